What follows belongs to an exercise in optimizing a design on an open flow for small area; a production flow would make more cautious choices. At most, simulation tests tie the RTL to the original design; equivalence was not proved. Runs are listed by start time; runs that overlapped did not see each other's results, and the first one shown may already differ from the original design. The series may have gaps, and a smaller design here may also do less where the tests do not look. No functional check of the RTL was part of runs 1 and 3.

==> design.v <==
module fp32_addsub (
    input  logic        sub,
    input  logic [31:0] a,
    input  logic [31:0] b,
    output logic        overflow,
    output logic [31:0] y
);
    logic        sign_a, sign_b;
    logic [ 7:0] exp_a_raw , exp_b_raw;
    logic [ 7:0] exp_a_eff , exp_b_eff;
    logic [22:0] frac_a_raw, frac_b_raw;
    logic        a_is_zero, b_is_zero;
    logic        a_is_denorm, b_is_denorm;
    logic [ 7:0] exp_a , exp_b;
    logic [31:0] mant_a, mant_b;
    logic [ 7:0] exp_diff, exp_res;
    logic [31:0] mant_a_align, mant_b_align;
    logic [31:0] alu_mant_res, mant_sub, mant_add;
    logic        alu_sign_res;
    logic        exact_zero_add;
    logic [ 4:0] leading_zeros;
    logic [31:0] alu_mant_norm;
    logic [ 8:0] alu_exp_norm;
    logic        alu_sign_out;
    logic [22:0] alu_mant_out;
    logic [ 8:0] alu_exp_out;
    always_comb begin
        sign_a      = a[31];
        sign_b      = sub ? ~b[31] : b[31];
        exp_a_raw   = a[30:23];
        exp_b_raw   = b[30:23];
        frac_a_raw  = a[22:0];
        frac_b_raw  = b[22:0];
        a_is_zero   = (exp_a_raw == 8'd0) && (frac_a_raw == 23'd0);
        b_is_zero   = (exp_b_raw == 8'd0) && (frac_b_raw == 23'd0);
        a_is_denorm = (exp_a_raw == 8'd0) && (frac_a_raw != 23'd0);
        b_is_denorm = (exp_b_raw == 8'd0) && (frac_b_raw != 23'd0);
        exp_a_eff   = (exp_a_raw == 8'd0) ? 8'd1 : exp_a_raw;
        exp_b_eff   = (exp_b_raw == 8'd0) ? 8'd1 : exp_b_raw;
        exp_a       = exp_a_eff;
        exp_b       = exp_b_eff;
        mant_a      = (exp_a_raw == 8'd0)
                        ? {2'b00, frac_a_raw, 7'd0}
                        : {2'b01, frac_a_raw, 7'd0};
        mant_b      = (exp_b_raw == 8'd0)
                        ? {2'b00, frac_b_raw, 7'd0}
                        : {2'b01, frac_b_raw, 7'd0};
    end
    always_comb begin
        if (exp_a > exp_b) begin
            exp_res      = exp_a;
            exp_diff     = exp_a - exp_b;
            mant_a_align = mant_a;
            mant_b_align = mant_b >> exp_diff;
        end else begin
            exp_res      = exp_b;
            exp_diff     = exp_b - exp_a;
            mant_a_align = mant_a >> exp_diff;
            mant_b_align = mant_b;
        end
    end
    always_comb begin
        mant_add = mant_a_align + mant_b_align;
        mant_sub = mant_a_align - mant_b_align;
        if (sign_a == sign_b) begin
            alu_sign_res = sign_a;
            alu_mant_res = mant_add;
        end else begin
            alu_sign_res = mant_sub[31] ? sign_b : sign_a;
            alu_mant_res = mant_sub[31] ? -mant_sub : mant_sub;
        end
        exact_zero_add = (alu_mant_res == 32'd0);
    end
    always_comb begin
        if (alu_mant_res == 32'd0) begin
            leading_zeros = 5'd31;
            alu_mant_norm = 32'd0;
            alu_exp_norm  = 9'd0;
        end else begin
            priority case (1'b1)
                alu_mant_res[30]: leading_zeros = 5'd0;
                alu_mant_res[29]: leading_zeros = 5'd1;
                alu_mant_res[28]: leading_zeros = 5'd2;
                alu_mant_res[27]: leading_zeros = 5'd3;
                alu_mant_res[26]: leading_zeros = 5'd4;
                alu_mant_res[25]: leading_zeros = 5'd5;
                alu_mant_res[24]: leading_zeros = 5'd6;
                alu_mant_res[23]: leading_zeros = 5'd7;
                alu_mant_res[22]: leading_zeros = 5'd8;
                alu_mant_res[21]: leading_zeros = 5'd9;
                alu_mant_res[20]: leading_zeros = 5'd10;
                alu_mant_res[19]: leading_zeros = 5'd11;
                alu_mant_res[18]: leading_zeros = 5'd12;
                alu_mant_res[17]: leading_zeros = 5'd13;
                alu_mant_res[16]: leading_zeros = 5'd14;
                alu_mant_res[15]: leading_zeros = 5'd15;
                alu_mant_res[14]: leading_zeros = 5'd16;
                alu_mant_res[13]: leading_zeros = 5'd17;
                alu_mant_res[12]: leading_zeros = 5'd18;
                alu_mant_res[11]: leading_zeros = 5'd19;
                alu_mant_res[10]: leading_zeros = 5'd20;
                alu_mant_res[9] : leading_zeros = 5'd21;
                alu_mant_res[8] : leading_zeros = 5'd22;
                alu_mant_res[7] : leading_zeros = 5'd23;
                alu_mant_res[6] : leading_zeros = 5'd24;
                alu_mant_res[5] : leading_zeros = 5'd25;
                alu_mant_res[4] : leading_zeros = 5'd26;
                alu_mant_res[3] : leading_zeros = 5'd27;
                alu_mant_res[2] : leading_zeros = 5'd28;
                alu_mant_res[1] : leading_zeros = 5'd29;
                alu_mant_res[0] : leading_zeros = 5'd30;
                default         : leading_zeros = 5'd31;
            endcase
            if (alu_mant_res[31]) begin
                alu_mant_norm = {1'd0, alu_mant_res[31:1]};
                alu_exp_norm  = {1'b0, exp_res} + 9'd1;
            end else begin
                alu_mant_norm = alu_mant_res << leading_zeros;
                alu_exp_norm  = {1'b0, exp_res} - {4'b0, leading_zeros};
            end
        end
    end
    always_comb begin
        alu_mant_out = alu_mant_norm[29:7];
        alu_exp_out  = alu_exp_norm;
        alu_sign_out = exact_zero_add ? 1'b0 : alu_sign_res;
        y = {alu_sign_out, alu_exp_out[7:0], alu_mant_out};
        overflow = alu_exp_norm[8] | alu_exp_out[8];
    end
endmodule
module fp32_mul (
    input  logic [31:0] a,
    input  logic [31:0] b,
    output logic        overflow,
    output logic [31:0] y
);
    logic        sign_1, sign_2;
    logic [ 7:0] exp1_raw, exp2_raw;
    logic [22:0] frac1_raw, frac2_raw;
    logic        is_zero_1, is_zero_2;
    logic        is_denorm_1, is_denorm_2;
    logic [ 8:0] exp_1 , exp_2;
    logic [23:0] mant_1, mant_2;
    logic        mul_sign_res;
    logic [ 8:0] mul_exp_res;
    logic [47:0] mul_mant_res;
    logic [ 8:0] mul_exp_norm;
    logic [31:0] mul_mant_norm;
    logic        mul_any_zero;
    logic        mul_sign_out;
    logic [ 8:0] mul_exp_out;
    logic [22:0] mul_mant_out;
    always_comb begin
        sign_1    = a[31];
        sign_2    = b[31];
        exp1_raw  = a[30:23];
        exp2_raw  = b[30:23];
        frac1_raw = a[22:0];
        frac2_raw = b[22:0];
        is_zero_1   = (exp1_raw == 8'd0) && (frac1_raw == 23'd0);
        is_zero_2   = (exp2_raw == 8'd0) && (frac2_raw == 23'd0);
        is_denorm_1 = (exp1_raw == 8'd0) && (frac1_raw != 23'd0);
        is_denorm_2 = (exp2_raw == 8'd0) && (frac2_raw != 23'd0);
        exp_1 = {1'b0, (exp1_raw == 8'd0) ? 8'd1 : exp1_raw};
        exp_2 = {1'b0, (exp2_raw == 8'd0) ? 8'd1 : exp2_raw};
        mant_1 = (exp1_raw == 8'd0) ? {1'b0, frac1_raw} : {1'b1, frac1_raw};
        mant_2 = (exp2_raw == 8'd0) ? {1'b0, frac2_raw} : {1'b1, frac2_raw};
        mul_any_zero = is_zero_1 || is_zero_2;
    end
    always_comb begin
        mul_sign_res = sign_1 ^ sign_2;
        mul_exp_res  = exp_1 + exp_2 - 9'd127;
        mul_mant_res = mant_1 * mant_2;
    end
    always_comb begin
        if (mul_mant_res == 48'd0 || mul_any_zero) begin
            mul_mant_norm = 32'd0;
            mul_exp_norm  = 9'd0;
        end else if (mul_mant_res[47]) begin
            mul_mant_norm = {1'd0, mul_mant_res[47:17]};
            mul_exp_norm  = mul_exp_res + 9'd1;
        end else begin
            mul_mant_norm = {1'd0, mul_mant_res[46:16]};
            mul_exp_norm  = mul_exp_res;
        end
    end
    always_comb begin
        mul_mant_out = mul_mant_norm[29:7];
        mul_exp_out  = mul_exp_norm;
        mul_sign_out = mul_sign_res;
        y = {mul_sign_out, mul_exp_out[7:0], mul_mant_out};
        overflow = mul_exp_res[8] | mul_exp_norm[8] | mul_exp_out[8];
    end
endmodule
module mv_mul_4x4_fp32 (
    input  logic        clk,
    input  logic        rst,
    input  logic        m_valid,
    input  logic [31:0] m00_i, m01_i, m02_i, m03_i,
    input  logic [31:0] m10_i, m11_i, m12_i, m13_i,
    input  logic [31:0] m20_i, m21_i, m22_i, m23_i,
    input  logic [31:0] m30_i, m31_i, m32_i, m33_i,
    input  logic        in_valid,
    input  logic [31:0] vx, vy, vz, vw,
    output logic        out_valid,
    output logic [31:0] ox, oy, oz, ow
);
    logic [127:0] m0_reg, m1_reg, m2_reg, m3_reg;
    always_ff @(posedge clk) begin
        if (rst) begin
            m0_reg <= '0;
            m1_reg <= '0;
            m2_reg <= '0;
            m3_reg <= '0;
        end else if (m_valid) begin
            m0_reg <= {m00_i, m01_i, m02_i, m03_i};
            m1_reg <= {m10_i, m11_i, m12_i, m13_i};
            m2_reg <= {m20_i, m21_i, m22_i, m23_i};
            m3_reg <= {m30_i, m31_i, m32_i, m33_i};
        end
    end
    logic [31:0] m00, m01, m02, m03;
    logic [31:0] m10, m11, m12, m13;
    logic [31:0] m20, m21, m22, m23;
    logic [31:0] m30, m31, m32, m33;
    always_comb begin
        if (m_valid) begin
            {m00, m01, m02, m03} = {m00_i, m01_i, m02_i, m03_i};
            {m10, m11, m12, m13} = {m10_i, m11_i, m12_i, m13_i};
            {m20, m21, m22, m23} = {m20_i, m21_i, m22_i, m23_i};
            {m30, m31, m32, m33} = {m30_i, m31_i, m32_i, m33_i};
        end else begin
            {m00, m01, m02, m03} = m0_reg;
            {m10, m11, m12, m13} = m1_reg;
            {m20, m21, m22, m23} = m2_reg;
            {m30, m31, m32, m33} = m3_reg;
        end
    end
    logic [31:0] p00,p01,p02,p03;
    logic [31:0] p10,p11,p12,p13;
    logic [31:0] p20,p21,p22,p23;
    logic [31:0] p30,p31,p32,p33;
    fp32_mul u_mul00 (.a(m00), .b(vx), .overflow(), .y(p00));
    fp32_mul u_mul01 (.a(m01), .b(vy), .overflow(), .y(p01));
    fp32_mul u_mul02 (.a(m02), .b(vz), .overflow(), .y(p02));
    fp32_mul u_mul03 (.a(m03), .b(vw), .overflow(), .y(p03));
    fp32_mul u_mul10 (.a(m10), .b(vx), .overflow(), .y(p10));
    fp32_mul u_mul11 (.a(m11), .b(vy), .overflow(), .y(p11));
    fp32_mul u_mul12 (.a(m12), .b(vz), .overflow(), .y(p12));
    fp32_mul u_mul13 (.a(m13), .b(vw), .overflow(), .y(p13));
    fp32_mul u_mul20 (.a(m20), .b(vx), .overflow(), .y(p20));
    fp32_mul u_mul21 (.a(m21), .b(vy), .overflow(), .y(p21));
    fp32_mul u_mul22 (.a(m22), .b(vz), .overflow(), .y(p22));
    fp32_mul u_mul23 (.a(m23), .b(vw), .overflow(), .y(p23));
    fp32_mul u_mul30 (.a(m30), .b(vx), .overflow(), .y(p30));
    fp32_mul u_mul31 (.a(m31), .b(vy), .overflow(), .y(p31));
    fp32_mul u_mul32 (.a(m32), .b(vz), .overflow(), .y(p32));
    fp32_mul u_mul33 (.a(m33), .b(vw), .overflow(), .y(p33));
    logic s1_valid;
    logic [31:0] s1_p00,s1_p01,s1_p02,s1_p03;
    logic [31:0] s1_p10,s1_p11,s1_p12,s1_p13;
    logic [31:0] s1_p20,s1_p21,s1_p22,s1_p23;
    logic [31:0] s1_p30,s1_p31,s1_p32,s1_p33;
    always_ff @(posedge clk) begin
        if (rst) begin
            s1_valid <= 1'b0;
        end else begin
            s1_valid <= in_valid;
            s1_p00 <= p00; s1_p01 <= p01; s1_p02 <= p02; s1_p03 <= p03;
            s1_p10 <= p10; s1_p11 <= p11; s1_p12 <= p12; s1_p13 <= p13;
            s1_p20 <= p20; s1_p21 <= p21; s1_p22 <= p22; s1_p23 <= p23;
            s1_p30 <= p30; s1_p31 <= p31; s1_p32 <= p32; s1_p33 <= p33;
        end
    end
    logic [31:0] a00,a01,a10,a11,a20,a21,a30,a31;
    fp32_addsub u_add00 (.sub(1'b0), .a(s1_p00), .b(s1_p01), .overflow(), .y(a00));
    fp32_addsub u_add01 (.sub(1'b0), .a(s1_p02), .b(s1_p03), .overflow(), .y(a01));
    fp32_addsub u_add10 (.sub(1'b0), .a(s1_p10), .b(s1_p11), .overflow(), .y(a10));
    fp32_addsub u_add11 (.sub(1'b0), .a(s1_p12), .b(s1_p13), .overflow(), .y(a11));
    fp32_addsub u_add20 (.sub(1'b0), .a(s1_p20), .b(s1_p21), .overflow(), .y(a20));
    fp32_addsub u_add21 (.sub(1'b0), .a(s1_p22), .b(s1_p23), .overflow(), .y(a21));
    fp32_addsub u_add30 (.sub(1'b0), .a(s1_p30), .b(s1_p31), .overflow(), .y(a30));
    fp32_addsub u_add31 (.sub(1'b0), .a(s1_p32), .b(s1_p33), .overflow(), .y(a31));
    logic [31:0] s2_a00, s2_a01, s2_a10, s2_a11;
    logic [31:0] s2_a20, s2_a21, s2_a30, s2_a31;
    logic         s2_valid;
    always_ff @(posedge clk) begin
        if (rst) begin
            out_valid <= 1'b0;
            s2_a00 <= '0; s2_a01 <= '0;
            s2_a10 <= '0; s2_a11 <= '0;
            s2_a20 <= '0; s2_a21 <= '0;
            s2_a30 <= '0; s2_a31 <= '0;
        end else begin
            out_valid <= s1_valid;
            s2_a00 <= a00; s2_a01 <= a01;
            s2_a10 <= a10; s2_a11 <= a11;
            s2_a20 <= a20; s2_a21 <= a21;
            s2_a30 <= a30; s2_a31 <= a31;
        end
    end
    fp32_addsub u_addf0 (.sub(1'b0), .a(s2_a00), .b(s2_a01), .overflow(), .y(ox));
    fp32_addsub u_addf1 (.sub(1'b0), .a(s2_a10), .b(s2_a11), .overflow(), .y(oy));
    fp32_addsub u_addf2 (.sub(1'b0), .a(s2_a20), .b(s2_a21), .overflow(), .y(oz));
    fp32_addsub u_addf3 (.sub(1'b0), .a(s2_a30), .b(s2_a31), .overflow(), .y(ow));
endmodule
==> run.sh <==
#!/bin/bash
# synth_recipe.tcl (not shown) runs the flow's synth.tcl, then flattens the netlist and writes it again
# the make line also repeats each setting of config.mk as NAME=value (left out here)
make -C /OpenROAD-flow-scripts/flow DESIGN_CONFIG=/design/flow/config.mk WORK_HOME=/design/flow/orfs CLKGATE_MAP_FILE= SYNTH_SCRIPT=/design/flow/synth_recipe.tcl finish
==> config.mk <==
export PLATFORM = sky130hd
export DESIGN_NAME = mv_mul_4x4_fp32
export DESIGN_NICKNAME = mv_mul_4x4_fp32
export VERILOG_FILES = /design/flow/design.v
export SDC_FILE = /design/flow/constraint.sdc
export NUM_CORES = 8
export LEC_CHECK = 0
export CAP_MARGIN = 20
export CORE_MARGIN = 2
export CORE_UTILIZATION = 35
export PLACE_DENSITY = 0.42
export SLEW_MARGIN = 20
==> constraint.sdc <==
create_clock -name core_clock -period 16.0 [get_ports {clk}]
set_input_delay 3.2000 -clock core_clock [delete_from_list [all_inputs] [get_ports {clk}]]
set_output_delay 3.2000 -clock core_clock [all_outputs]
set_load 0.01 [all_outputs]
==> parameters.txt, run 1 <==
Parameter                              Value

Synth
  Number of distinct library cells after synthesis ... 149
  Commonest cells post-synth ... sky130_fd_sc_hd__inv_1, sky130_fd_sc_hd__nand2_1, sky130_fd_sc_hd__fa_1
  Library cell with the largest summed area after synthesis ... sky130_fd_sc_hd__fa_1
  Most frequently used cell type in the post-synthesis netlist ... sky130_fd_sc_hd__inv_1
  Post-synthesis sequential element count ... 1282
  Number of enable flip-flop cells after synthesis ... 512
  Sequential area share after synthesis ... 6.32%
  Synthesized area per cell ... 8.22 µm²
  Most area-consuming cells after synthesis ... sky130_fd_sc_hd__fa_1, sky130_fd_sc_hd__ha_1, sky130_fd_sc_hd__inv_1, sky130_fd_sc_hd__nand2_1, sky130_fd_sc_hd__and2_1
  Proportion of synthesized flip-flops having asynchronous set or reset ... 0%
  Cell Area, Synth ... 487000 µm²
  Cell count after synthesis ... 59200
  Top FF cell, synth ... sky130_fd_sc_hd__dfxtp_1
  Share of Yosys cell area claimed by the top area cell type ... 31.9%
  Warning count from the yosys run ... 3

Worst setup path
  Critical path's largest stage delay ... 1140 ps
  Number of buffer and inverter stages on the critical path ... 2
  Depth of the critical timing path with buffers and inverters included ... 44
  R2r endpoint ... s2_a20[30]$_SDFF_PP0_
  Startpoint of the most critical register-to-register path ... s1_p21[25]$_SDFFCE_PP0N_
  Critical path start-end classification ... reg2reg
  CP endpoint kind ... flip-flop
  Data required, critical path ... 16870 ps
  Register-to-register setup slack ... 510 ps
  Critical-path cell with the highest stage delay ... sky130_fd_sc_hd__edfxtp_1
  Critical Path Source Type ... flip-flop
  Arrival time worst endpoint ... 16370 ps
  Family with the most delay on the worst path ... compound AO/OA/AOI/OAI gates
  Biggest fanout along the worst timing path ... 23
  Count of cells along the worst register-to-register path ... 44
  Crit-path most repeated cell ... sky130_fd_sc_hd__nor2_1

Global routing
  First-pass GRT wire length ... 3090000 µm
  Vias in the first global route ... 446000
  Total congestion overflow ... 0
  Number of antenna violations at the first check in global routing ... 245
  Maximum number of pins on one net before global-route repair ... 93
  Total global routing track utilization ... 29.4%

Clocking
  Buffer depth of the longest clock path ... 5
  # H-tree levels ... 4
  Root buf cell ... sky130_fd_sc_hd__clkbuf_16
  CTS Buf Count ... 210
  Hold_buf cts ... 0
  Clock Sink Count ... 1282
  Clk pin slew, worst setup/hold paths ... 70 ps
  TritonCTS clock tree ... done
  Clock latency on the worst-skew pair ... 1200 ps

Timing
  RSZ-0062 raised after global routing ... true
  Slew at the pin closest to its max-slew limit ... 1320 ps
  # setup viols final ... 0
  Share of the clock period used by the worst path after layout ... 96.8%
  Final worst clock skew ... 197 ps
  Final-report hold violation count ... 0
  Count of pins over their slew limit ... 0
  Min cycle time layout ... 15490 ps
  Final Hold Slack ... 463 ps
  Upper clock frequency limit ... 0.0645 GHz
  Max-slew headroom ... 11.1%

Die
  Height of the chip ... 1180 µm
  Core region area ... 1390000 µm²
  Ports ... 773
  Core Rows ... 433
  Chip Width ... 1180 µm
  Total Die Area ... 1400000 µm²
  Effective utilization at floorplan ... 35.1%

Cells and area
  Area growth from synthesis to layout ... 8.50%
  Fillers ... 144000
  Area taken by multi-input logic gates ... 410000 µm²
  Layout cells sized above 1 ... 7.26%
  Finished Cell Area ... 528000 µm²
  Register Area ... 30800 µm²
  Final net count ... 70800

Drt
  Via/cell ratio ... 5.54
  Remaining design rule violation count ... 0
  Post-DRT Antenna Nets ... 0
  Post-detailed-route wirelength per cell ... 27.2 µm
  Number of vias after detailed routing ... 427000
  Number of design-rule violations left by the first detailed-router iteration ... 34500
  Number of detailed-routing iterations run before antenna repair ... 8
  Overall routed net length ... 2100000 µm

Placement
  Global placement routability congestion ... 0.954
  # port buffers ... 772
  DP Area ... 519000 µm²
  HPWL Detailed ... 1690000 µm

Status
  Outcome ... complete, no violations

Hold path
  Hold Path Origin ... s1_valid$_SDFF_PP0_
  Worst Hold End ... out_valid$_SDFF_PP0_
  Tightest Hold Check Type ... reg2reg
  Hold depth ... 1

Flow run
  Maximum capacitance violations ... 0
[worst max-delay path by stage]
stage | from | endpoint | slack (ps)
detailed placement | s2_a10[26]$_SDFF_PP0_ | oy[30] | 210
finish | s1_p21[25]$_SDFFCE_PP0N_ | s2_a20[30]$_SDFF_PP0_ | 510
global route | s2_a11[24]$_SDFF_PP0_ | oy[30] | -90
floorplan | m_valid | s1_p10[0]$_SDFFCE_PP0N_ | 790
CTS | s2_a20[27]$_SDFF_PP0_ | oz[30] | 20
global placement | s2_a11[24]$_SDFF_PP0_ | oy[30] | 260
[cells by family (layout without fill, tap and decap cells)]
logic type | count (synthesis) | count (layout) | synth area share [%]
other cells | 0 | 87 | 0
fa+ha+maj | 11800 | 11800 | 42.2
compound gates | 8623 | 8623 | 11.9
simple gates | 20100 | 20100 | 19.4
mux | 2803 | 2803 | 6.87
buf+inv | 12800 | 12200 | 10.0
flops | 1282 | 1282 | 6.32
xor+xnor | 1822 | 1822 | 3.31
[per-stage QoR]
step	setup slack, ps	util, %	TNS, ps	std cells
6_report	508	38.0	0	77200
3_3_place_gp	261	37.3	0	76600
5_1_grt	-88.9	38.0	-146	77100
2_1_floorplan	790	-	0	59200
4_1_cts	15.5	37.9	0	77000
3_5_place_dp	213	37.4	0	76600
[cell type report]
type | instances | share of cell area (%)
multi-input cells | 45100 | 77.7
inverters | 9256 | 6.58
flip-flops and latches | 1282 | 5.83
well taps | 18500 | 4.38
repair buffers | 2555 | 4.11
clock buffers | 254 | 1.09
clock inverters | 123 | 0.278
diodes | 87 | 0.0412
[placed cells by master (no fill, tap or decap), types with 170 or more instances in the layout]
master                            netlist  layout
sky130_fd_sc_hd__inv_1               9207    9205
sky130_fd_sc_hd__nand2_1             8659    8649
sky130_fd_sc_hd__fa_1                7762    7757
sky130_fd_sc_hd__ha_1                4012    3989
sky130_fd_sc_hd__and2_1              3698    3697
sky130_fd_sc_hd__nor2_1              3465    3435
sky130_fd_sc_hd__a21oi_1             2209    2176
sky130_fd_sc_hd__buf_4                 42    1797
sky130_fd_sc_hd__mux2i_1             1667    1643
sky130_fd_sc_hd__o21ai_0             1488    1427
sky130_fd_sc_hd__xnor2_1             1302    1217
sky130_fd_sc_hd__nor3_1               979     959
sky130_fd_sc_hd__mux2_2               771     771
sky130_fd_sc_hd__dfxtp_1              770     770
sky130_fd_sc_hd__nand3_1              700     695
sky130_fd_sc_hd__clkdlybuf4s50_1        0     675
sky130_fd_sc_hd__a21o_1               541     541
sky130_fd_sc_hd__edfxtp_1             512     512
sky130_fd_sc_hd__xor2_1               500     469
sky130_fd_sc_hd__a211oi_1             483     467
sky130_fd_sc_hd__a31oi_1              417     410
sky130_fd_sc_hd__nand2b_1             399     399
sky130_fd_sc_hd__nor4_1               384     358
sky130_fd_sc_hd__mux4_2               352     352
sky130_fd_sc_hd__o211ai_1             303     303
sky130_fd_sc_hd__o21bai_1             298     292
sky130_fd_sc_hd__nor2b_1              291     289
sky130_fd_sc_hd__or3_1                288     287
sky130_fd_sc_hd__and3_1               279     278
sky130_fd_sc_hd__a22o_1               272     270
sky130_fd_sc_hd__o31ai_1              248     236
sky130_fd_sc_hd__o21a_1               222     222
sky130_fd_sc_hd__clkbuf_16              0     220
sky130_fd_sc_hd__nand4_1              211     211
sky130_fd_sc_hd__o22ai_1              208     200
sky130_fd_sc_hd__or2_2                171     170
[per-layer routing]
layer  vias up  global-route usage [%]  routed length [µm]
li1     190000                       -                   -
met1    221000                    41.3              953000
met2     13700                    47.4              950000
met3      2264                    3.78              124000
met4       108                    8.63               71800
met5         -                       0                 763
[timing repair]
action,CTS,global route
pin swaps,8,39
setup endpoints to repair,108,108
setup buffers,18,50
cloned,0,1
gates resized for setup,77,232
Power of run 1 is left out: the tool's default activity adds up to more than one toggle a clock period on the data nets, which glitch-free logic cannot reach.
==> run 2: too many edits to list; what changed since run 1 <==
design.v: 306 -> 1906 lines; modules unchanged: 0
  fp32_add: new, 62 lines
  gt31: new, 100 lines
  sub8: new, 48 lines
  add26: new, 145 lines
  lzc26: new, 126 lines
  booth_enc: new, 13 lines
  fp32_mul: edited, 64 -> 24 lines
  mul24_booth: new, 1333 lines, shown in part
  mv_mul_4x4_fp32: edited, 112 -> 55 lines
  removed: fp32_addsub
==> module fp32_add as of run 2 <==
module fp32_add #(
    parameter bit FAST_NORM = 1'b1    
) (
    input  logic [31:0] a,
    input  logic [31:0] b,
    output logic [31:0] y
);
    logic        a_gt, sub, sgn, hb, hs;
    logic [30:0] big, sml;
    logic [7:0]  ea, eb2, eb, da, db, d, e;
    logic        ha, hb2, da_pos;
    logic [30:0] x0, x1, x2, x3, x4, x5;      
    logic [24:0] xs;
    logic        sticky;
    logic [25:0] r, n1, n2, n3, n4, n5;
    logic [4:0]  lz;
    gt31 u_gt (.a(a[30:0]), .b(b[30:0]), .gt(a_gt));
    assign big = a_gt ? a[30:0] : b[30:0];
    assign sml = a_gt ? b[30:0] : a[30:0];
    assign sgn = a_gt ? a[31] : b[31];
    assign sub = a[31] ^ b[31];
    assign hb  = big[30:23] != 8'd0;
    assign hs  = sml[30:23] != 8'd0;
    assign eb  = {big[30:24], big[23] | ~hb};
    assign ha  = a[30:23] != 8'd0;
    assign hb2 = b[30:23] != 8'd0;
    assign ea  = {a[30:24], a[23] | ~ha};
    assign eb2 = {b[30:24], b[23] | ~hb2};
    sub8 u_da (.a(ea), .b(~eb2), .cin(1'b1), .s(da), .cout(da_pos));
    sub8 u_db (.a(eb2), .b(~ea), .cin(1'b1), .s(db), .cout());
    assign d = da_pos ? da : db;
    assign x0 = {hs, sml[22:0], 7'd0};
    assign x1 = d[0] ? {1'b0, x0[30:1]}   : x0;
    assign x2 = d[1] ? {2'b0, x1[30:2]}   : x1;
    assign x3 = d[2] ? {4'b0, x2[30:4]}   : x2;
    assign x4 = d[3] ? {8'b0, x3[30:8]}   : x3;
    assign x5 = d[4] ? {16'b0, x4[30:16]} : x4;
    assign xs     = (d[7:5] != 3'd0) ? 25'd0 : x5[30:6];
    assign sticky = (d[7:5] == 3'd0) & (x5[5:0] != 6'd0);
    add26 u_add (.a({1'b0, hb, big[22:0], 1'b0}), .b({sub, xs ^ {25{sub}}}), .cin(sub & ~sticky), .s(r));
    if (FAST_NORM) begin : g_fast
        lzc26 u_lz (.x(r), .z(lz));
        assign n1 = lz[4] ? {r[9:0], 16'd0} : r;
        assign n2 = lz[3] ? {n1[17:0], 8'd0} : n1;
        assign n3 = lz[2] ? {n2[21:0], 4'd0} : n2;
        assign n4 = lz[1] ? {n3[23:0], 2'd0} : n3;
        assign n5 = lz[0] ? {n4[24:0], 1'd0} : n4;
    end else begin : g_serial
        assign lz[4] = r[25:10] == 16'd0;
        assign n1    = lz[4] ? {r[9:0], 16'd0} : r;
        assign lz[3] = n1[25:18] == 8'd0;
        assign n2    = lz[3] ? {n1[17:0], 8'd0} : n1;
        assign lz[2] = n2[25:22] == 4'd0;
        assign n3    = lz[2] ? {n2[21:0], 4'd0} : n2;
        assign lz[1] = n3[25:24] == 2'd0;
        assign n4    = lz[1] ? {n3[23:0], 2'd0} : n3;
        assign lz[0] = ~n4[25];
        assign n5    = lz[0] ? {n4[24:0], 1'd0} : n4;
    end
    assign e = eb + 8'd1 - {3'd0, lz};
    assign y = n5[25] ? {sgn, e, n5[24:2]} : 32'd0;
endmodule
==> module gt31 as of run 2 <==
module gt31 (
    input  logic [30:0] a,
    input  logic [30:0] b,
    output logic gt
);
    logic [30:0] g, q;
    assign g = a & ~b;    
    assign q = a | ~b;    
    logic G1, Q1;
    assign G1 = g[30] | (q[30] & g[29]);
    assign Q1 = g[30] | (q[30] & q[29]);
    logic G2, Q2;
    assign G2 = g[28] | (q[28] & g[27]);
    assign Q2 = g[28] | (q[28] & q[27]);
    logic G3, Q3;
    assign G3 = G1 | (Q1 & G2);
    assign Q3 = G1 | (Q1 & Q2);
    logic G4, Q4;
    assign G4 = g[26] | (q[26] & g[25]);
    assign Q4 = g[26] | (q[26] & q[25]);
    logic G5, Q5;
    assign G5 = g[24] | (q[24] & g[23]);
    assign Q5 = g[24] | (q[24] & q[23]);
    logic G6, Q6;
    assign G6 = G4 | (Q4 & G5);
    assign Q6 = G4 | (Q4 & Q5);
    logic G7, Q7;
    assign G7 = G3 | (Q3 & G6);
    assign Q7 = G3 | (Q3 & Q6);
    logic G8, Q8;
    assign G8 = g[22] | (q[22] & g[21]);
    assign Q8 = g[22] | (q[22] & q[21]);
    logic G9, Q9;
    assign G9 = g[20] | (q[20] & g[19]);
    assign Q9 = g[20] | (q[20] & q[19]);
    logic G10, Q10;
    assign G10 = G8 | (Q8 & G9);
    assign Q10 = G8 | (Q8 & Q9);
    logic G11, Q11;
    assign G11 = g[18] | (q[18] & g[17]);
    assign Q11 = g[18] | (q[18] & q[17]);
    logic G12, Q12;
    assign G12 = g[16] | (q[16] & g[15]);
    assign Q12 = g[16] | (q[16] & q[15]);
    logic G13, Q13;
    assign G13 = G11 | (Q11 & G12);
    assign Q13 = G11 | (Q11 & Q12);
    logic G14, Q14;
    assign G14 = G10 | (Q10 & G13);
    assign Q14 = G10 | (Q10 & Q13);
    logic G15, Q15;
    assign G15 = G7 | (Q7 & G14);
    assign Q15 = G7 | (Q7 & Q14);
    logic G16, Q16;
    assign G16 = g[14] | (q[14] & g[13]);
    assign Q16 = g[14] | (q[14] & q[13]);
    logic G17, Q17;
    assign G17 = g[12] | (q[12] & g[11]);
    assign Q17 = g[12] | (q[12] & q[11]);
    logic G18, Q18;
    assign G18 = G16 | (Q16 & G17);
    assign Q18 = G16 | (Q16 & Q17);
    logic G19, Q19;
    assign G19 = g[10] | (q[10] & g[9]);
    assign Q19 = g[10] | (q[10] & q[9]);
    logic G20, Q20;
    assign G20 = g[8] | (q[8] & g[7]);
    assign Q20 = g[8] | (q[8] & q[7]);
    logic G21, Q21;
    assign G21 = G19 | (Q19 & G20);
    assign Q21 = G19 | (Q19 & Q20);
    logic G22, Q22;
    assign G22 = G18 | (Q18 & G21);
    assign Q22 = G18 | (Q18 & Q21);
    logic G23, Q23;
    assign G23 = g[6] | (q[6] & g[5]);
    assign Q23 = g[6] | (q[6] & q[5]);
    logic G24, Q24;
    assign G24 = g[4] | (q[4] & g[3]);
    assign Q24 = g[4] | (q[4] & q[3]);
    logic G25, Q25;
    assign G25 = G23 | (Q23 & G24);
    assign Q25 = G23 | (Q23 & Q24);
    logic G26, Q26;
    assign G26 = g[2] | (q[2] & g[1]);
    assign Q26 = g[2] | (q[2] & q[1]);
    logic G27, Q27;
    assign G27 = G26 | (Q26 & g[0]);
    assign Q27 = G26 | (Q26 & q[0]);
    logic G28, Q28;
    assign G28 = G25 | (Q25 & G27);
    assign Q28 = G25 | (Q25 & Q27);
    logic G29, Q29;
    assign G29 = G22 | (Q22 & G28);
    assign Q29 = G22 | (Q22 & Q28);
    logic G30, Q30;
    assign G30 = G15 | (Q15 & G29);
    assign Q30 = G15 | (Q15 & Q29);
    assign gt = G30;
endmodule
==> module sub8 as of run 2 <==
module sub8 (
    input  logic [7:0] a,
    input  logic [7:0] b,
    input  logic cin,
    output logic [7:0] s,
    output logic cout
);
    logic [7:0] g, p;
    assign g = a & b;
    assign p = a ^ b;
    logic G1, P1;
    assign G1 = g[0] | (p[0] & cin);
    logic G2, P2;
    assign G2 = g[2] | (p[2] & g[1]);
    assign P2 = p[2] & p[1];
    logic G3, P3;
    assign G3 = g[4] | (p[4] & g[3]);
    assign P3 = p[4] & p[3];
    logic G4, P4;
    assign G4 = g[6] | (p[6] & g[5]);
    assign P4 = p[6] & p[5];
    logic G5, P5;
    assign G5 = G2 | (P2 & G1);
    logic G6, P6;
    assign G6 = G4 | (P4 & G3);
    assign P6 = P4 & P3;
    logic G7, P7;
    assign G7 = G6 | (P6 & G5);
    logic G8, P8;
    assign G8 = G3 | (P3 & G5);
    logic G9, P9;
    assign G9 = g[1] | (p[1] & G1);
    logic G10, P10;
    assign G10 = g[3] | (p[3] & G5);
    logic G11, P11;
    assign G11 = g[5] | (p[5] & G8);
    logic G12, P12;
    assign G12 = g[7] | (p[7] & G7);
    assign s[0] = p[0] ^ cin;
    assign s[1] = p[1] ^ G1;
    assign s[2] = p[2] ^ G9;
    assign s[3] = p[3] ^ G5;
    assign s[4] = p[4] ^ G10;
    assign s[5] = p[5] ^ G8;
    assign s[6] = p[6] ^ G11;
    assign s[7] = p[7] ^ G7;
    assign cout = G12;
endmodule
==> module add26 as of run 2 <==
module add26 (
    input  logic [25:0] a,
    input  logic [25:0] b,
    input  logic cin,
    output logic [25:0] s
);
    logic [25:0] g, p;
    assign g = a & b;
    assign p = a ^ b;
    logic G1, P1;
    assign G1 = g[0] | (p[0] & cin);
    logic G2, P2;
    assign G2 = g[2] | (p[2] & g[1]);
    assign P2 = p[2] & p[1];
    logic G3, P3;
    assign G3 = g[4] | (p[4] & g[3]);
    assign P3 = p[4] & p[3];
    logic G4, P4;
    assign G4 = g[6] | (p[6] & g[5]);
    assign P4 = p[6] & p[5];
    logic G5, P5;
    assign G5 = g[8] | (p[8] & g[7]);
    assign P5 = p[8] & p[7];
    logic G6, P6;
    assign G6 = g[10] | (p[10] & g[9]);
    assign P6 = p[10] & p[9];
    logic G7, P7;
    assign G7 = g[12] | (p[12] & g[11]);
    assign P7 = p[12] & p[11];
    logic G8, P8;
    assign G8 = g[14] | (p[14] & g[13]);
    assign P8 = p[14] & p[13];
    logic G9, P9;
    assign G9 = g[16] | (p[16] & g[15]);
    assign P9 = p[16] & p[15];
    logic G10, P10;
    assign G10 = g[18] | (p[18] & g[17]);
    assign P10 = p[18] & p[17];
    logic G11, P11;
    assign G11 = g[20] | (p[20] & g[19]);
    assign P11 = p[20] & p[19];
    logic G12, P12;
    assign G12 = g[22] | (p[22] & g[21]);
    assign P12 = p[22] & p[21];
    logic G13, P13;
    assign G13 = g[24] | (p[24] & g[23]);
    assign P13 = p[24] & p[23];
    logic G14, P14;
    assign G14 = G2 | (P2 & G1);
    logic G15, P15;
    assign G15 = G4 | (P4 & G3);
    assign P15 = P4 & P3;
    logic G16, P16;
    assign G16 = G6 | (P6 & G5);
    assign P16 = P6 & P5;
    logic G17, P17;
    assign G17 = G8 | (P8 & G7);
    assign P17 = P8 & P7;
    logic G18, P18;
    assign G18 = G10 | (P10 & G9);
    assign P18 = P10 & P9;
    logic G19, P19;
    assign G19 = G12 | (P12 & G11);
    assign P19 = P12 & P11;
    logic G20, P20;
    assign G20 = G15 | (P15 & G14);
    logic G21, P21;
    assign G21 = G17 | (P17 & G16);
    assign P21 = P17 & P16;
    logic G22, P22;
    assign G22 = G19 | (P19 & G18);
    assign P22 = P19 & P18;
    logic G23, P23;
    assign G23 = G21 | (P21 & G20);
    logic G24, P24;
    assign G24 = G22 | (P22 & G23);
    logic G25, P25;
    assign G25 = G16 | (P16 & G20);
    logic G26, P26;
    assign G26 = G18 | (P18 & G23);
    logic G27, P27;
    assign G27 = G3 | (P3 & G14);
    logic G28, P28;
    assign G28 = G5 | (P5 & G20);
    logic G29, P29;
    assign G29 = G7 | (P7 & G25);
    logic G30, P30;
    assign G30 = G9 | (P9 & G23);
    logic G31, P31;
    assign G31 = G11 | (P11 & G26);
    logic G32, P32;
    assign G32 = G13 | (P13 & G24);
    logic G33, P33;
    assign G33 = g[1] | (p[1] & G1);
    logic G34, P34;
    assign G34 = g[3] | (p[3] & G14);
    logic G35, P35;
    assign G35 = g[5] | (p[5] & G27);
    logic G36, P36;
    assign G36 = g[7] | (p[7] & G20);
    logic G37, P37;
    assign G37 = g[9] | (p[9] & G28);
    logic G38, P38;
    assign G38 = g[11] | (p[11] & G25);
    logic G39, P39;
    assign G39 = g[13] | (p[13] & G29);
    logic G40, P40;
    assign G40 = g[15] | (p[15] & G23);
    logic G41, P41;
    assign G41 = g[17] | (p[17] & G30);
    logic G42, P42;
    assign G42 = g[19] | (p[19] & G26);
    logic G43, P43;
    assign G43 = g[21] | (p[21] & G31);
    logic G44, P44;
    assign G44 = g[23] | (p[23] & G24);
    logic G45, P45;
    assign G45 = g[25] | (p[25] & G32);
    assign s[0] = p[0] ^ cin;
    assign s[1] = p[1] ^ G1;
    assign s[2] = p[2] ^ G33;
    assign s[3] = p[3] ^ G14;
    assign s[4] = p[4] ^ G34;
    assign s[5] = p[5] ^ G27;
    assign s[6] = p[6] ^ G35;
    assign s[7] = p[7] ^ G20;
    assign s[8] = p[8] ^ G36;
    assign s[9] = p[9] ^ G28;
    assign s[10] = p[10] ^ G37;
    assign s[11] = p[11] ^ G25;
    assign s[12] = p[12] ^ G38;
    assign s[13] = p[13] ^ G29;
    assign s[14] = p[14] ^ G39;
    assign s[15] = p[15] ^ G23;
    assign s[16] = p[16] ^ G40;
    assign s[17] = p[17] ^ G30;
    assign s[18] = p[18] ^ G41;
    assign s[19] = p[19] ^ G26;
    assign s[20] = p[20] ^ G42;
    assign s[21] = p[21] ^ G31;
    assign s[22] = p[22] ^ G43;
    assign s[23] = p[23] ^ G24;
    assign s[24] = p[24] ^ G44;
    assign s[25] = p[25] ^ G32;
endmodule
==> module lzc26 as of run 2 <==
module lzc26 (
    input  logic [25:0] x,
    output logic [4:0] z
);
    logic [31:0] w;
    assign w = {x, 6'b111111};
    logic v1;
    assign v1 = w[31] | w[30];
    logic v2;
    assign v2 = w[29] | w[28];
    logic v3;
    assign v3 = v1 | v2;
    logic c3_0;
    assign c3_0 = v1 ? ~w[31] : ~w[29];
    logic v4;
    assign v4 = w[27] | w[26];
    logic v5;
    assign v5 = w[25] | w[24];
    logic v6;
    assign v6 = v4 | v5;
    logic c6_0;
    assign c6_0 = v4 ? ~w[27] : ~w[25];
    logic v7;
    assign v7 = v3 | v6;
    logic c7_0;
    assign c7_0 = v3 ? ~v1 : ~v4;
    logic c7_1;
    assign c7_1 = v3 ? c3_0 : c6_0;
    logic v8;
    assign v8 = w[23] | w[22];
    logic v9;
    assign v9 = w[21] | w[20];
    logic v10;
    assign v10 = v8 | v9;
    logic c10_0;
    assign c10_0 = v8 ? ~w[23] : ~w[21];
    logic v11;
    assign v11 = w[19] | w[18];
    logic v12;
    assign v12 = w[17] | w[16];
    logic v13;
    assign v13 = v11 | v12;
    logic c13_0;
    assign c13_0 = v11 ? ~w[19] : ~w[17];
    logic v14;
    assign v14 = v10 | v13;
    logic c14_0;
    assign c14_0 = v10 ? ~v8 : ~v11;
    logic c14_1;
    assign c14_1 = v10 ? c10_0 : c13_0;
    logic v15;
    assign v15 = v7 | v14;
    logic c15_0;
    assign c15_0 = v7 ? ~v3 : ~v10;
    logic c15_1;
    assign c15_1 = v7 ? c7_0 : c14_0;
    logic c15_2;
    assign c15_2 = v7 ? c7_1 : c14_1;
    logic v16;
    assign v16 = w[15] | w[14];
    logic v17;
    assign v17 = w[13] | w[12];
    logic v18;
    assign v18 = v16 | v17;
    logic c18_0;
    assign c18_0 = v16 ? ~w[15] : ~w[13];
    logic v19;
    assign v19 = w[11] | w[10];
    logic v20;
    assign v20 = w[9] | w[8];
    logic v21;
    assign v21 = v19 | v20;
    logic c21_0;
    assign c21_0 = v19 ? ~w[11] : ~w[9];
    logic v22;
    assign v22 = v18 | v21;
    logic c22_0;
    assign c22_0 = v18 ? ~v16 : ~v19;
    logic c22_1;
    assign c22_1 = v18 ? c18_0 : c21_0;
    logic v23;
    assign v23 = w[7] | w[6];
    logic v24;
    assign v24 = w[5] | w[4];
    logic v25;
    assign v25 = v23 | v24;
    logic c25_0;
    assign c25_0 = v23 ? ~w[7] : ~w[5];
    logic v26;
    assign v26 = w[3] | w[2];
    logic v27;
    assign v27 = w[1] | w[0];
    logic v28;
    assign v28 = v26 | v27;
    logic c28_0;
    assign c28_0 = v26 ? ~w[3] : ~w[1];
    logic v29;
    assign v29 = v25 | v28;
    logic c29_0;
    assign c29_0 = v25 ? ~v23 : ~v26;
    logic c29_1;
    assign c29_1 = v25 ? c25_0 : c28_0;
    logic v30;
    assign v30 = v22 | v29;
    logic c30_0;
    assign c30_0 = v22 ? ~v18 : ~v25;
    logic c30_1;
    assign c30_1 = v22 ? c22_0 : c29_0;
    logic c30_2;
    assign c30_2 = v22 ? c22_1 : c29_1;
    logic v31;
    assign v31 = v15 | v30;
    logic c31_0;
    assign c31_0 = v15 ? ~v7 : ~v22;
    logic c31_1;
    assign c31_1 = v15 ? c15_0 : c30_0;
    logic c31_2;
    assign c31_2 = v15 ? c15_1 : c30_1;
    logic c31_3;
    assign c31_3 = v15 ? c15_2 : c30_2;
    assign z[4] = ~v15;
    assign z[3] = c31_0;
    assign z[2] = c31_1;
    assign z[1] = c31_2;
    assign z[0] = c31_3;
endmodule
==> module booth_enc as of run 2 <==
module booth_enc (
    input  logic [23:0] b,
    output logic [11:0] one, two, neg
);
    for (genvar i = 0; i < 12; i++) begin : g_dig
        wire bm = (i == 0) ? 1'b0 : b[(i == 0) ? 0 : 2*i-1];
        wire b0 = b[2*i];
        wire b1 = b[2*i+1];
        assign one[i] = b0 ^ bm;
        assign two[i] = (b1 & ~b0 & ~bm) | (~b1 & b0 & bm);
        assign neg[i] = b1 & ~(b0 & bm);
    end
endmodule
==> module fp32_mul as of run 2 <==
module fp32_mul (
    input  logic [31:0] a,
    input  logic [31:0] b,
    input  logic [11:0] b_one, b_two, b_neg,
    input  logic        zm,
    output logic [31:0] y
);
    logic [23:0] ma;
    logic [47:0] sx, sy, p;
    logic        zero;
    logic [7:0]  ea, eb, e0, e1, e;
    assign ma = {|a[30:23], a[22:0]};
    mul24_booth u_m (.a(ma), .one(b_one), .two(b_two), .neg(b_neg), .b23(|b[30:23]), .sx(sx), .sy(sy));
    assign p = sx + sy;
    assign zero = zm | (a[30:0] == 31'd0) | (b[30:0] == 31'd0);
    assign ea = {a[30:24], a[23] | (a[30:23] == 8'd0)};
    assign eb = {b[30:24], b[23] | (b[30:23] == 8'd0)};
    assign e0 = ea + eb + 8'd129;
    assign e1 = ea + eb + 8'd130;
    assign e  = p[47] ? e1 : e0;
    assign y[31]    = (a[31] & ~zm) ^ b[31];
    assign y[30:23] = zero ? 8'd0 : e;
    assign y[22:0]  = zero ? 23'd0 : (p[47] ? p[46:24] : p[45:23]);
endmodule
==> module mul24_booth as of run 2, first 26 of 1333 lines <==
module mul24_booth (
    input  logic [23:0] a,
    input  logic [11:0] one, two, neg,    
    input  logic        b23,
    output logic [47:0] sx, sy           
);
    logic pp_0_0; assign pp_0_0 = ((one[0] & a[0])) ^ neg[0];
    logic pp_0_1; assign pp_0_1 = ((one[0] & a[1]) | (two[0] & a[0])) ^ neg[0];
    logic pp_0_2; assign pp_0_2 = ((one[0] & a[2]) | (two[0] & a[1])) ^ neg[0];
    logic pp_0_3; assign pp_0_3 = ((one[0] & a[3]) | (two[0] & a[2])) ^ neg[0];
    logic pp_0_4; assign pp_0_4 = ((one[0] & a[4]) | (two[0] & a[3])) ^ neg[0];
    logic pp_0_5; assign pp_0_5 = ((one[0] & a[5]) | (two[0] & a[4])) ^ neg[0];
    logic pp_0_6; assign pp_0_6 = ((one[0] & a[6]) | (two[0] & a[5])) ^ neg[0];
    logic pp_0_7; assign pp_0_7 = ((one[0] & a[7]) | (two[0] & a[6])) ^ neg[0];
    logic pp_0_8; assign pp_0_8 = ((one[0] & a[8]) | (two[0] & a[7])) ^ neg[0];
    logic pp_0_9; assign pp_0_9 = ((one[0] & a[9]) | (two[0] & a[8])) ^ neg[0];
    logic pp_0_10; assign pp_0_10 = ((one[0] & a[10]) | (two[0] & a[9])) ^ neg[0];
    logic pp_0_11; assign pp_0_11 = ((one[0] & a[11]) | (two[0] & a[10])) ^ neg[0];
    logic pp_0_12; assign pp_0_12 = ((one[0] & a[12]) | (two[0] & a[11])) ^ neg[0];
    logic pp_0_13; assign pp_0_13 = ((one[0] & a[13]) | (two[0] & a[12])) ^ neg[0];
    logic pp_0_14; assign pp_0_14 = ((one[0] & a[14]) | (two[0] & a[13])) ^ neg[0];
    logic pp_0_15; assign pp_0_15 = ((one[0] & a[15]) | (two[0] & a[14])) ^ neg[0];
    logic pp_0_16; assign pp_0_16 = ((one[0] & a[16]) | (two[0] & a[15])) ^ neg[0];
    logic pp_0_17; assign pp_0_17 = ((one[0] & a[17]) | (two[0] & a[16])) ^ neg[0];
    logic pp_0_18; assign pp_0_18 = ((one[0] & a[18]) | (two[0] & a[17])) ^ neg[0];
    logic pp_0_19; assign pp_0_19 = ((one[0] & a[19]) | (two[0] & a[18])) ^ neg[0];
==> module mv_mul_4x4_fp32 as of run 2 <==
module mv_mul_4x4_fp32 (
    input  logic        clk,
    input  logic        rst,
    input  logic        m_valid,
    input  logic [31:0] m00_i, m01_i, m02_i, m03_i,
    input  logic [31:0] m10_i, m11_i, m12_i, m13_i,
    input  logic [31:0] m20_i, m21_i, m22_i, m23_i,
    input  logic [31:0] m30_i, m31_i, m32_i, m33_i,
    input  logic        in_valid,
    input  logic [31:0] vx, vy, vz, vw,
    output logic        out_valid,
    output logic [31:0] ox, oy, oz, ow
);
    logic [511:0] m_reg, m_in, m_sel;
    logic         m_zero;
    assign m_in = {m33_i, m32_i, m31_i, m30_i, m23_i, m22_i, m21_i, m20_i,
                   m13_i, m12_i, m11_i, m10_i, m03_i, m02_i, m01_i, m00_i};
    assign m_sel = ({512{m_valid}} & m_in) | ({512{~m_valid}} & m_reg);
    always_ff @(posedge clk) begin
        m_reg <= m_sel;
        if (rst)          m_zero <= 1'b1;
        else if (m_valid) m_zero <= 1'b0;
    end
    wire zm = m_zero & ~m_valid;
    wire [127:0] v = {vw, vz, vy, vx};
    logic [511:0] p;
    for (genvar c = 0; c < 4; c++) begin : g_col
        wire [31:0] vc = v[32*c +: 32];
        wire [11:0] one, two, neg;
        booth_enc u_enc (.b({|vc[30:23], vc[22:0]}), .one(one), .two(two), .neg(neg));
        for (genvar r = 0; r < 4; r++) begin : g_row
            fp32_mul u_mul (.a(m_sel[32*(4*r+c) +: 32]), .b(vc), .b_one(one), .b_two(two),
                            .b_neg(neg), .zm(zm), .y(p[32*(4*r+c) +: 32]));
        end
    end
    logic         s1_valid;
    logic [511:0] s1_p;
    always_ff @(posedge clk) begin
        s1_valid <= in_valid & ~rst;
        s1_p     <= p;
    end
    logic [255:0] a;
    for (genvar i = 0; i < 8; i++) begin : g_add1
        fp32_add #(.FAST_NORM(1'b0)) u_add (.a(s1_p[64*i +: 32]), .b(s1_p[64*i+32 +: 32]), .y(a[32*i +: 32]));
    end
    logic [255:0] s2_a;
    always_ff @(posedge clk) begin
        out_valid <= s1_valid & ~rst;
        s2_a      <= a;
    end
    fp32_add u_addf0 (.a(s2_a[ 31:  0]), .b(s2_a[ 63: 32]), .y(ox));
    fp32_add u_addf1 (.a(s2_a[ 95: 64]), .b(s2_a[127: 96]), .y(oy));
    fp32_add u_addf2 (.a(s2_a[159:128]), .b(s2_a[191:160]), .y(oz));
    fp32_add u_addf3 (.a(s2_a[223:192]), .b(s2_a[255:224]), .y(ow));
endmodule
==> run 2 against run 1 <==
Against the previous run:
- register-to-register slack improved by 750 ps
- highest routed layer unchanged
- non-clock buffer count decreased by 616
- flip-flop and latch count rose by 1
- worst hold slack worse by 14 ps
- critical path depth grew 13
- critical path type is now reg2out
- first-iteration DRC count decreased by 14%
==> parameters.txt, run 2 <==
Parameter                              Value

Status
  Outcome ... complete, no violations

Synth
  Warning count from the yosys run ... 1 (-2)
  Number of enable flip-flop cells after synthesis ... 0 (-100%)
  Sequential area share after synthesis ... 7.48% (+1.2 points)
  Proportion of synthesized flip-flops having asynchronous set or reset ... 0% (unchanged)
  Synthesized area per cell ... 8.59 µm² (+4.5%)
  Top FF cell, synth ... sky130_fd_sc_hd__dfxtp_1
  Number of distinct library cells after synthesis ... 128 (-14%)
  Cell count after synthesis ... 40000 (-33%)
  Post-synthesis sequential element count ... 1283 (+0.078%)
  Most area-consuming cells after synthesis ... sky130_fd_sc_hd__fa_1, sky130_fd_sc_hd__xnor2_1, sky130_fd_sc_hd__a22oi_1, sky130_fd_sc_hd__ha_1, sky130_fd_sc_hd__dfxtp_1
  Most frequently used cell type in the post-synthesis netlist ... sky130_fd_sc_hd__inv_1
  Share of Yosys cell area claimed by the top area cell type ... 25.3% (-6.6 points)
  Library cell with the largest summed area after synthesis ... sky130_fd_sc_hd__fa_1
  Commonest cells post-synth ... sky130_fd_sc_hd__inv_1, sky130_fd_sc_hd__fa_1, sky130_fd_sc_hd__a22oi_1
  Cell Area, Synth ... 343000 µm² (-30%)

Global routing
  Number of antenna violations at the first check in global routing ... 180 (-27%)
  First-pass GRT wire length ... 2380000 µm (-23%)
  Total global routing track utilization ... 32.5% (+3.1 points)
  Maximum number of pins on one net before global-route repair ... 105 (+13%)
  Vias in the first global route ... 314000 (-30%)
  Total congestion overflow ... 0 (unchanged)

Cells and area
  Layout cells sized above 1 ... 7.79% (+0.54 points)
  Fillers ... 99800 (-31%)
  Final net count ... 46000 (-35%)
  Utilization of the core after routing ... 38.3% (+0.29 points)
  Finished Cell Area ... 375000 µm² (-29%)
  Commonest non-fill, non-tap cell in the layout ... sky130_fd_sc_hd__inv_1
  Area growth from synthesis to layout ... 9.17%
  Commonest cells after routing, fill and taps aside ... sky130_fd_sc_hd__inv_1, sky130_fd_sc_hd__fa_1, sky130_fd_sc_hd__a22oi_1, sky130_fd_sc_hd__xnor2_1, sky130_fd_sc_hd__nand2_1

Clocking
  # H-tree levels ... 4 (unchanged)
  Clk pin slew, worst setup/hold paths ... 60 ps (about the same)
  Buffer depth of the longest clock path ... 4 (-1)
  Clock latency on the worst-skew pair ... 1000 ps (-200 ps)
  Root buf cell ... sky130_fd_sc_hd__clkbuf_16
  TritonCTS clock tree ... done
  CTS Buf Count ... 187 (-11%)
  Clock Sink Count ... 1283 (+0.078%)

Die
  Height of the chip ... 994 µm (-16%)
  Ports ... 773 (unchanged)
  Total Die Area ... 989000 µm² (-29%)
  Core Rows ... 363 (-16%)
  Chip Width ... 994 µm (-16%)
  Core region area ... 977000 µm² (-30%)
  Effective utilization at floorplan ... 35.1% (+0.047 points)

Drt
  Post-detailed-route wirelength per cell ... 31.9 µm (+17%)
  Remaining design rule violation count ... 0 (unchanged)
  Via/cell ratio ... 5.89 (+6.4%)
  Post-DRT Antenna Nets ... 0 (unchanged)
  Number of detailed-routing iterations run before antenna repair ... 7 (-1)
  Number of vias after detailed routing ... 308000 (-28%)
  Overall routed net length ... 1670000 µm (-21%)
  Number of design-rule violations left by the first detailed-router iteration ... 29600 (-14%)

Placement
  HPWL Detailed ... 1240000 µm (-26%)
  # port buffers ... 772 (unchanged)
  Global placement routability congestion ... 0.987 (+3.4%)
  DP Area ... 367000 µm² (-29%)
  Setup Slack @ Placement ... 895 ps (+682 ps)

Hold path
  Tightest Hold Check Type ... reg2reg
  Worst Hold End ... out_valid$_DFF_P_
  Hold Path Origin ... s1_valid$_DFF_P_
  Hold depth ... 1 (unchanged)

Timing
  Min cycle time layout ... 15170 ps (-326 ps)
  Share of the clock period used by the worst path after layout ... 94.8% (-2.0 points)
  Final Hold Slack ... 449 ps (-14.2 ps)
  Max-slew headroom ... 9.39% (-1.7 points)
  Count of pins over their slew limit ... 0 (unchanged)
  Final-report hold violation count ... 0 (unchanged)
  RSZ-0062 raised after global routing ... false
  Upper clock frequency limit ... 0.0659 GHz (+2.1%)
  # setup viols final ... 0 (unchanged)
  Crit path setup slack, layout ... 834 ps (+326 ps)
  Final worst clock skew ... 96.2 ps (-101 ps)
  Slew at the pin closest to its max-slew limit ... 1350 ps (+25.4 ps)

Worst setup path
  Arrival time worst endpoint ... 11970 ps (-4400 ps)
  Start point of the critical path ... s2_a[57]$_SDFF_PN0_
  R2r endpoint ... s2_a[126]$_SDFF_PN0_
  Critical Path Source Type ... flip-flop
  Critical path's largest stage delay ... 550 ps (-590 ps)
  CP endpoint kind ... primary output
  Count of cells along the worst register-to-register path ... 52 (+18%)
  Biggest fanout along the worst timing path ... 7 (-70%)
  Critical path start-end classification ... reg2out
  Data required, critical path ... 12800 ps (-4070 ps)
  Critical-path cell with the highest stage delay ... sky130_fd_sc_hd__clkdlybuf4s50_1
  Startpoint of the most critical register-to-register path ... s1_p[254]$_SDFF_PP0_
  Register-to-register setup slack ... 1260 ps (+750 ps)

Flow run
  Maximum capacitance violations ... 0 (unchanged)
-- run 2: changes by cell type in the layout (fill, tap and decap cells not counted), sizes merged, moves of 513 or more --
cell / delta
nand2: -6368
inv: -4199
a22oi: +4112
fa: -3426
and2: -3299
xnor2: +2724
ha: -1927
nor2: -1795
xor2: +1022
a21oi: -767
buf: -702
o21ai: -663
nor3: -573
dfxtp: +513
-- run 2: stage by stage --
stage | setup TNS [ps] | instances
2_1_floorplan | 0 | 40000
3_3_place_gp | -7570 | 51700
3_5_place_dp | 0 | 51700
4_1_cts | 0 | 52000
5_1_grt | 0 | 52100
6_report | 0 | 52200
-- run 2: worst max-delay path by stage --
stage                           end  cells after the start  slack, ps
2_1_floorplan                oy[30]                     57       2330
3_3_place_gp   s1_p[124]$_SDFF_PP0_                     26       -590
3_5_place_dp                 oy[30]                     53        890
4_1_cts                      oz[30]                     50          4
5_1_grt                      oz[30]                     51         10
6_report                     ox[30]                     57        830
-- run 2: cell type report --
cell class / instances / area, µm² / share of cell area (%)
multi-input combinational: 30500 / 289000 / 77.2
sequential: 1283 / 25700 / 6.86
inverter: 5040 / 19000 / 5.06
timing repair buffer: 1939 / 17600 / 4.69
tap: 13000 / 16200 / 4.33
clock buffer: 224 / 5080 / 1.36
clock inverter: 122 / 1590 / 0.425
antenna: 172 / 430 / 0.115
-- run 2: repair_timing --
action / in CTS / in global routing
hold buffers: 0 / 0
pin swaps: 0 / 4
endpoints found under the setup margin: 3 / 65
cloned: 0 / 1
setup buffers: 0 / 19
resized for setup: 4 / 72
-- run 2: kinds of logic after synthesis --
family                     count (synthesis)  share of synthesized area, %
AOI/OAI and AO/OA                       9511                          19.5
buffers and inverters                   8186                          9.09
and+or+nand+nor                         6631                          9.06
adders and majority gates               6565                          33.3
xor gates and xnor gates                5568                          14.2
muxes                                   2207                          7.37
DFF                                     1283                          7.48
-- run 2: critical path: cells and delay by family, from the launching register on --
family	cells	cell delay [ps]
buffers and inverters	7	1150
adder cells (fa/ha/maj)	7	1890
AND/OR/NAND/NOR	18	2450
multiplexers	1	380
AO/OA/AOI/OAI	21	4160
XOR/XNOR	3	640
flip-flops	1	370
-- run 2: layer usage --
metal  global-route usage, %  part of all wire, %  up-vias
li1                        -                    -   134000
met1                    46.0                   45   158000
met2                    49.9                   43    13300
met3                    6.14                  7.8     2221
met4                    10.6                  3.7       72
met5                       0                0.032        -
Power of run 2 is left out for the same reason.
==> inputs of run 3 (changes only) <==
--- a/design.v
+++ b/design.v
@@ -506,5 +506,8 @@
     assign ma = {|a[30:23], a[22:0]};
     mul24_booth u_m (.a(ma), .one(b_one), .two(b_two), .neg(b_neg), .b23(|b[30:23]), .sx(sx), .sy(sy));
-    assign p = sx + sy;
+    logic c23;
+    carry23 u_c (.a(sx[22:0]), .b(sy[22:0]), .cout(c23));
+    add25 u_cpa (.a(sx[47:23]), .b(sy[47:23]), .cin(c23), .s(p[47:23]));
+    assign p[22:0] = 23'd0;
     assign zero = zm | (a[30:0] == 31'd0) | (b[30:0] == 31'd0);
     assign ea = {a[30:24], a[23] | (a[30:23] == 8'd0)};
@@ -1850,4 +1853,222 @@
     assign sy[47] = s595;
 endmodule
+module carry23 (
+    input  logic [22:0] a,
+    input  logic [22:0] b,
+    output logic cout
+);
+    logic [22:0] g, p;
+    assign g = a & b;
+    assign p = a | b;
+    logic G1, P1;
+    assign G1 = g[22] | (p[22] & g[21]);
+    assign P1 = p[22] & p[21];
+    logic G2, P2;
+    assign G2 = G1 | (P1 & g[20]);
+    assign P2 = P1 & p[20];
+    logic G3, P3;
+    assign G3 = g[19] | (p[19] & g[18]);
+    assign P3 = p[19] & p[18];
+    logic G4, P4;
+    assign G4 = G3 | (P3 & g[17]);
+    assign P4 = P3 & p[17];
+    logic G5, P5;
+    assign G5 = G2 | (P2 & G4);
+    assign P5 = P2 & P4;
+    logic G6, P6;
+    assign G6 = g[16] | (p[16] & g[15]);
+    assign P6 = p[16] & p[15];
+    logic G7, P7;
+    assign G7 = G6 | (P6 & g[14]);
+    assign P7 = P6 & p[14];
+    logic G8, P8;
+    assign G8 = g[13] | (p[13] & g[12]);
+    assign P8 = p[13] & p[12];
+    logic G9, P9;
+    assign G9 = G8 | (P8 & g[11]);
+    assign P9 = P8 & p[11];
+    logic G10, P10;
+    assign G10 = G7 | (P7 & G9);
+    assign P10 = P7 & P9;
+    logic G11, P11;
+    assign G11 = G5 | (P5 & G10);
+    assign P11 = P5 & P10;
+    logic G12, P12;
+    assign G12 = g[10] | (p[10] & g[9]);
+    assign P12 = p[10] & p[9];
+    logic G13, P13;
+    assign G13 = G12 | (P12 & g[8]);
+    assign P13 = P12 & p[8];
+    logic G14, P14;
+    assign G14 = g[7] | (p[7] & g[6]);
+    assign P14 = p[7] & p[6];
+    logic G15, P15;
+    assign G15 = G14 | (P14 & g[5]);
+    assign P15 = P14 & p[5];
+    logic G16, P16;
+    assign G16 = G13 | (P13 & G15);
+    assign P16 = P13 & P15;
+    logic G17, P17;
+    assign G17 = g[4] | (p[4] & g[3]);
+    assign P17 = p[4] & p[3];
+    logic G18, P18;
+    assign G18 = G17 | (P17 & g[2]);
+    assign P18 = P17 & p[2];
+    logic G19, P19;
+    assign G19 = g[1] | (p[1] & g[0]);
+    assign P19 = p[1] & p[0];
+    logic G20, P20;
+    assign G20 = G18 | (P18 & G19);
+    assign P20 = P18 & P19;
+    logic G21, P21;
+    assign G21 = G16 | (P16 & G20);
+    assign P21 = P16 & P20;
+    logic G22, P22;
+    assign G22 = G11 | (P11 & G21);
+    assign P22 = P11 & P21;
+    assign cout = G22;
+endmodule
+module add25 (
+    input  logic [24:0] a,
+    input  logic [24:0] b,
+    input  logic cin,
+    output logic [24:0] s
+);
+    logic [24:0] g, p;
+    assign g = a & b;
+    assign p = a ^ b;
+    logic G1, P1;
+    assign G1 = g[0] | (p[0] & cin);
+    logic G2, P2;
+    assign G2 = g[2] | (p[2] & g[1]);
+    assign P2 = p[2] & p[1];
+    logic G3, P3;
+    assign G3 = g[4] | (p[4] & g[3]);
+    assign P3 = p[4] & p[3];
+    logic G4, P4;
+    assign G4 = g[6] | (p[6] & g[5]);
+    assign P4 = p[6] & p[5];
+    logic G5, P5;
+    assign G5 = g[8] | (p[8] & g[7]);
+    assign P5 = p[8] & p[7];
+    logic G6, P6;
+    assign G6 = g[10] | (p[10] & g[9]);
+    assign P6 = p[10] & p[9];
+    logic G7, P7;
+    assign G7 = g[12] | (p[12] & g[11]);
+    assign P7 = p[12] & p[11];
+    logic G8, P8;
+    assign G8 = g[14] | (p[14] & g[13]);
+    assign P8 = p[14] & p[13];
+    logic G9, P9;
+    assign G9 = g[16] | (p[16] & g[15]);
+    assign P9 = p[16] & p[15];
+    logic G10, P10;
+    assign G10 = g[18] | (p[18] & g[17]);
+    assign P10 = p[18] & p[17];
+    logic G11, P11;
+    assign G11 = g[20] | (p[20] & g[19]);
+    assign P11 = p[20] & p[19];
+    logic G12, P12;
+    assign G12 = g[22] | (p[22] & g[21]);
+    assign P12 = p[22] & p[21];
+    logic G13, P13;
+    assign G13 = g[24] | (p[24] & g[23]);
+    assign P13 = p[24] & p[23];
+    logic G14, P14;
+    assign G14 = G2 | (P2 & G1);
+    logic G15, P15;
+    assign G15 = G4 | (P4 & G3);
+    assign P15 = P4 & P3;
+    logic G16, P16;
+    assign G16 = G6 | (P6 & G5);
+    assign P16 = P6 & P5;
+    logic G17, P17;
+    assign G17 = G8 | (P8 & G7);
+    assign P17 = P8 & P7;
+    logic G18, P18;
+    assign G18 = G10 | (P10 & G9);
+    assign P18 = P10 & P9;
+    logic G19, P19;
+    assign G19 = G12 | (P12 & G11);
+    assign P19 = P12 & P11;
+    logic G20, P20;
+    assign G20 = G15 | (P15 & G14);
+    logic G21, P21;
+    assign G21 = G17 | (P17 & G16);
+    assign P21 = P17 & P16;
+    logic G22, P22;
+    assign G22 = G19 | (P19 & G18);
+    assign P22 = P19 & P18;
+    logic G23, P23;
+    assign G23 = G21 | (P21 & G20);
+    logic G24, P24;
+    assign G24 = G22 | (P22 & G23);
+    logic G25, P25;
+    assign G25 = G16 | (P16 & G20);
+    logic G26, P26;
+    assign G26 = G18 | (P18 & G23);
+    logic G27, P27;
+    assign G27 = G3 | (P3 & G14);
+    logic G28, P28;
+    assign G28 = G5 | (P5 & G20);
+    logic G29, P29;
+    assign G29 = G7 | (P7 & G25);
+    logic G30, P30;
+    assign G30 = G9 | (P9 & G23);
+    logic G31, P31;
+    assign G31 = G11 | (P11 & G26);
+    logic G32, P32;
+    assign G32 = G13 | (P13 & G24);
+    logic G33, P33;
+    assign G33 = g[1] | (p[1] & G1);
+    logic G34, P34;
+    assign G34 = g[3] | (p[3] & G14);
+    logic G35, P35;
+    assign G35 = g[5] | (p[5] & G27);
+    logic G36, P36;
+    assign G36 = g[7] | (p[7] & G20);
+    logic G37, P37;
+    assign G37 = g[9] | (p[9] & G28);
+    logic G38, P38;
+    assign G38 = g[11] | (p[11] & G25);
+    logic G39, P39;
+    assign G39 = g[13] | (p[13] & G29);
+    logic G40, P40;
+    assign G40 = g[15] | (p[15] & G23);
+    logic G41, P41;
+    assign G41 = g[17] | (p[17] & G30);
+    logic G42, P42;
+    assign G42 = g[19] | (p[19] & G26);
+    logic G43, P43;
+    assign G43 = g[21] | (p[21] & G31);
+    logic G44, P44;
+    assign G44 = g[23] | (p[23] & G24);
+    assign s[0] = p[0] ^ cin;
+    assign s[1] = p[1] ^ G1;
+    assign s[2] = p[2] ^ G33;
+    assign s[3] = p[3] ^ G14;
+    assign s[4] = p[4] ^ G34;
+    assign s[5] = p[5] ^ G27;
+    assign s[6] = p[6] ^ G35;
+    assign s[7] = p[7] ^ G20;
+    assign s[8] = p[8] ^ G36;
+    assign s[9] = p[9] ^ G28;
+    assign s[10] = p[10] ^ G37;
+    assign s[11] = p[11] ^ G25;
+    assign s[12] = p[12] ^ G38;
+    assign s[13] = p[13] ^ G29;
+    assign s[14] = p[14] ^ G39;
+    assign s[15] = p[15] ^ G23;
+    assign s[16] = p[16] ^ G40;
+    assign s[17] = p[17] ^ G30;
+    assign s[18] = p[18] ^ G41;
+    assign s[19] = p[19] ^ G26;
+    assign s[20] = p[20] ^ G42;
+    assign s[21] = p[21] ^ G31;
+    assign s[22] = p[22] ^ G43;
+    assign s[23] = p[23] ^ G24;
+    assign s[24] = p[24] ^ G44;
+endmodule
 module mv_mul_4x4_fp32 (
     input  logic        clk,
--- a/config.mk
+++ b/config.mk
@@ -8,5 +8,5 @@
 export CAP_MARGIN = 20
 export CORE_MARGIN = 2
-export CORE_UTILIZATION = 35
-export PLACE_DENSITY = 0.42
+export CORE_UTILIZATION = 55
+export PLACE_DENSITY = 0.65
 export SLEW_MARGIN = 20
==> run 3 against run 2 <==
Against the previous run:
- routed wire length fell by 19%
- synthesized cell count fell by 3.5%
- highest routed layer unchanged
- largest cell class unchanged
- final cell count fell by 12%
- non-clock buffer count rose by 79
- critical path type unchanged
- synthesized area fell by 2.5%
- flip-flop and latch count did not move
- setup slack got worse by 130 ps
- clock-buffer cell count fell by 10
- via count fell by 1.9%
==> parameters.txt, run 3 <==
Parameter                              Value

Status
  Outcome ... complete, no violations

Cells and area
  Finished Cell Area ... 359000 µm² (-4.1%)
  Commonest non-fill, non-tap cell in the layout ... sky130_fd_sc_hd__inv_1
  Final net count ... 44600 (-3.1%)
  Register Area ... 25700 µm² (about the same)
  Fillers ... 54300 (-46%)
  Area taken by multi-input logic gates ... 281000 µm² (-2.9%)
  Layout cells sized above 1 ... 7.65% (-0.14 points)
  Commonest cells after routing, fill and taps aside ... sky130_fd_sc_hd__inv_1, sky130_fd_sc_hd__fa_1, sky130_fd_sc_hd__a22oi_1, sky130_fd_sc_hd__xnor2_1, sky130_fd_sc_hd__nand2_1
  Area growth from synthesis to layout ... 7.41%

Synth
  Complex-gate fraction of the synthesized area ... 19.1% (-0.33 points)
  Number of distinct library cells after synthesis ... 110 (-14%)
  Library cell with the largest summed area after synthesis ... sky130_fd_sc_hd__fa_1
  Most frequently used cell type in the post-synthesis netlist ... sky130_fd_sc_hd__inv_1
  Post-synthesis sequential element count ... 1283 (unchanged)
  Cell Area, Synth ... 335000 µm² (-2.5%)
  Synthesized area per cell ... 8.68 µm² (+1.0%)
  Cell count after synthesis ... 38500 (-3.5%)
  Share of Yosys cell area claimed by the top area cell type ... 27.2% (+1.9 points)
  Top FF cell, synth ... sky130_fd_sc_hd__dfxtp_1
  Sequential area share after synthesis ... 7.68% (+0.19 points)
  Fraction of synthesized area in multiplexers ... 6.96% (-0.40 points)
  Most area-consuming cells after synthesis ... sky130_fd_sc_hd__fa_1, sky130_fd_sc_hd__xnor2_1, sky130_fd_sc_hd__a22oi_1, sky130_fd_sc_hd__dfxtp_1, sky130_fd_sc_hd__ha_1
  Adder-cell share of the synthesized area ... 34.4% (+1.1 points)
  Combinational family with the most area after synthesis ... adder cells
  Warning count from the yosys run ... 1 (unchanged)
  Commonest cells post-synth ... sky130_fd_sc_hd__inv_1, sky130_fd_sc_hd__fa_1, sky130_fd_sc_hd__a22oi_1
  Synth Area in XOR/XNOR ... 14.5% (+0.26 points)
  Proportion of synthesized flip-flops having asynchronous set or reset ... 0% (unchanged)
  Number of enable flip-flop cells after synthesis ... 0 (unchanged)
  Area fraction in and, or, nand and nor cells after synthesis ... 8.15% (-0.91 points)

Die
  Effective utilization at floorplan ... 55.2% (+20 points)
  Total Die Area ... 615000 µm² (-38%)
  Chip Width ... 784 µm (-21%)
  Ports ... 773 (unchanged)
  Core Rows ... 286 (-21%)
  Height of the chip ... 784 µm (-21%)
  Core region area ... 606000 µm² (-38%)

Drt
  Overall routed net length ... 1350000 µm (-19%)
  Via/cell ratio ... 6.58 (+12%)
  Number of design-rule violations left by the first detailed-router iteration ... 38000 (+28%)
  Post-DRT Antenna Nets ... 0 (unchanged)
  Number of vias after detailed routing ... 302000 (-1.9%)
  Number of detailed-routing iterations run before antenna repair ... 9 (+2)
  Remaining design rule violation count ... 0 (unchanged)
  Post-detailed-route wirelength per cell ... 29.3 µm (-8.1%)

Clocking
  Clock Sink Count ... 1283 (unchanged)
  Clk pin slew, worst setup/hold paths ... 60 ps (about the same)
  Buffer depth of the longest clock path ... 4 (unchanged)
  Clock latency on the worst-skew pair ... 990 ps (about the same)
  # H-tree levels ... 4 (unchanged)
  TritonCTS clock tree ... done
  CTS Buf Count ... 168 (-10%)
  Root buf cell ... sky130_fd_sc_hd__clkbuf_16

Worst setup path
  Critical path's largest stage delay ... 650 ps (+100 ps)
  CP endpoint kind ... primary output
  Data required, critical path ... 12800 ps (about the same)
  Biggest fanout along the worst timing path ... 28 (+21)
  Arrival time worst endpoint ... 12090 ps (+120 ps)
  Crit-path most repeated cell ... sky130_fd_sc_hd__a21o_1
  Critical path start-end classification ... reg2out
  Critical Path Source Type ... flip-flop
  Critical-path cell with the highest stage delay ... sky130_fd_sc_hd__fa_1

Placement
  Global placement routability congestion ... 1.03 (+4.1%)
  HPWL Detailed ... 1020000 µm (-18%)
  DP Area ... 353000 µm² (-3.9%)
  # port buffers ... 772 (unchanged)

Timing
  Slew at the pin closest to its max-slew limit ... 1310 ps (-40.0 ps)
  Share of the clock period used by the worst path after layout ... 95.6% (+0.78 points)
  Upper clock frequency limit ... 0.0654 GHz (-0.82%)
  Min cycle time layout ... 15290 ps (+126 ps)
  Final Hold Slack ... 446 ps (-2.71 ps)
  Final-report hold violation count ... 0 (unchanged)
  Max-slew headroom ... 12.5% (+3.1 points)
  Count of pins over their slew limit ... 0 (unchanged)
  Final worst clock skew ... 84.0 ps (-12.2 ps)
  # setup viols final ... 0 (unchanged)

Global routing
  First-pass GRT wire length ... 1990000 µm (-16%)
  Total global routing track utilization ... 42.6% (+10 points)
  Number of antenna violations at the first check in global routing ... 89 (-51%)
  Maximum number of pins on one net before global-route repair ... 99 (-5.7%)
  Total congestion overflow ... 0 (unchanged)
  Vias in the first global route ... 304000 (-3.1%)

Hold path
  Tightest Hold Check Type ... reg2reg

Flow run
  Maximum capacitance violations ... 0 (unchanged)
-- run 3: changes by cell type after synthesis, sizes merged, moves of 117 or more --
cell    before   now
a21oi     1448  1112
buf       1146  1029
fa        4336  4544
nand2     2294  1873
a211oi     226   502
ha        2085  1717
-- run 3: per-layer routing --
| metal | track usage, % | up-vias | wire length, µm |
|---|---|---|---|
| li1 | - | 128000 | - |
| met1 | 56.2 | 149000 | 520000 |
| met2 | 62.8 | 19800 | 565000 |
| met3 | 11.8 | 4170 | 166000 |
| met4 | 24.9 | 67 | 95400 |
| met5 | 0 | - | 494 |
-- run 3: cells by family (layout without fill, tap and decap cells) --
| kind of cell | Yosys count | after routing |
|---|---|---|
| DFF | 1283 | 1283 |
| other | 0 | 46 |
| AOI/OAI and AO/OA | 9083 | 9086 |
| muxes | 2053 | 2055 |
| buffers and inverters | 8180 | 7409 |
| xor gates and xnor gates | 5532 | 5532 |
| and+or+nand+nor | 5901 | 5901 |
| adders and majority gates | 6515 | 6515 |
-- run 3: path summary, 6_finish.rpt --
kind                   startpoint                   end  slack, ps  cells past startpoint
max          s2_a[248]$_SDFF_PN0_                ow[30]        710                     51
min              s1_valid$_DFF_P_     out_valid$_DFF_P_        450                      1
max reg2reg  s1_p[344]$_SDFF_PP0_  s2_a[190]$_SDFF_PN0_       1240                     53
min reg2reg      s1_valid$_DFF_P_     out_valid$_DFF_P_        450                      1
-- run 3: timing repair --
item,CTS,global route
pin swaps,0,7
buffers inserted,0,37
endpoints found under the setup margin,7,85
hold buffers,0,0
resized for setup,10,81
cloned,0,6
-- run 3: worst max-delay path: cells and delay by family (launching register included) --
kind            cells  cell delay (ps)
compound gates     18             3160
xor+xnor            2              280
fa+ha+maj           7             2340
buf+inv             7             1320
flops               1              380
mux                 1              370
simple gates       16             3280
-- run 3: area by class of cell --
type / instances / area share, %
multi-input combinational: 29100 / 78.1
sequential: 1283 / 7.15
inverter: 5090 / 5.32
timing repair buffer: 2018 / 4.97
tap: 8064 / 2.81
clock buffer: 214 / 1.28
clock inverter: 87 / 0.300
antenna: 46 / 0.0320
-- run 3: per-stage QoR --
step / util [%] / TNS (ps) / setup WS [ps] / cells
floorplan: - / 0 / 181 / 38500
global placement: 58.2 / 0 / 605 / 45500
detailed placement: 58.2 / 0 / 483 / 45500
CTS: 59.1 / 0 / 9.66 / 45800
global route: 59.3 / -41.6 / -25.9 / 45900
finish: 59.3 / 0 / 708 / 45900
Power of run 3 is left out for the same reason.
==> inputs of run 4 (changes only) <==
==> design.v: back to that of run 2 <==
--- a/config.mk
+++ b/config.mk
@@ -6,7 +6,7 @@
 export NUM_CORES = 8
 export LEC_CHECK = 0
-export CAP_MARGIN = 20
+export CAP_MARGIN = 0
 export CORE_MARGIN = 2
 export CORE_UTILIZATION = 55
 export PLACE_DENSITY = 0.65
-export SLEW_MARGIN = 20
+export SLEW_MARGIN = 0
==> run 4 against run 3 <==
Against the previous run:
- sequential share of layout area decreased by 0.13 points
- the layout now fails its checks (capacitance limit, slew limit)
- core utilization decreased by 0.50 points
- critical endpoint unchanged
- synthesized cell count is 3.6% higher
- global-route usage rose by 2.2 points
- highest routed layer unchanged
- via count rose by 5.5%
==> parameters.txt, run 4 <==
Parameter                              Value

Status
  Outcome ... complete, but fails checks
  Failing Checks ... capacitance limit, slew limit

Placement
  HPWL Detailed ... 1060000 µm (+3.7%)
  DP Area ... 359000 µm² (+1.7%)
  # port buffers ... 772 (unchanged)
  Global placement routability congestion ... 1.05 (+2.6%)

Worst setup path
  Crit-path most repeated cell ... sky130_fd_sc_hd__a21o_1
  Depth of the critical timing path with buffers and inverters included ... 53 (+3.9%)
  Critical-path cell with the highest stage delay ... sky130_fd_sc_hd__clkdlybuf4s50_1
  Register-to-register setup slack ... 1470 ps (+230 ps)
  Number of buffer and inverter stages on the critical path ... 6 (-1)
  R2r endpoint ... s2_a[158]$_SDFF_PN0_
  CP endpoint kind ... primary output
  Critical Path Source Type ... flip-flop
  Count of cells along the worst register-to-register path ... 55 (+3.8%)
  Biggest fanout along the worst timing path ... 8 (-71%)
  Data required, critical path ... 12800 ps (about the same)
  Critical path's largest stage delay ... 550 ps (-100 ps)
  Family with the most delay on the worst path ... compound AO/OA/AOI/OAI gates
  Startpoint of the most critical register-to-register path ... s1_p[312]$_SDFF_PP0_
  Arrival time worst endpoint ... 12000 ps (-90 ps)
  Critical path start-end classification ... reg2out
  Start point of the critical path ... s2_a[250]$_SDFF_PN0_

Timing
  Count of pins over their slew limit ... 3 (+3)
  Final-report hold violation count ... 0 (unchanged)
  Final worst clock skew ... 125 ps (+41.1 ps)
  # setup viols final ... 0 (unchanged)
  Max-slew headroom ... -5.57% (-18 points)
  Upper clock frequency limit ... 0.0658 GHz (+0.60%)
  Share of the clock period used by the worst path after layout ... 95.0% (-0.57 points)
  Slew at the pin closest to its max-slew limit ... 1580 ps (+270 ps)
  Min cycle time layout ... 15200 ps (-91.4 ps)

Clocking
  Clk pin slew, worst setup/hold paths ... 60 ps (about the same)
  # H-tree levels ... 4 (unchanged)
  Buffer depth of the longest clock path ... 4 (unchanged)
  CTS Buf Count ... 181 (+7.7%)
  Hold_buf cts ... 0 (unchanged)
  Clock Sink Count ... 1283 (unchanged)
  Clock latency on the worst-skew pair ... 1070 ps (+80 ps)
  TritonCTS clock tree ... done
  Root buf cell ... sky130_fd_sc_hd__clkbuf_16

Synth
  Warning count from the yosys run ... 1 (unchanged)
  Number of distinct library cells after synthesis ... 128 (+16%)
  Cell Area, Synth ... 343000 µm² (+2.6%)
  Proportion of synthesized flip-flops having asynchronous set or reset ... 0% (unchanged)
  Share of Yosys cell area claimed by the top area cell type ... 25.3% (-1.9 points)
  Number of enable flip-flop cells after synthesis ... 0 (unchanged)
  Commonest cells post-synth ... sky130_fd_sc_hd__inv_1, sky130_fd_sc_hd__fa_1, sky130_fd_sc_hd__a22oi_1
  Cell count after synthesis ... 40000 (+3.6%)
  Sequential area share after synthesis ... 7.48% (-0.19 points)
  Top FF cell, synth ... sky130_fd_sc_hd__dfxtp_1
  Most frequently used cell type in the post-synthesis netlist ... sky130_fd_sc_hd__inv_1
  Library cell with the largest summed area after synthesis ... sky130_fd_sc_hd__fa_1
  Synthesized area per cell ... 8.59 µm² (-1.0%)
  Post-synthesis sequential element count ... 1283 (unchanged)
  Most area-consuming cells after synthesis ... sky130_fd_sc_hd__fa_1, sky130_fd_sc_hd__xnor2_1, sky130_fd_sc_hd__a22oi_1, sky130_fd_sc_hd__ha_1, sky130_fd_sc_hd__dfxtp_1

Die
  Core Rows ... 290 (+1.4%)
  Ports ... 773 (unchanged)
  Height of the chip ... 794 µm (+1.3%)
  Total Die Area ... 630000 µm² (+2.6%)
  Chip Width ... 794 µm (+1.3%)
  Effective utilization at floorplan ... 55.1% (-0.079 points)
  Core region area ... 623000 µm² (+2.7%)

Drt
  Overall routed net length ... 1460000 µm (+8.5%)
  Post-detailed-route wirelength per cell ... 30.9 µm (+5.4%)
  Remaining design rule violation count ... 0 (unchanged)
  Post-DRT Antenna Nets ... 0 (unchanged)
  Via/cell ratio ... 6.74 (+2.5%)
  Number of vias after detailed routing ... 318000 (+5.5%)
  Number of design-rule violations left by the first detailed-router iteration ... 42500 (+12%)
  Number of detailed-routing iterations run before antenna repair ... 12 (+3)

Hold path
  Tightest Hold Check Type ... reg2reg
  Hold Path Origin ... s1_valid$_DFF_P_
  Hold depth ... 1 (unchanged)
  Worst Hold End ... out_valid$_DFF_P_

Cells and area
  Commonest non-fill, non-tap cell in the layout ... sky130_fd_sc_hd__inv_1
  Area growth from synthesis to layout ... 6.66%
  Layout cells sized above 1 ... 7.06% (-0.59 points)
  Final net count ... 45700 (+2.6%)
  Finished Cell Area ... 366000 µm² (+1.9%)
  Utilization of the core after routing ... 58.8% (-0.50 points)
  Commonest cells after routing, fill and taps aside ... sky130_fd_sc_hd__inv_1, sky130_fd_sc_hd__fa_1, sky130_fd_sc_hd__a22oi_1, sky130_fd_sc_hd__xnor2_1, sky130_fd_sc_hd__nand2_1

Global routing
  Total global routing track utilization ... 44.8% (+2.2 points)
  First-pass GRT wire length ... 2140000 µm (+7.3%)
  Number of antenna violations at the first check in global routing ... 179 (+100%)
  Maximum number of pins on one net before global-route repair ... 97 (-2.0%)
  Vias in the first global route ... 321000 (+5.5%)
  Total congestion overflow ... 0 (unchanged)

Flow run
  Maximum capacitance violations ... 1 (+1)
-- run 4: cell types whose count changed in the layout (fill, tap and decap cells not counted), sizes merged, moves of 82 or more --
cell	delta
nand2	+421
a21o	+96
o21a	+103
a211oi	-276
buf	-354
a21oi	+335
fa	-208
maj3	-110
nand4	+82
ha	+368
-- run 4: cell families after synthesis --
logic type                 share of synthesized area, %
and+or+nand+nor                                    9.06
DFF                                                7.48
xor gates and xnor gates                           14.2
buffers and inverters                              9.09
muxes                                              7.37
AOI/OAI and AO/OA                                  19.5
adders and majority gates                          33.3
-- run 4: how the worst max path moves through the flow --
stage / slack, ps / end
after global placement: 900 / ow[30]
final: 800 / ow[30]
after floorplan: 2330 / oy[30]
after CTS: 7 / oz[30]
after detailed placement: 940 / ow[30]
after global routing: -70 / oy[30]
-- run 4: final cells by class --
| type | instances | area, µm² |
|---|---|---|
| Multi-Input combinational cell | 30500 | 289000 |
| Clock buffer | 215 | 4850 |
| Clock inverter | 115 | 1380 |
| Inverter | 5040 | 18900 |
| Timing Repair Buffer | 1662 | 15400 |
| Tap cell | 8322 | 10400 |
| Fill cell | 55800 | 257000 |
| Sequential cell | 1283 | 25700 |
| Antenna cell | 125 | 313 |
-- run 4: what timing repair did --
item                                    CTS  global route
pin swaps                                 0             8
gates resized for setup                   4            81
endpoints found under the setup margin    4            91
gates cloned                              0             3
setup buffers                             0            33
-- run 4: metrics by stage --
step	hold WS [ps]	cells	setup TNS (ps)	setup slack, ps
after global routing	467	47200	-130	-71.2
after global placement	423	46800	0	898
final	441	47200	0	800
after CTS	446	47100	0	6.73
after detailed placement	430	46800	0	939
after floorplan	414	40000	0	2330
-- run 4: per-layer routing --
metal	vias to the layer above	wire, µm	GRT usage [%]
li1	133000	-	-
met2	23000	601000	64.7
met5	-	1310	0.355
met1	157000	552000	57.8
met4	144	104000	26.3
met3	5669	202000	15.7
Power of run 4 is left out for the same reason.
## Run 5: large edit since run 4, in outline
design.v: 1906 -> 2391 lines; modules unchanged: 1
  ha: new, 7 lines
  gt31: edited, 100 -> 99 lines
  sub8: edited, 48 -> 58 lines
  add26: edited, 145 -> 187 lines
  fa: new, 7 lines
  aoi222: new, 6 lines
  cpa48: new, 256 lines
  mv_mul_4x4_fp32: edited, 55 -> 1645 lines, shown in part
  removed: fp32_add, booth_enc, fp32_mul, mul24_booth
==> module ha as of run 5 <==
module ha (
    input  logic a, b,
    output logic s, co
);
    assign s  = a ^ b;
    assign co = a & b;
endmodule
==> module gt31, changes in run 5 <==
@@ -1,10 +1,9 @@
 module gt31 (
-    input  logic [30:0] a,
-    input  logic [30:0] b,
+    input  logic [30:0] a, b,
     output logic gt
 );
     logic [30:0] g, q;
-    assign g = a & ~b;    
-    assign q = a | ~b;    
+    assign g = a & ~b;
+    assign q = a | ~b;
     logic G1, Q1;
     assign G1 = g[30] | (q[30] & g[29]);
==> module sub8 as of run 5 <==
module sub8 (
    input  logic [7:0] a, b,
    output logic [7:0] d,
    output logic pos
);
    logic [7:0] nb;
    assign nb = ~b;
    logic [7:0] g, p;
    ha h0 (.a(a[0]), .b(nb[0]), .s(p[0]), .co(g[0]));
    ha h1 (.a(a[1]), .b(nb[1]), .s(p[1]), .co(g[1]));
    ha h2 (.a(a[2]), .b(nb[2]), .s(p[2]), .co(g[2]));
    ha h3 (.a(a[3]), .b(nb[3]), .s(p[3]), .co(g[3]));
    ha h4 (.a(a[4]), .b(nb[4]), .s(p[4]), .co(g[4]));
    ha h5 (.a(a[5]), .b(nb[5]), .s(p[5]), .co(g[5]));
    ha h6 (.a(a[6]), .b(nb[6]), .s(p[6]), .co(g[6]));
    ha h7 (.a(a[7]), .b(nb[7]), .s(p[7]), .co(g[7]));
    logic G1;
    assign G1 = g[0] | (p[0] & 1'b1);
    logic G2;
    assign G2 = g[2] | (p[2] & g[1]);
    logic P2;
    assign P2 = p[2] & p[1];
    logic G3;
    assign G3 = g[4] | (p[4] & g[3]);
    logic P3;
    assign P3 = p[4] & p[3];
    logic G4;
    assign G4 = g[6] | (p[6] & g[5]);
    logic P4;
    assign P4 = p[6] & p[5];
    logic G5;
    assign G5 = G2 | (P2 & G1);
    logic G6;
    assign G6 = G4 | (P4 & G3);
    logic P6;
    assign P6 = P4 & P3;
    logic G7;
    assign G7 = G6 | (P6 & G5);
    logic G8;
    assign G8 = G3 | (P3 & G5);
    logic G9;
    assign G9 = g[1] | (p[1] & G1);
    logic G10;
    assign G10 = g[3] | (p[3] & G5);
    logic G11;
    assign G11 = g[5] | (p[5] & G8);
    logic G12;
    assign G12 = g[7] | (p[7] & G7);
    assign d[0] = p[0] ^ 1'b1;
    assign d[1] = p[1] ^ G1;
    assign d[2] = p[2] ^ G9;
    assign d[3] = p[3] ^ G5;
    assign d[4] = p[4] ^ G10;
    assign d[5] = p[5] ^ G8;
    assign d[6] = p[6] ^ G11;
    assign d[7] = p[7] ^ G7;
    assign pos = G12;
endmodule
==> module add26 as of run 5 <==
module add26 (
    input  logic [25:0] a, b,
    input  logic cin,
    output logic [25:0] s
);
    logic [25:0] g, p;
    ha h0 (.a(a[0]), .b(b[0]), .s(p[0]), .co(g[0]));
    ha h1 (.a(a[1]), .b(b[1]), .s(p[1]), .co(g[1]));
    ha h2 (.a(a[2]), .b(b[2]), .s(p[2]), .co(g[2]));
    ha h3 (.a(a[3]), .b(b[3]), .s(p[3]), .co(g[3]));
    ha h4 (.a(a[4]), .b(b[4]), .s(p[4]), .co(g[4]));
    ha h5 (.a(a[5]), .b(b[5]), .s(p[5]), .co(g[5]));
    ha h6 (.a(a[6]), .b(b[6]), .s(p[6]), .co(g[6]));
    ha h7 (.a(a[7]), .b(b[7]), .s(p[7]), .co(g[7]));
    ha h8 (.a(a[8]), .b(b[8]), .s(p[8]), .co(g[8]));
    ha h9 (.a(a[9]), .b(b[9]), .s(p[9]), .co(g[9]));
    ha h10 (.a(a[10]), .b(b[10]), .s(p[10]), .co(g[10]));
    ha h11 (.a(a[11]), .b(b[11]), .s(p[11]), .co(g[11]));
    ha h12 (.a(a[12]), .b(b[12]), .s(p[12]), .co(g[12]));
    ha h13 (.a(a[13]), .b(b[13]), .s(p[13]), .co(g[13]));
    ha h14 (.a(a[14]), .b(b[14]), .s(p[14]), .co(g[14]));
    ha h15 (.a(a[15]), .b(b[15]), .s(p[15]), .co(g[15]));
    ha h16 (.a(a[16]), .b(b[16]), .s(p[16]), .co(g[16]));
    ha h17 (.a(a[17]), .b(b[17]), .s(p[17]), .co(g[17]));
    ha h18 (.a(a[18]), .b(b[18]), .s(p[18]), .co(g[18]));
    ha h19 (.a(a[19]), .b(b[19]), .s(p[19]), .co(g[19]));
    ha h20 (.a(a[20]), .b(b[20]), .s(p[20]), .co(g[20]));
    ha h21 (.a(a[21]), .b(b[21]), .s(p[21]), .co(g[21]));
    ha h22 (.a(a[22]), .b(b[22]), .s(p[22]), .co(g[22]));
    ha h23 (.a(a[23]), .b(b[23]), .s(p[23]), .co(g[23]));
    ha h24 (.a(a[24]), .b(b[24]), .s(p[24]), .co(g[24]));
    ha h25 (.a(a[25]), .b(b[25]), .s(p[25]), .co(g[25]));
    logic G1;
    assign G1 = g[0] | (p[0] & cin);
    logic G2;
    assign G2 = g[2] | (p[2] & g[1]);
    logic P2;
    assign P2 = p[2] & p[1];
    logic G3;
    assign G3 = g[4] | (p[4] & g[3]);
    logic P3;
    assign P3 = p[4] & p[3];
    logic G4;
    assign G4 = g[6] | (p[6] & g[5]);
    logic P4;
    assign P4 = p[6] & p[5];
    logic G5;
    assign G5 = g[8] | (p[8] & g[7]);
    logic P5;
    assign P5 = p[8] & p[7];
    logic G6;
    assign G6 = g[10] | (p[10] & g[9]);
    logic P6;
    assign P6 = p[10] & p[9];
    logic G7;
    assign G7 = g[12] | (p[12] & g[11]);
    logic P7;
    assign P7 = p[12] & p[11];
    logic G8;
    assign G8 = g[14] | (p[14] & g[13]);
    logic P8;
    assign P8 = p[14] & p[13];
    logic G9;
    assign G9 = g[16] | (p[16] & g[15]);
    logic P9;
    assign P9 = p[16] & p[15];
    logic G10;
    assign G10 = g[18] | (p[18] & g[17]);
    logic P10;
    assign P10 = p[18] & p[17];
    logic G11;
    assign G11 = g[20] | (p[20] & g[19]);
    logic P11;
    assign P11 = p[20] & p[19];
    logic G12;
    assign G12 = g[22] | (p[22] & g[21]);
    logic P12;
    assign P12 = p[22] & p[21];
    logic G13;
    assign G13 = g[24] | (p[24] & g[23]);
    logic P13;
    assign P13 = p[24] & p[23];
    logic G14;
    assign G14 = G2 | (P2 & G1);
    logic G15;
    assign G15 = G4 | (P4 & G3);
    logic P15;
    assign P15 = P4 & P3;
    logic G16;
    assign G16 = G6 | (P6 & G5);
    logic P16;
    assign P16 = P6 & P5;
    logic G17;
    assign G17 = G8 | (P8 & G7);
    logic P17;
    assign P17 = P8 & P7;
    logic G18;
    assign G18 = G10 | (P10 & G9);
    logic P18;
    assign P18 = P10 & P9;
    logic G19;
    assign G19 = G12 | (P12 & G11);
    logic P19;
    assign P19 = P12 & P11;
    logic G20;
    assign G20 = G15 | (P15 & G14);
    logic G21;
    assign G21 = G17 | (P17 & G16);
    logic P21;
    assign P21 = P17 & P16;
    logic G22;
    assign G22 = G19 | (P19 & G18);
    logic P22;
    assign P22 = P19 & P18;
    logic G23;
    assign G23 = G21 | (P21 & G20);
    logic G24;
    assign G24 = G22 | (P22 & G23);
    logic G25;
    assign G25 = G16 | (P16 & G20);
    logic G26;
    assign G26 = G18 | (P18 & G23);
    logic G27;
    assign G27 = G3 | (P3 & G14);
    logic G28;
    assign G28 = G5 | (P5 & G20);
    logic G29;
    assign G29 = G7 | (P7 & G25);
    logic G30;
    assign G30 = G9 | (P9 & G23);
    logic G31;
    assign G31 = G11 | (P11 & G26);
    logic G32;
    assign G32 = G13 | (P13 & G24);
    logic G33;
    assign G33 = g[1] | (p[1] & G1);
    logic G34;
    assign G34 = g[3] | (p[3] & G14);
    logic G35;
    assign G35 = g[5] | (p[5] & G27);
    logic G36;
    assign G36 = g[7] | (p[7] & G20);
    logic G37;
    assign G37 = g[9] | (p[9] & G28);
    logic G38;
    assign G38 = g[11] | (p[11] & G25);
    logic G39;
    assign G39 = g[13] | (p[13] & G29);
    logic G40;
    assign G40 = g[15] | (p[15] & G23);
    logic G41;
    assign G41 = g[17] | (p[17] & G30);
    logic G42;
    assign G42 = g[19] | (p[19] & G26);
    logic G43;
    assign G43 = g[21] | (p[21] & G31);
    logic G44;
    assign G44 = g[23] | (p[23] & G24);
    logic G45;
    assign G45 = g[25] | (p[25] & G32);
    assign s[0] = p[0] ^ cin;
    assign s[1] = p[1] ^ G1;
    assign s[2] = p[2] ^ G33;
    assign s[3] = p[3] ^ G14;
    assign s[4] = p[4] ^ G34;
    assign s[5] = p[5] ^ G27;
    assign s[6] = p[6] ^ G35;
    assign s[7] = p[7] ^ G20;
    assign s[8] = p[8] ^ G36;
    assign s[9] = p[9] ^ G28;
    assign s[10] = p[10] ^ G37;
    assign s[11] = p[11] ^ G25;
    assign s[12] = p[12] ^ G38;
    assign s[13] = p[13] ^ G29;
    assign s[14] = p[14] ^ G39;
    assign s[15] = p[15] ^ G23;
    assign s[16] = p[16] ^ G40;
    assign s[17] = p[17] ^ G30;
    assign s[18] = p[18] ^ G41;
    assign s[19] = p[19] ^ G26;
    assign s[20] = p[20] ^ G42;
    assign s[21] = p[21] ^ G31;
    assign s[22] = p[22] ^ G43;
    assign s[23] = p[23] ^ G24;
    assign s[24] = p[24] ^ G44;
    assign s[25] = p[25] ^ G32;
endmodule
==> module fa as of run 5 <==
module fa (
    input  logic a, b, c,
    output logic s, co
);
    assign s  = a ^ b ^ c;
    assign co = (a & b) | (a & c) | (b & c);
endmodule
==> module aoi222 as of run 5 <==
module aoi222 (
    input  logic a1, a2, b1, b2, c1, c2,
    output logic y
);
    assign y = ~((a1 & a2) | (b1 & b2) | (c1 & c2));
endmodule
==> module cpa48 as of run 5 <==
module cpa48 (
    input  logic [47:0] xn, yn,
    output logic [24:0] phn
);
    logic c23;
    logic [22:0] k_g, k_p;
    assign k_g = xn[22:0] & yn[22:0];
    assign k_p = xn[22:0] | yn[22:0];
    logic k_G1, k_P1;
    assign k_G1 = k_g[22] | (k_p[22] & k_g[21]);
    assign k_P1 = k_p[22] & k_p[21];
    logic k_G2, k_P2;
    assign k_G2 = k_G1 | (k_P1 & k_g[20]);
    assign k_P2 = k_P1 & k_p[20];
    logic k_G3, k_P3;
    assign k_G3 = k_g[19] | (k_p[19] & k_g[18]);
    assign k_P3 = k_p[19] & k_p[18];
    logic k_G4, k_P4;
    assign k_G4 = k_G3 | (k_P3 & k_g[17]);
    assign k_P4 = k_P3 & k_p[17];
    logic k_G5, k_P5;
    assign k_G5 = k_G2 | (k_P2 & k_G4);
    assign k_P5 = k_P2 & k_P4;
    logic k_G6, k_P6;
    assign k_G6 = k_g[16] | (k_p[16] & k_g[15]);
    assign k_P6 = k_p[16] & k_p[15];
    logic k_G7, k_P7;
    assign k_G7 = k_G6 | (k_P6 & k_g[14]);
    assign k_P7 = k_P6 & k_p[14];
    logic k_G8, k_P8;
    assign k_G8 = k_g[13] | (k_p[13] & k_g[12]);
    assign k_P8 = k_p[13] & k_p[12];
    logic k_G9, k_P9;
    assign k_G9 = k_G8 | (k_P8 & k_g[11]);
    assign k_P9 = k_P8 & k_p[11];
    logic k_G10, k_P10;
    assign k_G10 = k_G7 | (k_P7 & k_G9);
    assign k_P10 = k_P7 & k_P9;
    logic k_G11, k_P11;
    assign k_G11 = k_G5 | (k_P5 & k_G10);
    assign k_P11 = k_P5 & k_P10;
    logic k_G12, k_P12;
    assign k_G12 = k_g[10] | (k_p[10] & k_g[9]);
    assign k_P12 = k_p[10] & k_p[9];
    logic k_G13, k_P13;
    assign k_G13 = k_G12 | (k_P12 & k_g[8]);
    assign k_P13 = k_P12 & k_p[8];
    logic k_G14, k_P14;
    assign k_G14 = k_g[7] | (k_p[7] & k_g[6]);
    assign k_P14 = k_p[7] & k_p[6];
    logic k_G15, k_P15;
    assign k_G15 = k_G14 | (k_P14 & k_g[5]);
    assign k_P15 = k_P14 & k_p[5];
    logic k_G16, k_P16;
    assign k_G16 = k_G13 | (k_P13 & k_G15);
    assign k_P16 = k_P13 & k_P15;
    logic k_G17, k_P17;
    assign k_G17 = k_g[4] | (k_p[4] & k_g[3]);
    assign k_P17 = k_p[4] & k_p[3];
    logic k_G18, k_P18;
    assign k_G18 = k_G17 | (k_P17 & k_g[2]);
    assign k_P18 = k_P17 & k_p[2];
    logic k_G19, k_P19;
    assign k_G19 = k_g[1] | (k_p[1] & k_g[0]);
    assign k_P19 = k_p[1] & k_p[0];
    logic k_G20, k_P20;
    assign k_G20 = k_G18 | (k_P18 & k_G19);
    assign k_P20 = k_P18 & k_P19;
    logic k_G21, k_P21;
    assign k_G21 = k_G16 | (k_P16 & k_G20);
    assign k_P21 = k_P16 & k_P20;
    logic k_G22, k_P22;
    assign k_G22 = k_G11 | (k_P11 & k_G21);
    assign k_P22 = k_P11 & k_P21;
    assign c23 = k_G22 | (k_P22 & 1'b1);
    logic [24:0] q_a, q_b;
    assign q_a = xn[47:23];
    assign q_b = yn[47:23];
    logic [24:0] q_g, q_p;
    ha q_h0 (.a(q_a[0]), .b(q_b[0]), .s(q_p[0]), .co(q_g[0]));
    ha q_h1 (.a(q_a[1]), .b(q_b[1]), .s(q_p[1]), .co(q_g[1]));
    ha q_h2 (.a(q_a[2]), .b(q_b[2]), .s(q_p[2]), .co(q_g[2]));
    ha q_h3 (.a(q_a[3]), .b(q_b[3]), .s(q_p[3]), .co(q_g[3]));
    ha q_h4 (.a(q_a[4]), .b(q_b[4]), .s(q_p[4]), .co(q_g[4]));
    ha q_h5 (.a(q_a[5]), .b(q_b[5]), .s(q_p[5]), .co(q_g[5]));
    ha q_h6 (.a(q_a[6]), .b(q_b[6]), .s(q_p[6]), .co(q_g[6]));
    ha q_h7 (.a(q_a[7]), .b(q_b[7]), .s(q_p[7]), .co(q_g[7]));
    ha q_h8 (.a(q_a[8]), .b(q_b[8]), .s(q_p[8]), .co(q_g[8]));
    ha q_h9 (.a(q_a[9]), .b(q_b[9]), .s(q_p[9]), .co(q_g[9]));
    ha q_h10 (.a(q_a[10]), .b(q_b[10]), .s(q_p[10]), .co(q_g[10]));
    ha q_h11 (.a(q_a[11]), .b(q_b[11]), .s(q_p[11]), .co(q_g[11]));
    ha q_h12 (.a(q_a[12]), .b(q_b[12]), .s(q_p[12]), .co(q_g[12]));
    ha q_h13 (.a(q_a[13]), .b(q_b[13]), .s(q_p[13]), .co(q_g[13]));
    ha q_h14 (.a(q_a[14]), .b(q_b[14]), .s(q_p[14]), .co(q_g[14]));
    ha q_h15 (.a(q_a[15]), .b(q_b[15]), .s(q_p[15]), .co(q_g[15]));
    ha q_h16 (.a(q_a[16]), .b(q_b[16]), .s(q_p[16]), .co(q_g[16]));
    ha q_h17 (.a(q_a[17]), .b(q_b[17]), .s(q_p[17]), .co(q_g[17]));
    ha q_h18 (.a(q_a[18]), .b(q_b[18]), .s(q_p[18]), .co(q_g[18]));
    ha q_h19 (.a(q_a[19]), .b(q_b[19]), .s(q_p[19]), .co(q_g[19]));
    ha q_h20 (.a(q_a[20]), .b(q_b[20]), .s(q_p[20]), .co(q_g[20]));
    ha q_h21 (.a(q_a[21]), .b(q_b[21]), .s(q_p[21]), .co(q_g[21]));
    ha q_h22 (.a(q_a[22]), .b(q_b[22]), .s(q_p[22]), .co(q_g[22]));
    ha q_h23 (.a(q_a[23]), .b(q_b[23]), .s(q_p[23]), .co(q_g[23]));
    ha q_h24 (.a(q_a[24]), .b(q_b[24]), .s(q_p[24]), .co(q_g[24]));
    logic q_G1;
    assign q_G1 = q_g[0] | (q_p[0] & c23);
    logic q_G2;
    assign q_G2 = q_g[2] | (q_p[2] & q_g[1]);
    logic q_P2;
    assign q_P2 = q_p[2] & q_p[1];
    logic q_G3;
    assign q_G3 = q_g[4] | (q_p[4] & q_g[3]);
    logic q_P3;
    assign q_P3 = q_p[4] & q_p[3];
    logic q_G4;
    assign q_G4 = q_g[6] | (q_p[6] & q_g[5]);
    logic q_P4;
    assign q_P4 = q_p[6] & q_p[5];
    logic q_G5;
    assign q_G5 = q_g[8] | (q_p[8] & q_g[7]);
    logic q_P5;
    assign q_P5 = q_p[8] & q_p[7];
    logic q_G6;
    assign q_G6 = q_g[10] | (q_p[10] & q_g[9]);
    logic q_P6;
    assign q_P6 = q_p[10] & q_p[9];
    logic q_G7;
    assign q_G7 = q_g[12] | (q_p[12] & q_g[11]);
    logic q_P7;
    assign q_P7 = q_p[12] & q_p[11];
    logic q_G8;
    assign q_G8 = q_g[14] | (q_p[14] & q_g[13]);
    logic q_P8;
    assign q_P8 = q_p[14] & q_p[13];
    logic q_G9;
    assign q_G9 = q_g[16] | (q_p[16] & q_g[15]);
    logic q_P9;
    assign q_P9 = q_p[16] & q_p[15];
    logic q_G10;
    assign q_G10 = q_g[18] | (q_p[18] & q_g[17]);
    logic q_P10;
    assign q_P10 = q_p[18] & q_p[17];
    logic q_G11;
    assign q_G11 = q_g[20] | (q_p[20] & q_g[19]);
    logic q_P11;
    assign q_P11 = q_p[20] & q_p[19];
    logic q_G12;
    assign q_G12 = q_g[22] | (q_p[22] & q_g[21]);
    logic q_P12;
    assign q_P12 = q_p[22] & q_p[21];
    logic q_G13;
    assign q_G13 = q_g[24] | (q_p[24] & q_g[23]);
    logic q_P13;
    assign q_P13 = q_p[24] & q_p[23];
    logic q_G14;
    assign q_G14 = q_G2 | (q_P2 & q_G1);
    logic q_G15;
    assign q_G15 = q_G4 | (q_P4 & q_G3);
    logic q_P15;
    assign q_P15 = q_P4 & q_P3;
    logic q_G16;
    assign q_G16 = q_G6 | (q_P6 & q_G5);
    logic q_P16;
    assign q_P16 = q_P6 & q_P5;
    logic q_G17;
    assign q_G17 = q_G8 | (q_P8 & q_G7);
    logic q_P17;
    assign q_P17 = q_P8 & q_P7;
    logic q_G18;
    assign q_G18 = q_G10 | (q_P10 & q_G9);
    logic q_P18;
    assign q_P18 = q_P10 & q_P9;
    logic q_G19;
    assign q_G19 = q_G12 | (q_P12 & q_G11);
    logic q_P19;
    assign q_P19 = q_P12 & q_P11;
    logic q_G20;
    assign q_G20 = q_G15 | (q_P15 & q_G14);
    logic q_G21;
    assign q_G21 = q_G17 | (q_P17 & q_G16);
    logic q_P21;
    assign q_P21 = q_P17 & q_P16;
    logic q_G22;
    assign q_G22 = q_G19 | (q_P19 & q_G18);
    logic q_P22;
    assign q_P22 = q_P19 & q_P18;
    logic q_G23;
    assign q_G23 = q_G21 | (q_P21 & q_G20);
    logic q_G24;
    assign q_G24 = q_G22 | (q_P22 & q_G23);
    logic q_G25;
    assign q_G25 = q_G16 | (q_P16 & q_G20);
    logic q_G26;
    assign q_G26 = q_G18 | (q_P18 & q_G23);
    logic q_G27;
    assign q_G27 = q_G3 | (q_P3 & q_G14);
    logic q_G28;
    assign q_G28 = q_G5 | (q_P5 & q_G20);
    logic q_G29;
    assign q_G29 = q_G7 | (q_P7 & q_G25);
    logic q_G30;
    assign q_G30 = q_G9 | (q_P9 & q_G23);
    logic q_G31;
    assign q_G31 = q_G11 | (q_P11 & q_G26);
    logic q_G32;
    assign q_G32 = q_G13 | (q_P13 & q_G24);
    logic q_G33;
    assign q_G33 = q_g[1] | (q_p[1] & q_G1);
    logic q_G34;
    assign q_G34 = q_g[3] | (q_p[3] & q_G14);
    logic q_G35;
    assign q_G35 = q_g[5] | (q_p[5] & q_G27);
    logic q_G36;
    assign q_G36 = q_g[7] | (q_p[7] & q_G20);
    logic q_G37;
    assign q_G37 = q_g[9] | (q_p[9] & q_G28);
    logic q_G38;
    assign q_G38 = q_g[11] | (q_p[11] & q_G25);
    logic q_G39;
    assign q_G39 = q_g[13] | (q_p[13] & q_G29);
    logic q_G40;
    assign q_G40 = q_g[15] | (q_p[15] & q_G23);
    logic q_G41;
    assign q_G41 = q_g[17] | (q_p[17] & q_G30);
    logic q_G42;
    assign q_G42 = q_g[19] | (q_p[19] & q_G26);
    logic q_G43;
    assign q_G43 = q_g[21] | (q_p[21] & q_G31);
    logic q_G44;
    assign q_G44 = q_g[23] | (q_p[23] & q_G24);
    assign phn[0] = q_p[0] ^ c23;
    assign phn[1] = q_p[1] ^ q_G1;
    assign phn[2] = q_p[2] ^ q_G33;
    assign phn[3] = q_p[3] ^ q_G14;
    assign phn[4] = q_p[4] ^ q_G34;
    assign phn[5] = q_p[5] ^ q_G27;
    assign phn[6] = q_p[6] ^ q_G35;
    assign phn[7] = q_p[7] ^ q_G20;
    assign phn[8] = q_p[8] ^ q_G36;
    assign phn[9] = q_p[9] ^ q_G28;
    assign phn[10] = q_p[10] ^ q_G37;
    assign phn[11] = q_p[11] ^ q_G25;
    assign phn[12] = q_p[12] ^ q_G38;
    assign phn[13] = q_p[13] ^ q_G29;
    assign phn[14] = q_p[14] ^ q_G39;
    assign phn[15] = q_p[15] ^ q_G23;
    assign phn[16] = q_p[16] ^ q_G40;
    assign phn[17] = q_p[17] ^ q_G30;
    assign phn[18] = q_p[18] ^ q_G41;
    assign phn[19] = q_p[19] ^ q_G26;
    assign phn[20] = q_p[20] ^ q_G42;
    assign phn[21] = q_p[21] ^ q_G31;
    assign phn[22] = q_p[22] ^ q_G43;
    assign phn[23] = q_p[23] ^ q_G24;
    assign phn[24] = q_p[24] ^ q_G44;
endmodule
==> module mv_mul_4x4_fp32, changes in run 5, first 30 of 1630 lines <==
@@ -26,10 +26,1505 @@
     logic [511:0] p;
     for (genvar c = 0; c < 4; c++) begin : g_col
-        wire [31:0] vc = v[32*c +: 32];
-        wire [11:0] one, two, neg;
-        booth_enc u_enc (.b({|vc[30:23], vc[22:0]}), .one(one), .two(two), .neg(neg));
+        wire [31:0] b = v[32*c +: 32];
+        wire        bh = |b[30:23];
+        wire [23:0] bm = {bh, b[22:0]};
+        wire [7:0]  ebp = {b[30:24], b[23] | ~bh} + 8'd129;
+        wire        bz  = b[30:0] == 31'd0;
+        logic [25:0] tb;
+        wire  [24:0] tb_a = {1'b0, bm};
+        wire  [24:0] tb_b = {bm, 1'b0};
+        logic [24:0] tb_g, tb_p;
+        ha tb_h0 (.a(tb_a[0]), .b(tb_b[0]), .s(tb_p[0]), .co(tb_g[0]));
+        ha tb_h1 (.a(tb_a[1]), .b(tb_b[1]), .s(tb_p[1]), .co(tb_g[1]));
+        ha tb_h2 (.a(tb_a[2]), .b(tb_b[2]), .s(tb_p[2]), .co(tb_g[2]));
+        ha tb_h3 (.a(tb_a[3]), .b(tb_b[3]), .s(tb_p[3]), .co(tb_g[3]));
+        ha tb_h4 (.a(tb_a[4]), .b(tb_b[4]), .s(tb_p[4]), .co(tb_g[4]));
+        ha tb_h5 (.a(tb_a[5]), .b(tb_b[5]), .s(tb_p[5]), .co(tb_g[5]));
+        ha tb_h6 (.a(tb_a[6]), .b(tb_b[6]), .s(tb_p[6]), .co(tb_g[6]));
+        ha tb_h7 (.a(tb_a[7]), .b(tb_b[7]), .s(tb_p[7]), .co(tb_g[7]));
+        ha tb_h8 (.a(tb_a[8]), .b(tb_b[8]), .s(tb_p[8]), .co(tb_g[8]));
+        ha tb_h9 (.a(tb_a[9]), .b(tb_b[9]), .s(tb_p[9]), .co(tb_g[9]));
+        ha tb_h10 (.a(tb_a[10]), .b(tb_b[10]), .s(tb_p[10]), .co(tb_g[10]));
+        ha tb_h11 (.a(tb_a[11]), .b(tb_b[11]), .s(tb_p[11]), .co(tb_g[11]));
+        ha tb_h12 (.a(tb_a[12]), .b(tb_b[12]), .s(tb_p[12]), .co(tb_g[12]));
+        ha tb_h13 (.a(tb_a[13]), .b(tb_b[13]), .s(tb_p[13]), .co(tb_g[13]));
+        ha tb_h14 (.a(tb_a[14]), .b(tb_b[14]), .s(tb_p[14]), .co(tb_g[14]));
--- a/config.mk
+++ b/config.mk
@@ -6,7 +6,8 @@
 export NUM_CORES = 8
 export LEC_CHECK = 0
-export CAP_MARGIN = 0
+export CAP_MARGIN = 20
 export CORE_MARGIN = 2
-export CORE_UTILIZATION = 55
-export PLACE_DENSITY = 0.65
-export SLEW_MARGIN = 0
+export CORE_UTILIZATION = 33
+export PLACE_DENSITY = 0.4
+export SLEW_MARGIN = 20
+export SYNTH_HIERARCHICAL = 1
==> run 5 against run 4 <==
Against the previous run:
- critical path type unchanged
- fmax down 1.3%
- routed wire length up 4.7%
- clock-buffer cell count up 14
- critical endpoint is now ox[30]
- the run now finishes clean
- global-route usage down 9.4 points
==> parameters.txt, run 5 <==
Parameter                              Value

Worst setup path
  Critical path start-end classification ... reg2out
  CP endpoint kind ... primary output
  Critical path's largest stage delay ... 560 ps (about the same)
  Critical Path Source Type ... flip-flop
  Data required, critical path ... 12800 ps (about the same)
  Family with the most delay on the worst path ... compound AO/OA/AOI/OAI gates
  Biggest fanout along the worst timing path ... 29 (+21)
  Arrival time worst endpoint ... 12200 ps (+200 ps)
  Critical-path cell with the highest stage delay ... sky130_fd_sc_hd__clkdlybuf4s50_1
  Number of buffer and inverter stages on the critical path ... 6 (unchanged)

Placement
  # port buffers ... 772 (unchanged)
  HPWL Detailed ... 1120000 µm (+6.2%)
  Setup Slack @ Placement ... 883 ps (-56.5 ps)
  Global placement routability congestion ... 0.981 (-6.9%)
  DP Area ... 303000 µm² (-15%)

Global routing
  Global Route met1 Usage ... 47.4% (-10 points)
  Total congestion overflow ... 0 (unchanged)
  Maximum number of pins on one net before global-route repair ... 98 (+1.0%)
  Most used routing layer ... met2
  GR Layer Usage met2 ... 53.8% (-11 points)
  Vias in the first global route ... 277000 (-14%)
  First-pass GRT wire length ... 2160000 µm (+0.87%)
  GRT met3 Usage ... 8.84% (-6.9 points)
  Total global routing track utilization ... 35.4% (-9.4 points)
  Number of antenna violations at the first check in global routing ... 157 (-12%)

Drt
  Via/cell ratio ... 6.87 (+2.0%)
  Overall routed net length ... 1530000 µm (+4.7%)
  Number of design-rule violations left by the first detailed-router iteration ... 58500 (+38%)
  Post-DRT Antenna Nets ... 0 (unchanged)
  Number of detailed-routing iterations run before antenna repair ... 15 (+3)
  Number of vias after detailed routing ... 277000 (-13%)
  Remaining design rule violation count ... 0 (unchanged)
  Post-detailed-route wirelength per cell ... 37.9 µm (+23%)

Cells and area
  Final net count ... 35300 (-23%)
  Finished Cell Area ... 311000 µm² (-15%)
  Area growth from synthesis to layout ... 14.9%
  Register Area ... 25700 µm² (unchanged)
  Commonest cells after routing, fill and taps aside ... sky130_fd_sc_hd__a222oi_1, sky130_fd_sc_hd__fa_1, sky130_fd_sc_hd__nand2_1, sky130_fd_sc_hd__nor2_1, sky130_fd_sc_hd__ha_1
  Commonest non-fill, non-tap cell in the layout ... sky130_fd_sc_hd__a222oi_1
  Fillers ... 82000 (+47%)
  Layout cells sized above 1 ... 13.0% (+5.9 points)
  Area taken by multi-input logic gates ... 241000 µm² (-16%)

Timing
  Count of pins over their slew limit ... 0 (-3)
  Slew at the pin closest to its max-slew limit ... 1370 ps (-206 ps)
  Upper clock frequency limit ... 0.0650 GHz (-1.3%)
  # setup viols final ... 0 (unchanged)
  Final total negative setup slack ... 0 ps (unchanged)
  Min cycle time layout ... 15400 ps (+195 ps)
  Crit path setup slack, layout ... 604 ps (-195 ps)
  Final worst clock skew ... 151 ps (+25.5 ps)
  RSZ-0062 raised after global routing ... false
  Share of the clock period used by the worst path after layout ... 96.2% (+1.2 points)
  Final-report hold violation count ... 0 (unchanged)
  Max-slew headroom ... 8.26% (+14 points)

Die
  Core Rows ... 332 (+14%)
  Total Die Area ... 827000 µm² (+31%)
  Effective utilization at floorplan ... 33.1% (-22 points)
  Ports ... 773 (unchanged)
  Height of the chip ... 909 µm (+15%)
  Core region area ... 817000 µm² (+31%)
  Chip Width ... 909 µm (+15%)

Clocking
  Clock Sink Count ... 1283 (unchanged)
  Buffer depth of the longest clock path ... 4 (unchanged)
  Hold_buf cts ... 0 (unchanged)
  Quantity of gates resized following cts ... 0 (-4)
  TritonCTS clock tree ... done
  Clk pin slew, worst setup/hold paths ... 60 ps (about the same)
  Root buf cell ... sky130_fd_sc_hd__clkbuf_16
  Clock latency on the worst-skew pair ... 1090 ps (+20 ps)
  Number of post-CTS setup repair buffers ... 0 (unchanged)
  # H-tree levels ... 4 (unchanged)
  CTS Buf Count ... 184 (+1.7%)

Synth
  Synthesized area per cell ... 9.96 µm² (+16%)
  Cell count after synthesis ... 27100 (-32%)
  Cell Area, Synth ... 270000 µm² (-21%)
  Warning count from the yosys run ... 7 (+6)

Status
  Outcome ... complete, no violations

Flow run
  Maximum capacitance violations ... 0 (-1)

Hold path
  Tightest Hold Check Type ... reg2reg
## run 5: layout make-up
cell class                      count  area share (%)
Multi-Input combinational cell  24300            77.7
Sequential cell                  1283            8.27
Timing Repair Buffer             2129            5.92
Tap cell                        10900            4.37
Clock buffer                      229            1.63
Inverter                         1202            1.46
Clock inverter                    102           0.466
Antenna cell                      221           0.178
## run 5: path summary, 6_finish.rpt
check                       startpoint              endpoint  slack [ps]  cells past startpoint
setup reg to reg  s1_p[459]$_SDFF_PP0_  s2_a[254]$_SDFF_PN0_         810                     52
hold reg to reg       s1_valid$_DFF_P_     out_valid$_DFF_P_         450                      1
setup / recovery   s2_a[58]$_SDFF_PN0_                ox[30]         600                     45
hold / removal        s1_valid$_DFF_P_     out_valid$_DFF_P_         450                      1
## run 5: per-layer routing
layer  vias to the layer above  part of all wire, %
li1                     114000                    -
met2                     19300                   43
met5                         -                0.027
met1                    140000                   40
met4                        62                  5.3
met3                      2899                   11
## run 5: through the flow
stage                     util (%)  hold slack [ps]  instances
after floorplan                  -              414      27600
after global placement        37.1              423      39700
after detailed placement      37.1              422      39800
after CTS                     37.9              449      40100
after global routing          38.0              482      40200
final                         38.0              448      40300
Power of run 5 is left out for the same reason.
==> inputs of run 6 (changes only) <==
--- a/design.v
+++ b/design.v
@@ -780,4 +780,5 @@
         wire  [24:0] tb_a = {1'b0, bm};
         wire  [24:0] tb_b = {bm, 1'b0};
+        logic [24:0] tb_s;
         logic [24:0] tb_g, tb_p;
         ha tb_h0 (.a(tb_a[0]), .b(tb_b[0]), .s(tb_p[0]), .co(tb_g[0]));
@@ -974,30 +975,31 @@
         logic tb_P42;
         assign tb_P42 = tb_p[24] & tb_P23;
-        assign tb[24:0][0] = tb_p[0];
-        assign tb[24:0][1] = tb_p[1] ^ tb_g[0];
-        assign tb[24:0][2] = tb_p[2] ^ tb_G1;
-        assign tb[24:0][3] = tb_p[3] ^ tb_G31;
-        assign tb[24:0][4] = tb_p[4] ^ tb_G13;
-        assign tb[24:0][5] = tb_p[5] ^ tb_G32;
-        assign tb[24:0][6] = tb_p[6] ^ tb_G26;
-        assign tb[24:0][7] = tb_p[7] ^ tb_G33;
-        assign tb[24:0][8] = tb_p[8] ^ tb_G19;
-        assign tb[24:0][9] = tb_p[9] ^ tb_G34;
-        assign tb[24:0][10] = tb_p[10] ^ tb_G27;
-        assign tb[24:0][11] = tb_p[11] ^ tb_G35;
-        assign tb[24:0][12] = tb_p[12] ^ tb_G24;
-        assign tb[24:0][13] = tb_p[13] ^ tb_G36;
-        assign tb[24:0][14] = tb_p[14] ^ tb_G28;
-        assign tb[24:0][15] = tb_p[15] ^ tb_G37;
-        assign tb[24:0][16] = tb_p[16] ^ tb_G22;
-        assign tb[24:0][17] = tb_p[17] ^ tb_G38;
-        assign tb[24:0][18] = tb_p[18] ^ tb_G29;
-        assign tb[24:0][19] = tb_p[19] ^ tb_G39;
-        assign tb[24:0][20] = tb_p[20] ^ tb_G25;
-        assign tb[24:0][21] = tb_p[21] ^ tb_G40;
-        assign tb[24:0][22] = tb_p[22] ^ tb_G30;
-        assign tb[24:0][23] = tb_p[23] ^ tb_G41;
-        assign tb[24:0][24] = tb_p[24] ^ tb_G23;
+        assign tb_s[0] = tb_p[0];
+        assign tb_s[1] = tb_p[1] ^ tb_g[0];
+        assign tb_s[2] = tb_p[2] ^ tb_G1;
+        assign tb_s[3] = tb_p[3] ^ tb_G31;
+        assign tb_s[4] = tb_p[4] ^ tb_G13;
+        assign tb_s[5] = tb_p[5] ^ tb_G32;
+        assign tb_s[6] = tb_p[6] ^ tb_G26;
+        assign tb_s[7] = tb_p[7] ^ tb_G33;
+        assign tb_s[8] = tb_p[8] ^ tb_G19;
+        assign tb_s[9] = tb_p[9] ^ tb_G34;
+        assign tb_s[10] = tb_p[10] ^ tb_G27;
+        assign tb_s[11] = tb_p[11] ^ tb_G35;
+        assign tb_s[12] = tb_p[12] ^ tb_G24;
+        assign tb_s[13] = tb_p[13] ^ tb_G36;
+        assign tb_s[14] = tb_p[14] ^ tb_G28;
+        assign tb_s[15] = tb_p[15] ^ tb_G37;
+        assign tb_s[16] = tb_p[16] ^ tb_G22;
+        assign tb_s[17] = tb_p[17] ^ tb_G38;
+        assign tb_s[18] = tb_p[18] ^ tb_G29;
+        assign tb_s[19] = tb_p[19] ^ tb_G39;
+        assign tb_s[20] = tb_p[20] ^ tb_G25;
+        assign tb_s[21] = tb_p[21] ^ tb_G40;
+        assign tb_s[22] = tb_p[22] ^ tb_G30;
+        assign tb_s[23] = tb_p[23] ^ tb_G41;
+        assign tb_s[24] = tb_p[24] ^ tb_G23;
         assign tb[25] = tb_G42;
+        assign tb[24:0] = tb_s;
         for (genvar r = 0; r < 4; r++) begin : g_row
             wire  [31:0] a = m_sel[32*(4*r+c) +: 32];
==> flow/run.sh (new file) <==
#!/bin/bash
# The standard layout (standard.sh: ORFS from synthesis to the routed layout, with the
# standard synthesis), with one change: the buffer that global placement puts on every input
# and output port is the smallest buffer cell, sky130_fd_sc_hd__buf_1, instead of the delay
# buffer the flow picks by default. Later repair steps may still resize these buffers.
# ORFS writes each step's full log under orfs/logs/; make's own output goes to make.log.
set -euo pipefail
export BUFFER_PORTS_ARGS="-buffer_cell sky130_fd_sc_hd__buf_1"
bash standard.sh finish > make.log 2>&1
==> standard.sh (new file) <==
#!/bin/bash
# synth_recipe.tcl (not shown) runs the flow's synth.tcl, then flattens the netlist and writes it again
# the make line also repeats each setting of config.mk as NAME=value (left out here)
make -C /OpenROAD-flow-scripts/flow DESIGN_CONFIG=/design/flow/config.mk WORK_HOME=/design/flow/orfs CLKGATE_MAP_FILE= SYNTH_SCRIPT=/design/flow/synth_recipe.tcl "${@:-finish}"
--- a/config.mk
+++ b/config.mk
@@ -7,4 +7,6 @@
 export LEC_CHECK = 0
 export CAP_MARGIN = 20
+export CELL_PAD_IN_SITES_DETAIL_PLACEMENT = 2
+export CELL_PAD_IN_SITES_GLOBAL_PLACEMENT = 2
 export CORE_MARGIN = 2
 export CORE_UTILIZATION = 33
removed: run.sh
==> run 6 against run 5 <==
Against the previous run:
- still clean on timing, DRC and antenna
- flip-flop and latch count unchanged
- fmax up 0.45%
- worst hold slack worse by 4.8 ps
- first-iteration DRC count down 5.2%
- synthesized cell count unchanged
- setup slack better by 69 ps
- critical endpoint is now ow[8]
- highest routed layer unchanged
==> parameters.txt, run 6 <==
Parameter                              Value

Status
  Outcome ... complete, no violations

Cells and area
  Commonest cells after routing, fill and taps aside ... sky130_fd_sc_hd__a222oi_1, sky130_fd_sc_hd__fa_1, sky130_fd_sc_hd__nand2_1, sky130_fd_sc_hd__nor2_1, sky130_fd_sc_hd__ha_1
  Final net count ... 35400 (+0.18%)
  Area growth from synthesis to layout ... 13.7%
  Register Area ... 25700 µm² (about the same)
  Finished Cell Area ... 307000 µm² (-1.0%)
  Layout cells sized above 1 ... 13.4% (+0.38 points)
  Fillers ... 88500 (+7.9%)
  Commonest non-fill, non-tap cell in the layout ... sky130_fd_sc_hd__a222oi_1
  Area taken by multi-input logic gates ... 242000 µm² (about the same)

Timing
  Max-slew headroom ... 9.50% (+1.2 points)
  Min cycle time layout ... 15330 ps (-69.1 ps)
  Final-report hold violation count ... 0 (unchanged)
  Count of pins over their slew limit ... 0 (unchanged)
  Final total negative setup slack ... 0 ps (unchanged)
  Final worst clock skew ... 115 ps (-35.3 ps)
  RSZ-0062 raised after global routing ... false
  # setup viols final ... 0 (unchanged)
  Slew at the pin closest to its max-slew limit ... 1350 ps (-24.2 ps)
  Share of the clock period used by the worst path after layout ... 95.8% (-0.43 points)
  Upper clock frequency limit ... 0.0652 GHz (+0.45%)

Synth
  Cell count after synthesis ... 27100 (unchanged)
  Warning count from the yosys run ... 7 (unchanged)
  Cell Area, Synth ... 270000 µm² (about the same)
  Synthesized area per cell ... 9.96 µm² (about the same)

Clocking
  Clk pin slew, worst setup/hold paths ... 60 ps (about the same)
  Clock Sink Count ... 1283 (unchanged)
  CTS Buf Count ... 189 (+2.7%)
  TritonCTS clock tree ... done
  # H-tree levels ... 4 (unchanged)
  Clock latency on the worst-skew pair ... 1090 ps (about the same)
  Hold_buf cts ... 0 (unchanged)
  Root buf cell ... sky130_fd_sc_hd__clkbuf_16
  Buffer depth of the longest clock path ... 4 (unchanged)

Worst setup path
  Critical Path Source Type ... flip-flop
  CP endpoint kind ... primary output
  Critical path's largest stage delay ... 550 ps (about the same)
  Data required, critical path ... 12800 ps (about the same)
  Crit-path most repeated cell ... sky130_fd_sc_hd__ha_1
  Arrival time worst endpoint ... 12130 ps (-70 ps)
  Critical-path cell with the highest stage delay ... sky130_fd_sc_hd__mux4_2
  Biggest fanout along the worst timing path ... 24 (-17%)
  Critical path start-end classification ... reg2out

Drt
  Via/cell ratio ... 7.04 (+2.4%)
  Number of detailed-routing iterations run before antenna repair ... 17 (+2)
  Remaining design rule violation count ... 0 (unchanged)
  Post-DRT Antenna Nets ... 0 (unchanged)
  Number of vias after detailed routing ... 285000 (+2.8%)
  Post-detailed-route wirelength per cell ... 40.5 µm (+6.7%)
  Number of design-rule violations left by the first detailed-router iteration ... 55400 (-5.2%)
  Overall routed net length ... 1640000 µm (+7.0%)

Placement
  HPWL Detailed ... 1220000 µm (+8.5%)
  # port buffers ... 772 (unchanged)
  Global placement routability congestion ... 1.03 (+4.7%)
  DP Area ... 300000 µm² (-1.1%)

Die
  Ports ... 773 (unchanged)
  Core region area ... 817000 µm² (unchanged)
  Chip Width ... 909 µm (about the same)
  Effective utilization at floorplan ... 33.1% (about the same)
  Height of the chip ... 909 µm (about the same)
  Total Die Area ... 827000 µm² (about the same)
  Core Rows ... 332 (unchanged)

Global routing
  Maximum number of pins on one net before global-route repair ... 99 (+1.0%)
  Total global routing track utilization ... 37.9% (+2.5 points)
  First-pass GRT wire length ... 2320000 µm (+7.3%)
  Vias in the first global route ... 301000 (+8.8%)
  Total congestion overflow ... 0 (unchanged)
  Number of antenna violations at the first check in global routing ... 191 (+22%)

Hold path
  Tightest Hold Check Type ... reg2reg

Flow run
  Maximum capacitance violations ... 0 (unchanged)
## run 6: cell type report
type	count	area share, %
Multi-Input combinational cell	24300	78.6
Sequential cell	1283	8.35
Timing Repair Buffer	2186	4.79
Tap cell	10900	4.42
Clock buffer	245	1.72
Inverter	1202	1.47
Clock inverter	103	0.430
Antenna cell	275	0.224
Timing Repair inverter	1	0.00163
## run 6: metrics by stage
| stage | hold slack (ps) | std cells | worst slack (ps) | util (%) |
|---|---|---|---|---|
| after global placement | 415 | 39800 | 805 | 36.7 |
| after global routing | 458 | 40400 | 4.14 | 37.6 |
| final | 444 | 40400 | 674 | 37.6 |
| after detailed placement | 433 | 39800 | 656 | 36.7 |
| after floorplan | 414 | 27600 | 1920 | - |
| after CTS | 448 | 40200 | 534 | 37.5 |
## run 6: worst max-delay path: cells and delay by family (launching register included)
kind | cells | cell delay (ps)
mux | 4 | 1250
buf+inv | 6 | 1390
compound gates | 13 | 2880
fa+ha+maj | 5 | 1420
flops | 1 | 430
xor+xnor | 1 | 130
simple gates | 13 | 3580
## run 6: final timing paths
kind,from,endpoint,slack (ps),cells past startpoint
worst max-delay path,s2_a[251]$_SDFF_PN0_,ow[8],670,42
worst min-delay path,s1_valid$_DFF_P_,out_valid$_DFF_P_,440,1
worst max register to register,s1_p[491]$_SDFF_PP0_,s2_a[254]$_SDFF_PN0_,930,53
worst min register to register,s1_valid$_DFF_P_,out_valid$_DFF_P_,440,1
## run 6: timing repair
item | in CTS | in global routing
buffers inserted | 0 | 0
hold endpoints to repair | 0 | 0
resized for setup | 0 | 9
endpoints found under the setup margin | 0 | 29
## run 6: per-layer routing
layer,up-vias,track usage [%],wire length [µm]
met3,3333,9.43,176000
met4,94,18.8,94200
met2,18200,57.6,705000
met5,-,0.0347,695
li1,114000,-,-
met1,149000,50.3,661000
Power of run 6 is left out for the same reason.
==> inputs of run 7 (changes only) <==
--- a/design.v
+++ b/design.v
@@ -164,8 +164,11 @@
 endmodule
 module add26 (
-    input  logic [25:0] a, b,
+    input  logic [24:1] ah,
+    input  logic [25:0] b,
     input  logic cin,
     output logic [25:0] s
 );
+    logic [25:0] a;
+    assign a = {1'b0, ah, 1'b0};
     logic [25:0] g, p;
     ha h0 (.a(a[0]), .b(b[0]), .s(p[0]), .co(g[0]));
@@ -483,4 +486,16 @@
     assign co = (a & b) | (a & c) | (b & c);
 endmodule
+module xnr (
+    input  logic a, b,
+    output logic y
+);
+    assign y = ~(a ^ b);
+endmodule
+module orr (
+    input  logic a, b,
+    output logic y
+);
+    assign y = a | b;
+endmodule
 module aoi222 (
     input  logic a1, a2, b1, b2, c1, c2,
@@ -490,8 +505,106 @@
 endmodule
 module cpa48 (
-    input  logic [47:0] xn, yn,
+    input  logic [47:0] xv,
+    input  logic [44:0] yv,
     output logic [24:0] phn
 );
+    logic [47:0] xn, yn;
     logic c23;
+    assign xn[0] = xv[0];
+    assign yn[0] = 1'b1;
+    assign xn[1] = xv[1];
+    assign yn[1] = 1'b1;
+    assign xn[2] = xv[2];
+    assign yn[2] = yv[0];
+    assign xn[3] = xv[3];
+    assign yn[3] = yv[1];
+    assign xn[4] = xv[4];
+    assign yn[4] = yv[2];
+    assign xn[5] = xv[5];
+    assign yn[5] = yv[3];
+    assign xn[6] = xv[6];
+    assign yn[6] = yv[4];
+    assign xn[7] = xv[7];
+    assign yn[7] = yv[5];
+    assign xn[8] = xv[8];
+    assign yn[8] = yv[6];
+    assign xn[9] = xv[9];
+    assign yn[9] = yv[7];
+    assign xn[10] = xv[10];
+    assign yn[10] = yv[8];
+    assign xn[11] = xv[11];
+    assign yn[11] = yv[9];
+    assign xn[12] = xv[12];
+    assign yn[12] = yv[10];
+    assign xn[13] = xv[13];
+    assign yn[13] = yv[11];
+    assign xn[14] = xv[14];
+    assign yn[14] = yv[12];
+    assign xn[15] = xv[15];
+    assign yn[15] = yv[13];
+    assign xn[16] = xv[16];
+    assign yn[16] = yv[14];
+    assign xn[17] = xv[17];
+    assign yn[17] = yv[15];
+    assign xn[18] = xv[18];
+    assign yn[18] = yv[16];
+    assign xn[19] = xv[19];
+    assign yn[19] = yv[17];
+    assign xn[20] = xv[20];
+    assign yn[20] = yv[18];
+    assign xn[21] = xv[21];
+    assign yn[21] = yv[19];
+    assign xn[22] = xv[22];
+    assign yn[22] = yv[20];
+    assign xn[23] = xv[23];
+    assign yn[23] = yv[21];
+    assign xn[24] = xv[24];
+    assign yn[24] = yv[22];
+    assign xn[25] = xv[25];
+    assign yn[25] = yv[23];
+    assign xn[26] = xv[26];
+    assign yn[26] = yv[24];
+    assign xn[27] = xv[27];
+    assign yn[27] = yv[25];
+    assign xn[28] = xv[28];
+    assign yn[28] = yv[26];
+    assign xn[29] = xv[29];
+    assign yn[29] = yv[27];
+    assign xn[30] = xv[30];
+    assign yn[30] = yv[28];
+    assign xn[31] = xv[31];
+    assign yn[31] = yv[29];
+    assign xn[32] = xv[32];
+    assign yn[32] = yv[30];
+    assign xn[33] = xv[33];
+    assign yn[33] = yv[31];
+    assign xn[34] = xv[34];
+    assign yn[34] = yv[32];
+    assign xn[35] = xv[35];
+    assign yn[35] = yv[33];
+    assign xn[36] = xv[36];
+    assign yn[36] = yv[34];
+    assign xn[37] = xv[37];
+    assign yn[37] = yv[35];
+    assign xn[38] = xv[38];
+    assign yn[38] = yv[36];
+    assign xn[39] = xv[39];
+    assign yn[39] = yv[37];
+    assign xn[40] = xv[40];
+    assign yn[40] = yv[38];
+    assign xn[41] = xv[41];
+    assign yn[41] = yv[39];
+    assign xn[42] = xv[42];
+    assign yn[42] = yv[40];
+    assign xn[43] = xv[43];
+    assign yn[43] = yv[41];
+    assign xn[44] = xv[44];
+    assign yn[44] = yv[42];
+    assign xn[45] = xv[45];
+    assign yn[45] = yv[43];
+    assign xn[46] = xv[46];
+    assign yn[46] = yv[44];
+    assign xn[47] = xv[47];
+    assign yn[47] = 1'b1;
     logic [22:0] k_g, k_p;
     assign k_g = xn[22:0] & yn[22:0];
@@ -1643,5 +1756,6 @@
             assign t_pn11_25 = ~((s3[11] & tb[25]));
             logic t_s1, t_c2;
-            fa t_s1_u (.a(t_pn0_18), .b(t_pn1_16), .c(1'b1), .s(t_s1), .co(t_c2));
+            xnr t_s1_u (.a(t_pn0_18), .b(t_pn1_16), .y(t_s1));
+            orr t_c2_u (.a(t_pn0_18), .b(t_pn1_16), .y(t_c2));
             logic t_s3, t_c4;
             fa t_s3_u (.a(t_pn0_19), .b(t_pn1_17), .c(t_pn2_15), .s(t_s3), .co(t_c4));
@@ -1649,5 +1763,6 @@
             fa t_s5_u (.a(t_pn0_20), .b(t_pn10_0), .c(t_pn1_18), .s(t_s5), .co(t_c6));
             logic t_s7, t_c8;
-            fa t_s7_u (.a(t_pn2_16), .b(t_pn3_14), .c(1'b1), .s(t_s7), .co(t_c8));
+            xnr t_s7_u (.a(t_pn2_16), .b(t_pn3_14), .y(t_s7));
+            orr t_c8_u (.a(t_pn2_16), .b(t_pn3_14), .y(t_c8));
             logic t_s9, t_c10;
             fa t_s9_u (.a(t_pn0_21), .b(t_pn10_1), .c(t_pn1_19), .s(t_s9), .co(t_c10));
@@ -1659,5 +1774,6 @@
             fa t_s15_u (.a(t_pn1_20), .b(t_pn2_18), .c(t_pn3_16), .s(t_s15), .co(t_c16));
             logic t_s17, t_c18;
-            fa t_s17_u (.a(t_pn4_14), .b(t_pn5_12), .c(1'b1), .s(t_s17), .co(t_c18));
+            xnr t_s17_u (.a(t_pn4_14), .b(t_pn5_12), .y(t_s17));
+            orr t_c18_u (.a(t_pn4_14), .b(t_pn5_12), .y(t_c18));
             logic t_s19, t_c20;
             fa t_s19_u (.a(t_pn0_23), .b(t_pn10_3), .c(t_pn11_1), .s(t_s19), .co(t_c20));
@@ -1683,5 +1799,6 @@
             fa t_s39_u (.a(t_pn2_22), .b(t_pn3_20), .c(t_pn4_18), .s(t_s39), .co(t_c40));
             logic t_s41, t_c42;
-            fa t_s41_u (.a(t_pn5_16), .b(t_pn6_14), .c(1'b1), .s(t_s41), .co(t_c42));
+            xnr t_s41_u (.a(t_pn5_16), .b(t_pn6_14), .y(t_s41));
+            orr t_c42_u (.a(t_pn5_16), .b(t_pn6_14), .y(t_c42));
             logic t_s43, t_c44;
             fa t_s43_u (.a(t_pn10_7), .b(t_pn11_5), .c(t_pn1_25), .s(t_s43), .co(t_c44));
@@ -1689,5 +1806,6 @@
             fa t_s45_u (.a(t_pn2_23), .b(t_pn3_21), .c(t_pn4_19), .s(t_s45), .co(t_c46));
             logic t_s47, t_c48;
-            fa t_s47_u (.a(t_pn5_17), .b(t_pn6_15), .c(1'b1), .s(t_s47), .co(t_c48));
+            xnr t_s47_u (.a(t_pn5_17), .b(t_pn6_15), .y(t_s47));
+            orr t_c48_u (.a(t_pn5_17), .b(t_pn6_15), .y(t_c48));
             logic t_s49, t_c50;
             fa t_s49_u (.a(t_pn10_8), .b(t_pn11_6), .c(t_pn2_24), .s(t_s49), .co(t_c50));
@@ -1697,11 +1815,14 @@
             fa t_s53_u (.a(t_pn10_9), .b(t_pn11_7), .c(t_pn2_25), .s(t_s53), .co(t_c54));
             logic t_s55, t_c56;
-            fa t_s55_u (.a(t_pn3_23), .b(t_pn4_21), .c(1'b1), .s(t_s55), .co(t_c56));
+            xnr t_s55_u (.a(t_pn3_23), .b(t_pn4_21), .y(t_s55));
+            orr t_c56_u (.a(t_pn3_23), .b(t_pn4_21), .y(t_c56));
             logic t_s57, t_c58;
             fa t_s57_u (.a(t_pn10_10), .b(t_pn11_8), .c(t_pn3_24), .s(t_s57), .co(t_c58));
             logic t_s59, t_c60;
-            fa t_s59_u (.a(t_pn10_11), .b(t_pn11_9), .c(1'b1), .s(t_s59), .co(t_c60));
+            xnr t_s59_u (.a(t_pn10_11), .b(t_pn11_9), .y(t_s59));
+            orr t_c60_u (.a(t_pn10_11), .b(t_pn11_9), .y(t_c60));
             logic t_s61, t_c62;
-            fa t_s61_u (.a(t_pn0_12), .b(t_pn1_10), .c(1'b1), .s(t_s61), .co(t_c62));
+            xnr t_s61_u (.a(t_pn0_12), .b(t_pn1_10), .y(t_s61));
+            orr t_c62_u (.a(t_pn0_12), .b(t_pn1_10), .y(t_c62));
             logic t_s63, t_c64;
             fa t_s63_u (.a(t_pn0_13), .b(t_pn1_11), .c(t_pn2_9), .s(t_s63), .co(t_c64));
@@ -1709,5 +1830,6 @@
             fa t_s65_u (.a(t_pn0_14), .b(t_pn1_12), .c(t_pn2_10), .s(t_s65), .co(t_c66));
             logic t_s67, t_c68;
-            fa t_s67_u (.a(t_pn3_8), .b(t_pn4_6), .c(1'b1), .s(t_s67), .co(t_c68));
+            xnr t_s67_u (.a(t_pn3_8), .b(t_pn4_6), .y(t_s67));
+            orr t_c68_u (.a(t_pn3_8), .b(t_pn4_6), .y(t_c68));
             logic t_s69, t_c70;
             fa t_s69_u (.a(t_pn0_15), .b(t_pn1_13), .c(t_pn2_11), .s(t_s69), .co(t_c70));
@@ -1719,5 +1841,6 @@
             fa t_s75_u (.a(t_pn3_10), .b(t_pn4_8), .c(t_pn5_6), .s(t_s75), .co(t_c76));
             logic t_s77, t_c78;
-            fa t_s77_u (.a(t_pn6_4), .b(t_pn7_2), .c(1'b1), .s(t_s77), .co(t_c78));
+            xnr t_s77_u (.a(t_pn6_4), .b(t_pn7_2), .y(t_s77));
+            orr t_c78_u (.a(t_pn6_4), .b(t_pn7_2), .y(t_c78));
             logic t_s79, t_c80;
             fa t_s79_u (.a(t_pn0_17), .b(t_pn1_15), .c(t_pn2_13), .s(t_s79), .co(t_c80));
@@ -1821,5 +1944,6 @@
             fa t_s177_u (.a(t_pn5_23), .b(t_pn6_21), .c(t_pn7_19), .s(t_s177), .co(t_c178));
             logic t_s179, t_c180;
-            fa t_s179_u (.a(t_pn8_17), .b(t_pn9_15), .c(1'b1), .s(t_s179), .co(t_c180));
+            xnr t_s179_u (.a(t_pn8_17), .b(t_pn9_15), .y(t_s179));
+            orr t_c180_u (.a(t_pn8_17), .b(t_pn9_15), .y(t_c180));
             logic t_s181, t_c182;
             fa t_s181_u (.a(t_pn10_14), .b(t_pn11_12), .c(t_pn5_24), .s(t_s181), .co(t_c182));
@@ -1829,11 +1953,14 @@
             fa t_s185_u (.a(t_pn10_15), .b(t_pn11_13), .c(t_pn5_25), .s(t_s185), .co(t_c186));
             logic t_s187, t_c188;
-            fa t_s187_u (.a(t_pn6_23), .b(t_pn7_21), .c(1'b1), .s(t_s187), .co(t_c188));
+            xnr t_s187_u (.a(t_pn6_23), .b(t_pn7_21), .y(t_s187));
+            orr t_c188_u (.a(t_pn6_23), .b(t_pn7_21), .y(t_c188));
             logic t_s189, t_c190;
             fa t_s189_u (.a(t_pn10_16), .b(t_pn11_14), .c(t_pn6_24), .s(t_s189), .co(t_c190));
             logic t_s191, t_c192;
-            fa t_s191_u (.a(t_pn10_17), .b(t_pn11_15), .c(1'b1), .s(t_s191), .co(t_c192));
+            xnr t_s191_u (.a(t_pn10_17), .b(t_pn11_15), .y(t_s191));
+            orr t_c192_u (.a(t_pn10_17), .b(t_pn11_15), .y(t_c192));
             logic t_s193, t_c194;
-            fa t_s193_u (.a(t_pn0_8), .b(t_pn1_6), .c(1'b1), .s(t_s193), .co(t_c194));
+            xnr t_s193_u (.a(t_pn0_8), .b(t_pn1_6), .y(t_s193));
+            orr t_c194_u (.a(t_pn0_8), .b(t_pn1_6), .y(t_c194));
             logic t_s195, t_c196;
             fa t_s195_u (.a(t_pn0_9), .b(t_pn1_7), .c(t_pn2_5), .s(t_s195), .co(t_c196));
@@ -1841,5 +1968,6 @@
             fa t_s197_u (.a(t_pn0_10), .b(t_pn1_8), .c(t_pn2_6), .s(t_s197), .co(t_c198));
             logic t_s199, t_c200;
-            fa t_s199_u (.a(t_pn3_4), .b(t_pn4_2), .c(1'b1), .s(t_s199), .co(t_c200));
+            xnr t_s199_u (.a(t_pn3_4), .b(t_pn4_2), .y(t_s199));
+            orr t_c200_u (.a(t_pn3_4), .b(t_pn4_2), .y(t_c200));
             logic t_s201, t_c202;
             fa t_s201_u (.a(t_pn0_11), .b(t_pn1_9), .c(t_pn2_7), .s(t_s201), .co(t_c202));
@@ -1957,11 +2085,14 @@
             fa t_s313_u (.a(t_pn10_19), .b(t_pn11_17), .c(t_pn7_25), .s(t_s313), .co(t_c314));
             logic t_s315, t_c316;
-            fa t_s315_u (.a(t_pn8_23), .b(t_pn9_21), .c(1'b1), .s(t_s315), .co(t_c316));
+            xnr t_s315_u (.a(t_pn8_23), .b(t_pn9_21), .y(t_s315));
+            orr t_c316_u (.a(t_pn8_23), .b(t_pn9_21), .y(t_c316));
             logic t_s317, t_c318;
             fa t_s317_u (.a(t_pn10_20), .b(t_pn11_18), .c(t_pn8_24), .s(t_s317), .co(t_c318));
             logic t_s319, t_c320;
-            fa t_s319_u (.a(t_pn10_21), .b(t_pn11_19), .c(1'b1), .s(t_s319), .co(t_c320));
+            xnr t_s319_u (.a(t_pn10_21), .b(t_pn11_19), .y(t_s319));
+            orr t_c320_u (.a(t_pn10_21), .b(t_pn11_19), .y(t_c320));
             logic t_s321, t_c322;
-            fa t_s321_u (.a(t_pn0_6), .b(t_pn1_4), .c(1'b1), .s(t_s321), .co(t_c322));
+            xnr t_s321_u (.a(t_pn0_6), .b(t_pn1_4), .y(t_s321));
+            orr t_c322_u (.a(t_pn0_6), .b(t_pn1_4), .y(t_c322));
             logic t_s323, t_c324;
             fa t_s323_u (.a(t_pn0_7), .b(t_pn1_5), .c(t_pn2_3), .s(t_s323), .co(t_c324));
@@ -2037,7 +2168,9 @@
             fa t_s393_u (.a(t_pn10_22), .b(t_pn11_20), .c(t_pn9_24), .s(t_s393), .co(t_c394));
             logic t_s395, t_c396;
-            fa t_s395_u (.a(t_pn10_23), .b(t_pn11_21), .c(1'b1), .s(t_s395), .co(t_c396));
+            xnr t_s395_u (.a(t_pn10_23), .b(t_pn11_21), .y(t_s395));
+            orr t_c396_u (.a(t_pn10_23), .b(t_pn11_21), .y(t_c396));
             logic t_s397, t_c398;
-            fa t_s397_u (.a(t_pn0_4), .b(t_pn1_2), .c(1'b1), .s(t_s397), .co(t_c398));
+            xnr t_s397_u (.a(t_pn0_4), .b(t_pn1_2), .y(t_s397));
+            orr t_c398_u (.a(t_pn0_4), .b(t_pn1_2), .y(t_c398));
             logic t_s399, t_c400;
             fa t_s399_u (.a(t_pn0_5), .b(t_pn1_3), .c(t_pn2_1), .s(t_s399), .co(t_c400));
@@ -2121,5 +2254,6 @@
             fa t_s477_u (.a(t_pn10_24), .b(t_pn11_22), .c(t_c396), .s(t_s477), .co(t_c478));
             logic t_s479, t_c480;
-            fa t_s479_u (.a(t_pn10_25), .b(t_pn11_23), .c(1'b1), .s(t_s479), .co(t_c480));
+            xnr t_s479_u (.a(t_pn10_25), .b(t_pn11_23), .y(t_s479));
+            orr t_c480_u (.a(t_pn10_25), .b(t_pn11_23), .y(t_c480));
             assign xn[0] = t_pn0_0;
             assign yn[0] = 1'b1;
@@ -2218,5 +2352,6 @@
             assign xn[47] = t_pn11_25;
             assign yn[47] = 1'b1;
-            cpa48 k_u (.xn(xn), .yn(yn), .phn(phn));
+            cpa48 k_u (.xv({xn[47], xn[46], xn[45], xn[44], xn[43], xn[42], xn[41], xn[40], xn[39], xn[38], xn[37], xn[36], xn[35], xn[34], xn[33], xn[32], xn[31], xn[30], xn[29], xn[28], xn[27], xn[26], xn[25], xn[24], xn[23], xn[22], xn[21], xn[20], xn[19], xn[18], xn[17], xn[16], xn[15], xn[14], xn[13], xn[12], xn[11], xn[10], xn[9], xn[8], xn[7], xn[6], xn[5], xn[4], xn[3], xn[2], xn[1], xn[0]}),
+                       .yv({yn[46], yn[45], yn[44], yn[43], yn[42], yn[41], yn[40], yn[39], yn[38], yn[37], yn[36], yn[35], yn[34], yn[33], yn[32], yn[31], yn[30], yn[29], yn[28], yn[27], yn[26], yn[25], yn[24], yn[23], yn[22], yn[21], yn[20], yn[19], yn[18], yn[17], yn[16], yn[15], yn[14], yn[13], yn[12], yn[11], yn[10], yn[9], yn[8], yn[7], yn[6], yn[5], yn[4], yn[3], yn[2]}), .phn(phn));
             assign ph   = ~phn;
             assign zero = zm | (a[30:0] == 31'd0) | bz;
@@ -2318,5 +2453,5 @@
         logic ad_ci;
         assign ad_ci = sub & ~sticky;
-        add26 ad_u (.a(ad_a), .b(ad_b), .cin(ad_ci), .s(r));
+        add26 ad_u (.ah(ad_a[24:1]), .b(ad_b), .cin(ad_ci), .s(r));
         assign lz[4] = r[25:10] == 16'd0;
         assign n1    = lz[4] ? {r[9:0], 16'd0} : r;
@@ -2379,5 +2514,5 @@
         logic ad_ci;
         assign ad_ci = sub & ~sticky;
-        add26 ad_u (.a(ad_a), .b(ad_b), .cin(ad_ci), .s(r));
+        add26 ad_u (.ah(ad_a[24:1]), .b(ad_b), .cin(ad_ci), .s(r));
         lzc26 lz_u (.x(r), .z(lz));
         assign n1 = lz[4] ? {r[9:0], 16'd0} : r;
==> run.sh (new file) <==
#!/bin/bash
# synth_recipe.tcl (not shown) runs the flow's synth.tcl, then flattens the netlist and writes it again
# the make line also repeats each setting of config.mk as NAME=value (left out here)
make -C /OpenROAD-flow-scripts/flow DESIGN_CONFIG=/design/flow/config.mk WORK_HOME=/design/flow/orfs CLKGATE_MAP_FILE= SYNTH_SCRIPT=/design/flow/synth_recipe.tcl finish
removed: flow/run.sh
removed: standard.sh
==> run 7 against run 6 <==
Against the previous run:
- now fails the layout checks on capacitance limit
- non-clock buffer count decreased by 115
- first-iteration DRC count increased by 0.73%
- flip-flop and latch count unchanged
- register-to-register slack improved by 200 ps
- setup slack improved by 190 ps
- global-route usage decreased by 1.0 points
- routed wire length decreased by 2.3%
- critical path type unchanged
- largest cell class unchanged
==> parameters.txt, run 7 <==
Parameter                              Value

Worst setup path
  Critical-path cell with the highest stage delay ... sky130_fd_sc_hd__clkdlybuf4s50_1
  Startpoint of the most critical register-to-register path ... s1_p[363]$_SDFF_PP0_
  Register-to-register setup slack ... 1130 ps (+200 ps)
  CP endpoint kind ... primary output
  Crit-path most repeated cell ... sky130_fd_sc_hd__ha_1
  Critical path start-end classification ... reg2out
  Arrival time worst endpoint ... 11940 ps (-190 ps)
  Data required, critical path ... 12800 ps (about the same)
  Count of cells along the worst register-to-register path ... 48 (-9.4%)
  R2r endpoint ... s2_a[186]$_SDFF_PN0_
  Critical path's largest stage delay ... 580 ps (+30 ps)
  Critical Path Source Type ... flip-flop
  Biggest fanout along the worst timing path ... 25 (+4.2%)

Drt
  Post-detailed-route wirelength per cell ... 39.5 µm (-2.5%)
  Remaining design rule violation count ... 0 (unchanged)
  Overall routed net length ... 1600000 µm (-2.3%)
  Number of design-rule violations left by the first detailed-router iteration ... 55800 (+0.73%)
  Number of detailed-routing iterations run before antenna repair ... 17 (unchanged)
  Post-DRT Antenna Nets ... 0 (unchanged)
  Via/cell ratio ... 7.01 (-0.46%)
  Number of vias after detailed routing ... 284000 (-0.32%)

Timing
  RSZ-0062 raised after global routing ... false
  Min cycle time layout ... 15140 ps (-187 ps)
  # setup viols final ... 0 (unchanged)
  Max-slew headroom ... -4.97% (-14 points)
  Final-report hold violation count ... 0 (unchanged)
  Slew at the pin closest to its max-slew limit ... 1570 ps (+222 ps)
  Count of pins over their slew limit ... 11 (+11)
  Final Hold Slack ... 454 ps (+10.9 ps)
  Upper clock frequency limit ... 0.0661 GHz (+1.2%)
  Final worst clock skew ... 139 ps (+23.5 ps)
  Share of the clock period used by the worst path after layout ... 94.6% (-1.2 points)
  Final total negative setup slack ... 0 ps (unchanged)

Clocking
  # H-tree levels ... 4 (unchanged)
  TritonCTS clock tree ... done
  Clock Sink Count ... 1283 (unchanged)
  Clock latency on the worst-skew pair ... 1060 ps (-30 ps)
  Clk pin slew, worst setup/hold paths ... 60 ps (about the same)
  Root buf cell ... sky130_fd_sc_hd__clkbuf_16
  CTS Buf Count ... 188 (-0.53%)
  Buffer depth of the longest clock path ... 4 (unchanged)

Die
  Core Rows ... 331 (-0.30%)
  Ports ... 773 (unchanged)
  Chip Width ... 907 µm (-0.26%)
  Core region area ... 813000 µm² (-0.55%)
  Total Die Area ... 822000 µm² (-0.52%)
  Height of the chip ... 907 µm (-0.26%)
  Effective utilization at floorplan ... 33.1% (about the same)

Cells and area
  Area growth from synthesis to layout ... 14.5%
  Layout cells sized above 1 ... 13.2% (-0.18 points)
  Finished Cell Area ... 308000 µm² (+0.19%)
  Final net count ... 34800 (-1.7%)
  Commonest cells after routing, fill and taps aside ... sky130_fd_sc_hd__a222oi_1, sky130_fd_sc_hd__fa_1, sky130_fd_sc_hd__nand2_1, sky130_fd_sc_hd__nor2_1, sky130_fd_sc_hd__ha_1
  Commonest non-fill, non-tap cell in the layout ... sky130_fd_sc_hd__a222oi_1

Global routing
  Total congestion overflow ... 0 (unchanged)
  Vias in the first global route ... 302000 (+0.14%)
  Total global routing track utilization ... 36.9% (-1.0 points)
  First-pass GRT wire length ... 2270000 µm (-2.2%)
  Number of antenna violations at the first check in global routing ... 190 (-0.52%)
  Maximum number of pins on one net before global-route repair ... 91 (-8.1%)

Placement
  HPWL Detailed ... 1160000 µm (-5.0%)
  DP Area ... 300000 µm² (about the same)
  Global placement routability congestion ... 0.932 (-9.2%)
  # port buffers ... 772 (unchanged)

Synth
  Cell Area, Synth ... 269000 µm² (-0.52%)
  Synthesized area per cell ... 9.81 µm² (-1.5%)
  Cell count after synthesis ... 27400 (+1.0%)
  Warning count from the yosys run ... 7 (unchanged)

Flow run
  Maximum capacitance violations ... 2 (+2)

Hold path
  Tightest Hold Check Type ... reg2reg
  Hold Path Origin ... s1_valid$_DFF_P_
  Worst Hold End ... out_valid$_DFF_P_
  Hold depth ... 1 (unchanged)

Status
  Outcome ... complete, but fails checks
  Failing Checks ... capacitance limit
-- run 7: layout make-up --
type / count / area [µm²]
clock inverters: 108 / 1340
fillers: 88200 / 505000
diodes: 641 / 1600
multi-input cells: 24200 / 239000
well taps: 10800 / 13500
flip-flops and latches: 1283 / 25700
clock buffers: 236 / 5120
repair buffers: 2071 / 17700
inverters: 1165 / 4370
-- run 7: timing repair --
action                                  CTS  global route
hold buffers                              0             0
endpoints found under the setup margin    0            34
gates resized for setup                   0             6
setup buffers                             0             3
-- run 7: worst max-delay path: cells and delay by family, from the launching register on --
| family | cells | cell delay [ps] |
|---|---|---|
| flops | 1 | 400 |
| simple gates | 11 | 2350 |
| compound gates | 15 | 3000 |
| mux | 4 | 1030 |
| fa+ha+maj | 8 | 2270 |
| buf+inv | 4 | 1430 |
| xor+xnor | 3 | 460 |
-- run 7: worst max path at each step --
stage / end / slack [ps] / startpoint / depth (start not counted)
floorplan: s1_p[413]$_SDFF_PP0_ / 2150 / vx[28] / 33
global placement: s2_a[62]$_SDFF_PN0_ / 1450 / s1_p[107]$_SDFF_PP0_ / 52
detailed placement: s2_a[62]$_SDFF_PN0_ / 1200 / s1_p[107]$_SDFF_PP0_ / 52
CTS: ow[30] / 320 / s2_a[251]$_SDFF_PN0_ / 43
global route: oz[30] / 40 / s2_a[190]$_SDFF_PN0_ / 46
finish: oy[30] / 860 / s2_a[122]$_SDFF_PN0_ / 45
-- run 7: per-stage QoR --
stage / setup WS [ps] / std cells / utilization [%]
2_1_floorplan: 2150 / 27400 / -
3_5_place_dp: 1200 / 39500 / 36.9
4_1_cts: 323 / 39900 / 37.7
6_report: 861 / 40500 / 37.9
3_3_place_gp: 1450 / 39500 / 36.9
5_1_grt: 40.5 / 40400 / 37.9
-- run 7: metal layers --
metal	GRT usage (%)	up-vias	wire [µm]
li1	-	115000	-
met1	47.9	147000	632000
met2	56.7	18200	701000
met3	8.85	3430	167000
met4	20.2	82	97700
met5	0	-	802
Power of run 7 is left out for the same reason.
==> inputs of run 8 (changes only) <==
==> flow/run.sh (new file) <==
#!/bin/bash
# The standard layout (standard.sh: ORFS from synthesis to the routed layout, with the
# standard synthesis), with one change: the buffer that global placement puts on every input
# and output port is the smallest buffer cell, sky130_fd_sc_hd__buf_1, instead of the delay
# buffer the flow picks by default. Later repair steps may still resize these buffers.
# ORFS writes each step's full log under orfs/logs/; make's own output goes to make.log.
set -euo pipefail
export BUFFER_PORTS_ARGS="-buffer_cell sky130_fd_sc_hd__buf_1"
bash standard.sh finish > make.log 2>&1
==> standard.sh (new file) <==
#!/bin/bash
# synth_recipe.tcl (not shown) runs the flow's synth.tcl, then flattens the netlist and writes it again
# the make line also repeats each setting of config.mk as NAME=value (left out here)
make -C /OpenROAD-flow-scripts/flow DESIGN_CONFIG=/design/flow/config.mk WORK_HOME=/design/flow/orfs CLKGATE_MAP_FILE= SYNTH_SCRIPT=/design/flow/synth_recipe.tcl "${@:-finish}"
removed: run.sh
==> run 8 against run 7 <==
Against the previous run:
- fails the layout checks on capacitance limit, slew limit
- setup slack worse by 56 ps
- global-route usage is 0.26 points higher
- synthesized cell count stayed put
- critical path type unchanged
==> parameters.txt, run 8 <==
Parameter                              Value

Clocking
  TritonCTS clock tree ... done
  CTS Buf Count ... 190 (+1.1%)
  Clock latency on the worst-skew pair ... 1090 ps (+30 ps)
  # H-tree levels ... 4 (unchanged)
  Quantity of gates resized following cts ... 0 (unchanged)
  Root buf cell ... sky130_fd_sc_hd__clkbuf_16
  Hold_buf cts ... 0 (unchanged)
  Number of post-CTS setup repair buffers ... 0 (unchanged)
  Clk pin slew, worst setup/hold paths ... 60 ps (about the same)
  Clock Sink Count ... 1283 (unchanged)
  Buffer depth of the longest clock path ... 4 (unchanged)

Drt
  Post-DRT Antenna Nets ... 0 (unchanged)
  Via/cell ratio ... 7.01 (about the same)
  Number of detailed-routing iterations run before antenna repair ... 15 (-2)
  Number of design-rule violations left by the first detailed-router iteration ... 52900 (-5.1%)
  Remaining design rule violation count ... 0 (unchanged)
  Number of vias after detailed routing ... 283000 (-0.28%)
  Overall routed net length ... 1600000 µm (+0.36%)
  Post-detailed-route wirelength per cell ... 39.7 µm (+0.59%)

Global routing
  Total congestion overflow ... 0 (unchanged)
  GR Layer Usage met2 ... 57.0% (+0.33 points)
  First-pass GRT wire length ... 2280000 µm (+0.55%)
  Vias in the first global route ... 302000 (+0.050%)
  Total global routing track utilization ... 37.2% (+0.26 points)
  Global Route met1 Usage ... 47.6% (-0.35 points)
  Number of antenna violations at the first check in global routing ... 227 (+19%)
  Most used routing layer ... met2
  GRT met3 Usage ... 10.0% (+1.2 points)
  Maximum number of pins on one net before global-route repair ... 94 (+3.3%)

Cells and area
  Layout cells sized above 1 ... 13.4% (+0.20 points)
  Commonest non-fill, non-tap cell in the layout ... sky130_fd_sc_hd__a222oi_1
  Fillers ... 88200 (+0.059%)
  Area growth from synthesis to layout ... 13.0%
  Final net count ... 34800 (-0.043%)
  Commonest cells after routing, fill and taps aside ... sky130_fd_sc_hd__a222oi_1, sky130_fd_sc_hd__fa_1, sky130_fd_sc_hd__nand2_1, sky130_fd_sc_hd__nor2_1, sky130_fd_sc_hd__ha_1

Die
  Effective utilization at floorplan ... 33.1% (unchanged)
  Core Rows ... 331 (unchanged)
  Ports ... 773 (unchanged)
  Total Die Area ... 822000 µm² (unchanged)
  Core region area ... 813000 µm² (unchanged)
  Height of the chip ... 907 µm (unchanged)
  Chip Width ... 907 µm (unchanged)

Worst setup path
  Biggest fanout along the worst timing path ... 29 (+16%)
  Start point of the critical path ... s2_a[251]$_SDFF_PN0_
  Startpoint of the most critical register-to-register path ... s1_p[331]$_SDFF_PP0_
  Critical Path Source Type ... flip-flop
  Data required, critical path ... 12800 ps (about the same)
  CP endpoint kind ... primary output
  Arrival time worst endpoint ... 12000 ps (+60 ps)
  Critical-path cell with the highest stage delay ... sky130_fd_sc_hd__mux2i_2
  Critical path's largest stage delay ... 900 ps (+320 ps)
  Critical path start-end classification ... reg2out

Timing
  Count of pins over their slew limit ... 28 (+17)
  Max-slew headroom ... -12.6% (-7.6 points)
  Final worst clock skew ... 140 ps (+1.73 ps)
  Final-report hold violation count ... 0 (unchanged)
  Upper clock frequency limit ... 0.0658 GHz (-0.37%)
  # setup viols final ... 0 (unchanged)
  Slew at the pin closest to its max-slew limit ... 1690 ps (+114 ps)
  Min cycle time layout ... 15200 ps (+56.1 ps)
  Share of the clock period used by the worst path after layout ... 95.0% (+0.35 points)
  Final total negative setup slack ... 0 ps (unchanged)

Synth
  Synthesized area per cell ... 9.81 µm² (unchanged)
  Warning count from the yosys run ... 7 (unchanged)
  Cell Area, Synth ... 269000 µm² (unchanged)
  Cell count after synthesis ... 27400 (unchanged)

Hold path
  Hold Path Origin ... s1_valid$_DFF_P_
  Tightest Hold Check Type ... reg2reg

Placement
  Global placement routability congestion ... 0.964 (+3.5%)
  HPWL Detailed ... 1160000 µm (+0.54%)
  # port buffers ... 772 (unchanged)

Flow run
  Maximum capacitance violations ... 5 (+3)

Status
  Outcome ... complete, but fails checks
  Failing Checks ... capacitance limit, slew limit
[run 8: changes by cell type in the layout (fill, tap and decap cells not counted), moves of 14 or more]
cell                              before   now
sky130_fd_sc_hd__a211oi_1            416   394
sky130_fd_sc_hd__a211oi_2             96   124
sky130_fd_sc_hd__buf_1                 0   678
sky130_fd_sc_hd__buf_12               31    45
sky130_fd_sc_hd__buf_4              1352  1234
sky130_fd_sc_hd__clkbuf_4              0    93
sky130_fd_sc_hd__clkdlybuf4s50_1     679     0
sky130_fd_sc_hd__diode_2             641   560
sky130_fd_sc_hd__nor2_1             1719  1704
sky130_fd_sc_hd__nor2_4               45    61
[run 8: critical path, delay by kind of cell (launching register included)]
| kind | cells | cell delay, ps |
|---|---|---|
| buffers and inverters | 5 | 1250 |
| adder cells (fa/ha/maj) | 7 | 2000 |
| AND/OR/NAND/NOR | 12 | 2850 |
| AO/OA/AOI/OAI | 14 | 2480 |
| multiplexers | 3 | 1540 |
| XOR/XNOR | 3 | 480 |
| flip-flops | 1 | 400 |
[run 8: path summary, 6_finish.rpt]
check,slack [ps],end,cells past startpoint
worst max register to register,940,s2_a[190]$_SDFF_PN0_,51
worst min register to register,450,out_valid$_DFF_P_,1
worst max-delay path,800,ow[30],44
worst min-delay path,450,out_valid$_DFF_P_,1
[run 8: through the flow]
step | utilization [%] | area, µm² | setup slack (ps) | hold WS, ps | instances
after global routing | 37.4 | 304000 | -120 | 468 | 40400
after global placement | 36.4 | 296000 | 1270 | 433 | 39500
after CTS | 37.2 | 302000 | 427 | 458 | 39800
final | 37.4 | 304000 | 805 | 452 | 40400
after floorplan | - | 269000 | 2150 | 414 | 27400
after detailed placement | 36.4 | 296000 | 982 | 444 | 39500
[run 8: layout make-up]
cell class                 instances  area, µm²  share of cell area [%]
tap                            10800      13500                    4.45
clock inverter                   128       1570                   0.517
inverter                        1165       4380                    1.44
multi-input combinational      24200     239000                    78.6
antenna                          560       1400                   0.461
timing repair buffer            2054      13500                    4.42
sequential                      1283      25700                    8.45
clock buffer                     223       5080                    1.67
[run 8: routing by layer]
layer	up-vias	part of all wire, %
li1	115000	-
met1	147000	39
met2	17900	44
met3	3459	11
met4	120	6.2
met5	-	0.050
Power of run 8 is left out for the same reason.
==> inputs of run 9 (changes only) <==
--- a/config.mk
+++ b/config.mk
@@ -6,5 +6,5 @@
 export NUM_CORES = 8
 export LEC_CHECK = 0
-export CAP_MARGIN = 20
+export CAP_MARGIN = 30
 export CELL_PAD_IN_SITES_DETAIL_PLACEMENT = 2
 export CELL_PAD_IN_SITES_GLOBAL_PLACEMENT = 2
@@ -12,4 +12,4 @@
 export CORE_UTILIZATION = 33
 export PLACE_DENSITY = 0.4
-export SLEW_MARGIN = 20
+export SLEW_MARGIN = 30
 export SYNTH_HIERARCHICAL = 1
==> run 9 against run 8 <==
Against the previous run:
- now clean on timing, DRC and antenna
- clock skew is essentially flat
- register-to-register slack worse by 120 ps
- critical path depth rose by 7
- die area unchanged
- non-clock buffer count is 5 higher
- worst hold slack better by 4.5 ps
- setup slack better by 15 ps
- synthesized cell count unchanged
- final cell count barely moved
- flip-flop and latch count is the same
- sequential share of layout area hardly changed
- routed wire length about the same
- critical path type is now reg2reg
- highest routed layer unchanged
==> parameters.txt, run 9 <==
Parameter                              Value

Die
  Total Die Area ... 822000 µm² (unchanged)
  Ports ... 773 (unchanged)
  Effective utilization at floorplan ... 33.1% (unchanged)
  Core region area ... 813000 µm² (unchanged)
  Core Rows ... 331 (unchanged)
  Height of the chip ... 907 µm (unchanged)
  Chip Width ... 907 µm (unchanged)

Timing
  Final-report hold violation count ... 0 (unchanged)
  Share of the clock period used by the worst path after layout ... 94.9% (-0.096 points)
  Count of pins over their slew limit ... 0 (-100%)
  Min cycle time layout ... 15180 ps (-15.4 ps)
  # setup viols final ... 0 (unchanged)
  Upper clock frequency limit ... 0.0659 GHz (+0.10%)
  Final total negative setup slack ... 0 ps (unchanged)
  Final worst clock skew ... 140 ps (-0.269 ps)
  RSZ-0062 raised after global routing ... false
  Slew at the pin closest to its max-slew limit ... 1380 ps (-301 ps)
  Max-slew headroom ... 7.56% (+20 points)

Drt
  Via/cell ratio ... 7.03 (+0.31%)
  Number of vias after detailed routing ... 284000 (+0.24%)
  Post-detailed-route wirelength per cell ... 39.7 µm (about the same)
  Post-DRT Antenna Nets ... 0 (unchanged)
  Overall routed net length ... 1600000 µm (about the same)
  Number of detailed-routing iterations run before antenna repair ... 15 (unchanged)
  Remaining design rule violation count ... 0 (unchanged)
  Number of design-rule violations left by the first detailed-router iteration ... 54400 (+2.8%)

Clocking
  Buffer depth of the longest clock path ... 4 (unchanged)
  CTS Buf Count ... 189 (-0.53%)
  Clock latency on the worst-skew pair ... 1090 ps (about the same)
  Hold_buf cts ... 0 (unchanged)
  Clock Sink Count ... 1283 (unchanged)
  Clk pin slew, worst setup/hold paths ... 60 ps (about the same)
  # H-tree levels ... 4 (unchanged)
  Number of post-CTS setup repair buffers ... 0 (unchanged)
  Quantity of gates resized following cts ... 0 (unchanged)
  TritonCTS clock tree ... done
  Root buf cell ... sky130_fd_sc_hd__clkbuf_16

Cells and area
  Area taken by multi-input logic gates ... 239000 µm² (+0.24%)
  Commonest non-fill, non-tap cell in the layout ... sky130_fd_sc_hd__a222oi_1
  Final net count ... 34800 (+0.011%)
  Fillers ... 88400 (+0.17%)
  Layout cells sized above 1 ... 13.6% (+0.16 points)
  Register Area ... 25700 µm² (unchanged)
  Area growth from synthesis to layout ... 13.2%
  Commonest cells after routing, fill and taps aside ... sky130_fd_sc_hd__a222oi_1, sky130_fd_sc_hd__fa_1, sky130_fd_sc_hd__nand2_1, sky130_fd_sc_hd__ha_1, sky130_fd_sc_hd__nor2_1

Global routing
  Total congestion overflow ... 0 (unchanged)
  Maximum number of pins on one net before global-route repair ... 94 (unchanged)
  First-pass GRT wire length ... 2280000 µm (about the same)
  Vias in the first global route ... 302000 (+0.095%)
  Total global routing track utilization ... 37.2% (about the same)
  Number of antenna violations at the first check in global routing ... 214 (-5.7%)

Worst setup path
  Critical path's largest stage delay ... 810 ps (-90 ps)
  Crit-path most repeated cell ... sky130_fd_sc_hd__ha_1
  Critical path start-end classification ... reg2reg
  Data required, critical path ... 16860 ps (+4060 ps)
  Number of buffer and inverter stages on the critical path ... 2 (-3)
  Register-to-register setup slack ... 820 ps (-120 ps)
  CP endpoint kind ... flip-flop
  Critical-path cell with the highest stage delay ... sky130_fd_sc_hd__nor2_1
  Critical Path Source Type ... flip-flop
  Biggest fanout along the worst timing path ... 23 (-21%)
  Arrival time worst endpoint ... 16040 ps (+4040 ps)
  Family with the most delay on the worst path ... simple AND/OR/NAND/NOR gates

Synth
  Warning count from the yosys run ... 7 (unchanged)
  Synthesized area per cell ... 9.81 µm² (unchanged)
  Cell count after synthesis ... 27400 (unchanged)
  Cell Area, Synth ... 269000 µm² (unchanged)

Flow run
  Maximum capacitance violations ... 0 (-5)

Placement
  HPWL Detailed ... 1160000 µm (about the same)
  # port buffers ... 772 (unchanged)
  Global placement routability congestion ... 0.964 (unchanged)

Status
  Outcome ... complete, no violations

Hold path
  Tightest Hold Check Type ... reg2reg
==> run 9: final timing paths <==
path / startpoint / end / depth (start not counted)
worst min register to register: s1_valid$_DFF_P_ / out_valid$_DFF_P_ / 1
worst min-delay path: s1_valid$_DFF_P_ / out_valid$_DFF_P_ / 1
worst max register to register: s1_p[107]$_SDFF_PP0_ / s2_a[62]$_SDFF_PN0_ / 51
worst max-delay path: s1_p[107]$_SDFF_PP0_ / s2_a[62]$_SDFF_PN0_ / 51
==> run 9: area by class of cell <==
class	count	share of cell area, %
clock buffer	224	1.67
clock inverter	125	0.534
inverter	1165	1.44
timing repair buffer	2059	4.43
antenna	529	0.435
sequential	1283	8.43
tap	10800	4.45
multi-input combinational	24200	78.6
==> run 9: stage by stage <==
stage               instances  area, µm²  setup slack [ps]  util, %  hold WS, ps
floorplan               27400     269000              2150        -          414
global placement        39500     296000              1270     36.4          433
detailed placement      39500     296000               925     36.5          437
CTS                     39800     303000               721     37.3          463
global route            40300     304000              55.9     37.5          479
finish                  40400     305000               820     37.5          456
==> run 9: per-layer routing <==
metal	track usage, %	part of all wire [%]	up-vias
met5	0	0.040	-
met3	9.43	11	3585
li1	-	-	115000
met1	47.9	39	147000
met4	20.4	6.2	90
met2	57.1	44	18500
Power of run 9 is left out for the same reason.
==> inputs of run 10 (changes only) <==
==> run.sh (new file) <==
#!/bin/bash
# synth_recipe.tcl (not shown) runs the flow's synth.tcl, then flattens the netlist and writes it again
# the make line also repeats each setting of config.mk as NAME=value (left out here)
make -C /OpenROAD-flow-scripts/flow DESIGN_CONFIG=/design/flow/config.mk WORK_HOME=/design/flow/orfs CLKGATE_MAP_FILE= SYNTH_SCRIPT=/design/flow/synth_recipe.tcl finish
removed: flow/run.sh
removed: standard.sh
==> run 10 against run 9 <==
Against the previous run:
- die area stayed put
- register-to-register slack better by 490 ps
- via count is 0.15% lower
- critical path type is now reg2out
- highest routed layer unchanged
==> parameters.txt, run 10 <==
Parameter                              Value

Worst setup path
  CP endpoint kind ... primary output
  Critical path's largest stage delay ... 610 ps (-200 ps)
  Critical-path cell with the highest stage delay ... sky130_fd_sc_hd__mux2i_4
  Register-to-register setup slack ... 1310 ps (+490 ps)
  Data required, critical path ... 12800 ps (-4060 ps)
  Biggest fanout along the worst timing path ... 29 (+26%)
  Arrival time worst endpoint ... 12030 ps (-4010 ps)
  Critical path start-end classification ... reg2out
  Critical Path Source Type ... flip-flop

Clocking
  Clock latency on the worst-skew pair ... 1080 ps (about the same)
  # H-tree levels ... 4 (unchanged)
  CTS Buf Count ... 186 (-1.6%)
  TritonCTS clock tree ... done
  Root buf cell ... sky130_fd_sc_hd__clkbuf_16
  Number of post-CTS setup repair buffers ... 0 (unchanged)
  Hold_buf cts ... 0 (unchanged)
  Clock Sink Count ... 1283 (unchanged)
  Buffer depth of the longest clock path ... 4 (unchanged)
  Clk pin slew, worst setup/hold paths ... 60 ps (about the same)

Drt
  Met3 WL post-DR ... 171000 µm (-1.8%)
  Via/cell ratio ... 7.00 (-0.35%)
  Number of vias after detailed routing ... 283000 (-0.15%)
  Met2 wire length ... 698000 µm (-0.67%)
  Number of detailed-routing iterations run before antenna repair ... 15 (unchanged)
  Remaining design rule violation count ... 0 (unchanged)
  Number of design-rule violations left by the first detailed-router iteration ... 54800 (+0.68%)
  Post-DRT Antenna Nets ... 0 (unchanged)
  Routed length on met1 ... 628000 µm (about the same)
  Highest routed layer ... met5
  Post-detailed-route wirelength per cell ... 39.4 µm (-0.74%)
  Overall routed net length ... 1600000 µm (-0.54%)

Placement
  # port buffers ... 772 (unchanged)
  Global placement routability congestion ... 0.932 (-3.4%)
  HPWL Detailed ... 1160000 µm (-0.54%)

Die
  Chip Width ... 907 µm (unchanged)
  Effective utilization at floorplan ... 33.1% (unchanged)
  Core region area ... 813000 µm² (unchanged)
  Total Die Area ... 822000 µm² (unchanged)
  Core Rows ... 331 (unchanged)
  Height of the chip ... 907 µm (unchanged)
  Ports ... 773 (unchanged)

Synth
  Warning count from the yosys run ... 7 (unchanged)
  Cell Area, Synth ... 269000 µm² (unchanged)
  Cell count after synthesis ... 27400 (unchanged)
  Synthesized area per cell ... 9.81 µm² (unchanged)

Global routing
  Total congestion overflow ... 0 (unchanged)
  Maximum number of pins on one net before global-route repair ... 91 (-3.2%)
  Vias in the first global route ... 302000 (-0.17%)
  Number of antenna violations at the first check in global routing ... 190 (-11%)
  First-pass GRT wire length ... 2270000 µm (-0.57%)
  Total global routing track utilization ... 36.9% (-0.26 points)

Timing
  Count of pins over their slew limit ... 0 (unchanged)
  RSZ-0062 raised after global routing ... false
  Max-slew headroom ... 6.99% (-0.57 points)
  # setup viols final ... 0 (unchanged)
  Final total negative setup slack ... 0 ps (unchanged)
  Upper clock frequency limit ... 0.0657 GHz (-0.31%)
  Min cycle time layout ... 15230 ps (+46.8 ps)
  Slew at the pin closest to its max-slew limit ... 1400 ps (+11.1 ps)
  Final-report hold violation count ... 0 (unchanged)
  Final worst clock skew ... 141 ps (+0.438 ps)
  Share of the clock period used by the worst path after layout ... 95.2% (+0.29 points)

Cells and area
  Commonest non-fill, non-tap cell in the layout ... sky130_fd_sc_hd__a222oi_1
  Layout cells sized above 1 ... 13.4% (-0.20 points)
  Final net count ... 34800 (+0.023%)
  Area taken by multi-input logic gates ... 239000 µm² (about the same)
  Utilization of the core after routing ... 38.0% (+0.50 points)
  Area growth from synthesis to layout ... 14.7%
  Fillers ... 87900 (-0.49%)
  Register Area ... 25700 µm² (about the same)
  Commonest cells after routing, fill and taps aside ... sky130_fd_sc_hd__a222oi_1, sky130_fd_sc_hd__fa_1, sky130_fd_sc_hd__nand2_1, sky130_fd_sc_hd__nor2_1, sky130_fd_sc_hd__ha_1

Status
  Outcome ... complete, no violations

Flow run
  Maximum capacitance violations ... 0 (unchanged)

Hold path
  Tightest Hold Check Type ... reg2reg
[run 10: changes by cell type in the layout (fill, tap and decap cells not counted), moves of 6 or more]
cell                              delta
sky130_fd_sc_hd__nor2_1             +23
sky130_fd_sc_hd__a211oi_4           +21
sky130_fd_sc_hd__nor2_4             -21
sky130_fd_sc_hd__a211oi_1           +24
sky130_fd_sc_hd__clkdlybuf4s50_1   +674
sky130_fd_sc_hd__buf_4             +112
sky130_fd_sc_hd__buf_1             -676
sky130_fd_sc_hd__diode_2            +75
sky130_fd_sc_hd__buf_12             -15
sky130_fd_sc_hd__inv_8               -7
sky130_fd_sc_hd__buf_16              +6
sky130_fd_sc_hd__clkbuf_4           -93
sky130_fd_sc_hd__a21oi_2             +6
sky130_fd_sc_hd__a211oi_2           -45
[run 10: stage by stage]
stage	hold slack (ps)	std cells	setup slack, ps	area (µm²)
floorplan	414	27400	2150	269000
global route	469	40400	59.8	308000
detailed placement	441	39500	1170	300000
CTS	459	39800	446	307000
finish	456	40500	773	309000
global placement	422	39500	1450	300000
[run 10: area by class of cell]
| cell class | instances | area share (%) |
|---|---|---|
| multi-input combinational | 24200 | 77.5 |
| inverter | 1165 | 1.42 |
| antenna | 604 | 0.490 |
| clock buffer | 224 | 1.63 |
| timing repair buffer | 2070 | 5.74 |
| tap | 10800 | 4.39 |
| sequential | 1283 | 8.32 |
| clock inverter | 119 | 0.502 |
[run 10: worst max-delay path, delay by kind of cell, from the launching register on]
family	cells	cell delay (ps)
adders and majority gates	7	1990
DFF	1	390
AOI/OAI and AO/OA	16	2840
muxes	2	980
buffers and inverters	5	1620
xor gates and xnor gates	3	490
and+or+nand+nor	10	2740
[run 10: what timing repair did]
item / CTS / global route
setup endpoints to repair: 0 / 11
endpoints found under the hold margin: 0 / 0
resized for setup: 0 / 5
[run 10: final timing paths]
kind / startpoint / end / depth (start not counted)
setup / recovery: s2_a[250]$_SDFF_PN0_ / ow[30] / 43
hold reg to reg: s1_valid$_DFF_P_ / out_valid$_DFF_P_ / 1
setup reg to reg: s1_p[331]$_SDFF_PP0_ / s2_a[186]$_SDFF_PN0_ / 48
hold / removal: s1_valid$_DFF_P_ / out_valid$_DFF_P_ / 1
[run 10: layer usage]
metal | vias up | GRT usage [%]
met3 | 3494 | 9.23
met5 | - | 0.0347
met1 | 147000 | 47.8
met4 | 96 | 20.0
met2 | 18300 | 56.7
li1 | 115000 | -
Power of run 10 is left out for the same reason.
==> inputs of run 11 (changes only) <==
==> flow/run.sh (new file) <==
#!/bin/bash
# The standard layout (standard.sh: ORFS from synthesis to the routed layout, with the
# standard synthesis), with two changes:
# - the buffer that global placement puts on every input and output port is the smallest
#   buffer cell, sky130_fd_sc_hd__buf_1, instead of the delay buffer the flow picks by default
#   (later repair steps may still resize these buffers);
# - the floorplan step removes the buffers synthesis inserted (REMOVE_ABC_BUFFERS) instead of
#   resizing gates against the placement-free timing estimate; timing is repaired after
#   placement, after clock tree synthesis and after global routing as usual.
# ORFS writes each step's full log under orfs/logs/; make's own output goes to make.log.
set -euo pipefail
export BUFFER_PORTS_ARGS="-buffer_cell sky130_fd_sc_hd__buf_1"
export REMOVE_ABC_BUFFERS=1
bash standard.sh finish > make.log 2>&1
==> standard.sh (new file) <==
#!/bin/bash
# synth_recipe.tcl (not shown) runs the flow's synth.tcl, then flattens the netlist and writes it again
# the make line also repeats each setting of config.mk as NAME=value (left out here)
make -C /OpenROAD-flow-scripts/flow DESIGN_CONFIG=/design/flow/config.mk WORK_HOME=/design/flow/orfs CLKGATE_MAP_FILE= SYNTH_SCRIPT=/design/flow/synth_recipe.tcl "${@:-finish}"
removed: run.sh
==> run 11 against run 10 <==
Against the previous run:
- clock-buffer cell count grew 9
- synthesized area unchanged
- synthesized cell count unchanged
- sequential share of layout area increased by 0.15 points
- setup slack better by 140 ps
- first-iteration DRC count shrank 4.8%
- die area did not move
- design area down 1.7%
- global-route usage is essentially flat
- critical endpoint is now ox[21]
==> parameters.txt, run 11 <==
Parameter                              Value

Drt
  Post-DRT Antenna Nets ... 0 (unchanged)
  Via/cell ratio ... 7.04 (+0.47%)
  Number of vias after detailed routing ... 283000 (-0.23%)
  Number of detailed-routing iterations run before antenna repair ... 14 (-1)
  Overall routed net length ... 1590000 µm (-0.39%)
  Number of design-rule violations left by the first detailed-router iteration ... 52200 (-4.8%)
  Post-detailed-route wirelength per cell ... 39.6 µm (+0.31%)
  Remaining design rule violation count ... 0 (unchanged)

Die
  Total Die Area ... 822000 µm² (unchanged)
  Ports ... 773 (unchanged)
  Height of the chip ... 907 µm (unchanged)
  Effective utilization at floorplan ... 33.1% (unchanged)
  Core Rows ... 331 (unchanged)
  Chip Width ... 907 µm (unchanged)
  Core region area ... 813000 µm² (unchanged)

Cells and area
  Commonest cells after routing, fill and taps aside ... sky130_fd_sc_hd__a222oi_1, sky130_fd_sc_hd__fa_1, sky130_fd_sc_hd__nand2_1, sky130_fd_sc_hd__nor2_1, sky130_fd_sc_hd__ha_1
  Final net count ... 34800 (-0.040%)
  Layout cells sized above 1 ... 13.1% (-0.27 points)
  Commonest non-fill, non-tap cell in the layout ... sky130_fd_sc_hd__a222oi_1
  Register Area ... 25700 µm² (about the same)
  Fillers ... 88300 (+0.40%)
  Area taken by multi-input logic gates ... 239000 µm² (-0.21%)
  Area growth from synthesis to layout ... 12.8%

Worst setup path
  Critical path's largest stage delay ... 600 ps (about the same)
  Critical-path cell with the highest stage delay ... sky130_fd_sc_hd__xnor2_1
  Data required, critical path ... 12800 ps (about the same)
  Arrival time worst endpoint ... 11890 ps (-140 ps)
  CP endpoint kind ... primary output
  Critical Path Source Type ... flip-flop
  Critical path start-end classification ... reg2out
  Biggest fanout along the worst timing path ... 35 (+21%)

Synth
  Cell count after synthesis ... 27400 (unchanged)
  Warning count from the yosys run ... 7 (unchanged)
  Synthesized area per cell ... 9.81 µm² (unchanged)
  Cell Area, Synth ... 269000 µm² (unchanged)

Timing
  Final-report hold violation count ... 0 (unchanged)
  Final worst clock skew ... 67.1 ps (-73.5 ps)
  # setup viols final ... 0 (unchanged)
  Upper clock frequency limit ... 0.0663 GHz (+0.94%)
  RSZ-0062 raised after global routing ... false
  Share of the clock period used by the worst path after layout ... 94.3% (-0.89 points)
  Final total negative setup slack ... 0 ps (unchanged)
  Count of pins over their slew limit ... 0 (unchanged)
  Max-slew headroom ... 25.4% (+18 points)
  Slew at the pin closest to its max-slew limit ... 1110 ps (-283 ps)
  Min cycle time layout ... 15090 ps (-142 ps)

Global routing
  Number of antenna violations at the first check in global routing ... 156 (-18%)
  First-pass GRT wire length ... 2270000 µm (about the same)
  Total global routing track utilization ... 36.9% (about the same)
  Maximum number of pins on one net before global-route repair ... 98 (+7.7%)
  Total congestion overflow ... 0 (unchanged)
  Vias in the first global route ... 304000 (+0.90%)

Clocking
  Clock Sink Count ... 1283 (unchanged)
  CTS Buf Count ... 193 (+3.8%)
  # H-tree levels ... 4 (unchanged)
  TritonCTS clock tree ... done
  Clk pin slew, worst setup/hold paths ... 60 ps (about the same)
  Root buf cell ... sky130_fd_sc_hd__clkbuf_16
  Buffer depth of the longest clock path ... 4 (unchanged)
  Number of post-CTS setup repair buffers ... 0 (unchanged)
  Clock latency on the worst-skew pair ... 1040 ps (-40 ps)

Placement
  HPWL Detailed ... 1150000 µm (-0.87%)
  # port buffers ... 772 (unchanged)
  Global placement routability congestion ... 0.921 (-1.2%)

Status
  Outcome ... complete, no violations

Hold path
  Tightest Hold Check Type ... reg2reg

Flow run
  Maximum capacitance violations ... 0 (unchanged)
## run 11: stage by stage
stage	hold WS (ps)	setup WS [ps]	instance area [µm²]	util, %	instances
6_report	440	915	303000	37.3	40200
4_1_cts	445	647	302000	37.2	39800
3_3_place_gp	420	1080	295000	36.3	39500
3_5_place_dp	428	1330	296000	36.4	39500
2_1_floorplan	414	42.1	266000	-	26600
5_1_grt	462	36.0	303000	37.3	40100
## run 11: path summary, 6_finish.rpt
path	start	to	slack (ps)	cells after the start
worst min-delay path	s1_valid$_DFF_P_	out_valid$_DFF_P_	440	1
worst min register to register	s1_valid$_DFF_P_	out_valid$_DFF_P_	440	1
worst max-delay path	s2_a[59]$_SDFF_PN0_	ox[21]	910	43
worst max register to register	s1_p[275]$_SDFF_PP0_	s2_a[158]$_SDFF_PN0_	1210	55
## run 11: layout make-up
cell class              count  share of cell area (%)
clock inverters           118                   0.512
flip-flops and latches   1283                    8.47
clock buffers             233                    1.71
diodes                    334                   0.276
well taps               10800                    4.46
multi-input cells       24200                    78.7
inverters                1165                    1.44
repair buffers           2049                    4.42
## run 11: metal layers
layer | GRT usage [%] | vias to the layer above | part of all wire, %
met4 | 20.0 | 80 | 6.2
met3 | 8.77 | 3785 | 10
met5 | 0.0463 | - | 0.033
li1 | - | 115000 | -
met2 | 58.7 | 17600 | 45
met1 | 46.3 | 147000 | 39
## run 11: timing repair
item,in CTS,in global routing
hold buffers,0,0
gates resized for setup,0,1
endpoints found under the setup margin,0,1
## run 11: worst max-delay path: cells and delay by family, from the launching register on
kind	cells	cell delay, ps
mux	4	1250
fa+ha+maj	4	820
xor+xnor	1	600
buf+inv	7	1760
simple gates	13	3400
flops	1	390
compound gates	14	2610
Power of run 11 is left out for the same reason.
==> inputs of run 12 (changes only) <==
--- a/design.v
+++ b/design.v
@@ -498,4 +498,12 @@
     assign y = a | b;
 endmodule
+module dig4 (
+    input  logic h, l,
+    output logic s1, s2, s3
+);
+    assign s1 = ~h &  l;
+    assign s2 =  h & ~l;
+    assign s3 =  h &  l;
+endmodule
 module aoi222 (
     input  logic a1, a2, b1, b2, c1, c2,
@@ -1126,8 +1134,8 @@
             logic [7:0]  ea, e;
             assign ma = {|a[30:23], a[22:0]};
+            logic [11:0] s1b, s2b, s3b;
             for (genvar i = 0; i < 12; i++) begin : g_dig
-                assign s1[i] = ~ma[2*i+1] &  ma[2*i];
-                assign s2[i] =  ma[2*i+1] & ~ma[2*i];
-                assign s3[i] =  ma[2*i+1] &  ma[2*i];
+                dig4 u_lo (.h(ma[2*i+1]), .l(ma[2*i]), .s1(s1[i]),  .s2(s2[i]),  .s3(s3[i]));
+                dig4 u_hi (.h(ma[2*i+1]), .l(ma[2*i]), .s1(s1b[i]), .s2(s2b[i]), .s3(s3b[i]));
             end
             logic t_pn0_0;
@@ -1158,29 +1166,29 @@
             aoi222 t_pn0_12_u (.a1(s1[0]), .a2(bm[12]), .b1(s2[0]), .b2(bm[11]), .c1(s3[0]), .c2(tb[12]), .y(t_pn0_12));
             logic t_pn0_13;
-            aoi222 t_pn0_13_u (.a1(s1[0]), .a2(bm[13]), .b1(s2[0]), .b2(bm[12]), .c1(s3[0]), .c2(tb[13]), .y(t_pn0_13));
+            aoi222 t_pn0_13_u (.a1(s1b[0]), .a2(bm[13]), .b1(s2b[0]), .b2(bm[12]), .c1(s3b[0]), .c2(tb[13]), .y(t_pn0_13));
             logic t_pn0_14;
-            aoi222 t_pn0_14_u (.a1(s1[0]), .a2(bm[14]), .b1(s2[0]), .b2(bm[13]), .c1(s3[0]), .c2(tb[14]), .y(t_pn0_14));
+            aoi222 t_pn0_14_u (.a1(s1b[0]), .a2(bm[14]), .b1(s2b[0]), .b2(bm[13]), .c1(s3b[0]), .c2(tb[14]), .y(t_pn0_14));
             logic t_pn0_15;
-            aoi222 t_pn0_15_u (.a1(s1[0]), .a2(bm[15]), .b1(s2[0]), .b2(bm[14]), .c1(s3[0]), .c2(tb[15]), .y(t_pn0_15));
+            aoi222 t_pn0_15_u (.a1(s1b[0]), .a2(bm[15]), .b1(s2b[0]), .b2(bm[14]), .c1(s3b[0]), .c2(tb[15]), .y(t_pn0_15));
             logic t_pn0_16;
-            aoi222 t_pn0_16_u (.a1(s1[0]), .a2(bm[16]), .b1(s2[0]), .b2(bm[15]), .c1(s3[0]), .c2(tb[16]), .y(t_pn0_16));
+            aoi222 t_pn0_16_u (.a1(s1b[0]), .a2(bm[16]), .b1(s2b[0]), .b2(bm[15]), .c1(s3b[0]), .c2(tb[16]), .y(t_pn0_16));
             logic t_pn0_17;
-            aoi222 t_pn0_17_u (.a1(s1[0]), .a2(bm[17]), .b1(s2[0]), .b2(bm[16]), .c1(s3[0]), .c2(tb[17]), .y(t_pn0_17));
+            aoi222 t_pn0_17_u (.a1(s1b[0]), .a2(bm[17]), .b1(s2b[0]), .b2(bm[16]), .c1(s3b[0]), .c2(tb[17]), .y(t_pn0_17));
             logic t_pn0_18;
-            aoi222 t_pn0_18_u (.a1(s1[0]), .a2(bm[18]), .b1(s2[0]), .b2(bm[17]), .c1(s3[0]), .c2(tb[18]), .y(t_pn0_18));
+            aoi222 t_pn0_18_u (.a1(s1b[0]), .a2(bm[18]), .b1(s2b[0]), .b2(bm[17]), .c1(s3b[0]), .c2(tb[18]), .y(t_pn0_18));
             logic t_pn0_19;
-            aoi222 t_pn0_19_u (.a1(s1[0]), .a2(bm[19]), .b1(s2[0]), .b2(bm[18]), .c1(s3[0]), .c2(tb[19]), .y(t_pn0_19));
+            aoi222 t_pn0_19_u (.a1(s1b[0]), .a2(bm[19]), .b1(s2b[0]), .b2(bm[18]), .c1(s3b[0]), .c2(tb[19]), .y(t_pn0_19));
             logic t_pn0_20;
-            aoi222 t_pn0_20_u (.a1(s1[0]), .a2(bm[20]), .b1(s2[0]), .b2(bm[19]), .c1(s3[0]), .c2(tb[20]), .y(t_pn0_20));
+            aoi222 t_pn0_20_u (.a1(s1b[0]), .a2(bm[20]), .b1(s2b[0]), .b2(bm[19]), .c1(s3b[0]), .c2(tb[20]), .y(t_pn0_20));
             logic t_pn0_21;
-            aoi222 t_pn0_21_u (.a1(s1[0]), .a2(bm[21]), .b1(s2[0]), .b2(bm[20]), .c1(s3[0]), .c2(tb[21]), .y(t_pn0_21));
+            aoi222 t_pn0_21_u (.a1(s1b[0]), .a2(bm[21]), .b1(s2b[0]), .b2(bm[20]), .c1(s3b[0]), .c2(tb[21]), .y(t_pn0_21));
             logic t_pn0_22;
-            aoi222 t_pn0_22_u (.a1(s1[0]), .a2(bm[22]), .b1(s2[0]), .b2(bm[21]), .c1(s3[0]), .c2(tb[22]), .y(t_pn0_22));
+            aoi222 t_pn0_22_u (.a1(s1b[0]), .a2(bm[22]), .b1(s2b[0]), .b2(bm[21]), .c1(s3b[0]), .c2(tb[22]), .y(t_pn0_22));
             logic t_pn0_23;
-            aoi222 t_pn0_23_u (.a1(s1[0]), .a2(bm[23]), .b1(s2[0]), .b2(bm[22]), .c1(s3[0]), .c2(tb[23]), .y(t_pn0_23));
+            aoi222 t_pn0_23_u (.a1(s1b[0]), .a2(bm[23]), .b1(s2b[0]), .b2(bm[22]), .c1(s3b[0]), .c2(tb[23]), .y(t_pn0_23));
             logic t_pn0_24;
-            assign t_pn0_24 = ~((s2[0] & bm[23]) | (s3[0] & tb[24]));
+            assign t_pn0_24 = ~((s2b[0] & bm[23]) | (s3b[0] & tb[24]));
             logic t_pn0_25;
-            assign t_pn0_25 = ~((s3[0] & tb[25]));
+            assign t_pn0_25 = ~((s3b[0] & tb[25]));
             logic t_pn1_0;
             assign t_pn1_0 = ~((s1[1] & bm[0]) | (s3[1] & tb[0]));
@@ -1210,29 +1218,29 @@
             aoi222 t_pn1_12_u (.a1(s1[1]), .a2(bm[12]), .b1(s2[1]), .b2(bm[11]), .c1(s3[1]), .c2(tb[12]), .y(t_pn1_12));
             logic t_pn1_13;
-            aoi222 t_pn1_13_u (.a1(s1[1]), .a2(bm[13]), .b1(s2[1]), .b2(bm[12]), .c1(s3[1]), .c2(tb[13]), .y(t_pn1_13));
+            aoi222 t_pn1_13_u (.a1(s1b[1]), .a2(bm[13]), .b1(s2b[1]), .b2(bm[12]), .c1(s3b[1]), .c2(tb[13]), .y(t_pn1_13));
             logic t_pn1_14;
-            aoi222 t_pn1_14_u (.a1(s1[1]), .a2(bm[14]), .b1(s2[1]), .b2(bm[13]), .c1(s3[1]), .c2(tb[14]), .y(t_pn1_14));
+            aoi222 t_pn1_14_u (.a1(s1b[1]), .a2(bm[14]), .b1(s2b[1]), .b2(bm[13]), .c1(s3b[1]), .c2(tb[14]), .y(t_pn1_14));
             logic t_pn1_15;
-            aoi222 t_pn1_15_u (.a1(s1[1]), .a2(bm[15]), .b1(s2[1]), .b2(bm[14]), .c1(s3[1]), .c2(tb[15]), .y(t_pn1_15));
+            aoi222 t_pn1_15_u (.a1(s1b[1]), .a2(bm[15]), .b1(s2b[1]), .b2(bm[14]), .c1(s3b[1]), .c2(tb[15]), .y(t_pn1_15));
             logic t_pn1_16;
-            aoi222 t_pn1_16_u (.a1(s1[1]), .a2(bm[16]), .b1(s2[1]), .b2(bm[15]), .c1(s3[1]), .c2(tb[16]), .y(t_pn1_16));
+            aoi222 t_pn1_16_u (.a1(s1b[1]), .a2(bm[16]), .b1(s2b[1]), .b2(bm[15]), .c1(s3b[1]), .c2(tb[16]), .y(t_pn1_16));
             logic t_pn1_17;
-            aoi222 t_pn1_17_u (.a1(s1[1]), .a2(bm[17]), .b1(s2[1]), .b2(bm[16]), .c1(s3[1]), .c2(tb[17]), .y(t_pn1_17));
+            aoi222 t_pn1_17_u (.a1(s1b[1]), .a2(bm[17]), .b1(s2b[1]), .b2(bm[16]), .c1(s3b[1]), .c2(tb[17]), .y(t_pn1_17));
             logic t_pn1_18;
-            aoi222 t_pn1_18_u (.a1(s1[1]), .a2(bm[18]), .b1(s2[1]), .b2(bm[17]), .c1(s3[1]), .c2(tb[18]), .y(t_pn1_18));
+            aoi222 t_pn1_18_u (.a1(s1b[1]), .a2(bm[18]), .b1(s2b[1]), .b2(bm[17]), .c1(s3b[1]), .c2(tb[18]), .y(t_pn1_18));
             logic t_pn1_19;
-            aoi222 t_pn1_19_u (.a1(s1[1]), .a2(bm[19]), .b1(s2[1]), .b2(bm[18]), .c1(s3[1]), .c2(tb[19]), .y(t_pn1_19));
+            aoi222 t_pn1_19_u (.a1(s1b[1]), .a2(bm[19]), .b1(s2b[1]), .b2(bm[18]), .c1(s3b[1]), .c2(tb[19]), .y(t_pn1_19));
             logic t_pn1_20;
-            aoi222 t_pn1_20_u (.a1(s1[1]), .a2(bm[20]), .b1(s2[1]), .b2(bm[19]), .c1(s3[1]), .c2(tb[20]), .y(t_pn1_20));
+            aoi222 t_pn1_20_u (.a1(s1b[1]), .a2(bm[20]), .b1(s2b[1]), .b2(bm[19]), .c1(s3b[1]), .c2(tb[20]), .y(t_pn1_20));
             logic t_pn1_21;
-            aoi222 t_pn1_21_u (.a1(s1[1]), .a2(bm[21]), .b1(s2[1]), .b2(bm[20]), .c1(s3[1]), .c2(tb[21]), .y(t_pn1_21));
+            aoi222 t_pn1_21_u (.a1(s1b[1]), .a2(bm[21]), .b1(s2b[1]), .b2(bm[20]), .c1(s3b[1]), .c2(tb[21]), .y(t_pn1_21));
             logic t_pn1_22;
-            aoi222 t_pn1_22_u (.a1(s1[1]), .a2(bm[22]), .b1(s2[1]), .b2(bm[21]), .c1(s3[1]), .c2(tb[22]), .y(t_pn1_22));
+            aoi222 t_pn1_22_u (.a1(s1b[1]), .a2(bm[22]), .b1(s2b[1]), .b2(bm[21]), .c1(s3b[1]), .c2(tb[22]), .y(t_pn1_22));
             logic t_pn1_23;
-            aoi222 t_pn1_23_u (.a1(s1[1]), .a2(bm[23]), .b1(s2[1]), .b2(bm[22]), .c1(s3[1]), .c2(tb[23]), .y(t_pn1_23));
+            aoi222 t_pn1_23_u (.a1(s1b[1]), .a2(bm[23]), .b1(s2b[1]), .b2(bm[22]), .c1(s3b[1]), .c2(tb[23]), .y(t_pn1_23));
             logic t_pn1_24;
-            assign t_pn1_24 = ~((s2[1] & bm[23]) | (s3[1] & tb[24]));
+            assign t_pn1_24 = ~((s2b[1] & bm[23]) | (s3b[1] & tb[24]));
             logic t_pn1_25;
-            assign t_pn1_25 = ~((s3[1] & tb[25]));
+            assign t_pn1_25 = ~((s3b[1] & tb[25]));
             logic t_pn2_0;
             assign t_pn2_0 = ~((s1[2] & bm[0]) | (s3[2] & tb[0]));
@@ -1262,29 +1270,29 @@
             aoi222 t_pn2_12_u (.a1(s1[2]), .a2(bm[12]), .b1(s2[2]), .b2(bm[11]), .c1(s3[2]), .c2(tb[12]), .y(t_pn2_12));
             logic t_pn2_13;
-            aoi222 t_pn2_13_u (.a1(s1[2]), .a2(bm[13]), .b1(s2[2]), .b2(bm[12]), .c1(s3[2]), .c2(tb[13]), .y(t_pn2_13));
+            aoi222 t_pn2_13_u (.a1(s1b[2]), .a2(bm[13]), .b1(s2b[2]), .b2(bm[12]), .c1(s3b[2]), .c2(tb[13]), .y(t_pn2_13));
             logic t_pn2_14;
-            aoi222 t_pn2_14_u (.a1(s1[2]), .a2(bm[14]), .b1(s2[2]), .b2(bm[13]), .c1(s3[2]), .c2(tb[14]), .y(t_pn2_14));
+            aoi222 t_pn2_14_u (.a1(s1b[2]), .a2(bm[14]), .b1(s2b[2]), .b2(bm[13]), .c1(s3b[2]), .c2(tb[14]), .y(t_pn2_14));
             logic t_pn2_15;
-            aoi222 t_pn2_15_u (.a1(s1[2]), .a2(bm[15]), .b1(s2[2]), .b2(bm[14]), .c1(s3[2]), .c2(tb[15]), .y(t_pn2_15));
+            aoi222 t_pn2_15_u (.a1(s1b[2]), .a2(bm[15]), .b1(s2b[2]), .b2(bm[14]), .c1(s3b[2]), .c2(tb[15]), .y(t_pn2_15));
             logic t_pn2_16;
-            aoi222 t_pn2_16_u (.a1(s1[2]), .a2(bm[16]), .b1(s2[2]), .b2(bm[15]), .c1(s3[2]), .c2(tb[16]), .y(t_pn2_16));
+            aoi222 t_pn2_16_u (.a1(s1b[2]), .a2(bm[16]), .b1(s2b[2]), .b2(bm[15]), .c1(s3b[2]), .c2(tb[16]), .y(t_pn2_16));
             logic t_pn2_17;
-            aoi222 t_pn2_17_u (.a1(s1[2]), .a2(bm[17]), .b1(s2[2]), .b2(bm[16]), .c1(s3[2]), .c2(tb[17]), .y(t_pn2_17));
+            aoi222 t_pn2_17_u (.a1(s1b[2]), .a2(bm[17]), .b1(s2b[2]), .b2(bm[16]), .c1(s3b[2]), .c2(tb[17]), .y(t_pn2_17));
             logic t_pn2_18;
-            aoi222 t_pn2_18_u (.a1(s1[2]), .a2(bm[18]), .b1(s2[2]), .b2(bm[17]), .c1(s3[2]), .c2(tb[18]), .y(t_pn2_18));
+            aoi222 t_pn2_18_u (.a1(s1b[2]), .a2(bm[18]), .b1(s2b[2]), .b2(bm[17]), .c1(s3b[2]), .c2(tb[18]), .y(t_pn2_18));
             logic t_pn2_19;
-            aoi222 t_pn2_19_u (.a1(s1[2]), .a2(bm[19]), .b1(s2[2]), .b2(bm[18]), .c1(s3[2]), .c2(tb[19]), .y(t_pn2_19));
+            aoi222 t_pn2_19_u (.a1(s1b[2]), .a2(bm[19]), .b1(s2b[2]), .b2(bm[18]), .c1(s3b[2]), .c2(tb[19]), .y(t_pn2_19));
             logic t_pn2_20;
-            aoi222 t_pn2_20_u (.a1(s1[2]), .a2(bm[20]), .b1(s2[2]), .b2(bm[19]), .c1(s3[2]), .c2(tb[20]), .y(t_pn2_20));
+            aoi222 t_pn2_20_u (.a1(s1b[2]), .a2(bm[20]), .b1(s2b[2]), .b2(bm[19]), .c1(s3b[2]), .c2(tb[20]), .y(t_pn2_20));
             logic t_pn2_21;
-            aoi222 t_pn2_21_u (.a1(s1[2]), .a2(bm[21]), .b1(s2[2]), .b2(bm[20]), .c1(s3[2]), .c2(tb[21]), .y(t_pn2_21));
+            aoi222 t_pn2_21_u (.a1(s1b[2]), .a2(bm[21]), .b1(s2b[2]), .b2(bm[20]), .c1(s3b[2]), .c2(tb[21]), .y(t_pn2_21));
             logic t_pn2_22;
-            aoi222 t_pn2_22_u (.a1(s1[2]), .a2(bm[22]), .b1(s2[2]), .b2(bm[21]), .c1(s3[2]), .c2(tb[22]), .y(t_pn2_22));
+            aoi222 t_pn2_22_u (.a1(s1b[2]), .a2(bm[22]), .b1(s2b[2]), .b2(bm[21]), .c1(s3b[2]), .c2(tb[22]), .y(t_pn2_22));
             logic t_pn2_23;
-            aoi222 t_pn2_23_u (.a1(s1[2]), .a2(bm[23]), .b1(s2[2]), .b2(bm[22]), .c1(s3[2]), .c2(tb[23]), .y(t_pn2_23));
+            aoi222 t_pn2_23_u (.a1(s1b[2]), .a2(bm[23]), .b1(s2b[2]), .b2(bm[22]), .c1(s3b[2]), .c2(tb[23]), .y(t_pn2_23));
             logic t_pn2_24;
-            assign t_pn2_24 = ~((s2[2] & bm[23]) | (s3[2] & tb[24]));
+            assign t_pn2_24 = ~((s2b[2] & bm[23]) | (s3b[2] & tb[24]));
             logic t_pn2_25;
-            assign t_pn2_25 = ~((s3[2] & tb[25]));
+            assign t_pn2_25 = ~((s3b[2] & tb[25]));
             logic t_pn3_0;
             assign t_pn3_0 = ~((s1[3] & bm[0]) | (s3[3] & tb[0]));
@@ -1314,29 +1322,29 @@
             aoi222 t_pn3_12_u (.a1(s1[3]), .a2(bm[12]), .b1(s2[3]), .b2(bm[11]), .c1(s3[3]), .c2(tb[12]), .y(t_pn3_12));
             logic t_pn3_13;
-            aoi222 t_pn3_13_u (.a1(s1[3]), .a2(bm[13]), .b1(s2[3]), .b2(bm[12]), .c1(s3[3]), .c2(tb[13]), .y(t_pn3_13));
+            aoi222 t_pn3_13_u (.a1(s1b[3]), .a2(bm[13]), .b1(s2b[3]), .b2(bm[12]), .c1(s3b[3]), .c2(tb[13]), .y(t_pn3_13));
             logic t_pn3_14;
-            aoi222 t_pn3_14_u (.a1(s1[3]), .a2(bm[14]), .b1(s2[3]), .b2(bm[13]), .c1(s3[3]), .c2(tb[14]), .y(t_pn3_14));
+            aoi222 t_pn3_14_u (.a1(s1b[3]), .a2(bm[14]), .b1(s2b[3]), .b2(bm[13]), .c1(s3b[3]), .c2(tb[14]), .y(t_pn3_14));
             logic t_pn3_15;
-            aoi222 t_pn3_15_u (.a1(s1[3]), .a2(bm[15]), .b1(s2[3]), .b2(bm[14]), .c1(s3[3]), .c2(tb[15]), .y(t_pn3_15));
+            aoi222 t_pn3_15_u (.a1(s1b[3]), .a2(bm[15]), .b1(s2b[3]), .b2(bm[14]), .c1(s3b[3]), .c2(tb[15]), .y(t_pn3_15));
             logic t_pn3_16;
-            aoi222 t_pn3_16_u (.a1(s1[3]), .a2(bm[16]), .b1(s2[3]), .b2(bm[15]), .c1(s3[3]), .c2(tb[16]), .y(t_pn3_16));
+            aoi222 t_pn3_16_u (.a1(s1b[3]), .a2(bm[16]), .b1(s2b[3]), .b2(bm[15]), .c1(s3b[3]), .c2(tb[16]), .y(t_pn3_16));
             logic t_pn3_17;
-            aoi222 t_pn3_17_u (.a1(s1[3]), .a2(bm[17]), .b1(s2[3]), .b2(bm[16]), .c1(s3[3]), .c2(tb[17]), .y(t_pn3_17));
+            aoi222 t_pn3_17_u (.a1(s1b[3]), .a2(bm[17]), .b1(s2b[3]), .b2(bm[16]), .c1(s3b[3]), .c2(tb[17]), .y(t_pn3_17));
             logic t_pn3_18;
-            aoi222 t_pn3_18_u (.a1(s1[3]), .a2(bm[18]), .b1(s2[3]), .b2(bm[17]), .c1(s3[3]), .c2(tb[18]), .y(t_pn3_18));
+            aoi222 t_pn3_18_u (.a1(s1b[3]), .a2(bm[18]), .b1(s2b[3]), .b2(bm[17]), .c1(s3b[3]), .c2(tb[18]), .y(t_pn3_18));
             logic t_pn3_19;
-            aoi222 t_pn3_19_u (.a1(s1[3]), .a2(bm[19]), .b1(s2[3]), .b2(bm[18]), .c1(s3[3]), .c2(tb[19]), .y(t_pn3_19));
+            aoi222 t_pn3_19_u (.a1(s1b[3]), .a2(bm[19]), .b1(s2b[3]), .b2(bm[18]), .c1(s3b[3]), .c2(tb[19]), .y(t_pn3_19));
             logic t_pn3_20;
-            aoi222 t_pn3_20_u (.a1(s1[3]), .a2(bm[20]), .b1(s2[3]), .b2(bm[19]), .c1(s3[3]), .c2(tb[20]), .y(t_pn3_20));
+            aoi222 t_pn3_20_u (.a1(s1b[3]), .a2(bm[20]), .b1(s2b[3]), .b2(bm[19]), .c1(s3b[3]), .c2(tb[20]), .y(t_pn3_20));
             logic t_pn3_21;
-            aoi222 t_pn3_21_u (.a1(s1[3]), .a2(bm[21]), .b1(s2[3]), .b2(bm[20]), .c1(s3[3]), .c2(tb[21]), .y(t_pn3_21));
+            aoi222 t_pn3_21_u (.a1(s1b[3]), .a2(bm[21]), .b1(s2b[3]), .b2(bm[20]), .c1(s3b[3]), .c2(tb[21]), .y(t_pn3_21));
             logic t_pn3_22;
-            aoi222 t_pn3_22_u (.a1(s1[3]), .a2(bm[22]), .b1(s2[3]), .b2(bm[21]), .c1(s3[3]), .c2(tb[22]), .y(t_pn3_22));
+            aoi222 t_pn3_22_u (.a1(s1b[3]), .a2(bm[22]), .b1(s2b[3]), .b2(bm[21]), .c1(s3b[3]), .c2(tb[22]), .y(t_pn3_22));
             logic t_pn3_23;
-            aoi222 t_pn3_23_u (.a1(s1[3]), .a2(bm[23]), .b1(s2[3]), .b2(bm[22]), .c1(s3[3]), .c2(tb[23]), .y(t_pn3_23));
+            aoi222 t_pn3_23_u (.a1(s1b[3]), .a2(bm[23]), .b1(s2b[3]), .b2(bm[22]), .c1(s3b[3]), .c2(tb[23]), .y(t_pn3_23));
             logic t_pn3_24;
-            assign t_pn3_24 = ~((s2[3] & bm[23]) | (s3[3] & tb[24]));
+            assign t_pn3_24 = ~((s2b[3] & bm[23]) | (s3b[3] & tb[24]));
             logic t_pn3_25;
-            assign t_pn3_25 = ~((s3[3] & tb[25]));
+            assign t_pn3_25 = ~((s3b[3] & tb[25]));
             logic t_pn4_0;
             assign t_pn4_0 = ~((s1[4] & bm[0]) | (s3[4] & tb[0]));
@@ -1366,29 +1374,29 @@
             aoi222 t_pn4_12_u (.a1(s1[4]), .a2(bm[12]), .b1(s2[4]), .b2(bm[11]), .c1(s3[4]), .c2(tb[12]), .y(t_pn4_12));
             logic t_pn4_13;
-            aoi222 t_pn4_13_u (.a1(s1[4]), .a2(bm[13]), .b1(s2[4]), .b2(bm[12]), .c1(s3[4]), .c2(tb[13]), .y(t_pn4_13));
+            aoi222 t_pn4_13_u (.a1(s1b[4]), .a2(bm[13]), .b1(s2b[4]), .b2(bm[12]), .c1(s3b[4]), .c2(tb[13]), .y(t_pn4_13));
             logic t_pn4_14;
-            aoi222 t_pn4_14_u (.a1(s1[4]), .a2(bm[14]), .b1(s2[4]), .b2(bm[13]), .c1(s3[4]), .c2(tb[14]), .y(t_pn4_14));
+            aoi222 t_pn4_14_u (.a1(s1b[4]), .a2(bm[14]), .b1(s2b[4]), .b2(bm[13]), .c1(s3b[4]), .c2(tb[14]), .y(t_pn4_14));
             logic t_pn4_15;
-            aoi222 t_pn4_15_u (.a1(s1[4]), .a2(bm[15]), .b1(s2[4]), .b2(bm[14]), .c1(s3[4]), .c2(tb[15]), .y(t_pn4_15));
+            aoi222 t_pn4_15_u (.a1(s1b[4]), .a2(bm[15]), .b1(s2b[4]), .b2(bm[14]), .c1(s3b[4]), .c2(tb[15]), .y(t_pn4_15));
             logic t_pn4_16;
-            aoi222 t_pn4_16_u (.a1(s1[4]), .a2(bm[16]), .b1(s2[4]), .b2(bm[15]), .c1(s3[4]), .c2(tb[16]), .y(t_pn4_16));
+            aoi222 t_pn4_16_u (.a1(s1b[4]), .a2(bm[16]), .b1(s2b[4]), .b2(bm[15]), .c1(s3b[4]), .c2(tb[16]), .y(t_pn4_16));
             logic t_pn4_17;
-            aoi222 t_pn4_17_u (.a1(s1[4]), .a2(bm[17]), .b1(s2[4]), .b2(bm[16]), .c1(s3[4]), .c2(tb[17]), .y(t_pn4_17));
+            aoi222 t_pn4_17_u (.a1(s1b[4]), .a2(bm[17]), .b1(s2b[4]), .b2(bm[16]), .c1(s3b[4]), .c2(tb[17]), .y(t_pn4_17));
             logic t_pn4_18;
-            aoi222 t_pn4_18_u (.a1(s1[4]), .a2(bm[18]), .b1(s2[4]), .b2(bm[17]), .c1(s3[4]), .c2(tb[18]), .y(t_pn4_18));
+            aoi222 t_pn4_18_u (.a1(s1b[4]), .a2(bm[18]), .b1(s2b[4]), .b2(bm[17]), .c1(s3b[4]), .c2(tb[18]), .y(t_pn4_18));
             logic t_pn4_19;
-            aoi222 t_pn4_19_u (.a1(s1[4]), .a2(bm[19]), .b1(s2[4]), .b2(bm[18]), .c1(s3[4]), .c2(tb[19]), .y(t_pn4_19));
+            aoi222 t_pn4_19_u (.a1(s1b[4]), .a2(bm[19]), .b1(s2b[4]), .b2(bm[18]), .c1(s3b[4]), .c2(tb[19]), .y(t_pn4_19));
             logic t_pn4_20;
-            aoi222 t_pn4_20_u (.a1(s1[4]), .a2(bm[20]), .b1(s2[4]), .b2(bm[19]), .c1(s3[4]), .c2(tb[20]), .y(t_pn4_20));
+            aoi222 t_pn4_20_u (.a1(s1b[4]), .a2(bm[20]), .b1(s2b[4]), .b2(bm[19]), .c1(s3b[4]), .c2(tb[20]), .y(t_pn4_20));
             logic t_pn4_21;
-            aoi222 t_pn4_21_u (.a1(s1[4]), .a2(bm[21]), .b1(s2[4]), .b2(bm[20]), .c1(s3[4]), .c2(tb[21]), .y(t_pn4_21));
+            aoi222 t_pn4_21_u (.a1(s1b[4]), .a2(bm[21]), .b1(s2b[4]), .b2(bm[20]), .c1(s3b[4]), .c2(tb[21]), .y(t_pn4_21));
             logic t_pn4_22;
-            aoi222 t_pn4_22_u (.a1(s1[4]), .a2(bm[22]), .b1(s2[4]), .b2(bm[21]), .c1(s3[4]), .c2(tb[22]), .y(t_pn4_22));
+            aoi222 t_pn4_22_u (.a1(s1b[4]), .a2(bm[22]), .b1(s2b[4]), .b2(bm[21]), .c1(s3b[4]), .c2(tb[22]), .y(t_pn4_22));
             logic t_pn4_23;
-            aoi222 t_pn4_23_u (.a1(s1[4]), .a2(bm[23]), .b1(s2[4]), .b2(bm[22]), .c1(s3[4]), .c2(tb[23]), .y(t_pn4_23));
+            aoi222 t_pn4_23_u (.a1(s1b[4]), .a2(bm[23]), .b1(s2b[4]), .b2(bm[22]), .c1(s3b[4]), .c2(tb[23]), .y(t_pn4_23));
             logic t_pn4_24;
-            assign t_pn4_24 = ~((s2[4] & bm[23]) | (s3[4] & tb[24]));
+            assign t_pn4_24 = ~((s2b[4] & bm[23]) | (s3b[4] & tb[24]));
             logic t_pn4_25;
-            assign t_pn4_25 = ~((s3[4] & tb[25]));
+            assign t_pn4_25 = ~((s3b[4] & tb[25]));
             logic t_pn5_0;
             assign t_pn5_0 = ~((s1[5] & bm[0]) | (s3[5] & tb[0]));
@@ -1418,29 +1426,29 @@
             aoi222 t_pn5_12_u (.a1(s1[5]), .a2(bm[12]), .b1(s2[5]), .b2(bm[11]), .c1(s3[5]), .c2(tb[12]), .y(t_pn5_12));
             logic t_pn5_13;
-            aoi222 t_pn5_13_u (.a1(s1[5]), .a2(bm[13]), .b1(s2[5]), .b2(bm[12]), .c1(s3[5]), .c2(tb[13]), .y(t_pn5_13));
+            aoi222 t_pn5_13_u (.a1(s1b[5]), .a2(bm[13]), .b1(s2b[5]), .b2(bm[12]), .c1(s3b[5]), .c2(tb[13]), .y(t_pn5_13));
             logic t_pn5_14;
-            aoi222 t_pn5_14_u (.a1(s1[5]), .a2(bm[14]), .b1(s2[5]), .b2(bm[13]), .c1(s3[5]), .c2(tb[14]), .y(t_pn5_14));
+            aoi222 t_pn5_14_u (.a1(s1b[5]), .a2(bm[14]), .b1(s2b[5]), .b2(bm[13]), .c1(s3b[5]), .c2(tb[14]), .y(t_pn5_14));
             logic t_pn5_15;
-            aoi222 t_pn5_15_u (.a1(s1[5]), .a2(bm[15]), .b1(s2[5]), .b2(bm[14]), .c1(s3[5]), .c2(tb[15]), .y(t_pn5_15));
+            aoi222 t_pn5_15_u (.a1(s1b[5]), .a2(bm[15]), .b1(s2b[5]), .b2(bm[14]), .c1(s3b[5]), .c2(tb[15]), .y(t_pn5_15));
             logic t_pn5_16;
-            aoi222 t_pn5_16_u (.a1(s1[5]), .a2(bm[16]), .b1(s2[5]), .b2(bm[15]), .c1(s3[5]), .c2(tb[16]), .y(t_pn5_16));
+            aoi222 t_pn5_16_u (.a1(s1b[5]), .a2(bm[16]), .b1(s2b[5]), .b2(bm[15]), .c1(s3b[5]), .c2(tb[16]), .y(t_pn5_16));
             logic t_pn5_17;
-            aoi222 t_pn5_17_u (.a1(s1[5]), .a2(bm[17]), .b1(s2[5]), .b2(bm[16]), .c1(s3[5]), .c2(tb[17]), .y(t_pn5_17));
+            aoi222 t_pn5_17_u (.a1(s1b[5]), .a2(bm[17]), .b1(s2b[5]), .b2(bm[16]), .c1(s3b[5]), .c2(tb[17]), .y(t_pn5_17));
             logic t_pn5_18;
-            aoi222 t_pn5_18_u (.a1(s1[5]), .a2(bm[18]), .b1(s2[5]), .b2(bm[17]), .c1(s3[5]), .c2(tb[18]), .y(t_pn5_18));
+            aoi222 t_pn5_18_u (.a1(s1b[5]), .a2(bm[18]), .b1(s2b[5]), .b2(bm[17]), .c1(s3b[5]), .c2(tb[18]), .y(t_pn5_18));
             logic t_pn5_19;
-            aoi222 t_pn5_19_u (.a1(s1[5]), .a2(bm[19]), .b1(s2[5]), .b2(bm[18]), .c1(s3[5]), .c2(tb[19]), .y(t_pn5_19));
+            aoi222 t_pn5_19_u (.a1(s1b[5]), .a2(bm[19]), .b1(s2b[5]), .b2(bm[18]), .c1(s3b[5]), .c2(tb[19]), .y(t_pn5_19));
             logic t_pn5_20;
-            aoi222 t_pn5_20_u (.a1(s1[5]), .a2(bm[20]), .b1(s2[5]), .b2(bm[19]), .c1(s3[5]), .c2(tb[20]), .y(t_pn5_20));
+            aoi222 t_pn5_20_u (.a1(s1b[5]), .a2(bm[20]), .b1(s2b[5]), .b2(bm[19]), .c1(s3b[5]), .c2(tb[20]), .y(t_pn5_20));
             logic t_pn5_21;
-            aoi222 t_pn5_21_u (.a1(s1[5]), .a2(bm[21]), .b1(s2[5]), .b2(bm[20]), .c1(s3[5]), .c2(tb[21]), .y(t_pn5_21));
+            aoi222 t_pn5_21_u (.a1(s1b[5]), .a2(bm[21]), .b1(s2b[5]), .b2(bm[20]), .c1(s3b[5]), .c2(tb[21]), .y(t_pn5_21));
             logic t_pn5_22;
-            aoi222 t_pn5_22_u (.a1(s1[5]), .a2(bm[22]), .b1(s2[5]), .b2(bm[21]), .c1(s3[5]), .c2(tb[22]), .y(t_pn5_22));
+            aoi222 t_pn5_22_u (.a1(s1b[5]), .a2(bm[22]), .b1(s2b[5]), .b2(bm[21]), .c1(s3b[5]), .c2(tb[22]), .y(t_pn5_22));
             logic t_pn5_23;
-            aoi222 t_pn5_23_u (.a1(s1[5]), .a2(bm[23]), .b1(s2[5]), .b2(bm[22]), .c1(s3[5]), .c2(tb[23]), .y(t_pn5_23));
+            aoi222 t_pn5_23_u (.a1(s1b[5]), .a2(bm[23]), .b1(s2b[5]), .b2(bm[22]), .c1(s3b[5]), .c2(tb[23]), .y(t_pn5_23));
             logic t_pn5_24;
-            assign t_pn5_24 = ~((s2[5] & bm[23]) | (s3[5] & tb[24]));
+            assign t_pn5_24 = ~((s2b[5] & bm[23]) | (s3b[5] & tb[24]));
             logic t_pn5_25;
-            assign t_pn5_25 = ~((s3[5] & tb[25]));
+            assign t_pn5_25 = ~((s3b[5] & tb[25]));
             logic t_pn6_0;
             assign t_pn6_0 = ~((s1[6] & bm[0]) | (s3[6] & tb[0]));
@@ -1470,29 +1478,29 @@
             aoi222 t_pn6_12_u (.a1(s1[6]), .a2(bm[12]), .b1(s2[6]), .b2(bm[11]), .c1(s3[6]), .c2(tb[12]), .y(t_pn6_12));
             logic t_pn6_13;
-            aoi222 t_pn6_13_u (.a1(s1[6]), .a2(bm[13]), .b1(s2[6]), .b2(bm[12]), .c1(s3[6]), .c2(tb[13]), .y(t_pn6_13));
+            aoi222 t_pn6_13_u (.a1(s1b[6]), .a2(bm[13]), .b1(s2b[6]), .b2(bm[12]), .c1(s3b[6]), .c2(tb[13]), .y(t_pn6_13));
             logic t_pn6_14;
-            aoi222 t_pn6_14_u (.a1(s1[6]), .a2(bm[14]), .b1(s2[6]), .b2(bm[13]), .c1(s3[6]), .c2(tb[14]), .y(t_pn6_14));
+            aoi222 t_pn6_14_u (.a1(s1b[6]), .a2(bm[14]), .b1(s2b[6]), .b2(bm[13]), .c1(s3b[6]), .c2(tb[14]), .y(t_pn6_14));
             logic t_pn6_15;
-            aoi222 t_pn6_15_u (.a1(s1[6]), .a2(bm[15]), .b1(s2[6]), .b2(bm[14]), .c1(s3[6]), .c2(tb[15]), .y(t_pn6_15));
+            aoi222 t_pn6_15_u (.a1(s1b[6]), .a2(bm[15]), .b1(s2b[6]), .b2(bm[14]), .c1(s3b[6]), .c2(tb[15]), .y(t_pn6_15));
             logic t_pn6_16;
-            aoi222 t_pn6_16_u (.a1(s1[6]), .a2(bm[16]), .b1(s2[6]), .b2(bm[15]), .c1(s3[6]), .c2(tb[16]), .y(t_pn6_16));
+            aoi222 t_pn6_16_u (.a1(s1b[6]), .a2(bm[16]), .b1(s2b[6]), .b2(bm[15]), .c1(s3b[6]), .c2(tb[16]), .y(t_pn6_16));
             logic t_pn6_17;
-            aoi222 t_pn6_17_u (.a1(s1[6]), .a2(bm[17]), .b1(s2[6]), .b2(bm[16]), .c1(s3[6]), .c2(tb[17]), .y(t_pn6_17));
+            aoi222 t_pn6_17_u (.a1(s1b[6]), .a2(bm[17]), .b1(s2b[6]), .b2(bm[16]), .c1(s3b[6]), .c2(tb[17]), .y(t_pn6_17));
             logic t_pn6_18;
-            aoi222 t_pn6_18_u (.a1(s1[6]), .a2(bm[18]), .b1(s2[6]), .b2(bm[17]), .c1(s3[6]), .c2(tb[18]), .y(t_pn6_18));
+            aoi222 t_pn6_18_u (.a1(s1b[6]), .a2(bm[18]), .b1(s2b[6]), .b2(bm[17]), .c1(s3b[6]), .c2(tb[18]), .y(t_pn6_18));
             logic t_pn6_19;
-            aoi222 t_pn6_19_u (.a1(s1[6]), .a2(bm[19]), .b1(s2[6]), .b2(bm[18]), .c1(s3[6]), .c2(tb[19]), .y(t_pn6_19));
+            aoi222 t_pn6_19_u (.a1(s1b[6]), .a2(bm[19]), .b1(s2b[6]), .b2(bm[18]), .c1(s3b[6]), .c2(tb[19]), .y(t_pn6_19));
             logic t_pn6_20;
-            aoi222 t_pn6_20_u (.a1(s1[6]), .a2(bm[20]), .b1(s2[6]), .b2(bm[19]), .c1(s3[6]), .c2(tb[20]), .y(t_pn6_20));
+            aoi222 t_pn6_20_u (.a1(s1b[6]), .a2(bm[20]), .b1(s2b[6]), .b2(bm[19]), .c1(s3b[6]), .c2(tb[20]), .y(t_pn6_20));
             logic t_pn6_21;
-            aoi222 t_pn6_21_u (.a1(s1[6]), .a2(bm[21]), .b1(s2[6]), .b2(bm[20]), .c1(s3[6]), .c2(tb[21]), .y(t_pn6_21));
+            aoi222 t_pn6_21_u (.a1(s1b[6]), .a2(bm[21]), .b1(s2b[6]), .b2(bm[20]), .c1(s3b[6]), .c2(tb[21]), .y(t_pn6_21));
             logic t_pn6_22;
-            aoi222 t_pn6_22_u (.a1(s1[6]), .a2(bm[22]), .b1(s2[6]), .b2(bm[21]), .c1(s3[6]), .c2(tb[22]), .y(t_pn6_22));
+            aoi222 t_pn6_22_u (.a1(s1b[6]), .a2(bm[22]), .b1(s2b[6]), .b2(bm[21]), .c1(s3b[6]), .c2(tb[22]), .y(t_pn6_22));
             logic t_pn6_23;
-            aoi222 t_pn6_23_u (.a1(s1[6]), .a2(bm[23]), .b1(s2[6]), .b2(bm[22]), .c1(s3[6]), .c2(tb[23]), .y(t_pn6_23));
+            aoi222 t_pn6_23_u (.a1(s1b[6]), .a2(bm[23]), .b1(s2b[6]), .b2(bm[22]), .c1(s3b[6]), .c2(tb[23]), .y(t_pn6_23));
             logic t_pn6_24;
-            assign t_pn6_24 = ~((s2[6] & bm[23]) | (s3[6] & tb[24]));
+            assign t_pn6_24 = ~((s2b[6] & bm[23]) | (s3b[6] & tb[24]));
             logic t_pn6_25;
-            assign t_pn6_25 = ~((s3[6] & tb[25]));
+            assign t_pn6_25 = ~((s3b[6] & tb[25]));
             logic t_pn7_0;
             assign t_pn7_0 = ~((s1[7] & bm[0]) | (s3[7] & tb[0]));
@@ -1522,29 +1530,29 @@
             aoi222 t_pn7_12_u (.a1(s1[7]), .a2(bm[12]), .b1(s2[7]), .b2(bm[11]), .c1(s3[7]), .c2(tb[12]), .y(t_pn7_12));
             logic t_pn7_13;
-            aoi222 t_pn7_13_u (.a1(s1[7]), .a2(bm[13]), .b1(s2[7]), .b2(bm[12]), .c1(s3[7]), .c2(tb[13]), .y(t_pn7_13));
+            aoi222 t_pn7_13_u (.a1(s1b[7]), .a2(bm[13]), .b1(s2b[7]), .b2(bm[12]), .c1(s3b[7]), .c2(tb[13]), .y(t_pn7_13));
             logic t_pn7_14;
-            aoi222 t_pn7_14_u (.a1(s1[7]), .a2(bm[14]), .b1(s2[7]), .b2(bm[13]), .c1(s3[7]), .c2(tb[14]), .y(t_pn7_14));
+            aoi222 t_pn7_14_u (.a1(s1b[7]), .a2(bm[14]), .b1(s2b[7]), .b2(bm[13]), .c1(s3b[7]), .c2(tb[14]), .y(t_pn7_14));
             logic t_pn7_15;
-            aoi222 t_pn7_15_u (.a1(s1[7]), .a2(bm[15]), .b1(s2[7]), .b2(bm[14]), .c1(s3[7]), .c2(tb[15]), .y(t_pn7_15));
+            aoi222 t_pn7_15_u (.a1(s1b[7]), .a2(bm[15]), .b1(s2b[7]), .b2(bm[14]), .c1(s3b[7]), .c2(tb[15]), .y(t_pn7_15));
             logic t_pn7_16;
-            aoi222 t_pn7_16_u (.a1(s1[7]), .a2(bm[16]), .b1(s2[7]), .b2(bm[15]), .c1(s3[7]), .c2(tb[16]), .y(t_pn7_16));
+            aoi222 t_pn7_16_u (.a1(s1b[7]), .a2(bm[16]), .b1(s2b[7]), .b2(bm[15]), .c1(s3b[7]), .c2(tb[16]), .y(t_pn7_16));
             logic t_pn7_17;
-            aoi222 t_pn7_17_u (.a1(s1[7]), .a2(bm[17]), .b1(s2[7]), .b2(bm[16]), .c1(s3[7]), .c2(tb[17]), .y(t_pn7_17));
+            aoi222 t_pn7_17_u (.a1(s1b[7]), .a2(bm[17]), .b1(s2b[7]), .b2(bm[16]), .c1(s3b[7]), .c2(tb[17]), .y(t_pn7_17));
             logic t_pn7_18;
-            aoi222 t_pn7_18_u (.a1(s1[7]), .a2(bm[18]), .b1(s2[7]), .b2(bm[17]), .c1(s3[7]), .c2(tb[18]), .y(t_pn7_18));
+            aoi222 t_pn7_18_u (.a1(s1b[7]), .a2(bm[18]), .b1(s2b[7]), .b2(bm[17]), .c1(s3b[7]), .c2(tb[18]), .y(t_pn7_18));
             logic t_pn7_19;
-            aoi222 t_pn7_19_u (.a1(s1[7]), .a2(bm[19]), .b1(s2[7]), .b2(bm[18]), .c1(s3[7]), .c2(tb[19]), .y(t_pn7_19));
+            aoi222 t_pn7_19_u (.a1(s1b[7]), .a2(bm[19]), .b1(s2b[7]), .b2(bm[18]), .c1(s3b[7]), .c2(tb[19]), .y(t_pn7_19));
             logic t_pn7_20;
-            aoi222 t_pn7_20_u (.a1(s1[7]), .a2(bm[20]), .b1(s2[7]), .b2(bm[19]), .c1(s3[7]), .c2(tb[20]), .y(t_pn7_20));
+            aoi222 t_pn7_20_u (.a1(s1b[7]), .a2(bm[20]), .b1(s2b[7]), .b2(bm[19]), .c1(s3b[7]), .c2(tb[20]), .y(t_pn7_20));
             logic t_pn7_21;
-            aoi222 t_pn7_21_u (.a1(s1[7]), .a2(bm[21]), .b1(s2[7]), .b2(bm[20]), .c1(s3[7]), .c2(tb[21]), .y(t_pn7_21));
+            aoi222 t_pn7_21_u (.a1(s1b[7]), .a2(bm[21]), .b1(s2b[7]), .b2(bm[20]), .c1(s3b[7]), .c2(tb[21]), .y(t_pn7_21));
             logic t_pn7_22;
-            aoi222 t_pn7_22_u (.a1(s1[7]), .a2(bm[22]), .b1(s2[7]), .b2(bm[21]), .c1(s3[7]), .c2(tb[22]), .y(t_pn7_22));
+            aoi222 t_pn7_22_u (.a1(s1b[7]), .a2(bm[22]), .b1(s2b[7]), .b2(bm[21]), .c1(s3b[7]), .c2(tb[22]), .y(t_pn7_22));
             logic t_pn7_23;
-            aoi222 t_pn7_23_u (.a1(s1[7]), .a2(bm[23]), .b1(s2[7]), .b2(bm[22]), .c1(s3[7]), .c2(tb[23]), .y(t_pn7_23));
+            aoi222 t_pn7_23_u (.a1(s1b[7]), .a2(bm[23]), .b1(s2b[7]), .b2(bm[22]), .c1(s3b[7]), .c2(tb[23]), .y(t_pn7_23));
             logic t_pn7_24;
-            assign t_pn7_24 = ~((s2[7] & bm[23]) | (s3[7] & tb[24]));
+            assign t_pn7_24 = ~((s2b[7] & bm[23]) | (s3b[7] & tb[24]));
             logic t_pn7_25;
-            assign t_pn7_25 = ~((s3[7] & tb[25]));
+            assign t_pn7_25 = ~((s3b[7] & tb[25]));
             logic t_pn8_0;
             assign t_pn8_0 = ~((s1[8] & bm[0]) | (s3[8] & tb[0]));
@@ -1574,29 +1582,29 @@
             aoi222 t_pn8_12_u (.a1(s1[8]), .a2(bm[12]), .b1(s2[8]), .b2(bm[11]), .c1(s3[8]), .c2(tb[12]), .y(t_pn8_12));
             logic t_pn8_13;
-            aoi222 t_pn8_13_u (.a1(s1[8]), .a2(bm[13]), .b1(s2[8]), .b2(bm[12]), .c1(s3[8]), .c2(tb[13]), .y(t_pn8_13));
+            aoi222 t_pn8_13_u (.a1(s1b[8]), .a2(bm[13]), .b1(s2b[8]), .b2(bm[12]), .c1(s3b[8]), .c2(tb[13]), .y(t_pn8_13));
             logic t_pn8_14;
-            aoi222 t_pn8_14_u (.a1(s1[8]), .a2(bm[14]), .b1(s2[8]), .b2(bm[13]), .c1(s3[8]), .c2(tb[14]), .y(t_pn8_14));
+            aoi222 t_pn8_14_u (.a1(s1b[8]), .a2(bm[14]), .b1(s2b[8]), .b2(bm[13]), .c1(s3b[8]), .c2(tb[14]), .y(t_pn8_14));
             logic t_pn8_15;
-            aoi222 t_pn8_15_u (.a1(s1[8]), .a2(bm[15]), .b1(s2[8]), .b2(bm[14]), .c1(s3[8]), .c2(tb[15]), .y(t_pn8_15));
+            aoi222 t_pn8_15_u (.a1(s1b[8]), .a2(bm[15]), .b1(s2b[8]), .b2(bm[14]), .c1(s3b[8]), .c2(tb[15]), .y(t_pn8_15));
             logic t_pn8_16;
-            aoi222 t_pn8_16_u (.a1(s1[8]), .a2(bm[16]), .b1(s2[8]), .b2(bm[15]), .c1(s3[8]), .c2(tb[16]), .y(t_pn8_16));
+            aoi222 t_pn8_16_u (.a1(s1b[8]), .a2(bm[16]), .b1(s2b[8]), .b2(bm[15]), .c1(s3b[8]), .c2(tb[16]), .y(t_pn8_16));
             logic t_pn8_17;
-            aoi222 t_pn8_17_u (.a1(s1[8]), .a2(bm[17]), .b1(s2[8]), .b2(bm[16]), .c1(s3[8]), .c2(tb[17]), .y(t_pn8_17));
+            aoi222 t_pn8_17_u (.a1(s1b[8]), .a2(bm[17]), .b1(s2b[8]), .b2(bm[16]), .c1(s3b[8]), .c2(tb[17]), .y(t_pn8_17));
             logic t_pn8_18;
-            aoi222 t_pn8_18_u (.a1(s1[8]), .a2(bm[18]), .b1(s2[8]), .b2(bm[17]), .c1(s3[8]), .c2(tb[18]), .y(t_pn8_18));
+            aoi222 t_pn8_18_u (.a1(s1b[8]), .a2(bm[18]), .b1(s2b[8]), .b2(bm[17]), .c1(s3b[8]), .c2(tb[18]), .y(t_pn8_18));
             logic t_pn8_19;
-            aoi222 t_pn8_19_u (.a1(s1[8]), .a2(bm[19]), .b1(s2[8]), .b2(bm[18]), .c1(s3[8]), .c2(tb[19]), .y(t_pn8_19));
+            aoi222 t_pn8_19_u (.a1(s1b[8]), .a2(bm[19]), .b1(s2b[8]), .b2(bm[18]), .c1(s3b[8]), .c2(tb[19]), .y(t_pn8_19));
             logic t_pn8_20;
-            aoi222 t_pn8_20_u (.a1(s1[8]), .a2(bm[20]), .b1(s2[8]), .b2(bm[19]), .c1(s3[8]), .c2(tb[20]), .y(t_pn8_20));
+            aoi222 t_pn8_20_u (.a1(s1b[8]), .a2(bm[20]), .b1(s2b[8]), .b2(bm[19]), .c1(s3b[8]), .c2(tb[20]), .y(t_pn8_20));
             logic t_pn8_21;
-            aoi222 t_pn8_21_u (.a1(s1[8]), .a2(bm[21]), .b1(s2[8]), .b2(bm[20]), .c1(s3[8]), .c2(tb[21]), .y(t_pn8_21));
+            aoi222 t_pn8_21_u (.a1(s1b[8]), .a2(bm[21]), .b1(s2b[8]), .b2(bm[20]), .c1(s3b[8]), .c2(tb[21]), .y(t_pn8_21));
             logic t_pn8_22;
-            aoi222 t_pn8_22_u (.a1(s1[8]), .a2(bm[22]), .b1(s2[8]), .b2(bm[21]), .c1(s3[8]), .c2(tb[22]), .y(t_pn8_22));
+            aoi222 t_pn8_22_u (.a1(s1b[8]), .a2(bm[22]), .b1(s2b[8]), .b2(bm[21]), .c1(s3b[8]), .c2(tb[22]), .y(t_pn8_22));
             logic t_pn8_23;
-            aoi222 t_pn8_23_u (.a1(s1[8]), .a2(bm[23]), .b1(s2[8]), .b2(bm[22]), .c1(s3[8]), .c2(tb[23]), .y(t_pn8_23));
+            aoi222 t_pn8_23_u (.a1(s1b[8]), .a2(bm[23]), .b1(s2b[8]), .b2(bm[22]), .c1(s3b[8]), .c2(tb[23]), .y(t_pn8_23));
             logic t_pn8_24;
-            assign t_pn8_24 = ~((s2[8] & bm[23]) | (s3[8] & tb[24]));
+            assign t_pn8_24 = ~((s2b[8] & bm[23]) | (s3b[8] & tb[24]));
             logic t_pn8_25;
-            assign t_pn8_25 = ~((s3[8] & tb[25]));
+            assign t_pn8_25 = ~((s3b[8] & tb[25]));
             logic t_pn9_0;
             assign t_pn9_0 = ~((s1[9] & bm[0]) | (s3[9] & tb[0]));
@@ -1626,29 +1634,29 @@
             aoi222 t_pn9_12_u (.a1(s1[9]), .a2(bm[12]), .b1(s2[9]), .b2(bm[11]), .c1(s3[9]), .c2(tb[12]), .y(t_pn9_12));
             logic t_pn9_13;
-            aoi222 t_pn9_13_u (.a1(s1[9]), .a2(bm[13]), .b1(s2[9]), .b2(bm[12]), .c1(s3[9]), .c2(tb[13]), .y(t_pn9_13));
+            aoi222 t_pn9_13_u (.a1(s1b[9]), .a2(bm[13]), .b1(s2b[9]), .b2(bm[12]), .c1(s3b[9]), .c2(tb[13]), .y(t_pn9_13));
             logic t_pn9_14;
-            aoi222 t_pn9_14_u (.a1(s1[9]), .a2(bm[14]), .b1(s2[9]), .b2(bm[13]), .c1(s3[9]), .c2(tb[14]), .y(t_pn9_14));
+            aoi222 t_pn9_14_u (.a1(s1b[9]), .a2(bm[14]), .b1(s2b[9]), .b2(bm[13]), .c1(s3b[9]), .c2(tb[14]), .y(t_pn9_14));
             logic t_pn9_15;
-            aoi222 t_pn9_15_u (.a1(s1[9]), .a2(bm[15]), .b1(s2[9]), .b2(bm[14]), .c1(s3[9]), .c2(tb[15]), .y(t_pn9_15));
+            aoi222 t_pn9_15_u (.a1(s1b[9]), .a2(bm[15]), .b1(s2b[9]), .b2(bm[14]), .c1(s3b[9]), .c2(tb[15]), .y(t_pn9_15));
             logic t_pn9_16;
-            aoi222 t_pn9_16_u (.a1(s1[9]), .a2(bm[16]), .b1(s2[9]), .b2(bm[15]), .c1(s3[9]), .c2(tb[16]), .y(t_pn9_16));
+            aoi222 t_pn9_16_u (.a1(s1b[9]), .a2(bm[16]), .b1(s2b[9]), .b2(bm[15]), .c1(s3b[9]), .c2(tb[16]), .y(t_pn9_16));
             logic t_pn9_17;
-            aoi222 t_pn9_17_u (.a1(s1[9]), .a2(bm[17]), .b1(s2[9]), .b2(bm[16]), .c1(s3[9]), .c2(tb[17]), .y(t_pn9_17));
+            aoi222 t_pn9_17_u (.a1(s1b[9]), .a2(bm[17]), .b1(s2b[9]), .b2(bm[16]), .c1(s3b[9]), .c2(tb[17]), .y(t_pn9_17));
             logic t_pn9_18;
-            aoi222 t_pn9_18_u (.a1(s1[9]), .a2(bm[18]), .b1(s2[9]), .b2(bm[17]), .c1(s3[9]), .c2(tb[18]), .y(t_pn9_18));
+            aoi222 t_pn9_18_u (.a1(s1b[9]), .a2(bm[18]), .b1(s2b[9]), .b2(bm[17]), .c1(s3b[9]), .c2(tb[18]), .y(t_pn9_18));
             logic t_pn9_19;
-            aoi222 t_pn9_19_u (.a1(s1[9]), .a2(bm[19]), .b1(s2[9]), .b2(bm[18]), .c1(s3[9]), .c2(tb[19]), .y(t_pn9_19));
+            aoi222 t_pn9_19_u (.a1(s1b[9]), .a2(bm[19]), .b1(s2b[9]), .b2(bm[18]), .c1(s3b[9]), .c2(tb[19]), .y(t_pn9_19));
             logic t_pn9_20;
-            aoi222 t_pn9_20_u (.a1(s1[9]), .a2(bm[20]), .b1(s2[9]), .b2(bm[19]), .c1(s3[9]), .c2(tb[20]), .y(t_pn9_20));
+            aoi222 t_pn9_20_u (.a1(s1b[9]), .a2(bm[20]), .b1(s2b[9]), .b2(bm[19]), .c1(s3b[9]), .c2(tb[20]), .y(t_pn9_20));
             logic t_pn9_21;
-            aoi222 t_pn9_21_u (.a1(s1[9]), .a2(bm[21]), .b1(s2[9]), .b2(bm[20]), .c1(s3[9]), .c2(tb[21]), .y(t_pn9_21));
+            aoi222 t_pn9_21_u (.a1(s1b[9]), .a2(bm[21]), .b1(s2b[9]), .b2(bm[20]), .c1(s3b[9]), .c2(tb[21]), .y(t_pn9_21));
             logic t_pn9_22;
-            aoi222 t_pn9_22_u (.a1(s1[9]), .a2(bm[22]), .b1(s2[9]), .b2(bm[21]), .c1(s3[9]), .c2(tb[22]), .y(t_pn9_22));
+            aoi222 t_pn9_22_u (.a1(s1b[9]), .a2(bm[22]), .b1(s2b[9]), .b2(bm[21]), .c1(s3b[9]), .c2(tb[22]), .y(t_pn9_22));
             logic t_pn9_23;
-            aoi222 t_pn9_23_u (.a1(s1[9]), .a2(bm[23]), .b1(s2[9]), .b2(bm[22]), .c1(s3[9]), .c2(tb[23]), .y(t_pn9_23));
+            aoi222 t_pn9_23_u (.a1(s1b[9]), .a2(bm[23]), .b1(s2b[9]), .b2(bm[22]), .c1(s3b[9]), .c2(tb[23]), .y(t_pn9_23));
             logic t_pn9_24;
-            assign t_pn9_24 = ~((s2[9] & bm[23]) | (s3[9] & tb[24]));
+            assign t_pn9_24 = ~((s2b[9] & bm[23]) | (s3b[9] & tb[24]));
             logic t_pn9_25;
-            assign t_pn9_25 = ~((s3[9] & tb[25]));
+            assign t_pn9_25 = ~((s3b[9] & tb[25]));
             logic t_pn10_0;
             assign t_pn10_0 = ~((s1[10] & bm[0]) | (s3[10] & tb[0]));
@@ -1678,29 +1686,29 @@
             aoi222 t_pn10_12_u (.a1(s1[10]), .a2(bm[12]), .b1(s2[10]), .b2(bm[11]), .c1(s3[10]), .c2(tb[12]), .y(t_pn10_12));
             logic t_pn10_13;
-            aoi222 t_pn10_13_u (.a1(s1[10]), .a2(bm[13]), .b1(s2[10]), .b2(bm[12]), .c1(s3[10]), .c2(tb[13]), .y(t_pn10_13));
+            aoi222 t_pn10_13_u (.a1(s1b[10]), .a2(bm[13]), .b1(s2b[10]), .b2(bm[12]), .c1(s3b[10]), .c2(tb[13]), .y(t_pn10_13));
             logic t_pn10_14;
-            aoi222 t_pn10_14_u (.a1(s1[10]), .a2(bm[14]), .b1(s2[10]), .b2(bm[13]), .c1(s3[10]), .c2(tb[14]), .y(t_pn10_14));
+            aoi222 t_pn10_14_u (.a1(s1b[10]), .a2(bm[14]), .b1(s2b[10]), .b2(bm[13]), .c1(s3b[10]), .c2(tb[14]), .y(t_pn10_14));
             logic t_pn10_15;
-            aoi222 t_pn10_15_u (.a1(s1[10]), .a2(bm[15]), .b1(s2[10]), .b2(bm[14]), .c1(s3[10]), .c2(tb[15]), .y(t_pn10_15));
+            aoi222 t_pn10_15_u (.a1(s1b[10]), .a2(bm[15]), .b1(s2b[10]), .b2(bm[14]), .c1(s3b[10]), .c2(tb[15]), .y(t_pn10_15));
             logic t_pn10_16;
-            aoi222 t_pn10_16_u (.a1(s1[10]), .a2(bm[16]), .b1(s2[10]), .b2(bm[15]), .c1(s3[10]), .c2(tb[16]), .y(t_pn10_16));
+            aoi222 t_pn10_16_u (.a1(s1b[10]), .a2(bm[16]), .b1(s2b[10]), .b2(bm[15]), .c1(s3b[10]), .c2(tb[16]), .y(t_pn10_16));
             logic t_pn10_17;
-            aoi222 t_pn10_17_u (.a1(s1[10]), .a2(bm[17]), .b1(s2[10]), .b2(bm[16]), .c1(s3[10]), .c2(tb[17]), .y(t_pn10_17));
+            aoi222 t_pn10_17_u (.a1(s1b[10]), .a2(bm[17]), .b1(s2b[10]), .b2(bm[16]), .c1(s3b[10]), .c2(tb[17]), .y(t_pn10_17));
             logic t_pn10_18;
-            aoi222 t_pn10_18_u (.a1(s1[10]), .a2(bm[18]), .b1(s2[10]), .b2(bm[17]), .c1(s3[10]), .c2(tb[18]), .y(t_pn10_18));
+            aoi222 t_pn10_18_u (.a1(s1b[10]), .a2(bm[18]), .b1(s2b[10]), .b2(bm[17]), .c1(s3b[10]), .c2(tb[18]), .y(t_pn10_18));
             logic t_pn10_19;
-            aoi222 t_pn10_19_u (.a1(s1[10]), .a2(bm[19]), .b1(s2[10]), .b2(bm[18]), .c1(s3[10]), .c2(tb[19]), .y(t_pn10_19));
+            aoi222 t_pn10_19_u (.a1(s1b[10]), .a2(bm[19]), .b1(s2b[10]), .b2(bm[18]), .c1(s3b[10]), .c2(tb[19]), .y(t_pn10_19));
             logic t_pn10_20;
-            aoi222 t_pn10_20_u (.a1(s1[10]), .a2(bm[20]), .b1(s2[10]), .b2(bm[19]), .c1(s3[10]), .c2(tb[20]), .y(t_pn10_20));
+            aoi222 t_pn10_20_u (.a1(s1b[10]), .a2(bm[20]), .b1(s2b[10]), .b2(bm[19]), .c1(s3b[10]), .c2(tb[20]), .y(t_pn10_20));
             logic t_pn10_21;
-            aoi222 t_pn10_21_u (.a1(s1[10]), .a2(bm[21]), .b1(s2[10]), .b2(bm[20]), .c1(s3[10]), .c2(tb[21]), .y(t_pn10_21));
+            aoi222 t_pn10_21_u (.a1(s1b[10]), .a2(bm[21]), .b1(s2b[10]), .b2(bm[20]), .c1(s3b[10]), .c2(tb[21]), .y(t_pn10_21));
             logic t_pn10_22;
-            aoi222 t_pn10_22_u (.a1(s1[10]), .a2(bm[22]), .b1(s2[10]), .b2(bm[21]), .c1(s3[10]), .c2(tb[22]), .y(t_pn10_22));
+            aoi222 t_pn10_22_u (.a1(s1b[10]), .a2(bm[22]), .b1(s2b[10]), .b2(bm[21]), .c1(s3b[10]), .c2(tb[22]), .y(t_pn10_22));
             logic t_pn10_23;
-            aoi222 t_pn10_23_u (.a1(s1[10]), .a2(bm[23]), .b1(s2[10]), .b2(bm[22]), .c1(s3[10]), .c2(tb[23]), .y(t_pn10_23));
+            aoi222 t_pn10_23_u (.a1(s1b[10]), .a2(bm[23]), .b1(s2b[10]), .b2(bm[22]), .c1(s3b[10]), .c2(tb[23]), .y(t_pn10_23));
             logic t_pn10_24;
-            assign t_pn10_24 = ~((s2[10] & bm[23]) | (s3[10] & tb[24]));
+            assign t_pn10_24 = ~((s2b[10] & bm[23]) | (s3b[10] & tb[24]));
             logic t_pn10_25;
-            assign t_pn10_25 = ~((s3[10] & tb[25]));
+            assign t_pn10_25 = ~((s3b[10] & tb[25]));
             logic t_pn11_0;
             assign t_pn11_0 = ~((s1[11] & bm[0]) | (s3[11] & tb[0]));
@@ -1730,29 +1738,29 @@
             aoi222 t_pn11_12_u (.a1(s1[11]), .a2(bm[12]), .b1(s2[11]), .b2(bm[11]), .c1(s3[11]), .c2(tb[12]), .y(t_pn11_12));
             logic t_pn11_13;
-            aoi222 t_pn11_13_u (.a1(s1[11]), .a2(bm[13]), .b1(s2[11]), .b2(bm[12]), .c1(s3[11]), .c2(tb[13]), .y(t_pn11_13));
+            aoi222 t_pn11_13_u (.a1(s1b[11]), .a2(bm[13]), .b1(s2b[11]), .b2(bm[12]), .c1(s3b[11]), .c2(tb[13]), .y(t_pn11_13));
             logic t_pn11_14;
-            aoi222 t_pn11_14_u (.a1(s1[11]), .a2(bm[14]), .b1(s2[11]), .b2(bm[13]), .c1(s3[11]), .c2(tb[14]), .y(t_pn11_14));
+            aoi222 t_pn11_14_u (.a1(s1b[11]), .a2(bm[14]), .b1(s2b[11]), .b2(bm[13]), .c1(s3b[11]), .c2(tb[14]), .y(t_pn11_14));
             logic t_pn11_15;
-            aoi222 t_pn11_15_u (.a1(s1[11]), .a2(bm[15]), .b1(s2[11]), .b2(bm[14]), .c1(s3[11]), .c2(tb[15]), .y(t_pn11_15));
+            aoi222 t_pn11_15_u (.a1(s1b[11]), .a2(bm[15]), .b1(s2b[11]), .b2(bm[14]), .c1(s3b[11]), .c2(tb[15]), .y(t_pn11_15));
             logic t_pn11_16;
-            aoi222 t_pn11_16_u (.a1(s1[11]), .a2(bm[16]), .b1(s2[11]), .b2(bm[15]), .c1(s3[11]), .c2(tb[16]), .y(t_pn11_16));
+            aoi222 t_pn11_16_u (.a1(s1b[11]), .a2(bm[16]), .b1(s2b[11]), .b2(bm[15]), .c1(s3b[11]), .c2(tb[16]), .y(t_pn11_16));
             logic t_pn11_17;
-            aoi222 t_pn11_17_u (.a1(s1[11]), .a2(bm[17]), .b1(s2[11]), .b2(bm[16]), .c1(s3[11]), .c2(tb[17]), .y(t_pn11_17));
+            aoi222 t_pn11_17_u (.a1(s1b[11]), .a2(bm[17]), .b1(s2b[11]), .b2(bm[16]), .c1(s3b[11]), .c2(tb[17]), .y(t_pn11_17));
             logic t_pn11_18;
-            aoi222 t_pn11_18_u (.a1(s1[11]), .a2(bm[18]), .b1(s2[11]), .b2(bm[17]), .c1(s3[11]), .c2(tb[18]), .y(t_pn11_18));
+            aoi222 t_pn11_18_u (.a1(s1b[11]), .a2(bm[18]), .b1(s2b[11]), .b2(bm[17]), .c1(s3b[11]), .c2(tb[18]), .y(t_pn11_18));
             logic t_pn11_19;
-            aoi222 t_pn11_19_u (.a1(s1[11]), .a2(bm[19]), .b1(s2[11]), .b2(bm[18]), .c1(s3[11]), .c2(tb[19]), .y(t_pn11_19));
+            aoi222 t_pn11_19_u (.a1(s1b[11]), .a2(bm[19]), .b1(s2b[11]), .b2(bm[18]), .c1(s3b[11]), .c2(tb[19]), .y(t_pn11_19));
             logic t_pn11_20;
-            aoi222 t_pn11_20_u (.a1(s1[11]), .a2(bm[20]), .b1(s2[11]), .b2(bm[19]), .c1(s3[11]), .c2(tb[20]), .y(t_pn11_20));
+            aoi222 t_pn11_20_u (.a1(s1b[11]), .a2(bm[20]), .b1(s2b[11]), .b2(bm[19]), .c1(s3b[11]), .c2(tb[20]), .y(t_pn11_20));
             logic t_pn11_21;
-            aoi222 t_pn11_21_u (.a1(s1[11]), .a2(bm[21]), .b1(s2[11]), .b2(bm[20]), .c1(s3[11]), .c2(tb[21]), .y(t_pn11_21));
+            aoi222 t_pn11_21_u (.a1(s1b[11]), .a2(bm[21]), .b1(s2b[11]), .b2(bm[20]), .c1(s3b[11]), .c2(tb[21]), .y(t_pn11_21));
             logic t_pn11_22;
-            aoi222 t_pn11_22_u (.a1(s1[11]), .a2(bm[22]), .b1(s2[11]), .b2(bm[21]), .c1(s3[11]), .c2(tb[22]), .y(t_pn11_22));
+            aoi222 t_pn11_22_u (.a1(s1b[11]), .a2(bm[22]), .b1(s2b[11]), .b2(bm[21]), .c1(s3b[11]), .c2(tb[22]), .y(t_pn11_22));
             logic t_pn11_23;
-            aoi222 t_pn11_23_u (.a1(s1[11]), .a2(bm[23]), .b1(s2[11]), .b2(bm[22]), .c1(s3[11]), .c2(tb[23]), .y(t_pn11_23));
+            aoi222 t_pn11_23_u (.a1(s1b[11]), .a2(bm[23]), .b1(s2b[11]), .b2(bm[22]), .c1(s3b[11]), .c2(tb[23]), .y(t_pn11_23));
             logic t_pn11_24;
-            assign t_pn11_24 = ~((s2[11] & bm[23]) | (s3[11] & tb[24]));
+            assign t_pn11_24 = ~((s2b[11] & bm[23]) | (s3b[11] & tb[24]));
             logic t_pn11_25;
-            assign t_pn11_25 = ~((s3[11] & tb[25]));
+            assign t_pn11_25 = ~((s3b[11] & tb[25]));
             logic t_s1, t_c2;
             xnr t_s1_u (.a(t_pn0_18), .b(t_pn1_16), .y(t_s1));
==> flow/run.sh (replaced) <==
#!/bin/bash
# The standard layout (standard.sh: ORFS from synthesis to the routed layout, with the
# standard synthesis), with one change: the buffer that global placement puts on every input
# and output port is the smallest buffer cell, sky130_fd_sc_hd__buf_1, instead of the delay
# buffer the flow picks by default. Later repair steps may still resize these buffers.
# ORFS writes each step's full log under orfs/logs/; make's own output goes to make.log.
set -euo pipefail
export BUFFER_PORTS_ARGS="-buffer_cell sky130_fd_sc_hd__buf_1"
bash standard.sh finish > make.log 2>&1
==> run 12 against run 11 <==
Against the previous run:
- fmax down 0.43%
- global-route usage down 2.6 points
- still clean on timing, DRC and antenna
- synthesized cell count down 0.72%
- routed wire length down 5.9%
- synthesized area up 1.2%
- worst hold slack better by 14 ps
- flip-flop and latch count unchanged
- sequential share of layout area about the same
- die area up 1.1%
- first-iteration DRC count down 1.1%
- critical path depth up 2
==> parameters.txt, run 12 <==
Parameter                              Value

Global routing
  Vias in the first global route ... 291000 (-4.3%)
  Maximum number of pins on one net before global-route repair ... 98 (unchanged)
  Total congestion overflow ... 0 (unchanged)
  Total global routing track utilization ... 34.3% (-2.6 points)
  First-pass GRT wire length ... 2150000 µm (-5.1%)
  Number of antenna violations at the first check in global routing ... 185 (+19%)

Placement
  Setup Slack @ Placement ... 1100 ps (-237 ps)
  HPWL Detailed ... 1130000 µm (-1.4%)
  # port buffers ... 772 (unchanged)
  Global placement routability congestion ... 0.928 (+0.80%)

Synth
  Warning count from the yosys run ... 7 (unchanged)
  Synthesized area per cell ... 10.0 µm² (+1.9%)
  Cell count after synthesis ... 27200 (-0.72%)
  Cell Area, Synth ... 272000 µm² (+1.2%)

Timing
  Slew at the pin closest to its max-slew limit ... 1180 ps (+69.8 ps)
  Final total negative setup slack ... 0 ps (unchanged)
  RSZ-0062 raised after global routing ... false
  Min cycle time layout ... 15150 ps (+64.5 ps)
  Max-slew headroom ... 20.8% (-4.7 points)
  Final worst clock skew ... 85.1 ps (+17.9 ps)
  Final-report hold violation count ... 0 (unchanged)
  Crit path setup slack, layout ... 850 ps (-64.5 ps)
  Count of pins over their slew limit ... 0 (unchanged)
  # setup viols final ... 0 (unchanged)
  Share of the clock period used by the worst path after layout ... 94.7% (+0.40 points)
  Upper clock frequency limit ... 0.0660 GHz (-0.43%)

Cells and area
  Layout cells sized above 1 ... 15.0% (+1.9 points)
  Area growth from synthesis to layout ... 11.1%
  Commonest non-fill, non-tap cell in the layout ... sky130_fd_sc_hd__a222oi_1
  Fillers ... 88700 (+0.45%)
  Final net count ... 34100 (-1.9%)
  Commonest cells after routing, fill and taps aside ... sky130_fd_sc_hd__a222oi_1, sky130_fd_sc_hd__fa_1, sky130_fd_sc_hd__nand2_1, sky130_fd_sc_hd__ha_1, sky130_fd_sc_hd__nor2_1

Worst setup path
  Arrival time worst endpoint ... 11950 ps (+60 ps)
  Critical path start-end classification ... reg2out
  Critical path's largest stage delay ... 650 ps (+50 ps)
  Number of buffer and inverter stages on the critical path ... 5 (-2)
  Critical-path cell with the highest stage delay ... sky130_fd_sc_hd__o21ai_0
  CP endpoint kind ... primary output
  Family with the most delay on the worst path ... compound AO/OA/AOI/OAI gates
  Biggest fanout along the worst timing path ... 39 (+11%)
  Data required, critical path ... 12800 ps (about the same)
  Critical Path Source Type ... flip-flop
  Crit-path most repeated cell ... sky130_fd_sc_hd__ha_1

Die
  Height of the chip ... 912 µm (+0.57%)
  Total Die Area ... 832000 µm² (+1.1%)
  Ports ... 773 (unchanged)
  Chip Width ... 912 µm (+0.57%)
  Core region area ... 822000 µm² (+1.2%)
  Effective utilization at floorplan ... 33.1% (about the same)
  Core Rows ... 333 (+0.60%)

Drt
  Post-detailed-route wirelength per cell ... 38.0 µm (-4.1%)
  Number of design-rule violations left by the first detailed-router iteration ... 51600 (-1.1%)
  Number of detailed-routing iterations run before antenna repair ... 15 (+1)
  Via/cell ratio ... 6.98 (-0.87%)
  Overall routed net length ... 1500000 µm (-5.9%)
  Remaining design rule violation count ... 0 (unchanged)
  Post-DRT Antenna Nets ... 0 (unchanged)
  Number of vias after detailed routing ... 275000 (-2.7%)

Clocking
  Buffer depth of the longest clock path ... 4 (unchanged)
  Clock latency on the worst-skew pair ... 1030 ps (about the same)
  Root buf cell ... sky130_fd_sc_hd__clkbuf_16
  Clk pin slew, worst setup/hold paths ... 70 ps (about the same)
  TritonCTS clock tree ... done
  # H-tree levels ... 4 (unchanged)
  Clock Sink Count ... 1283 (unchanged)
  CTS Buf Count ... 180 (-6.7%)

Flow run
  Maximum capacitance violations ... 0 (unchanged)

Status
  Outcome ... complete, no violations

Hold path
  Tightest Hold Check Type ... reg2reg
## run 12: worst reg2reg max path, delay by kind of cell, from the launching register on
kind / cells / cell delay [ps]
DFF: 1 / 360
AOI/OAI and AO/OA: 16 / 4190
muxes: 2 / 940
and+or+nand+nor: 14 / 3400
buffers and inverters: 6 / 1350
adders and majority gates: 12 / 3780
xor gates and xnor gates: 3 / 550
## run 12: final timing paths
check                            start                   end  slack (ps)  cells past startpoint
setup / recovery  s2_a[219]$_SDFF_PN0_                ow[30]         850                     45
hold / removal        s1_valid$_DFF_P_     out_valid$_DFF_P_         450                      1
setup reg to reg  s1_p[491]$_SDFF_PP0_  s2_a[254]$_SDFF_PN0_        1340                     53
hold reg to reg       s1_valid$_DFF_P_     out_valid$_DFF_P_         450                      1
## run 12: per-stage QoR
step	cells	utilization, %	hold WS [ps]	instance area, µm²
floorplan	27200	-	414	272000
global placement	38900	35.8	417	294000
detailed placement	38900	35.9	446	295000
CTS	39200	36.6	458	301000
global route	39300	36.7	486	302000
finish	39400	36.8	453	302000
## run 12: per-layer routing
layer / track usage, % / vias to the layer above / wire (µm)
met5: 0.205 / - / 1060
met4: 12.2 / 122 / 59000
li1: - / 113000 / -
met3: 8.06 / 2385 / 144000
met2: 53.2 / 15000 / 662000
met1: 46.5 / 144000 / 631000
## run 12: cell type report
cell class | count | area [µm²] | share of cell area (%)
sequential | 1283 | 25700 | 8.49
tap | 10900 | 13600 | 4.51
clock inverter | 93 | 1160 | 0.384
timing repair buffer | 1608 | 10300 | 3.41
antenna | 185 | 463 | 0.153
multi-input combinational | 24300 | 243000 | 80.4
clock buffer | 231 | 5000 | 1.65
inverter | 807 | 3030 | 1.00
## run 12: repair_timing
item / CTS / global route
endpoints found under the setup margin: 0 / 2
buffers inserted: 0 / 0
hold endpoints to repair: 0 / 0
resized for setup: 0 / 2
hold buffers: 0 / 0
Power of run 12 is left out for the same reason.
==> inputs of run 13 (changes only) <==
==> flow/run.sh (replaced) <==
#!/bin/bash
# The standard layout (standard.sh: ORFS from synthesis to the routed layout, with the
# standard synthesis), with two changes:
# - the buffer that global placement puts on every input and output port is the smallest
#   buffer cell, sky130_fd_sc_hd__buf_1, instead of the delay buffer the flow picks by default
#   (later repair steps may still resize these buffers);
# - the floorplan step removes the buffers synthesis inserted (REMOVE_ABC_BUFFERS) instead of
#   resizing gates against the placement-free timing estimate; timing is repaired after
#   placement, after clock tree synthesis and after global routing as usual.
# ORFS writes each step's full log under orfs/logs/; make's own output goes to make.log.
set -euo pipefail
export BUFFER_PORTS_ARGS="-buffer_cell sky130_fd_sc_hd__buf_1"
export REMOVE_ABC_BUFFERS=1
bash standard.sh finish > make.log 2>&1
==> run 13 against run 12 <==
Against the previous run:
- still clean
- final cell count about the same
- die area did not move
- register-to-register slack worse by 160 ps
- synthesized cell count unchanged
- sequential share of layout area about the same
- setup slack lost 80 ps
- fmax down 0.53%
- design area about the same
- highest routed layer unchanged
==> parameters.txt, run 13 <==
Parameter                              Value

Die
  Height of the chip ... 912 µm (unchanged)
  Core region area ... 822000 µm² (unchanged)
  Effective utilization at floorplan ... 33.1% (unchanged)
  Core Rows ... 333 (unchanged)
  Ports ... 773 (unchanged)
  Total Die Area ... 832000 µm² (unchanged)
  Chip Width ... 912 µm (unchanged)

Drt
  Overall routed net length ... 1490000 µm (-0.34%)
  Number of detailed-routing iterations run before antenna repair ... 15 (unchanged)
  Remaining design rule violation count ... 0 (unchanged)
  Number of vias after detailed routing ... 273000 (-0.56%)
  Post-DRT Antenna Nets ... 0 (unchanged)
  Via/cell ratio ... 6.93 (-0.63%)
  Number of design-rule violations left by the first detailed-router iteration ... 50300 (-2.4%)
  Post-detailed-route wirelength per cell ... 37.8 µm (-0.41%)

Placement
  Setup Slack @ Placement ... 1070 ps (-31.1 ps)
  Global placement routability congestion ... 0.952 (+2.5%)
  # port buffers ... 772 (unchanged)
  HPWL Detailed ... 1120000 µm (-0.72%)
  DP Area ... 295000 µm² (about the same)

Worst setup path
  Startpoint of the most critical register-to-register path ... s1_p[404]$_SDFF_PP0_
  Data required, critical path ... 12800 ps (about the same)
  R2r endpoint ... s2_a[222]$_SDFF_PN0_
  Register-to-register setup slack ... 1180 ps (-160 ps)
  Arrival time worst endpoint ... 12030 ps (+80 ps)
  Count of cells along the worst register-to-register path ... 54 (+1.9%)
  CP endpoint kind ... primary output
  Termination of the worst setup path ... ow[30]
  Critical path start-end classification ... reg2out
  Start point of the critical path ... s2_a[243]$_SDFF_PN0_
  Critical-path cell with the highest stage delay ... sky130_fd_sc_hd__mux4_2
  Critical Path Source Type ... flip-flop
  Biggest fanout along the worst timing path ... 39 (unchanged)
  Critical path's largest stage delay ... 630 ps (-20 ps)

Timing
  Share of the clock period used by the worst path after layout ... 95.2% (+0.50 points)
  Count of pins over their slew limit ... 0 (unchanged)
  Min cycle time layout ... 15230 ps (+80.3 ps)
  Final-report hold violation count ... 0 (unchanged)
  Final worst clock skew ... 133 ps (+47.6 ps)
  # setup viols final ... 0 (unchanged)
  Slew at the pin closest to its max-slew limit ... 1270 ps (+86.3 ps)
  Upper clock frequency limit ... 0.0657 GHz (-0.53%)
  RSZ-0062 raised after global routing ... false
  Crit path setup slack, layout ... 770 ps (-80.3 ps)
  Final total negative setup slack ... 0 ps (unchanged)
  Max-slew headroom ... 15.2% (-5.6 points)

Clocking
  Root buf cell ... sky130_fd_sc_hd__clkbuf_16
  Clk pin slew, worst setup/hold paths ... 60 ps (about the same)
  # H-tree levels ... 4 (unchanged)
  TritonCTS clock tree ... done
  Buffer depth of the longest clock path ... 4 (unchanged)
  Clock Sink Count ... 1283 (unchanged)
  CTS Buf Count ... 181 (+0.56%)
  Hold_buf cts ... 0 (unchanged)
  Clock latency on the worst-skew pair ... 1060 ps (+30 ps)

Status
  Outcome ... complete, no violations

Global routing
  Maximum number of pins on one net before global-route repair ... 98 (unchanged)
  Total global routing track utilization ... 34.2% (-0.061 points)
  Total congestion overflow ... 0 (unchanged)
  Vias in the first global route ... 290000 (-0.40%)
  First-pass GRT wire length ... 2140000 µm (-0.24%)
  Number of antenna violations at the first check in global routing ... 136 (-26%)

Cells and area
  Commonest non-fill, non-tap cell in the layout ... sky130_fd_sc_hd__a222oi_1
  Final net count ... 34100 (-0.11%)
  Commonest cells after routing, fill and taps aside ... sky130_fd_sc_hd__a222oi_1, sky130_fd_sc_hd__fa_1, sky130_fd_sc_hd__nand2_1, sky130_fd_sc_hd__ha_1, sky130_fd_sc_hd__nor2_1
  Fillers ... 88800 (+0.13%)
  Layout cells sized above 1 ... 15.0% (+0.071 points)
  Finished Cell Area ... 303000 µm² (about the same)
  Area growth from synthesis to layout ... 11.2% (about the same)
  Area taken by multi-input logic gates ... 243000 µm² (+0.13%)
  Register Area ... 25700 µm² (unchanged)

Flow run
  Maximum capacitance violations ... 0 (unchanged)

Hold path
  Tightest Hold Check Type ... reg2reg

Synth
  Synthesized area per cell ... 10.0 µm² (unchanged)
  Cell count after synthesis ... 27200 (unchanged)
  Warning count from the yosys run ... 7 (unchanged)
  Cell Area, Synth ... 272000 µm² (unchanged)
## run 13: timing repair
item / 4_1_cts / 5_1_grt
setup buffers: 0 / 4
resized for setup: 0 / 4
endpoints found under the setup margin: 0 / 53
## run 13: how the worst min path moves through the flow
stage	start	endpoint	slack [ps]	cells after the start
final	s1_valid$_DFF_P_	out_valid$_DFF_P_	450	1
after global routing	s1_valid$_DFF_P_	out_valid$_DFF_P_	480	1
after CTS	s1_valid$_DFF_P_	out_valid$_DFF_P_	460	1
after detailed placement	s1_valid$_DFF_P_	out_valid$_DFF_P_	430	1
after global placement	s1_valid$_DFF_P_	out_valid$_DFF_P_	430	1
after floorplan	s1_valid$_DFF_P_	out_valid$_DFF_P_	410	1
## run 13: worst max-delay path, delay by kind of cell, from the launching register on
| family | cells | cell delay, ps |
|---|---|---|
| adders and majority gates | 9 | 2790 |
| muxes | 2 | 860 |
| and+or+nand+nor | 9 | 1780 |
| DFF | 1 | 390 |
| buffers and inverters | 4 | 1080 |
| AOI/OAI and AO/OA | 16 | 3420 |
| xor gates and xnor gates | 3 | 650 |
## run 13: cell type report
cell class | instances | share of cell area, %
timing repair buffer | 1568 | 3.26
tap | 10900 | 4.50
clock inverter | 112 | 0.464
multi-input combinational | 24300 | 80.5
sequential | 1283 | 8.49
clock buffer | 218 | 1.62
antenna | 245 | 0.203
inverter | 807 | 1.00
## run 13: routing by layer
metal	share of wire [%]	vias to the layer above	GRT usage (%)
li1	-	113000	-
met1	42	143000	46.6
met2	45	14700	54.1
met3	8.5	2155	5.50
met4	4.4	34	13.9
met5	0.022	-	0.0911
## run 13: through the flow
step	util (%)	hold WS (ps)	instances
2_1_floorplan	-	414	26400
3_3_place_gp	35.8	432	38900
3_5_place_dp	35.9	434	38900
4_1_cts	36.7	455	39200
5_1_grt	36.8	477	39400
6_report	36.8	450	39500
Power of run 13 is left out for the same reason.

-- static timing again, ports no longer ideal --
How much do the figures lean on ideal ports? The routed layouts below were timed once more, with nothing changed but the port constraints. Step 1 assumes that a clkbuf_16 drives the clock port and a buf_2 every other input. Step 2, shift: input delay + t, output delay - t, t = (earliest + latest rising clock arrival at the registers) / 2. This alone moves slack from input paths to output paths. Three values: no drivers, after step 1, after step 2; two values: the first two.
run	t (ns)	setup WS [ns]	worst setup path at the end	worst register clock-pin slew, ns
run 1	1.287	0.508 / 0.410 / 0.249	input to register	0.09 / 0.09
run 2	1.108	0.834 / 0.671 / 1.258	register to register	0.08 / 0.08
run 3	1.087	0.708 / 0.577 / 0.338	input to register	0.09 / 0.09
run 4	1.171	0.800 / 0.640 / 1.466	register to register	0.09 / 0.09
run 5	1.169	0.604 / 0.442 / 0.648	input to register	0.08 / 0.08
run 6	1.169	0.674 / 0.519 / 0.605	input to register	0.07 / 0.07
run 7	1.161	0.861 / 0.693 / 1.028	input to register	0.09 / 0.09
run 8	1.183	0.805 / 0.640 / 0.895	input to register	0.08 / 0.08
run 9	1.188	0.820 / 0.756 / 0.820	register to register	0.09 / 0.09
run 10	1.177	0.773 / 0.607 / 0.917	input to register	0.09 / 0.09
run 11	1.169	0.915 / 0.747 / 1.208	register to register	0.08 / 0.08
run 12	1.127	0.850 / 0.707 / 0.675	input to register	0.10 / 0.10
run 13	1.155	0.770 / 0.616 / 0.877	input to register	0.08 / 0.08
The setup slack of run 3, which loses most, moves by -0.131 ns with the drivers and by -0.370 ns with both steps.
